This is an optimization exercise on Yosys and OpenROAD, whose aim is small area, not a production implementation.
RTL that was checked went through simulation tests only; none was proved equivalent to the original.
Runs are listed by start time; runs that overlapped did not see each other's results, and the first one shown may already differ from the original design.
Some runs may be left out. An edit can pass the tests and still lose a function that they never use.
No functional check of the RTL was part of runs 18, 21 and 22.
In runs 10 to 22 the design's own scripts or RTL, not TritonCTS, make the clock network.
The clock port is modelled as an ideal driver, which makes a skipped or thinned clock tree look cheaper than it is; a real chip needs a root buffer or a tree.

==> flow/design.v <==
module main_clock( clock, reset, clock_out );
input clock, reset;
output reg clock_out;
reg[7:0] counter;
always @(posedge clock or negedge reset)
begin
    if (!reset)
    begin
        counter <= 8'h00;
        clock_out <= 1'h0;
    end
    else
    begin
        if (counter==8'h00)
        begin
            counter <= 0;
            clock_out <= ~clock_out;
        end
        else        
        begin
            counter <= counter+1;
            clock_out <= clock_out;
        end
    end
end
endmodule
module two_mhz_clock( clock_in, reset, clock_out );
input clock_in, reset;
output reg clock_out;
reg[11:0] counter;
always @(posedge clock_in or negedge reset)
begin
    if (!reset)
    begin
        counter <= 0;
        clock_out <= 0;
    end
    else
    begin
        if (counter==12'd49)
        begin
            counter <= 0;
            clock_out <= ~clock_out;
        end
        else
        begin
            counter <= counter+1;
            clock_out <= clock_out;
        end
    end
end
endmodule
module modulator( clock, ce, reset, trigger_signal, output_signal );
input clock, ce, reset, trigger_signal;
output reg output_signal;
reg[15:0] clock_counter;
reg[5:0] counter;
always @(negedge reset or posedge clock)
begin
    if (~reset)
    begin
        clock_counter <= 0;
        output_signal <= 1'b0;
        counter <= 0;
    end
    else if (ce)
    begin
    if (trigger_signal)
    begin
        if (counter==0)
        begin
            counter <= counter+1;
            clock_counter <= clock_counter+1;
            if (clock_counter<=16'd448)
                output_signal <= 1'b0;
            else if (clock_counter<=16'd6000)
                output_signal <= 1'b1;
            else
                output_signal <= 1'b0;
        end
        else
        begin
            counter <= counter+1;
            if (counter==6'd49)
                counter <= 0;
        end
    end
    else
    begin
        clock_counter <= 16'd0;
        output_signal <= 1'b0;
        counter <= 0;
    end
    end
end
endmodule
module data_source( clock, ce, reset, trigger, input_data, output_data );
input clock, ce, reset;
input trigger;
input[9:0] input_data;
output reg output_data;
localparam [7:0] data1 = 8'b10010010;
localparam [7:0] data4 = 8'b00000000;
reg[143:0] state;
reg[15:0] counter;
reg[7:0] data2;
reg[7:0] data3;
always @(posedge clock or negedge reset)
begin
    if (!reset)
    begin
        output_data <= 0;
        data2 <= 8'b10101010;
        data3 <= 8'b00000010;
        state[143:0] <= {data1,data1,data1,data1,data1,data1, 8'b10101010,8'b10101010,8'b10101010, 8'b00000010,8'b00000010,8'b00000010, data1,data1,data1, data4,data4,data4};
        counter <= 0;
    end
    else if (ce)
    begin
    if (trigger)
    begin
        if (counter==16'd0)
        begin
            counter <= counter+1;
            state <= {state[142:0],state[143]};
            output_data <= state[143];
        end
        else
        begin
            counter <= counter + 1;
            if (counter==16'd49)
                counter <= 0;
        end
    end
    else
    begin
        output_data <= 0;
        data2 <= input_data[7:0];
        data3[1:0] <= input_data[9:8];
        data3[7:2] <= 6'b000000;
        state[143:0] <= {data1,data1,data1,data1,data1,data1, data2,data2,data2, data3,data3,data3, data1,data1,data1, data4,data4,data4};        
        counter <= 0;
    end
    end
end
endmodule
module whitening( clock, ce_rise, ce_fall, reset, input_data, trigger, output_whitening );
input clock, ce_rise, ce_fall, reset;
input trigger;
input input_data;
output reg output_whitening;
reg[15:0] counter;
reg[6:0] state;
always @(posedge clock or negedge reset)
begin
    if (!reset)
    begin
        counter <= 0;
        state[0] <= 0;
        state[1] <= 0;
        state[2] <= 0;
        state[3] <= 0;
        state[4] <= 0;
        state[5] <= 0;
        state[6] <= 0;
    end
    else if (ce_rise)
    begin
    if (trigger)
    begin
        if (counter==16'd0)
        begin
            counter <= counter+1;
            state[6] <= state[5];
            state[5] <= state[4];
            state[4] <= state[3];
            state[3] <= state[2];
            state[2] <= state[1];
            state[1] <= state[0];
            state[0] <= input_data;
        end
        else
        begin
            counter <= counter + 1;
            if (counter==16'd49)
                counter <= 0;
        end
    end
    else
    begin
        counter <= 0;
        state[0] <= 0;
        state[1] <= 0;
        state[2] <= 0;
        state[3] <= 0;
        state[4] <= 0;
        state[5] <= 0;
        state[6] <= 0;
    end
    end
end
reg[15:0] output_counter;
always @(posedge clock or negedge reset)
begin
    if (!reset)
    begin
        output_whitening <= 0;
        output_counter <= 0;
    end
    else if (ce_fall)
    begin
    if (trigger)
    begin
        if (output_counter==16'd0)
        begin
            output_counter <= output_counter+1;
            output_whitening <= input_data ^ state[6] ^ state[3];
        end
        else
        begin
            output_counter <= output_counter + 1;
            if (output_counter==16'd49)
                output_counter <= 0;
        end
    end
    else
    begin
        output_whitening <= 0;
    end
    end
end
endmodule
module dbpsk_modulator( clock, ce, reset, input_data, trigger, output_dbpsk);
input clock, ce, reset;
input trigger;
input input_data;
output reg output_dbpsk;
reg[15:0] counter;
always @(posedge clock or negedge reset)
begin
    if (!reset)
    begin
        output_dbpsk <= 0;
        counter <= 0;
    end
    else if (ce)
    begin
    if (trigger)
    begin
        if (counter==16'd0)
        begin
            counter <= counter+1;
            if (input_data==0)
                output_dbpsk <= output_dbpsk;
            else
                output_dbpsk <= ~output_dbpsk;
        end
        else
        begin
            counter <= counter + 1;
            if (counter==16'd49)
                counter <= 0;
        end
    end
    else
    begin
        output_dbpsk <= 0;
        counter <= 0;
    end
    end
end
endmodule
module hitchhike_tx(
    clock,
    input_data,
    reset,
    trigger_signal,
    RSS_EN,
    clock_out,
    output_data_rate,
    output_signal,
    ref_signal,
    signal_into_switch
);
input        clock;
input  [9:0] input_data;
input        reset;
input        trigger_signal;
output       RSS_EN;
output       clock_out;
output       output_data_rate;
output       output_signal;
output       ref_signal;
output       signal_into_switch;
wire         ref_signal_net_0;
wire         output_signal_net_0;
wire         output_data_rate_net_0;
wire         data_source_0_output_data;
wire         whitening_0_output_whitening;
wire         data_path_signal;
wire         ce_rise;
wire         ce_fall;
assign RSS_EN             = 1'b1;
assign ref_signal         = ref_signal_net_0;
assign output_signal      = output_signal_net_0;
assign output_data_rate   = output_data_rate_net_0;
assign ce_rise = ~ref_signal_net_0;
assign ce_fall =  ref_signal_net_0;
assign data_path_signal   = (ref_signal_net_0 & output_data_rate_net_0) |
                            (~ref_signal_net_0 & ~output_data_rate_net_0);
assign signal_into_switch = (data_path_signal & output_signal_net_0) |
                            (ref_signal_net_0 & ~output_signal_net_0);
main_clock main_clock_0(
        .clock     ( clock ),
        .reset     ( reset ),
        .clock_out ( ref_signal_net_0 )
        );
two_mhz_clock two_mhz_clock_0(
        .clock_in  ( clock ),
        .reset     ( reset ),
        .clock_out ( clock_out )
        );
modulator modulator_0(
        .clock          ( clock ),
        .ce             ( ce_rise ),
        .reset          ( reset ),
        .trigger_signal ( trigger_signal ),
        .output_signal  ( output_signal_net_0 )
        );
data_source data_source_0(
        .clock       ( clock ),
        .ce          ( ce_rise ),
        .reset       ( reset ),
        .trigger     ( output_signal_net_0 ),
        .input_data  ( input_data ),
        .output_data ( data_source_0_output_data )
        );
whitening whitening_0(
        .clock            ( clock ),
        .ce_rise          ( ce_rise ),
        .ce_fall          ( ce_fall ),
        .reset            ( reset ),
        .input_data       ( data_source_0_output_data ),
        .trigger          ( output_signal_net_0 ),
        .output_whitening ( whitening_0_output_whitening )
        );
dbpsk_modulator dbpsk_modulator_0(
        .clock        ( clock ),
        .ce           ( ce_rise ),
        .reset        ( reset ),
        .input_data   ( whitening_0_output_whitening ),
        .trigger      ( output_signal_net_0 ),
        .output_dbpsk ( output_data_rate_net_0 )
        );
endmodule
==> flow/run.sh <==
#!/bin/bash
# synth_recipe.tcl (not shown) runs the flow's synth.tcl, then flattens the netlist and writes it again
# the make line also repeats each setting of config.mk as NAME=value (left out here)
make -C /OpenROAD-flow-scripts/flow DESIGN_CONFIG=/design/flow/config.mk WORK_HOME=/design/flow/orfs CLKGATE_MAP_FILE= SYNTH_SCRIPT=/design/flow/synth_recipe.tcl finish
==> flow/config.mk <==
export PLATFORM = sky130hd
export DESIGN_NAME = hitchhike_tx
export DESIGN_NICKNAME = hitchhike_tx
export VERILOG_FILES = /design/flow/design.v
export SDC_FILE = /design/flow/constraint.sdc
export NUM_CORES = 4
export LEC_CHECK = 0
export CAP_MARGIN = 20
export CORE_MARGIN = 2
export CORE_UTILIZATION = 40
export SLEW_MARGIN = 20
==> flow/constraint.sdc <==
create_clock -name core_clock -period 5.0 [get_ports {clock}]
set_input_delay 1.0000 -clock core_clock [delete_from_list [all_inputs] [get_ports {clock}]]
set_output_delay 1.0000 -clock core_clock [all_outputs]
set_load 0.01 [all_outputs]
==> impl_metrics.json, run 1 <==
{
  "r2r_start": "data_source_0.counter[0]$_DFFE_PN0N_",
  "syn_avg_cell_area_um2": 10.5,
  "grt_usage_pct": 15.3,
  "setup_viol": 0,
  "critPathSlowestCell": "clkdlybuf4s50_1",
  "drc": 0,
  "htreeDepth": 1,
  "crit_type": "register to output port",
  "fp.coreArea_um2": 29600,
  "hold_depth": 2,
  "synth_fp_nets": 1172,
  "postCtsSetupRepairBufs": 0,
  "finalSetupTns_ps": 0,
  "cts_sinks": 272,
  "cts_resized": 0,
  "synth_cells": 1138,
  "finalHoldViolCount": 0,
  "yosysSeqAreaShare_pct": 57.2,
  "chipWidth_um": 177,
  "synth_edf_count": 0,
  "ant_nets": 0,
  "ys_types": 55,
  "cts_tree": "yes",
  "worstRegToRegCells": 8,
  "crit_family": "buffers and inverters",
  "fin_crit_sh_pct": 64.8,
  "overflow": 0,
  "hold_buffers": 0,
  "rsz0062_at_grt": "false",
  "fin_crit_ps": 3240,
  "clk_pin_slew_worst_paths_ps": 60,
  "hold_end": "data_source_0.data3[1]$_DFFE_PN1P_",
  "min_from": "data_source_0.data3[1]$_DFFE_PN1P_",
  "vias": 8252,
  "relSlewSlack_pct": 34.7,
  "async_flop_share_pct": 100,
  "grt_max_degree": 147,
  "fmax_ghz": 0.309,
  "cap_violations": 0,
  "reg2reg_to": "data_source_0.state[126]$_DFFE_PN0P_",
  "drt-initial-drc-count": 596,
  "ys_seq_elements": 272,
  "drt_wl_total_mm": 23.1,
  "rows": 63,
  "drt-pass1-iter-count": 4,
  "yosysWarnings": 6,
  "drive_gt1_share_pct": 10.9,
  "arrival_ps": 2240,
  "clockRootBuffer": "clkbuf_16",
  "io_buffers": 17,
  "grt_pass1_vias": 8155,
  "clock_latency_ps": 540,
  "skew_ps": 11.2,
  "path_cells": "buf_4, xnor2_1, clkdlybuf4s50_1",
  "worst-path-buf-inv": 2,
  "routedWlPerCell_um": 14.9,
  "synthesis.area_um2": 12000,
  "min_path_type": "register to register",
  "start_kind": "register",
  "critPathMaxFanout": 47,
  "required_ps": 4000,
  "vias_per_cell": 5.32,
  "slew_viol_final": 0,
  "antenna_found_initial": 0,
  "status": "no timing/DRC/antenna violations",
  "fp.dieArea_um2": 31400,
  "synth_flop_cell": "dfrtp_1",
  "reg2reg_slack_ps": 2370,
  "start_util_pct": 40.6,
  "io_pins": 19,
  "clock_path_buffers": 3,
  "numCtsBuffers": 30,
  "final_nets": 1171,
  "gp_congestion": 0.809,
  "dp_hpwl_mm": 13.5,
  "worst_slew_pin_slew_ps": 980,
  "crit_path_end_kind": "output port",
  "area_delta_synth_final_pct": 13.1,
  "die_h_um": 177,
  "grt_pass1_wl_mm": 40.8,
  "critPathMaxStageDelay_ps": 550,
  "diodes": 0
}
-- worst min-delay path, stage by stage, from the launching register on --
cell     delay [ps]
dfstp_2         360
nand2_1          50
nand2_1          40
-- placed cells by master (no fill, tap or decap), types with 7 or more instances in the layout --
master           count
a21oi_1             51
a22o_1              95
and2_1               7
and3_1              17
and4_1               9
buf_4                9
clkbuf_1             7
clkbuf_16           31
clkdlybuf4s50_1     16
dfrtp_1            223
dfstp_2             47
ha_1                21
inv_1               26
nand2_1            163
nand2b_1             8
nand3_1             70
nand4_1             28
nor2_1              63
nor2b_1             14
nor3_1              13
nor4_1              14
o21ai_0             58
or3_1               12
or4_1               13
xnor2_1             33
xor2_1              32
-- state kept, by name (all words and copies together) (netlist names), 7 cells and up --
name	count
data_source_0.counter	16
data_source_0.data2	8
data_source_0.state	144
dbpsk_modulator_0.counter	16
main_clock_0.counter	8
modulator_0.clock_counter	16
two_mhz_clock_0.counter	12
whitening_0.counter	16
whitening_0.output_counter	16
whitening_0.state	7
-- cells by family (layout without fill, tap and decap cells) --
group / after synthesis / after routing / synth area share, %
AO/OA/AOI/OAI: 233 / 233 / 13.4
XOR/XNOR: 65 / 65 / 4.74
adder cells (fa/ha/maj): 21 / 21 / 2.19
buffers and inverters: 87 / 110 / 2.90
flip-flops: 272 / 272 / 57.2
multiplexers: 3 / 3 / 0.250
other: 1 / 1 / 0.0312
AND/OR/NAND/NOR: 456 / 456 / 19.3
-- worst max-delay path by stage --
stage                                             from                                         to  slack, ps  cells after the start
floorplan           main_clock_0.clock_out$_DFFE_PN0N_                         signal_into_switch       2430                      5
global placement                        trigger_signal  modulator_0.clock_counter[15]$_DFFE_PN0P_       1870                      5
detailed placement                      trigger_signal  modulator_0.clock_counter[15]$_DFFE_PN0P_       1760                      5
CTS                 main_clock_0.clock_out$_DFFE_PN0N_                         signal_into_switch       1730                      3
global route        main_clock_0.clock_out$_DFFE_PN0N_                         signal_into_switch       1620                      3
finish              main_clock_0.clock_out$_DFFE_PN0N_                         signal_into_switch       1760                      3
-- metrics by stage --
stage,area (um^2),setup slack (ps),util [%],instances,hold WS (ps)
6_report,13600,1760,45.9,1551,455
4_1_cts,13600,1730,45.9,1551,460
2_1_floorplan,12000,2430,-,1138,433
5_1_grt,13600,1620,45.9,1551,478
3_5_place_dp,12600,1760,42.5,1495,449
3_3_place_gp,12600,1870,42.5,1495,447
-- cell type report --
class / count / area [um^2]
inverters: 26 / 97.6
well taps: 390 / 488
fillers: 2768 / 16000
repair buffers: 28 / 283
clock inverters: 13 / 154
multi-input cells: 779 / 4820
clock buffers: 43 / 871
flip-flops and latches: 272 / 6870
-- routing by layer --
layer	vias to the layer above	GRT usage, %	part of all wire [%]
met5	-	0	0
met4	0	3.68	1.4
met3	26	2.15	3.1
met2	99	23.5	44
met1	4091	22.9	51
li1	4036	-	-
-- cell usage after synthesis, types with 3 or more instances --
library cell	n	area [um^2]
inv_1	26	97.6
nor4_2	3	37.5
xor2_1	32	280
nor2b_1	14	87.6
a21o_1	6	45.0
o311ai_0	4	35.0
and2_1	7	43.8
or4_1	13	97.6
o31ai_1	4	30.0
ha_1	21	263
or2_2	3	18.8
clkbuf_1	42	158
nand4_1	28	175
nor4_1	14	87.6
nand3_1	70	350
a22o_1	95	832
nand2_1	163	612
nor4b_1	4	35.0
nor2_1	64	240
nand3b_1	3	22.5
nand2b_1	8	50.1
or3_1	12	75.1
and4_1	9	78.8
mux2i_1	3	30.0
buf_2	12	60.1
a21oi_1	52	260
o21ai_0	58	290
and3_1	17	106
dfstp_2	47	1230
xnor2_1	33	289
buf_1	4	15.0
nor3_1	13	65.1
dfrtp_1	225	5630
Power of run 1 is not shown: the default activity estimate is doubtful for this run.
==> run 2, diff against run 1 <==
==> flow/design.v (replaced) <==
module hitchhike_tx(
    clock,
    input_data,
    reset,
    trigger_signal,
    RSS_EN,
    clock_out,
    output_data_rate,
    output_signal,
    ref_signal,
    signal_into_switch
);
input        clock;
input  [9:0] input_data;
input        reset;
input        trigger_signal;
output       RSS_EN;
output       clock_out;
output       output_data_rate;
output       output_signal;
output       ref_signal;
output       signal_into_switch;
localparam [7:0] A = 8'b10010010;
reg        ref_r;
reg  [4:0] c25;
reg        clk_out_r;
reg  [5:0] phase;
reg [15:0] sym;
reg        os;
reg        dr;
reg  [9:0] pq;
reg  [4:0] byte_i;
reg  [2:0] bit_i;
reg        src;
reg  [6:0] sr;
wire rise    = ~ref_r;
wire in_win  = (sym >= 16'd449) && (sym <= 16'd6000);
wire os_next = trigger_signal && (phase == 6'd0) && in_win;
wire rot     = os && (phase == 6'd1);
reg  [7:0] fbyte;
always @(*) begin
    if (byte_i < 5'd6)       fbyte = A;
    else if (byte_i < 5'd9)  fbyte = pq[7:0];
    else if (byte_i < 5'd12) fbyte = {6'b0, pq[9:8]};
    else if (byte_i < 5'd15) fbyte = A;
    else                     fbyte = 8'h00;
end
wire fbit = fbyte[~bit_i];
assign RSS_EN             = 1'b1;
assign ref_signal         = ref_r;
assign clock_out          = clk_out_r;
assign output_signal      = os;
assign output_data_rate   = dr;
assign signal_into_switch = os ? ~(ref_r ^ dr) : ref_r;
always @(posedge clock or negedge reset) begin
    if (!reset) begin
        ref_r     <= 1'b0;
        c25       <= 5'd0;
        clk_out_r <= 1'b0;
    end else begin
        ref_r <= ~ref_r;
        if (ref_r) begin
            if (c25 == 5'd24) begin
                c25       <= 5'd0;
                clk_out_r <= ~clk_out_r;
            end else begin
                c25 <= c25 + 5'd1;
            end
        end
    end
end
always @(posedge clock or negedge reset) begin
    if (!reset) begin
        phase <= 6'd0;
        sym   <= 16'd0;
        os    <= 1'b0;
        dr    <= 1'b0;
    end else if (rise) begin
        if (!trigger_signal) begin
            phase <= 6'd0;
            sym   <= 16'd0;
            os    <= 1'b0;
        end else begin
            phase <= (phase == 6'd49) ? 6'd0 : phase + 6'd1;
            if (phase == 6'd0) begin
                sym <= sym + 16'd1;
                os  <= in_win;
            end
        end
        if (!os)
            dr <= 1'b0;
        else if (rot)
            dr <= dr ^ src ^ sr[3] ^ sr[6];
    end
end
always @(posedge clock) begin
    if (rise) begin
        if (!os) begin
            src    <= 1'b0;
            sr     <= 7'd0;
            byte_i <= 5'd0;
            bit_i  <= 3'd0;
            if (!os_next)
                pq <= input_data;
        end else if (rot) begin
            src   <= fbit;
            sr    <= {sr[5:0], src};
            bit_i <= bit_i + 3'd1;
            if (bit_i == 3'd7)
                byte_i <= (byte_i == 5'd17) ? 5'd0 : byte_i + 5'd1;
        end
    end
end
endmodule
==> run 2 against run 1 <==
  * Still clean
  * Worst hold slack better by 13 ps
  * Clock-buffer cell count down 32
  * First-iteration DRC count down 85%
  * Die area decreased by 74%
  * Utilization rose by 1.4 points
  * Cell count fell by 74%
  * Sequential cell count shrank 215
  * Maximum frequency increased by 2.2%
  * Setup slack better by 70 ps
  * Clock skew fell by 6.9 ps
==> impl_metrics.json, run 2 <==
{
  "status": "no timing/DRC/antenna violations",
  "overflow": 0,
  "start_util_pct": 41.0,
  "multi_input_area_um2": 1310,
  "cts_sinks": 57,
  "antenna_found_initial": 0,
  "rows": 31,
  "clock_path_buffers": 2,
  "largest_reg_flops": 16,
  "worstRegToRegCells": 6,
  "final_nets": 330,
  "htreeDepth": 3,
  "drive_gt1_share_pct": 7.42,
  "die_h_um": 90.0,
  "postCtsSetupRepairBufs": 0,
  "vias": 2070,
  "relSlewSlack_pct": 50.0,
  "fillers": 690,
  "fp.coreArea_um2": 7210,
  "synthesis.area_um2": 2960,
  "dpl_cell_area_um2": 3240,
  "io_pins": 19,
  "fp.dieArea_um2": 8100,
  "synth_fp_nets": 309,
  "synth_flop_cell": "dfrtp_1",
  "grt_pass1_vias": 1943,
  "crit_path_end_kind": "output port",
  "drc": 0,
  "numCtsBuffers": 9,
  "arrival_ps": 2170,
  "chipWidth_um": 90.0,
  "worst_slew_pin_slew_ps": 744,
  "diodes": 0,
  "syn_avg_cell_area_um2": 10.4,
  "synth_top_cells_by_count": "nor2_1 (34), dfrtp_1 (31), edfxtp_1 (26), nand2_1 (24), xnor2_1 (15)",
  "yosysTopAreaCell": "edfxtp_1",
  "clockRootBuffer": "clkbuf_8",
  "final_common_cell": "nor2_1",
  "fin_crit_ps": 3170,
  "required_ps": 4000,
  "yosysWarnings": 1,
  "grt_pass1_wl_mm": 9.43,
  "grt_max_degree": 32,
  "fmax_ghz": 0.316,
  "yosysSeqAreaShare_pct": 52.6,
  "synth_edf_count": 26,
  "synth_cells": 284,
  "clk_pin_slew_worst_paths_ps": 60,
  "hold_depth": 1,
  "reg_top3": "sym x16, pq x10, sr x7",
  "seq_area_um2": 1560,
  "hold_buffers": 0,
  "setup_viol": 0,
  "cts_resized": 0,
  "area_delta_synth_final_pct": 15.4,
  "fin_crit_sh_pct": 63.4,
  "finalHoldViolCount": 0,
  "drt_wl_total_mm": 5.42,
  "gp_congestion": 0.841,
  "vias_per_cell": 5.06,
  "synth.area.top_cells": "edfxtp_1 (26%), dfrtp_1 (26%), ha_1 (5.1%), xnor2_1 (4.4%), nor2_1 (4.3%)",
  "io_buffers": 17,
  "start_kind": "register",
  "routedWlPerCell_um": 13.3,
  "ys_types": 49,
  "cap_violations": 0,
  "ys_seq_elements": 57,
  "crit_type": "register to output port",
  "critPathMaxFanout": 22,
  "clock_latency_ps": 330,
  "synth.most_common_cell": "nor2_1",
  "synth_top_area_share_pct": 26.4,
  "cts_tree": "yes",
  "min_path_type": "register to register",
  "async_flop_share_pct": 54.4,
  "finalSetupTns_ps": 0,
  "dp_hpwl_mm": 3.60,
  "skew_ps": 4.27,
  "regMostFlops": "sym",
  "rsz0062_at_grt": "false",
  "fin_area_um2": 3420,
  "drt-pass1-iter-count": 4,
  "grt_usage_pct": 14.4,
  "drt-initial-drc-count": 92,
  "ant_nets": 0,
  "slew_viol_final": 0,
  "final_cell_mix": "nor2_1 (34), dfrtp_1 (31), edfxtp_1 (26), nand2_1 (24), clkdlybuf4s50_1 (17)"
}
[run 2: changes by cell type after synthesis, moves of 18 or more]
cell / previous run / this run
clkbuf_1: 42 / 9
edfxtp_1: 0 / 26
xor2_1: 32 / 12
nand3_1: 70 / 14
o21ai_0: 58 / 13
dfrtp_1: 225 / 31
dfstp_2: 47 / 0
nand2_1: 163 / 24
a22o_1: 95 / 3
nor2_1: 64 / 34
xnor2_1: 33 / 15
nand4_1: 28 / 7
a21oi_1: 52 / 7
[run 2: final timing paths]
check                      slack, ps             startpoint                      end
setup / recovery                1830        ref_r$_DFF_PN0_       signal_into_switch
setup reg to reg                2330   phase[2]$_DFFE_PN0N_  byte_i[0]$_SDFFCE_PP0P_
max in group asynchronous       3650                  reset          ref_r$_DFF_PN0_
hold / removal                   470  clk_out_r$_DFFE_PN0P_    clk_out_r$_DFFE_PN0P_
hold reg to reg                  470  clk_out_r$_DFFE_PN0P_    clk_out_r$_DFFE_PN0P_
min in group asynchronous       1060                  reset       sym[9]$_DFFE_PN0P_
[run 2: worst max-delay path, stage by stage, from the launching register on]
cell and delay (ps):
dfrtp_1 780, inv_1 290, xnor2_1 220, clkdlybuf4s50_1 550
[run 2: area by class of cell]
cell class / count / share of cell area (%)
timing repair buffer: 21 / 5.86
sequential: 57 / 45.6
tap: 99 / 3.63
multi-input combinational: 203 / 38.3
clock inverter: 5 / 1.36
clock buffer: 11 / 3.85
inverter: 13 / 1.43
[run 2: cell families (layout without fill, tap and decap cells)]
group           after synthesis  after routing  share of synthesized area, %
compound gates               38             38                          8.50
xor+xnor                     27             27                          7.99
fa+ha+maj                    12             12                          5.07
buf+inv                      24             50                          3.17
flops                        57             57                          52.6
mux                           4              4                          1.44
other cells                   1              1                         0.127
simple gates                121            121                          21.1
[run 2: through the flow]
stage	instances	hold WS (ps)	util (%)	setup slack, ps
4_1_cts	409	474	47.3	1800
6_report	409	468	47.3	1830
3_5_place_dp	393	461	44.9	1890
2_1_floorplan	284	503	-	2240
5_1_grt	409	491	47.3	1620
3_3_place_gp	393	457	44.9	1940
[run 2: layer usage]
metal	routed length, um	GRT usage, %
met3	135	2.85
met1	2580	19.1
met5	0	0
met4	109	7.69
met2	2590	22.4
Power of run 2 is not shown: the default activity estimate is doubtful for this run.
==> run 3, diff against run 2 <==
==> flow/design.v (replaced) <==
module hitchhike_tx(
    clock,
    input_data,
    reset,
    trigger_signal,
    RSS_EN,
    clock_out,
    output_data_rate,
    output_signal,
    ref_signal,
    signal_into_switch
);
input        clock;
input  [9:0] input_data;
input        reset;
input        trigger_signal;
output       RSS_EN;
output       clock_out;
output       output_data_rate;
output       output_signal;
output       ref_signal;
output       signal_into_switch;
reg        ref_r;
reg  [4:0] c25;
reg        clko;
wire       c49    = ref_r & c25[4] & c25[3];           
wire [4:0] c25_t  = {c25_t[3:0] & c25[3:0], ref_r};    
wire [4:0] c25_n  = c49 ? 5'd0 : c25 ^ c25_t;
always @(posedge clock or negedge reset) begin
    if (!reset) begin
        ref_r <= 1'b0;
        c25   <= 5'd0;
        clko  <= 1'b0;
    end else begin
        ref_r <= ~ref_r;
        c25   <= c25_n;
        clko  <= clko ^ c49;
    end
end
reg  [5:0] phase;
reg  [8:0] hi;
reg  [2:0] t;
reg  [1:0] r;
reg  [2:0] bi;
reg        os;
wire rise  = ~ref_r;
wire en    = rise & trigger_signal;
wire clr   = rise & ~trigger_signal;
wire ph_z  = ~|phase[5:1];
wire ph0   = ph_z & ~phase[0];
wire ph1   = ph_z &  phase[0];
wire ph49  = phase[5] & phase[4] & phase[0];           
wire [5:0] ph_t = {ph_t[4:0] & phase[4:0], en};
wire [5:0] phase_n = (clr | (en & ph49)) ? 6'd0 : phase ^ ph_t;
wire s_449  = (hi == 9'd3) & ~t[2] & ~t[0] & r[1] & (&bi);
wire s_6001 = hi[5] & hi[3] & hi[0] & t[1] & ~t[0] & (&bi);
wire s_last = (&hi[8:6]) & (&hi[2:0]) & r[1] & bi[2] & bi[0];
wire se    = en & ph0;                                 
wire sclr  = clr | (se & s_last);
wire [2:0] bi_t = {bi_t[1:0] & bi[1:0], se};
wire bi_c  = bi_t[2] & bi[2];                          
wire r_c   = bi_c & r[1];                              
wire t_c   = r_c & t[2] & ~t[1];                       
wire [8:0] hi_t = {hi_t[7:0] & hi[7:0], t_c};
wire [2:0] bi_n = sclr ? 3'd6 : bi ^ bi_t;
wire [1:0] r_n  = (sclr | r_c) ? 2'd0 : bi_c ? {r[0], ~r[0] & ~r[1]} : r;
wire [2:0] t_n  = sclr ? 3'd0 : r_c ? {t[1:0], ~t[2]} : t;
wire [8:0] hi_n = sclr ? 9'd0 : hi ^ hi_t;
wire os_set = s_449 | (os & ~s_6001);
wire os_n   = clr ? 1'b0 : (se ? os_set : os);
always @(posedge clock or negedge reset) begin
    if (!reset) begin
        phase <= 6'd0;
        hi    <= 9'd0;
        t     <= 3'd0;
        r     <= 2'd0;
        bi    <= 3'd6;
        os    <= 1'b0;
    end else begin
        phase <= phase_n;
        hi    <= hi_n;
        t     <= t_n;
        r     <= r_n;
        bi    <= bi_n;
        os    <= os_n;
    end
end
reg  [9:0] pq;                                         
wire tr_p = t[2] & t[0];                               
wire tr_q = t[1] & ~t[0];                              
wire tr_0 = ~t[2] & ~t[0];                             
wire a_bit = (bi == 3'd0) | (bi == 3'd3) | (bi == 3'd6);
wire p_bit = pq[~bi];
wire q_bit = bi[2] & bi[1] & (bi[0] ? pq[8] : pq[9]);
wire fbit  = tr_p ? p_bit : tr_q ? q_bit : tr_0 ? 1'b0 : a_bit;
reg        src;
reg  [6:0] sr;
reg        dr;
wire shift = rise & ph1;
always @(posedge clock) begin
    if (shift) begin
        src <= fbit;
        sr  <= {sr[5:0], src};
    end
    if (rise & ~os & ~(ph0 & s_449))
        pq <= input_data;
end
always @(posedge clock or negedge reset) begin
    if (!reset)
        dr <= 1'b0;
    else if (rise)
        dr <= os & (dr ^ (ph1 & (src ^ sr[3] ^ sr[6])));
end
assign RSS_EN             = 1'b1;
assign ref_signal         = ref_r;
assign clock_out          = clko;
assign output_signal      = os;
assign output_data_rate   = dr;
assign signal_into_switch = os ? ~(ref_r ^ dr) : ref_r;
endmodule
==> run 3 against run 2 <==
  * Non-clock buffer count down 1
  * Die area shrank 20%
  * Worst hold slack got worse by 37 ps
  * Setup slack got worse by 1100 ps
  * First-iteration DRC count fell by 46%
  * Sequential cell count is 7 lower
  * Synthesized cell count shrank 38%
  * Clock skew grew 1.6 ps
  * Critical path depth grew 15
  * Routed wire length is 32% lower
  * Largest cell class unchanged
==> impl_metrics.json, run 3 <==
{
  "status": "no timing/DRC/antenna violations",
  "grt_pass1_wl_mm": 6.29,
  "die_h_um": 80.3,
  "drive_gt1_share_pct": 12.6,
  "antenna_found_initial": 0,
  "arrival_ps": 4460,
  "start_util_pct": 41.8,
  "yosysTopAreaCell": "dfrtp_1",
  "routedWlPerCell_um": 13.7,
  "finalSetupTns_ps": 0,
  "io_buffers": 17,
  "syn_avg_cell_area_um2": 13.2,
  "synth_fp_nets": 210,
  "fin_crit_sh_pct": 85.6,
  "fillers": 498,
  "placed_cells": 262,
  "yosysWarnings": 1,
  "synth_top_cells_by_count": "dfrtp_1 (30), ha_1 (20), edfxtp_1 (18), nor2b_1 (11), nand2_1 (9)",
  "io_pins": 19,
  "clock_latency_ps": 290,
  "met2_usage_pct": 20.2,
  "worst-path-buf-inv": 1,
  "synth_top_area_share_pct": 32.2,
  "fp.dieArea_um2": 6450,
  "crit_path_end_kind": "register",
  "drt-initial-drc-count": 50,
  "grt_util_met3_pct": 3.15,
  "drt_wl_total_mm": 3.71,
  "hold_buffers": 0,
  "top_usage_layer": "met2",
  "ant_nets": 0,
  "synth_cells": 177,
  "path_cells": "clkdlybuf4s50_1, nor2b_1, and2b_1, ha_1, ha_1, ha_1, nand2_1, nor3b_1, ha_1, ha_1, ha_1, ha_1, ha_1, ha_1, ha_1, ha_1, xor2_1, and2_1",
  "clockRootBuffer": "clkbuf_8",
  "crit_family": "adder cells",
  "reg_top3": "pq x10, hi x9, sr x7",
  "overflow": 0,
  "rsz0062_at_grt": "false",
  "vias_per_cell": 4.96,
  "critPathMaxFanout": 6,
  "critPathMaxStageDelay_ps": 490,
  "synth_edf_count": 18,
  "cap_violations": 0,
  "start_kind": "primary input",
  "rows": 27,
  "critPathSlowestCell": "clkdlybuf4s50_1",
  "yosysSeqAreaShare_pct": 57.6,
  "drc": 0,
  "slew_viol_final": 0,
  "skew_ps": 5.91,
  "async_flop_share_pct": 64.0,
  "whs_ps": 431,
  "postCtsSetupRepairBufs": 0,
  "synthesis.area_um2": 2330,
  "synth.area.top_cells": "dfrtp_1 (32%), edfxtp_1 (23%), ha_1 (11%), and2_4 (3.0%), nor2b_1 (3.0%)",
  "drt-pass1-iter-count": 4,
  "finalHoldViolCount": 0,
  "fmax_ghz": 0.234,
  "grt_usage_pct": 12.6,
  "diodes": 0,
  "numCtsBuffers": 5,
  "final_cells": 270,
  "area_delta_synth_final_pct": 15.1,
  "setup_viol": 0,
  "final_nets": 230,
  "final_cell_mix": "dfrtp_1 (30), ha_1 (20), edfxtp_1 (18), clkdlybuf4s50_1 (17), nor2b_1 (11)",
  "largest_reg_flops": 10,
  "ys_types": 42,
  "synth.most_common_cell": "dfrtp_1",
  "cts_sinks": 50,
  "gp_congestion": 0.808,
  "synth_flop_cell": "dfrtp_1",
  "grt_pass1_vias": 1373,
  "cpMostUsedCell": "ha_1",
  "clock_path_buffers": 2,
  "cts_tree": "yes",
  "vias": 1338,
  "required_ps": 5180,
  "final_common_cell": "dfrtp_1",
  "grt_util_met1_pct": 17.0,
  "cts_resized": 0,
  "crit_type": "primary input to register",
  "fin_crit_ps": 4280,
  "min_path_type": "register to register",
  "grt_max_degree": 33,
  "htreeDepth": 2,
  "clk_pin_slew_worst_paths_ps": 80,
  "regMostFlops": "pq",
  "ys_seq_elements": 50,
  "chipWidth_um": 80.3,
  "fp.coreArea_um2": 5570,
  "dp_hpwl_mm": 2.65
}
[run 3: cell count changes in the layout (fill, tap and decap cells not counted), sizes merged, moves of 8 or more]
cell    before  now
nand2       24    9
ha          12   20
nor2        34    5
xor2        12    2
edfxtp      26   18
inv         13    1
xnor2       15    6
o21ai       14    2
[run 3: final timing paths]
check / from / to / slack (ps) / depth (start not counted)
hold reg to reg: sr[1]$_DFFE_PP_ / sr[2]$_DFFE_PP_ / 430 / 0
hold / removal: sr[1]$_DFFE_PP_ / sr[2]$_DFFE_PP_ / 430 / 0
setup reg to reg: phase[5]$_DFF_PN0_ / hi[8]$_DFF_PN0_ / 1070 / 18
min in group asynchronous: reset / c25[0]$_DFF_PN0_ / 1090 / 2
max in group asynchronous: reset / bi[2]$_DFF_PN1_ / 3570 / 2
setup / recovery: trigger_signal / hi[8]$_DFF_PN0_ / 720 / 18
[run 3: layout make-up]
| class | count | area, um^2 | area share [%] |
|---|---|---|---|
| Inverter | 1 | 3.75 | 0.140 |
| Sequential cell | 50 | 1340 | 50.1 |
| Clock inverter | 2 | 33.8 | 1.26 |
| Clock buffer | 6 | 72.6 | 2.71 |
| Timing Repair Buffer | 20 | 193 | 7.18 |
| Tap cell | 72 | 90.1 | 3.36 |
| Multi-Input combinational cell | 119 | 946 | 35.3 |
[run 3: kinds of logic after synthesis]
family,after synthesis,synth area share [%]
simple gates,67,17.8
flops,50,57.6
fa+ha+maj,20,10.7
compound gates,15,4.83
xor+xnor,8,3.01
mux,8,4.03
buf+inv,8,1.77
other cells,1,0.161
[run 3: through the flow]
stage	util [%]	setup WS, ps	instance area, um^2
floorplan	-	1170	2330
global placement	46.2	509	2580
detailed placement	46.2	425	2580
CTS	48.1	723	2680
global route	48.1	502	2680
finish	48.1	722	2680
[run 3: metal layers]
| metal | wire, um | share of wire (%) |
|---|---|---|
| met3 | 85 | 2.3 |
| met5 | 0 | 0 |
| met2 | 1800 | 48 |
| met4 | 25 | 0.67 |
| met1 | 1800 | 49 |
[run 3: worst reg2reg max path, stage by stage, from the launching register on]
cell	delay [ps]
dfrtp_1	410
or3_4	400
or4_4	470
and2b_1	220
ha_1	140
ha_1	150
ha_1	270
nand2_1	150
nor3b_1	210
ha_1	180
ha_1	140
ha_1	140
ha_1	140
ha_1	140
ha_1	140
ha_1	140
ha_1	160
xor2_1	140
and2_1	130
Power of run 3 is not shown: the default activity estimate is doubtful for this run.
==> run 4, diff against run 3 <==
--- a/flow/config.mk
+++ b/flow/config.mk
@@ -8,4 +8,7 @@
 export CAP_MARGIN = 20
 export CORE_MARGIN = 2
 export CORE_UTILIZATION = 40
+export CTS_BUF_LIST = sky130_fd_sc_hd__clkbuf_8
+export CTS_CLUSTER_DIAMETER = 500
+export CTS_CLUSTER_SIZE = 100
 export SLEW_MARGIN = 20
==> run 4 against run 3 <==
  * First-iteration DRC count rose by 8.0%
  * Utilization did not move
  * Maximum frequency fell by 0.19%
  * Sequential cell count did not move
  * Largest cell class unchanged
  * Cell count did not move
  * Sequential share of layout area did not move
  * Still clean on timing, DRC and antenna
  * Critical path type unchanged
==> impl_metrics.json, run 4 <==
{
  "yosysTopAreaCell": "dfrtp_1",
  "cpMostUsedCell": "ha_1",
  "critPathMaxStageDelay_ps": 490,
  "clock_latency_ps": 290,
  "synth_top_cells_by_count": "dfrtp_1 (30), ha_1 (20), edfxtp_1 (18), nor2b_1 (11), nand2_1 (9)",
  "rsz0062_at_grt": "false",
  "worst-path-buf-inv": 1,
  "vias": 1320,
  "synthesis.area_um2": 2330,
  "async_flop_share_pct": 64.0,
  "finalSetupTns_ps": 0,
  "grt_usage_pct": 12.6,
  "grt_pass1_wl_mm": 6.29,
  "fillers": 498,
  "placed_cells": 262,
  "final_cells": 270,
  "r2r_start": "phase[5]$_DFF_PN0_",
  "numCtsBuffers": 5,
  "pre_cts_slack_ps": 425,
  "setup_viol": 0,
  "drt-initial-drc-count": 54,
  "cap_violations": 0,
  "dp_hpwl_mm": 2.65,
  "final_cell_mix": "dfrtp_1 (30), ha_1 (20), edfxtp_1 (18), clkdlybuf4s50_1 (17), nor2b_1 (11)",
  "gp_congestion": 0.808,
  "fin_crit_sh_pct": 85.7,
  "io_buffers": 17,
  "overflow": 0,
  "met2WireLength_mm": 1.81,
  "start_kind": "primary input",
  "largest_reg_flops": 10,
  "io_pins": 19,
  "start_util_pct": 41.8,
  "synth_top_area_share_pct": 32.2,
  "slew_viol_final": 0,
  "htreeDepth": 2,
  "min_path_type": "register to register",
  "rows": 27,
  "yosysSeqAreaShare_pct": 57.6,
  "synth_edf_count": 18,
  "drt_wl_total_mm": 3.71,
  "syn_avg_cell_area_um2": 13.2,
  "met1_length_mm": 1.78,
  "grt_max_degree": 33,
  "chipWidth_um": 80.3,
  "status": "no timing/DRC/antenna violations",
  "postCtsSetupRepairBufs": 0,
  "synth_cells": 177,
  "hold_depth": 0,
  "cts_tree": "yes",
  "crit_family": "adder cells",
  "fmax_ghz": 0.233,
  "min_from": "sr[1]$_DFFE_PP_",
  "clock_path_buffers": 2,
  "final_common_cell": "dfrtp_1",
  "reg2reg_slack_ps": 1060,
  "fin_crit_ps": 4290,
  "path_cells": "clkdlybuf4s50_1, nor2b_1, and2b_1, ha_1, ha_1, ha_1, nand2_1, nor3b_1, ha_1, ha_1, ha_1, ha_1, ha_1, ha_1, ha_1, ha_1, xor2_1, and2_1",
  "ant_nets": 0,
  "critPathSlowestCell": "clkdlybuf4s50_1",
  "drive_gt1_share_pct": 12.6,
  "drt-pass1-iter-count": 2,
  "synth.area.top_cells": "dfrtp_1 (32%), edfxtp_1 (23%), ha_1 (11%), and2_4 (3.0%), nor2b_1 (3.0%)",
  "die_h_um": 80.3,
  "skew_ps": 5.53,
  "finalHoldViolCount": 0,
  "fp.dieArea_um2": 6450,
  "arrival_ps": 4470,
  "diodes": 0,
  "routedWlPerCell_um": 13.8,
  "reg_top3": "pq x10, hi x9, sr x7",
  "synth_fp_nets": 210,
  "vias_per_cell": 4.89,
  "whs_ps": 431,
  "cts_resized": 0,
  "critPathMaxFanout": 6,
  "reg2reg_to": "hi[8]$_DFF_PN0_",
  "hold_buffers": 0,
  "wl_met3_um": 89,
  "synth_flop_cell": "dfrtp_1",
  "antenna_found_initial": 0,
  "crit_type": "primary input to register",
  "setup_ws_ps": 714,
  "drc": 0,
  "clk_pin_slew_worst_paths_ps": 80,
  "regMostFlops": "pq",
  "area_delta_synth_final_pct": 15.1,
  "grt_pass1_vias": 1373,
  "synth.most_common_cell": "dfrtp_1",
  "worstRegToRegCells": 18,
  "fp.coreArea_um2": 5570,
  "hold_end": "sr[2]$_DFFE_PP_",
  "final_nets": 230,
  "ys_seq_elements": 50,
  "cts_sinks": 50,
  "crit_path_end_kind": "register",
  "clockRootBuffer": "clkbuf_8",
  "required_ps": 5180,
  "top_layer_used": "met4",
  "ys_types": 42,
  "yosysWarnings": 1
}
run 4: cell counts after synthesis:
No cell type changed its count.
run 4: layer usage:
layer  global-route usage, %  vias to the layer above
li1                        -                      660
met1                    17.0                      651
met5                       0                        -
met2                    20.2                        7
met4                    3.73                        0
met3                    3.15                        2
run 4: layout make-up:
class	instances	area (um^2)	area share, %
Sequential cell	50	1340	50.1
Multi-Input combinational cell	119	946	35.3
Timing Repair Buffer	20	193	7.18
Tap cell	72	90.1	3.36
Clock buffer	5	68.8	2.57
Clock inverter	3	37.5	1.40
Inverter	1	3.75	0.140
run 4: metrics by stage:
step / util [%] / area [um^2]
floorplan: - / 2330
global placement: 46.2 / 2580
detailed placement: 46.2 / 2580
CTS: 48.1 / 2680
global route: 48.1 / 2680
finish: 48.1 / 2680
run 4: kinds of logic after synthesis:
| group | after synthesis | share of synthesized area (%) |
|---|---|---|
| buffers and inverters | 8 | 1.77 |
| DFF | 50 | 57.6 |
| and+or+nand+nor | 67 | 17.8 |
| other | 1 | 0.161 |
| AOI/OAI and AO/OA | 15 | 4.83 |
| adders and majority gates | 20 | 10.7 |
| muxes | 8 | 4.03 |
| xor gates and xnor gates | 8 | 3.01 |
run 4: worst max path at each step:
stage | from | cells after the start | end | slack [ps]
2_1_floorplan | trigger_signal | 17 | hi[8]$_DFF_PN0_ | 1170
3_3_place_gp | trigger_signal | 18 | hi[8]$_DFF_PN0_ | 510
3_5_place_dp | trigger_signal | 18 | hi[8]$_DFF_PN0_ | 420
4_1_cts | trigger_signal | 18 | hi[8]$_DFF_PN0_ | 720
5_1_grt | trigger_signal | 18 | hi[8]$_DFF_PN0_ | 500
6_report | trigger_signal | 18 | hi[8]$_DFF_PN0_ | 710
Power of run 4 is not shown: the default activity estimate is doubtful for this run.
==> run 5, diff against run 4 <==
==> flow/flow/run.sh (new file) <==
#!/bin/bash
# The standard ORFS layout (standard.sh, unchanged synthesis) with two changes:
# - ports are buffered with buf_1 instead of the resizer's default choice;
# - clock tree synthesis inserts no dummy loads.
set -euo pipefail
export BUFFER_PORTS_ARGS="-buffer_cell sky130_fd_sc_hd__buf_1"
export CTS_ARGS="-sink_clustering_enable -repair_clock_nets -dont_use_dummy_load -buf_list sky130_fd_sc_hd__clkbuf_8"
bash standard.sh > standard_flow.log 2>&1
==> flow/standard.sh (new file) <==
#!/bin/bash
# synth_recipe.tcl (not shown) runs the flow's synth.tcl, then flattens the netlist and writes it again
# the make line also repeats each setting of config.mk as NAME=value (left out here)
make -C /OpenROAD-flow-scripts/flow DESIGN_CONFIG=/design/flow/config.mk WORK_HOME=/design/flow/orfs CLKGATE_MAP_FILE= SYNTH_SCRIPT=/design/flow/synth_recipe.tcl "${@:-finish}"
--- a/flow/config.mk
+++ b/flow/config.mk
@@ -8,7 +8,4 @@
 export CAP_MARGIN = 20
 export CORE_MARGIN = 2
 export CORE_UTILIZATION = 40
-export CTS_BUF_LIST = sky130_fd_sc_hd__clkbuf_8
-export CTS_CLUSTER_DIAMETER = 500
-export CTS_CLUSTER_SIZE = 100
 export SLEW_MARGIN = 20
removed: flow/run.sh
==> run 5 against run 4 <==
  * Setup slack gained 360 ps
  * Clock skew grew 4.4 ps
  * Register-to-register slack is essentially flat
  * Maximum frequency grew 9.2%
  * Cell area shrank 5.4%
  * Cell count shrank 1.1%
  * Routed wire length grew 0.54%
  * Utilization shrank 2.6 points
  * Sequential cell count is the same
  * Clock-buffer cell count is the same
  * Area after synthesis is the same
  * Largest cell class unchanged
==> impl_metrics.json, run 5 <==
{
  "start_kind": "register",
  "chipWidth_um": 80.3,
  "drive_gt1_share_pct": 12.3,
  "yosysWarnings": 1,
  "synth_top_area_share_pct": 32.2,
  "r2r_start": "phase[5]$_DFF_PN0_",
  "numCtsBuffers": 5,
  "drt-pass1-iter-count": 4,
  "finalSetupTns_ps": 0,
  "setup_viol": 0,
  "slew_viol_final": 0,
  "worstRegToRegCells": 18,
  "async_flop_share_pct": 64.0,
  "crit_type": "register to register",
  "clk_pin_slew_worst_paths_ps": 80,
  "path_cells": "or3_4, or4_4, and2b_1, ha_1, ha_1, ha_1, nand2_1, nor3b_1, ha_1, ha_1, ha_1, ha_1, ha_1, ha_1, ha_1, ha_1, xor2_1, and2_1",
  "dp_hpwl_mm": 2.69,
  "seq_area_um2": 1340,
  "synthesis.area_um2": 2330,
  "routedWlPerCell_um": 14.0,
  "ys_types": 42,
  "skew_ps": 9.88,
  "hold_buffers": 0,
  "grt_usage_pct": 12.6,
  "synth.most_common_cell": "dfrtp_1",
  "grt_max_degree": 33,
  "area_delta_synth_final_pct": 8.91,
  "grt_pass1_vias": 1331,
  "synth_top_cells_by_count": "dfrtp_1 (30), ha_1 (20), edfxtp_1 (18), nor2b_1 (11), nand2_1 (9)",
  "htreeDepth": 2,
  "ant_nets": 0,
  "diodes": 0,
  "start_util_pct": 41.8,
  "synth_flop_cell": "dfrtp_1",
  "final_common_cell": "dfrtp_1",
  "yosysTopAreaCell": "dfrtp_1",
  "rsz0062_at_grt": "false",
  "whs_ps": 436,
  "gp_congestion": 0.782,
  "final_cell_mix": "dfrtp_1 (30), ha_1 (20), edfxtp_1 (18), buf_1 (17), nor2b_1 (11)",
  "multi_input_area_um2": 946,
  "cts_tree": "yes",
  "grt_pass1_wl_mm": 6.16,
  "vias": 1343,
  "io_pins": 19,
  "min_path_type": "register to register",
  "io_buffers": 17,
  "finalHoldViolCount": 0,
  "fin_crit_sh_pct": 78.5,
  "fillers": 526,
  "cap_violations": 0,
  "synth_edf_count": 18,
  "drt_wl_total_mm": 3.73,
  "synth.area.top_cells": "dfrtp_1 (32%), edfxtp_1 (23%), ha_1 (11%), and2_4 (3.0%), nor2b_1 (3.0%)",
  "required_ps": 5230,
  "die_h_um": 80.3,
  "clock_path_buffers": 2,
  "critPathMaxStageDelay_ps": 470,
  "timing.critical_path.from": "phase[5]$_DFF_PN0_",
  "postCtsSetupRepairBufs": 0,
  "antenna_found_initial": 0,
  "crit_path_end_kind": "register",
  "min_from": "sr[4]$_DFFE_PP_",
  "cts_sinks": 50,
  "fin_crit_ps": 3930,
  "arrival_ps": 4160,
  "status": "no timing/DRC/antenna violations",
  "fp.coreArea_um2": 5570,
  "fp.dieArea_um2": 6450,
  "regMostFlops": "pq",
  "yosysSeqAreaShare_pct": 57.6,
  "fmax_ghz": 0.255,
  "overflow": 0,
  "critPathMaxFanout": 6,
  "endpoint": "hi[8]$_DFF_PN0_",
  "reg_top3": "pq x10, hi x9, sr x7",
  "rows": 27,
  "critPathSlowestCell": "or4_4",
  "reg2reg_to": "hi[8]$_DFF_PN0_",
  "drc": 0,
  "cpMostUsedCell": "ha_1",
  "reg2reg_slack_ps": 1070,
  "synth_cells": 177,
  "clock_latency_ps": 300,
  "final_nets": 230,
  "syn_avg_cell_area_um2": 13.2,
  "drt-initial-drc-count": 56,
  "ys_seq_elements": 50,
  "largest_reg_flops": 10,
  "synth_fp_nets": 210,
  "cts_resized": 0,
  "clockRootBuffer": "clkbuf_8",
  "vias_per_cell": 5.03
}
## run 5: logic make-up (layout without fill, tap and decap cells)
| logic type | Yosys count | after routing | share of synthesized area [%] |
|---|---|---|---|
| flip-flops | 50 | 50 | 57.6 |
| multiplexers | 8 | 8 | 4.03 |
| AND/OR/NAND/NOR | 67 | 67 | 17.8 |
| other | 1 | 1 | 0.161 |
| adder cells (fa/ha/maj) | 20 | 20 | 10.7 |
| buffers and inverters | 8 | 26 | 1.77 |
| XOR/XNOR | 8 | 8 | 3.01 |
| AO/OA/AOI/OAI | 15 | 15 | 4.83 |
## run 5: metrics by stage
step,instances,cell area (um^2),setup WS (ps),utilization [%]
floorplan,177,2330,1170,-
global placement,262,2470,883,44.3
detailed placement,262,2470,820,44.3
CTS,267,2540,1050,45.5
global route,267,2540,797,45.5
finish,267,2540,1070,45.5
## run 5: worst min path at each step
stage	cells after the start	to
after floorplan	0	sr[1]$_DFFE_PP_
final	0	sr[5]$_DFFE_PP_
after global routing	0	sr[2]$_DFFE_PP_
after global placement	0	sr[2]$_DFFE_PP_
after detailed placement	0	sr[3]$_DFFE_PP_
after CTS	0	sr[2]$_DFFE_PP_
## run 5: layer usage
metal / routed length (um) / GRT usage, % / vias up
li1: - / - / 659
met1: 1840 / 16.6 / 667
met2: 1750 / 19.7 / 9
met3: 90 / 3.71 / 8
met4: 54 / 4.58 / 0
met5: 0 / 0 / -
## run 5: worst max-delay path: cells and delay by family (launching register included)
family / cells / cell delay [ps]
XOR/XNOR: 1 / 130
adder cells (fa/ha/maj): 11 / 1740
flip-flops: 1 / 410
AND/OR/NAND/NOR: 6 / 1610
## run 5: layout make-up
type                    instances  share of cell area (%)
well taps                      72                    3.55
repair buffers                 20                    3.40
flip-flops and latches         50                    52.9
inverters                       1                   0.148
multi-input cells             119                    37.3
clock buffers                   5                    2.71
Power of run 5 is not shown: the default activity estimate is doubtful for this run.
==> run 6, diff against run 5 <==
==> flow/flow/run.sh (replaced) <==
#!/bin/bash
# Layout flow: the standard flow (standard.sh) with these changes:
# - after the standard synthesis, Yosys/ABC re-map the combinational logic
#   for area (flip-flops and their names are kept; the result is checked
#   for equivalence with the standard netlist, and dropped if that fails);
# - ports are buffered with buf_1 instead of the resizer's default choice;
# - clock tree synthesis inserts no dummy loads.
set -euo pipefail
W=$PWD
F=$W/flow
RES=$W/orfs/results/${FLOW_PLATFORM}/hitchhike_tx/base
LIB=$FLOW_HOME/platforms/${FLOW_PLATFORM}/lib/sky130_fd_sc_hd__tt_025C_1v80.lib
Y=$(command -v yosys || echo "$FLOW_HOME/../tools/install/yosys/bin/yosys")

export BUFFER_PORTS_ARGS="-buffer_cell sky130_fd_sc_hd__buf_1"
export CTS_ARGS="-sink_clustering_enable -repair_clock_nets -dont_use_dummy_load -buf_list sky130_fd_sc_hd__clkbuf_8"

bash standard.sh synth > log_synth.txt 2>&1

cp "$RES/1_2_yosys.v" "$W/netlist_standard.v"
DONTUSE=$(grep -o 'cell *( *"\?sky130_fd_sc_hd__\(lpflow_[a-z0-9_]*\|probe[a-z0-9_]*\)' "$LIB" | sed 's/.*(\s*"\?//; s/^/-dont_use /' | sort -u | tr '\n' ' ')
sed -e "s#{LIB}#$LIB#g" -e "s#{IN}#$W/netlist_standard.v#" -e "s#{OUT}#$W/netlist_remap.v#" \
    -e "s#{TOP}#$FLOW_TOP#" -e "s#{DONTUSE}#$DONTUSE#" "$F/remap.ys" > "$W/remap_run.ys"
sed -e "s#{LIB}#$LIB#g" -e "s#{GOLD}#$W/netlist_standard.v#" -e "s#{GATE}#$W/netlist_remap.v#" \
    -e "s#{TOP}#$FLOW_TOP#g" "$F/equiv.ys" > "$W/equiv_run.ys"
if "$Y" -l "$W/log_remap.txt" -q "$W/remap_run.ys" > /dev/null 2>&1 \
   && "$Y" -l "$W/log_equiv.txt" -q "$W/equiv_run.ys" > /dev/null 2>&1; then
    cp "$W/netlist_remap.v" "$RES/1_2_yosys.v"
    rm -f "$RES/1_synth.odb" "$RES/1_synth.sdc"
    echo "using the re-mapped netlist"
else
    echo "re-mapping failed or not equivalent: using the standard netlist"
fi

bash standard.sh > log_layout.txt 2>&1
==> flow/flow/equiv.ys (new file) <==
# Check the re-mapped netlist against the standard one.
read_liberty -ignore_miss_func {LIB}
read_verilog {GOLD}
rename {TOP} gold
read_verilog {GATE}
rename {TOP} gate
flatten
opt_clean
async2sync
equiv_make gold gate eq
hierarchy -top eq
equiv_simple -undef
equiv_induct -undef
equiv_status -assert
==> flow/flow/remap.ys (new file) <==
# Re-map the combinational logic of the standard synthesis netlist for area.
# Flip-flops (and the tie cell) stay as they are, with their instance names.
read_liberty -ignore_miss_func {LIB}
read_verilog {IN}
hierarchy -top {TOP}
blackbox sky130_fd_sc_hd__df* sky130_fd_sc_hd__edf* sky130_fd_sc_hd__sdf* sky130_fd_sc_hd__conb_1
flatten
opt_clean
abc -liberty {LIB} {DONTUSE} -script +strash;dch,-f;amap;strash;dc2;dch,-f;amap;strash;dch,-f;amap;topo
opt_clean -purge
stat -liberty {LIB}
write_verilog -noattr {OUT}
==> run 6 against run 5 <==
  * Still clean on timing, DRC and antenna
  * Critical path depth decreased by 4
  * Synthesized cell count increased by 11%
  * Cell area decreased by 9.1%
  * Clock skew increased by 9.5 ps
  * Sequential cell count unchanged
  * Maximum frequency increased by 16%
  * Cell count increased by 8.6%
  * Clock-buffer cell count unchanged
  * Routed wire length decreased by 2.4%
  * Highest routed layer unchanged
==> impl_metrics.json, run 6 <==
{
  "status": "no timing/DRC/antenna violations",
  "yosysWarnings": 1,
  "whs_ps": 428,
  "syn_avg_cell_area_um2": 10.5,
  "cts_sinks": 50,
  "seq_area_um2": 1340,
  "worst_slew_pin_slew_ps": 792,
  "drt-pass1-iter-count": 6,
  "min_from": "sr[2]$_DFFE_PP_",
  "drive_gt1_share_pct": 4.09,
  "crit_path_end_kind": "register",
  "arrival_ps": 3600,
  "hold_depth": 0,
  "diodes": 0,
  "ant_nets": 0,
  "required_ps": 5210,
  "final_nets": 235,
  "vias": 1486,
  "fin_crit_sh_pct": 67.8,
  "synth_fp_nets": 210,
  "hold_end": "sr[3]$_DFFE_PP_",
  "rows": 26,
  "multi_input_area_um2": 659,
  "area_delta_synth_final_pct": 11.0,
  "critPathMaxStageDelay_ps": 400,
  "overflow": 0,
  "regMostFlops": "pq",
  "die_h_um": 76.1,
  "routedWlPerCell_um": 12.6,
  "relSlewSlack_pct": 47.2,
  "skew_ps": 19.3,
  "start_kind": "primary input",
  "fillers": 520,
  "hold_buffers": 0,
  "largest_reg_flops": 10,
  "io_pins": 19,
  "clock_latency_ps": 300,
  "dp_hpwl_mm": 2.65,
  "grt_usage_pct": 13.8,
  "start_util_pct": 41.0,
  "met1_length_mm": 1.79,
  "finalSetupTns_ps": 0,
  "reg_top3": "pq x10, hi x9, sr x7",
  "final_cell_mix": "nor2_1 (39), dfrtp_1 (30), nor3_1 (21), clkinv_1 (20), edfxtp_1 (18)",
  "met2WireLength_mm": 1.67,
  "top_layer_used": "met4",
  "crit_type": "primary input to register",
  "rsz0062_at_grt": "false",
  "drt_wl_total_mm": 3.65,
  "numCtsBuffers": 5,
  "grt_pass1_wl_mm": 6.49,
  "critPathSlowestCell": "or3_1",
  "drt-initial-drc-count": 67,
  "clock_path_buffers": 2,
  "r2r_start": "phase[4]$_DFF_PN0_",
  "cts_resized": 0,
  "postCtsSetupRepairBufs": 0,
  "finalHoldViolCount": 0,
  "io_buffers": 17,
  "cap_violations": 0,
  "fp.coreArea_um2": 5070,
  "path_cells": "buf_1, clkinv_1, or3_1, nor3_1, nand2_1, nor2_1, nand2_1, nor3_1, nand2_1, clkinv_1, and3_1, and3_1, nor2_1, nor3_1",
  "worstRegToRegCells": 15,
  "fmax_ghz": 0.295,
  "clockRootBuffer": "clkbuf_8",
  "critPathMaxFanout": 6,
  "cts_tree": "yes",
  "gp_congestion": 0.800,
  "reg2reg_to": "hi[7]$_DFF_PN0_",
  "antenna_found_initial": 0,
  "grt_max_degree": 33,
  "fin_crit_ps": 3390,
  "setup_viol": 0,
  "crit_family": "simple AND/OR/NAND/NOR gates",
  "fp.dieArea_um2": 5790,
  "drc": 0,
  "final_common_cell": "nor2_1",
  "chipWidth_um": 76.1,
  "htreeDepth": 2,
  "clk_pin_slew_worst_paths_ps": 80,
  "synth_cells": 197,
  "grt_pass1_vias": 1396,
  "min_path_type": "register to register",
  "slew_viol_final": 0,
  "vias_per_cell": 5.12,
  "synthesis.area_um2": 2080,
  "worst-path-buf-inv": 3,
  "wl_met3_um": 146,
  "reg2reg_slack_ps": 1620
}
==> run 6: cell types whose count changed in the layout (fill, tap and decap cells not counted), moves of 4 or more <==
cell      previous run  this run
o21ai_0              2         6
nand3_1              7         3
and2_4               8         0
and3_1               0        11
clkinv_1             0        20
nor2b_1             11         1
nor2_1               5        39
mux2i_1              6         0
ha_1                20         0
and2_1               8         0
xnor2_1              6         0
nor3_1               2        21
==> run 6: stage by stage <==
step,instance area (um^2),cells,setup slack (ps),util (%)
final,2310,290,1610,45.5
after global routing,2310,290,1200,45.5
after CTS,2310,290,1600,45.5
after detailed placement,2240,285,1290,44.1
after global placement,2240,285,1400,44.1
after floorplan,2080,197,1760,-
==> run 6: worst max path at each step <==
| stage | cells after the start | slack, ps | startpoint | to |
|---|---|---|---|---|
| finish | 14 | 1610 | trigger_signal | hi[7]$_DFF_PN0_ |
| global route | 15 | 1200 | phase[4]$_DFF_PN0_ | hi[7]$_DFF_PN0_ |
| CTS | 15 | 1600 | phase[4]$_DFF_PN0_ | hi[7]$_DFF_PN0_ |
| detailed placement | 14 | 1290 | trigger_signal | hi[7]$_DFF_PN0_ |
| global placement | 14 | 1400 | trigger_signal | hi[7]$_DFF_PN0_ |
| floorplan | 13 | 1760 | trigger_signal | hi[7]$_DFF_PN0_ |
==> run 6: layout make-up <==
class                           instances  share of cell area, %
Tap cell                               70                   3.80
Multi-Input combinational cell        127                   28.6
Sequential cell                        50                   58.2
Timing Repair Buffer                   18                   3.15
Inverter                               20                   3.25
Clock buffer                            5                   2.98
==> run 6: layer usage <==
layer / global-route usage [%] / vias up
met4: 3.82 / 0
li1: - / 759
met1: 19.6 / 691
met5: 0 / -
met3: 3.20 / 5
met2: 21.3 / 31
Power of run 6 is not shown: the default activity estimate is doubtful for this run.
==> run 7, diff against run 6 <==
--- a/flow/design.v
+++ b/flow/design.v
@@ -85,23 +85,28 @@
         os    <= os_n;
     end
 end
+localparam [7:0] A = 8'b10010010;
 reg  [9:0] pq;                                         
-wire tr_p = t[2] & t[0];                               
-wire tr_q = t[1] & ~t[0];                              
-wire tr_0 = ~t[2] & ~t[0];                             
-wire a_bit = (bi == 3'd0) | (bi == 3'd3) | (bi == 3'd6);
-wire p_bit = pq[~bi];
-wire q_bit = bi[2] & bi[1] & (bi[0] ? pq[8] : pq[9]);
-wire fbit  = tr_p ? p_bit : tr_q ? q_bit : tr_0 ? 1'b0 : a_bit;
-reg        src;
-reg  [6:0] sr;
+function [7:0] tbyte;
+    input [2:0] tj;
+    begin
+        if (tj[2] & tj[0])        tbyte = pq[7:0];           
+        else if (tj[1] & ~tj[0])  tbyte = {6'b0, pq[9:8]};   
+        else if (~tj[2] & ~tj[0]) tbyte = 8'h00;             
+        else                      tbyte = A;
+    end
+endfunction
+wire [2:0] t_back = {~t[0], t[2:1]};
+wire [7:0] cb = tbyte(t);
+wire [7:0] pb = (r == 2'd0) ? tbyte(t_back) : cb;
+wire [15:0] win = {pb, cb};                            
+wire [3:0] pos  = {1'b1, bi};                          
+wire tap1 = win[4'd15 - (pos - 4'd1)];
+wire tap5 = win[4'd15 - (pos - 4'd5)];
+wire tap8 = win[4'd15 - (pos - 4'd8)];
+wire wbit = tap1 ^ tap5 ^ tap8;
 reg        dr;
-wire shift = rise & ph1;
 always @(posedge clock) begin
-    if (shift) begin
-        src <= fbit;
-        sr  <= {sr[5:0], src};
-    end
     if (rise & ~os & ~(ph0 & s_449))
         pq <= input_data;
 end
@@ -109,7 +114,7 @@
     if (!reset)
         dr <= 1'b0;
     else if (rise)
-        dr <= os & (dr ^ (ph1 & (src ^ sr[3] ^ sr[6])));
+        dr <= os & (dr ^ (ph1 & wbit));
 end
 assign RSS_EN             = 1'b1;
 assign ref_signal         = ref_r;
--- a/flow/flow/run.sh
+++ b/flow/flow/run.sh
@@ -19,17 +19,38 @@
 
 cp "$RES/1_2_yosys.v" "$W/netlist_standard.v"
 DONTUSE=$(grep -o 'cell *( *"\?sky130_fd_sc_hd__\(lpflow_[a-z0-9_]*\|probe[a-z0-9_]*\)' "$LIB" | sed 's/.*(\s*"\?//; s/^/-dont_use /' | sort -u | tr '\n' ' ')
-sed -e "s#{LIB}#$LIB#g" -e "s#{IN}#$W/netlist_standard.v#" -e "s#{OUT}#$W/netlist_remap.v#" \
-    -e "s#{TOP}#$FLOW_TOP#" -e "s#{DONTUSE}#$DONTUSE#" "$F/remap.ys" > "$W/remap_run.ys"
-sed -e "s#{LIB}#$LIB#g" -e "s#{GOLD}#$W/netlist_standard.v#" -e "s#{GATE}#$W/netlist_remap.v#" \
-    -e "s#{TOP}#$FLOW_TOP#g" "$F/equiv.ys" > "$W/equiv_run.ys"
-if "$Y" -l "$W/log_remap.txt" -q "$W/remap_run.ys" > /dev/null 2>&1 \
-   && "$Y" -l "$W/log_equiv.txt" -q "$W/equiv_run.ys" > /dev/null 2>&1; then
-    cp "$W/netlist_remap.v" "$RES/1_2_yosys.v"
-    rm -f "$RES/1_synth.odb" "$RES/1_synth.sdc"
-    echo "using the re-mapped netlist"
+# Several ABC scripts; keep the smallest result that is equivalent.
+SCRIPTS=(
+  "+strash;dch,-f;amap;strash;dc2;dch,-f;amap;strash;dch,-f;amap;topo"
+  "+strash;dch,-f;amap;topo"
+  "+strash;dc2;dch,-f;amap;topo"
+  "+strash;dch,-f;map,-a;amap;topo"
+  "+strash;dch,-f;amap;strash;dch,-f;amap;topo"
+)
+best=""
+best_area=""
+for i in "${!SCRIPTS[@]}"; do
+  sed -e "s#{LIB}#$LIB#g" -e "s#{IN}#$W/netlist_standard.v#" -e "s#{OUT}#$W/netlist_remap_$i.v#" \
+      -e "s#{TOP}#$FLOW_TOP#" -e "s#{DONTUSE}#$DONTUSE#" -e "s#{SCRIPT}#${SCRIPTS[$i]}#" "$F/remap.ys" > "$W/remap_run_$i.ys"
+  sed -e "s#{LIB}#$LIB#g" -e "s#{GOLD}#$W/netlist_standard.v#" -e "s#{GATE}#$W/netlist_remap_$i.v#" \
+      -e "s#{TOP}#$FLOW_TOP#g" "$F/equiv.ys" > "$W/equiv_run_$i.ys"
+  if "$Y" -l "$W/log_remap_$i.txt" -q "$W/remap_run_$i.ys" > /dev/null 2>&1 \
+     && "$Y" -l "$W/log_equiv_$i.txt" -q "$W/equiv_run_$i.ys" > /dev/null 2>&1; then
+    area=$(grep 'Chip area' "$W/log_remap_$i.txt" | awk '{print $NF}')
+    echo "script $i: area $area"
+    if [[ -z "$best" ]] || awk "BEGIN{exit !($area < $best_area)}"; then
+      best=$i; best_area=$area
+    fi
+  else
+    echo "script $i: failed or not equivalent"
+  fi
+done
+if [[ -n "$best" ]]; then
+  cp "$W/netlist_remap_$best.v" "$RES/1_2_yosys.v"
+  rm -f "$RES/1_synth.odb" "$RES/1_synth.sdc"
+  echo "using re-mapped netlist $best ($best_area um2)"
 else
-    echo "re-mapping failed or not equivalent: using the standard netlist"
+  echo "no re-mapped netlist: using the standard netlist"
 fi
 
 bash standard.sh > log_layout.txt 2>&1
--- a/flow/flow/remap.ys
+++ b/flow/flow/remap.ys
@@ -6,7 +6,7 @@
 blackbox sky130_fd_sc_hd__df* sky130_fd_sc_hd__edf* sky130_fd_sc_hd__sdf* sky130_fd_sc_hd__conb_1
 flatten
 opt_clean
-abc -liberty {LIB} {DONTUSE} -script +strash;dch,-f;amap;strash;dc2;dch,-f;amap;strash;dch,-f;amap;topo
+abc -liberty {LIB} {DONTUSE} -script {SCRIPT}
 opt_clean -purge
 stat -liberty {LIB}
 write_verilog -noattr {OUT}
==> run 7 against run 6 <==
  * Utilization up 0.12 points
  * Via count up 15%
  * Clock-buffer cell count unchanged
  * Critical path depth down 1
  * Routed wire length up 18%
  * Non-clock buffer count unchanged
  * Highest routed layer unchanged
  * Global-route usage up 2.3 points
  * Synthesized cell count up 16%
  * First-iteration DRC count up 63%
  * Still clean on timing, DRC and antenna
  * Critical path type is now register to register
  * Register-to-register slack worse by 260 ps
  * Sequential cell count down 8
  * Clock skew down 5.5 ps
  * Critical endpoint unchanged
==> impl_metrics.json, run 7 <==
{
  "status": "no timing/DRC/antenna violations",
  "ant_nets": 0,
  "finalHoldViolCount": 0,
  "clockRootBuffer": "clkbuf_8",
  "worst_slew_pin_slew_ps": 765,
  "syn_avg_cell_area_um2": 9.04,
  "cts_tree": "yes",
  "setup_viol": 0,
  "drt-initial-drc-count": 109,
  "clock_latency_ps": 290,
  "largest_reg_flops": 10,
  "fp.dieArea_um2": 5770,
  "grt_max_degree": 33,
  "clock_path_buffers": 2,
  "vias_per_cell": 5.31,
  "slew_viol_final": 0,
  "fin_crit_sh_pct": 72.8,
  "reg_top3": "pq x10, hi x9, phase x6",
  "skew_ps": 13.9,
  "regMostFlops": "pq",
  "fmax_ghz": 0.275,
  "clk_pin_slew_worst_paths_ps": 80,
  "start_util_pct": 41.0,
  "io_buffers": 17,
  "vias": 1709,
  "min_path_type": "register to register",
  "final_common_cell": "nor2_1",
  "chipWidth_um": 75.9,
  "hold_buffers": 0,
  "drive_gt1_share_pct": 3.57,
  "seq_area_um2": 1100,
  "grt_usage_pct": 16.0,
  "die_h_um": 75.9,
  "relSlewSlack_pct": 49.0,
  "antenna_found_initial": 0,
  "fp.coreArea_um2": 5040,
  "final_cell_mix": "nor2_1 (46), dfrtp_1 (30), nor3_1 (23), clkinv_1 (22), buf_1 (16)",
  "start_kind": "register",
  "gp_congestion": 0.851,
  "rsz0062_at_grt": "false",
  "multi_input_area_um2": 883,
  "dp_hpwl_mm": 3.20,
  "synthesis.area_um2": 2070,
  "synth_fp_nets": 242,
  "crit_path_end_kind": "register",
  "required_ps": 5200,
  "arrival_ps": 3840,
  "grt_pass1_vias": 1575,
  "critPathMaxFanout": 9,
  "overflow": 0,
  "yosysWarnings": 1,
  "crit_type": "register to register",
  "cts_sinks": 42,
  "grt_pass1_wl_mm": 7.58,
  "numCtsBuffers": 5,
  "cap_violations": 0,
  "diodes": 0,
  "rows": 26,
  "htreeDepth": 2,
  "drc": 0,
  "final_nets": 267,
  "area_delta_synth_final_pct": 11.1,
  "drt_wl_total_mm": 4.28,
  "postCtsSetupRepairBufs": 0,
  "fillers": 491,
  "routedWlPerCell_um": 13.3,
  "synth_cells": 229,
  "io_pins": 19,
  "finalSetupTns_ps": 0,
  "cts_resized": 0,
  "drt-pass1-iter-count": 5,
  "fin_crit_ps": 3640
}
## run 7: path summary, 6_finish.rpt
| kind | startpoint | endpoint | slack (ps) | depth (start not counted) |
|---|---|---|---|---|
| max | bi[0]$_DFF_PN0_ | hi[7]$_DFF_PN0_ | 1360 | 13 |
| min | clko$_DFF_PN0_ | clko$_DFF_PN0_ | 470 | 1 |
| max reg2reg | bi[0]$_DFF_PN0_ | hi[7]$_DFF_PN0_ | 1360 | 13 |
| min reg2reg | clko$_DFF_PN0_ | clko$_DFF_PN0_ | 470 | 1 |
| max in group asynchronous | reset | bi[0]$_DFF_PN0_ | 3730 | 1 |
| min in group asynchronous | reset | c25[3]$_DFF_PN0_ | 770 | 1 |
## run 7: routing by layer
metal,vias to the layer above,global-route usage [%],wire length [um],part of all wire [%]
met1,782,23.6,2220,52
met2,44,24.3,1860,43
li1,881,-,-,-
met4,0,3.82,21,0.49
met5,-,0,0,0
met3,2,3.57,183,4.3
## run 7: worst max-delay path: stages (launching register included)
cell	delay [ps]
dfrtp_1	490
clkinv_1	310
a21oi_1	470
nand2_1	210
nor3_1	330
nand2_1	190
nor3_1	380
nand2_1	120
nor2_1	160
nand2_1	120
nor3_1	350
and2_0	220
nor2_1	50
nor3_1	170
## run 7: layout make-up
| cell class | count | area share [%] |
|---|---|---|
| repair buffers | 18 | 3.16 |
| inverters | 22 | 3.59 |
| flip-flops and latches | 42 | 48.0 |
| clock buffers | 5 | 2.99 |
| multi-input cells | 165 | 38.4 |
| well taps | 70 | 3.81 |
## run 7: stage by stage
stage          utilization [%]  cell area [um^2]  setup WS (ps)  instances  hold WS (ps)
6_report                  45.6              2300           1360        322           468
4_1_cts                   45.6              2300           1380        322           470
2_1_floorplan                -              2070           1800        229           455
3_3_place_gp              44.2              2230           1420        317           449
3_5_place_dp              44.2              2230           1290        317           459
5_1_grt                   45.6              2300            890        322           499
Power of run 7 is not shown: the default activity estimate is doubtful for this run.
==> run 8, diff against run 7 <==
--- a/flow/config.mk
+++ b/flow/config.mk
@@ -7,5 +7,5 @@
 export LEC_CHECK = 0
 export CAP_MARGIN = 20
 export CORE_MARGIN = 2
-export CORE_UTILIZATION = 40
+export CORE_UTILIZATION = 60
 export SLEW_MARGIN = 20
==> run 8 against run 7 <==
  * Routed wire length rose by 7.0%
  * Synthesized cell count did not move
  * Area after synthesis did not move
  * Die area decreased by 32%
  * Via count grew 8.3%
  * Critical path depth unchanged
  * Non-clock buffer count rose by 1
  * Critical endpoint unchanged
==> impl_metrics.json, run 8 <==
{
  "synth_cells": 229,
  "min_from": "clko$_DFF_PN0_",
  "vias": 1851,
  "fin_crit_sh_pct": 78.7,
  "synthesis.area_um2": 2070,
  "hold_buffers": 0,
  "setup_viol": 0,
  "final_cell_mix": "nor2_1 (46), dfrtp_1 (30), nor3_1 (23), clkinv_1 (22), buf_1 (17)",
  "fp.dieArea_um2": 3940,
  "utilization_pct": 68.2,
  "largest_reg_flops": 10,
  "clock_path_buffers": 2,
  "dp_hpwl_mm": 3.37,
  "chipWidth_um": 62.7,
  "start_kind": "register",
  "drc": 0,
  "cap_violations": 0,
  "timing.critical_path.from": "bi[0]$_DFF_PN0_",
  "skew_ps": 11.4,
  "drive_gt1_share_pct": 3.56,
  "overflow": 0,
  "final_common_cell": "nor2_1",
  "grt_max_degree": 33,
  "syn_avg_cell_area_um2": 9.04,
  "die_h_um": 62.7,
  "gp_congestion": 0.880,
  "drt-pass1-iter-count": 6,
  "rsz0062_at_grt": "false",
  "finalHoldViolCount": 0,
  "pre_cts_slack_ps": 1230,
  "critPathSlowestCell": "a21oi_1",
  "slew_viol_final": 0,
  "reg_top3": "pq x10, hi x9, phase x6",
  "htreeDepth": 2,
  "grt_usage_pct": 25.3,
  "cts_tree": "yes",
  "rows": 21,
  "min_path_type": "register to register",
  "area_delta_synth_final_pct": 9.92,
  "critPathMaxStageDelay_ps": 550,
  "reg2reg_slack_ps": 1060,
  "numCtsBuffers": 5,
  "r2r_start": "bi[0]$_DFF_PN0_",
  "arrival_ps": 4150,
  "clockRootBuffer": "clkbuf_8",
  "io_buffers": 17,
  "drt_wl_total_mm": 4.59,
  "ant_nets": 0,
  "endpoint": "hi[7]$_DFF_PN0_",
  "diodes": 0,
  "regMostFlops": "pq",
  "relSlewSlack_pct": 63.2,
  "critPathMaxFanout": 9,
  "reg2reg_to": "hi[7]$_DFF_PN0_",
  "grt_pass1_wl_mm": 7.80,
  "crit_path_end_kind": "register",
  "fin_crit_ps": 3940,
  "setup_ws_ps": 1060,
  "worstRegToRegCells": 13,
  "required_ps": 5220,
  "worst_slew_pin_slew_ps": 552,
  "whs_ps": 479,
  "status": "no timing/DRC/antenna violations",
  "grt_pass1_vias": 1681,
  "fp.coreArea_um2": 3340,
  "path_cells": "clkinv_1, a21oi_1, nand2_1, nor3_1, nand2_1, nor3_1, nand2_1, nor2_1, nand2_1, nor3_1, and2_0, nor2_1, nor3_1",
  "start_util_pct": 62.0,
  "antenna_found_initial": 0,
  "crit_type": "register to register",
  "yosysWarnings": 1,
  "cts_sinks": 42,
  "finalSetupTns_ps": 0,
  "cts_resized": 0,
  "drt-initial-drc-count": 176,
  "postCtsSetupRepairBufs": 0,
  "hold_depth": 1,
  "clk_pin_slew_worst_paths_ps": 70,
  "vias_per_cell": 6.19,
  "fmax_ghz": 0.254,
  "routedWlPerCell_um": 15.3,
  "final_nets": 268,
  "clock_latency_ps": 300,
  "io_pins": 19,
  "synth_fp_nets": 242
}
run 8: cell count changes in the layout (fill, tap and decap cells not counted):
| cell | change |
|---|---|
| clkbuf_2 | -1 |
| buf_1 | +1 |
| buf_4 | +1 |
run 8: critical path: cells and delay by family (launching register included):
| family | cells | cell delay [ps] |
|---|---|---|
| AND/OR/NAND/NOR | 11 | 2450 |
| AO/OA/AOI/OAI | 1 | 550 |
| flip-flops | 1 | 520 |
| buffers and inverters | 1 | 350 |
run 8: cell type report:
type                       count  area (um^2)
clock buffer                   5         68.8
timing repair buffer          19         78.8
inverter                      22         82.6
fill                         302         1060
multi-input combinational    165          883
tap                           46         57.6
sequential                    42         1100
run 8: worst min-delay path by stage:
stage | endpoint | slack [ps]
global placement | clko$_DFF_PN0_ | 450
detailed placement | clko$_DFF_PN0_ | 470
global route | clko$_DFF_PN0_ | 500
floorplan | hi[1]$_DFF_PN0_ | 460
finish | clko$_DFF_PN0_ | 480
CTS | clko$_DFF_PN0_ | 480
run 8: metrics by stage:
step / area (um^2) / cells
after floorplan: 2070 / 229
after global placement: 2210 / 294
after detailed placement: 2210 / 294
after CTS: 2270 / 299
after global routing: 2270 / 299
final: 2270 / 299
run 8: per-layer routing:
metal | share of wire [%] | GRT usage [%]
met5 | 0 | 0
met4 | 2.0 | 10.6
met3 | 8.9 | 5.95
met2 | 44 | 36.7
met1 | 45 | 36.9
Power of run 8 is not shown: the default activity estimate is doubtful for this run.
==> run 9, diff against run 8 <==
--- a/flow/config.mk
+++ b/flow/config.mk
@@ -7,5 +7,6 @@
 export LEC_CHECK = 0
 export CAP_MARGIN = 20
 export CORE_MARGIN = 2
-export CORE_UTILIZATION = 60
+export CORE_UTILIZATION = 40
+export GPL_TIMING_DRIVEN = 0
 export SLEW_MARGIN = 20
==> run 9 against run 8 <==
  * Largest cell class unchanged
  * Synthesized cell count did not move
  * Worst hold slack got worse by 7.9 ps
  * Maximum frequency rose by 1.9%
==> impl_metrics.json, run 9 <==
{
  "clk_pin_slew_worst_paths_ps": 80,
  "fp.coreArea_um2": 5040,
  "critPathMaxFanout": 9,
  "required_ps": 5200,
  "final_cells": 322,
  "min_path_type": "register to register",
  "gp_congestion": 0.876,
  "cts_resized": 0,
  "overflow": 0,
  "postCtsSetupRepairBufs": 0,
  "drive_gt1_share_pct": 3.97,
  "cts_sinks": 42,
  "diodes": 0,
  "synthesis.area_um2": 2070,
  "syn_avg_cell_area_um2": 9.04,
  "io_buffers": 17,
  "arrival_ps": 4060,
  "fin_crit_sh_pct": 77.3,
  "rows": 26,
  "worst_slew_pin_slew_ps": 810,
  "finalSetupTns_ps": 0,
  "clock_path_buffers": 2,
  "grt_pass1_vias": 1648,
  "htreeDepth": 2,
  "rsz0062_at_grt": "false",
  "area_delta_synth_final_pct": 12.3,
  "routedWlPerCell_um": 13.8,
  "numCtsBuffers": 5,
  "fillers": 498,
  "largest_reg_flops": 10,
  "setup_viol": 0,
  "fin_area_um2": 2320,
  "start_kind": "register",
  "clock_latency_ps": 290,
  "final_cell_mix": "nor2_1 (46), dfrtp_1 (30), clkinv_1 (22), nor3_1 (22), buf_1 (16)",
  "vias": 1738,
  "clockRootBuffer": "clkbuf_8",
  "drc": 0,
  "final_nets": 267,
  "fp.dieArea_um2": 5770,
  "regMostFlops": "pq",
  "dp_hpwl_mm": 3.26,
  "drt_wl_total_mm": 4.44,
  "drt-initial-drc-count": 143,
  "yosysWarnings": 1,
  "dpl_cell_area_um2": 2250,
  "placed_cells": 317,
  "drt-pass1-iter-count": 4,
  "grt_usage_pct": 16.6,
  "chipWidth_um": 75.9,
  "crit_type": "register to register",
  "grt_pass1_wl_mm": 7.78,
  "die_h_um": 75.9,
  "fin_crit_ps": 3860,
  "skew_ps": 18.9,
  "finalHoldViolCount": 0,
  "antenna_found_initial": 0,
  "status": "no timing/DRC/antenna violations",
  "cap_violations": 0,
  "start_util_pct": 41.0,
  "crit_path_end_kind": "register",
  "final_common_cell": "nor2_1",
  "reg_top3": "pq x10, hi x9, phase x6",
  "io_pins": 19,
  "synth_cells": 229,
  "slew_viol_final": 0,
  "fmax_ghz": 0.259,
  "vias_per_cell": 5.40,
  "relSlewSlack_pct": 45.7,
  "grt_max_degree": 18,
  "hold_buffers": 0,
  "cts_tree": "yes",
  "synth_fp_nets": 242,
  "ant_nets": 0
}
[run 9: cell count changes in the layout (fill, tap and decap cells not counted), sizes merged]
| cell | delta |
|---|---|
| buf | -1 |
[run 9: layout make-up]
class / count / area, um^2 / area share, %
Sequential cell: 42 / 1100 / 47.5
Tap cell: 70 / 87.6 / 3.77
Timing Repair Buffer: 18 / 92.6 / 3.98
Multi-Input combinational cell: 165 / 888 / 38.2
Inverter: 22 / 82.6 / 3.55
Clock buffer: 5 / 68.8 / 2.96
[run 9: metrics by stage]
step           util, %  setup slack [ps]  hold WS (ps)
2_1_floorplan        -              1800           455
3_3_place_gp      44.0              1190           449
3_5_place_dp      44.7              1090           457
4_1_cts           46.1              1150           469
5_1_grt           46.1               607           508
6_report          46.1              1140           471
[run 9: per-layer routing]
metal | global-route usage, % | part of all wire, % | vias up
met3 | 3.57 | 3.1 | 5
li1 | - | - | 888
met1 | 24.7 | 52 | 818
met4 | 4.91 | 1.2 | 0
met5 | 0 | 0 | -
met2 | 24.6 | 44 | 27
[run 9: final timing paths]
path	slack, ps	depth (start not counted)	endpoint	from
min in group asynchronous	640	1	c25[3]$_DFF_PN0_	reset
hold / removal	470	1	clko$_DFF_PN0_	clko$_DFF_PN0_
setup / recovery	1140	13	hi[7]$_DFF_PN0_	bi[0]$_DFF_PN0_
max in group asynchronous	3840	2	bi[2]$_DFF_PN1_	reset
setup reg to reg	1140	13	hi[7]$_DFF_PN0_	bi[0]$_DFF_PN0_
hold reg to reg	470	1	clko$_DFF_PN0_	clko$_DFF_PN0_
[run 9: worst max-delay path, cell delays in order (launching register included)]
cell and delay [ps]:
dfrtp_1 510, clkinv_1 330, a21oi_1 520, nand2_1 240, nor3_1 370, nand2_1 190
nor3_1 400, nand2_1 130, nor2_1 180, nand2_1 120, nor3_1 360, and2_0 210
nor2_1 50, nor3_1 160
Power of run 9 is not shown: the default activity estimate is doubtful for this run.
==> run 10, diff against run 9 <==
--- a/flow/flow/run.sh
+++ b/flow/flow/run.sh
@@ -4,7 +4,9 @@
 #   for area (flip-flops and their names are kept; the result is checked
 #   for equivalence with the standard netlist, and dropped if that fails);
 # - ports are buffered with buf_1 instead of the resizer's default choice;
-# - clock tree synthesis inserts no dummy loads.
+# - clock tree synthesis inserts no dummy loads, and after it the clock tree
+#   is replaced by 2 to 4 leaf buffers fed from the clock port, the smallest
+#   set that keeps the flip-flops' clock-pin slew low (flow/post_cts.tcl).
 set -euo pipefail
 W=$PWD
 F=$W/flow
@@ -13,6 +15,8 @@
 Y=$(command -v yosys || echo "$FLOW_HOME/../tools/install/yosys/bin/yosys")
 
 export BUFFER_PORTS_ARGS="-buffer_cell sky130_fd_sc_hd__buf_1"
+export POST_CTS_TCL="$F/post_cts.tcl"
+export CLOCK_SLEW_TARGET_PS=110
 export CTS_ARGS="-sink_clustering_enable -repair_clock_nets -dont_use_dummy_load -buf_list sky130_fd_sc_hd__clkbuf_8"
 
 bash standard.sh synth > log_synth.txt 2>&1
==> flow/flow/post_cts.tcl (new file) <==
source [file join [file dirname [info script]] rebuild_clock.tcl]
set cands {
  {2 sky130_fd_sc_hd__clkbuf_4}
  {3 sky130_fd_sc_hd__clkbuf_4}
  {2 sky130_fd_sc_hd__clkbuf_8}
  {4 sky130_fd_sc_hd__clkbuf_4}
  {3 sky130_fd_sc_hd__clkbuf_8}
  {2 sky130_fd_sc_hd__clkbuf_16}
  {4 sky130_fd_sc_hd__clkbuf_8}
  {3 sky130_fd_sc_hd__clkbuf_16}
  {4 sky130_fd_sc_hd__clkbuf_16}
}
foreach c $cands {
  set ::env(CLOCK_LEAVES) [lindex $c 0]
  set ::env(CLOCK_LEAF_CELL) [lindex $c 1]
  rebuild_clock_tree
  detailed_placement
  estimate_parasitics -placement
  set worst 0
  foreach p [all_registers -clock_pins -edge_triggered] {
    foreach e {rise fall} { foreach a {min max} {
      set s [expr {[sta::time_ui_sta [get_property $p slew_${a}_$e]] * 1e12}]
      if {$s > $worst} { set worst $s }
    } }
  }
  puts "clock tree [lindex $c 0] x [lindex $c 1]: worst clock-pin slew $worst ps"
  if {$worst <= $::env(CLOCK_SLEW_TARGET_PS)} break
}
check_placement -verbose
==> flow/flow/rebuild_clock.tcl (new file) <==
# Replace the clock tree with CLOCK_LEAVES buffers of type CLOCK_LEAF_CELL,
# driven straight from the clock port, each driving the flip-flops of one
# vertical strip of the core.
proc rebuild_clock_tree {} {
  set block [ord::get_db_block]
  set db [ord::get_db]
  set nleaf $::env(CLOCK_LEAVES)
  set master [$db findMaster $::env(CLOCK_LEAF_CELL)]
  set port_net [$block findNet clock]
  # collect the sinks below the tree and the tree's cells
  set todo [list $port_net]
  set kill {}
  set sinks {}
  while {[llength $todo]} {
    set n [lindex $todo 0]; set todo [lrange $todo 1 end]
    foreach it [$n getITerms] {
      if {[$it isOutputSignal]} continue
      set inst [$it getInst]
      set mn [[$inst getMaster] getName]
      if {[string match clkbuf_* [$inst getName]] || [string match clkload* [$inst getName]]} {
        lappend kill $inst
        foreach o [$inst getITerms] { if {[$o isOutputSignal] && [$o getNet] ne "NULL"} { lappend todo [$o getNet] } }
      } else {
        lappend sinks $it
      }
    }
  }
  set nets {}
  foreach inst $kill {
    foreach o [$inst getITerms] { set n [$o getNet]; if {$n ne "NULL" && $n ne $port_net} { lappend nets $n } }
    odb::dbInst_destroy $inst
  }
  foreach n [lsort -unique $nets] { odb::dbNet_destroy $n }
  # sort the sinks by x and cut them into nleaf groups
  set xs {}
  foreach it $sinks {
    set b [[$it getInst] getBBox]
    lappend xs [list [expr {([$b xMin] + [$b xMax]) / 2}] [expr {([$b yMin] + [$b yMax]) / 2}] $it]
  }
  set xs [lsort -integer -index 0 $xs]
  set n [llength $xs]
  for {set g 0} {$g < $nleaf} {incr g} {
    set lo [expr {$g * $n / $nleaf}]
    set hi [expr {($g + 1) * $n / $nleaf - 1}]
    set grp [lrange $xs $lo $hi]
    set sx 0; set sy 0
    foreach e $grp { incr sx [lindex $e 0]; incr sy [lindex $e 1] }
    set cx [expr {$sx / [llength $grp]}]; set cy [expr {$sy / [llength $grp]}]
    set net [odb::dbNet_create $block "clknet_leaf_$g"]
    $net setSigType CLOCK
    set buf [odb::dbInst_create $block $master "clkbuf_leaf_$g"]
    $buf setLocation $cx $cy
    $buf setPlacementStatus PLACED
    foreach it [$buf getITerms] {
      if {[$it isOutputSignal]} { $it connect $net } elseif {[$it isInputSignal]} { $it connect $port_net }
    }
    foreach e $grp { set it [lindex $e 2]; $it disconnect; $it connect $net }
  }
  puts "rebuild_clock_tree: $n sinks, $nleaf x $::env(CLOCK_LEAF_CELL), removed [llength $kill] cells"
}
--- a/flow/config.mk
+++ b/flow/config.mk
@@ -8,5 +8,4 @@
 export CAP_MARGIN = 20
 export CORE_MARGIN = 2
 export CORE_UTILIZATION = 40
-export GPL_TIMING_DRIVEN = 0
 export SLEW_MARGIN = 20
==> run 10 against run 9 <==
  * Still clean
  * Sequential cell count stayed put
  * Synthesized cell count stayed put
  * Die area stayed put
  * Global-route usage is 0.66 points lower
  * First-iteration DRC count is 21% lower
  * Cell area is 2.3% lower
  * Via count is 0.75% lower
  * Largest cell class unchanged
  * Highest routed layer unchanged
==> impl_metrics.json, run 10 <==
{
  "status": "no timing/DRC/antenna violations",
  "drt-initial-drc-count": 113,
  "fp.dieArea_um2": 5770,
  "vias_per_cell": 5.39,
  "chipWidth_um": 75.9,
  "required_ps": 5060,
  "fin_crit_ps": 3680,
  "diodes": 0,
  "grt_util_met1_pct": 22.8,
  "skew_ps": 10.0,
  "arrival_ps": 3740,
  "relSlewSlack_pct": 49.3,
  "met2_usage_pct": 25.2,
  "worst_slew_pin_slew_ps": 760,
  "vias": 1725,
  "reg_top3": "pq x10, hi x9, phase x6",
  "io_pins": 19,
  "cts_sinks": 42,
  "largest_reg_flops": 10,
  "die_h_um": 75.9,
  "regMostFlops": "pq",
  "fillers": 497,
  "area_delta_synth_final_pct": 9.73,
  "routedWlPerCell_um": 13.4,
  "final_nets": 265,
  "fin_crit_sh_pct": 73.6,
  "yosysWarnings": 1,
  "synth_cells": 229,
  "final_cell_mix": "nor2_1 (46), dfrtp_1 (30), nor3_1 (23), clkinv_1 (22), buf_1 (16)",
  "clock_latency_ps": 150,
  "drt-pass1-iter-count": 4,
  "clk_pin_slew_worst_paths_ps": 90,
  "syn_avg_cell_area_um2": 9.04,
  "gp_congestion": 0.851,
  "drive_gt1_share_pct": 2.80,
  "crit_type": "register to register",
  "min_path_type": "register to register",
  "antenna_found_initial": 0,
  "setup_viol": 0,
  "grt_max_degree": 33,
  "top_usage_layer": "met2",
  "fmax_ghz": 0.272,
  "grt_pass1_vias": 1593,
  "finalSetupTns_ps": 0,
  "dp_hpwl_mm": 3.20,
  "rsz0062_at_grt": "false",
  "finalHoldViolCount": 0,
  "critPathMaxFanout": 9,
  "crit_path_end_kind": "register",
  "drc": 0,
  "slew_viol_final": 0,
  "drt_wl_total_mm": 4.27,
  "grt_pass1_wl_mm": 7.59,
  "io_buffers": 17,
  "start_kind": "register",
  "synth_fp_nets": 242,
  "rows": 26,
  "grt_util_met3_pct": 3.10,
  "overflow": 0,
  "grt_usage_pct": 16.0,
  "fp.coreArea_um2": 5040,
  "utilization_pct": 45.0,
  "cap_violations": 0,
  "final_common_cell": "nor2_1",
  "synthesis.area_um2": 2070,
  "ant_nets": 0,
  "start_util_pct": 41.0
}
## run 10: cell type report
cell class	count	area [um^2]	area share, %
Sequential cell	42	1100	48.6
Multi-Input combinational cell	165	883	38.9
Tap cell	70	87.6	3.86
Inverter	22	82.6	3.64
Timing Repair Buffer	18	72.6	3.20
Buffer	3	41.3	1.82
## run 10: per-stage QoR
| step | instance area, um^2 | hold WS (ps) | cells | worst slack, ps |
|---|---|---|---|---|
| finish | 2270 | 470 | 320 | 1320 |
| global route | 2270 | 502 | 320 | 854 |
| detailed placement | 2230 | 459 | 317 | 1290 |
| global placement | 2230 | 449 | 317 | 1420 |
| floorplan | 2070 | 455 | 229 | 1800 |
## run 10: worst max-delay path: stages, from the launching register on
cell and delay (ps):
dfrtp_1 500, clkinv_1 310, a21oi_1 480, nand2_1 210
nor3_1 320, nand2_1 190, nor3_1 380, nand2_1 120
nor2_1 160, nand2_1 120, nor3_1 350, and2_0 220
nor2_1 50, nor3_1 170
## run 10: final timing paths
kind,from,end,slack [ps],depth (start not counted)
worst max register to register,bi[0]$_DFF_PN0_,hi[7]$_DFF_PN0_,1320,13
worst min register to register,clko$_DFF_PN0_,clko$_DFF_PN0_,470,1
max in group asynchronous,reset,dr$_DFFE_PN0N_,3610,1
worst min-delay path,clko$_DFF_PN0_,clko$_DFF_PN0_,470,1
worst max-delay path,bi[0]$_DFF_PN0_,hi[7]$_DFF_PN0_,1320,13
min in group asynchronous,reset,c25[1]$_DFF_PN0_,900,1
## run 10: layer usage
metal  wire length (um)  part of all wire, %  vias to the layer above
met5                  0                    0                        -
met4                 51                  1.2                        0
met3                168                  3.9                        5
met2               1870                   44                       37
met1               2180                   51                      804
li1                   -                    -                      879
Power of run 10 is not shown: the default activity estimate is doubtful for this run.
==> run 11, diff against run 10 <==
--- a/flow/flow/run.sh
+++ b/flow/flow/run.sh
@@ -30,6 +30,8 @@
   "+strash;dc2;dch,-f;amap;topo"
   "+strash;dch,-f;map,-a;amap;topo"
   "+strash;dch,-f;amap;strash;dch,-f;amap;topo"
+  "+strash;dch,-f;amap;strash;dch,-f;amap;strash;dch,-f;amap;strash;dch,-f;amap;strash;dch,-f;amap;topo"
+  "+strash;dch,-f;amap;strash;dc2;dch,-f;amap;strash;dch,-f;amap;strash;dch,-f;map,-a;strash;dch,-f;amap;topo"
 )
 best=""
 best_area=""
==> run 11 against run 10 <==
  * Critical path type is now primary input to register
  * Global-route usage grew 0.68 points
  * Register-to-register slack improved by 520 ps
  * Largest cell class unchanged
  * Synthesized cell count increased by 0.87%
  * Utilization is 0.27 points lower
  * Worst hold slack barely moved
  * Sequential share of layout area grew 0.30 points
  * Cell count is 0.63% higher
  * Setup slack better by 230 ps
  * Sequential cell count unchanged
  * Die area shrank 0.63%
  * Maximum frequency increased by 6.7%
==> impl_metrics.json, run 11 <==
{
  "diodes": 0,
  "critPathMaxStageDelay_ps": 370,
  "start_kind": "primary input",
  "fillers": 502,
  "reg_top3": "pq x10, hi x9, phase x6",
  "antenna_found_initial": 0,
  "endpoint": "hi[8]$_DFF_PN0_",
  "path_cells": "buf_1, nor2b_1, nand2_1, nor3_1, nand2_1, clkinv_1, and3_1, nand2_1, nor2_1, nand2_1, nor3_1, nand2_1, nor2_1, nor2_1, nor2_1",
  "final_common_cell": "nor2_1",
  "regMostFlops": "pq",
  "io_buffers": 17,
  "synth_fp_nets": 244,
  "area_delta_synth_final_pct": 9.80,
  "r2r_start": "bi[0]$_DFF_PN0_",
  "min_from": "clko$_DFF_PN0_",
  "worstRegToRegCells": 16,
  "fmax_ghz": 0.290,
  "io_pins": 19,
  "multi_input_area_um2": 866,
  "drc": 0,
  "ant_nets": 0,
  "final_cell_mix": "nor2_1 (56), dfrtp_1 (30), clkinv_1 (23), nor3_1 (19), buf_1 (16)",
  "status": "no timing/DRC/antenna violations",
  "cap_violations": 0,
  "die_h_um": 75.7,
  "start_util_pct": 40.8,
  "min_path_type": "register to register",
  "clk_pin_slew_worst_paths_ps": 90,
  "finalHoldViolCount": 0,
  "grt_max_degree": 33,
  "rows": 26,
  "crit_type": "primary input to register",
  "timing.critical_path.from": "trigger_signal",
  "setup_viol": 0,
  "path_depth": 15,
  "critPathSlowestCell": "nor3_1",
  "critPathMaxFanout": 7,
  "final_nets": 267,
  "fin_crit_ps": 3450,
  "drt-initial-drc-count": 70,
  "clock_latency_ps": 150,
  "cts_sinks": 42,
  "grt_pass1_wl_mm": 7.23,
  "worst-path-buf-inv": 2,
  "grt_pass1_vias": 1584,
  "drt_wl_total_mm": 4.24,
  "synthesis.area_um2": 2060,
  "relSlewSlack_pct": 48.4,
  "reg2reg_slack_ps": 1840,
  "skew_ps": 12.2,
  "vias": 1699,
  "largest_reg_flops": 10,
  "routedWlPerCell_um": 13.2,
  "cpMostUsedCell": "nand2_1",
  "synth_cells": 231,
  "finalSetupTns_ps": 0,
  "vias_per_cell": 5.28,
  "fp.coreArea_um2": 5040,
  "seq_area_um2": 1100,
  "syn_avg_cell_area_um2": 8.90,
  "crit_family": "simple AND/OR/NAND/NOR gates",
  "arrival_ps": 3530,
  "fin_crit_sh_pct": 68.9,
  "drive_gt1_share_pct": 2.78,
  "worst_slew_pin_slew_ps": 773,
  "yosysWarnings": 1,
  "grt_usage_pct": 16.7,
  "drt-pass1-iter-count": 4,
  "chipWidth_um": 75.7,
  "dp_hpwl_mm": 3.12,
  "required_ps": 5080,
  "gp_congestion": 0.794,
  "fp.dieArea_um2": 5730,
  "reg2reg_to": "hi[8]$_DFF_PN0_",
  "slew_viol_final": 0,
  "hold_depth": 1,
  "crit_path_end_kind": "register",
  "rsz0062_at_grt": "false",
  "overflow": 0
}
[run 11: final cells by class]
type | count | area share [%]
plain buffers | 3 | 1.83
repair buffers | 18 | 3.22
inverters | 23 | 3.82
flip-flops and latches | 42 | 48.9
multi-input cells | 166 | 38.4
well taps | 70 | 3.88
[run 11: worst min path at each step]
stage	slack, ps	endpoint
floorplan	450	hi[1]$_DFF_PN0_
global placement	450	clko$_DFF_PN0_
detailed placement	460	clko$_DFF_PN0_
global route	510	clko$_DFF_PN0_
finish	470	clko$_DFF_PN0_
[run 11: through the flow]
step	hold slack [ps]	instance area (um^2)	instances	worst slack (ps)	util, %
after floorplan	448	2060	231	1960	-
after global placement	450	2220	319	1620	43.9
after detailed placement	460	2220	319	1520	43.9
after global routing	509	2260	322	1180	44.8
final	470	2260	322	1550	44.8
[run 11: routing by layer]
metal,global-route usage (%),wire length [um]
met1,22.4,2140
met2,27.1,1920
met3,3.57,117
met4,4.87,61
met5,0,0
Power of run 11 is not shown: the default activity estimate is doubtful for this run.
==> run 12, diff against run 11 <==
--- a/flow/design.v
+++ b/flow/design.v
@@ -86,29 +86,35 @@
     end
 end
 localparam [7:0] A = 8'b10010010;
-reg  [9:0] pq;                                         
-function [7:0] tbyte;
-    input [2:0] tj;
-    begin
-        if (tj[2] & tj[0])        tbyte = pq[7:0];           
-        else if (tj[1] & ~tj[0])  tbyte = {6'b0, pq[9:8]};   
-        else if (~tj[2] & ~tj[0]) tbyte = 8'h00;             
-        else                      tbyte = A;
-    end
-endfunction
-wire [2:0] t_back = {~t[0], t[2:1]};
-wire [7:0] cb = tbyte(t);
-wire [7:0] pb = (r == 2'd0) ? tbyte(t_back) : cb;
-wire [15:0] win = {pb, cb};                            
-wire [3:0] pos  = {1'b1, bi};                          
-wire tap1 = win[4'd15 - (pos - 4'd1)];
-wire tap5 = win[4'd15 - (pos - 4'd5)];
-wire tap8 = win[4'd15 - (pos - 4'd8)];
-wire wbit = tap1 ^ tap5 ^ tap8;
+reg  [7:0] p;                                          
+reg  [1:0] q;                                          
+wire t_0 = ~t[2] & ~t[0];
+wire t_1 =  t[0] & ~t[1];
+wire t_2 =  t[1] & ~t[2];
+wire t_3 =  t[2] &  t[0];
+wire t_4 =  t[1] & ~t[0];
+wire t_5 =  t[2] & ~t[1];
+wire r0  = ~r[1] & ~r[0];                              
+wire [7:0] bd = 8'b1 << bi;                            
+wire f0 = t_3 & ~r0 | t_4 & r0;
+wire f3 = t_3 & ~r0 | t_3 & r0 & (bi > 3'd4) | t_4 & r0 & (bi < 3'd5);
+wire f7 = t_3 & ~r0 | t_3 & r0 & (bi != 3'd0) | t_4 & r0 & bd[0];
+wire qq = t_4 & ~r0 | t_5 & r0;
+wire g0 = qq & (bd[0] | bd[4] | bd[7]);
+wire g1 = qq & (bd[3] | bd[6]) | t_4 & bd[7];
+wire a_row = t_1 | t_2 | t_5 & ~r0;                    
+wire cst = a_row & (bd[1] | bd[4] | bd[5] | bd[7] | bd[6] & ~(t_1 & r0))
+         | t_5 & r0 & (bd[1] | bd[4] | bd[5] | bd[7])
+         | (t_0 | t_3) & r0 & bd[6];
+wire wbit = (f0 & p[7]) ^ (f3 & p[4]) ^ (f7 & p[0]) ^ (g0 & q[0]) ^ (g1 & q[1]) ^ cst;
 reg        dr;
 always @(posedge clock) begin
-    if (rise & ~os & ~(ph0 & s_449))
-        pq <= input_data;
+    if (rise & ~os & ~(ph0 & s_449)) begin
+        p <= input_data[7:0];
+        q <= input_data[9:8];
+    end else if (rise & os & ph1) begin
+        p <= {p[6:0], p[7]};
+    end
 end
 always @(posedge clock or negedge reset) begin
     if (!reset)
==> run 12 against run 11 <==
  * Utilization increased by 1.1 points
  * Sequential cell count unchanged
  * Register-to-register slack improved by 100 ps
  * Synthesized cell count decreased by 1.3%
  * Die area decreased by 2.4%
  * Area after synthesis decreased by 2.6%
  * First-iteration DRC count increased by 33%
  * Routed wire length decreased by 6.6%
  * Via count decreased by 6.8%
  * Sequential share of layout area increased by 1.4 points
  * Global-route usage decreased by 0.65 points
==> impl_metrics.json, run 12 <==
{
  "fp.dieArea_um2": 5590,
  "clock_latency_ps": 150,
  "worst-path-buf-inv": 1,
  "cap_violations": 0,
  "setup_viol": 0,
  "start_util_pct": 41.9,
  "vias": 1584,
  "largest_reg_flops": 9,
  "cpMostUsedCell": "nor2_1",
  "io_buffers": 17,
  "fin_crit_ps": 3350,
  "grt_pass1_wl_mm": 6.81,
  "crit_family": "simple AND/OR/NAND/NOR gates",
  "whs_ps": 473,
  "crit_path_end_kind": "register",
  "cts_sinks": 42,
  "ant_nets": 0,
  "drt-initial-drc-count": 93,
  "io_pins": 19,
  "start_kind": "primary input",
  "rsz0062_at_grt": "false",
  "syn_avg_cell_area_um2": 8.79,
  "critPathMaxStageDelay_ps": 320,
  "yosysWarnings": 1,
  "synth_cells": 228,
  "rows": 25,
  "overflow": 0,
  "drive_gt1_share_pct": 2.42,
  "critPathSlowestCell": "nor2_1",
  "grt_max_degree": 33,
  "drt-pass1-iter-count": 4,
  "final_cells": 315,
  "min_path_type": "register to register",
  "reg_top3": "hi x9, p x8, phase x6",
  "arrival_ps": 3420,
  "fmax_ghz": 0.299,
  "fin_area_um2": 2190,
  "diodes": 0,
  "slew_viol_final": 0,
  "final_cell_mix": "nor2_1 (44), clkinv_1 (31), dfrtp_1 (30), nor3_1 (23), a21oi_1 (17)",
  "final_nets": 263,
  "synthesis.area_um2": 2000,
  "chipWidth_um": 74.8,
  "synth_fp_nets": 241,
  "finalHoldViolCount": 0,
  "regMostFlops": "hi",
  "drc": 0,
  "clk_pin_slew_worst_paths_ps": 90,
  "status": "no timing/DRC/antenna violations",
  "skew_ps": 9.23,
  "dpl_cell_area_um2": 2150,
  "required_ps": 5070,
  "grt_pass1_vias": 1452,
  "worst_slew_pin_slew_ps": 782,
  "grt_usage_pct": 16.0,
  "routedWlPerCell_um": 12.6,
  "die_h_um": 74.8,
  "fp.coreArea_um2": 4790,
  "path_cells": "buf_1, nand2_1, nor3_1, nand4_1, nor2_1, nand2_1, nor2_1, nand2_1, nor2_1, nand2_1, nor2_1, nand2_1, nor2_1, nor2_1, nor3_1",
  "vias_per_cell": 5.03,
  "dp_hpwl_mm": 2.99,
  "placed_cells": 312,
  "fin_crit_sh_pct": 67.0,
  "finalSetupTns_ps": 0,
  "area_delta_synth_final_pct": 9.49,
  "relSlewSlack_pct": 47.9,
  "antenna_found_initial": 0,
  "crit_type": "primary input to register",
  "final_common_cell": "nor2_1",
  "critPathMaxFanout": 6,
  "gp_congestion": 0.794,
  "drt_wl_total_mm": 3.96
}
==> run 12: routing by layer <==
layer  up-vias  GRT usage [%]  part of all wire [%]  wire [um]
li1        834              -                     -          -
met1       730           23.5                    51       2020
met2        15           24.9                    45       1800
met3         5           2.95                   2.5        100
met4         0           3.57                   1.0         40
met5         -              0                     0          0
==> run 12: final timing paths <==
| path | from | to | slack (ps) | cells after the start |
|---|---|---|---|---|
| setup reg to reg | ref_r$_DFF_PN0_ | hi[7]$_DFF_PN0_ | 1940 | 15 |
| hold reg to reg | clko$_DFF_PN0_ | clko$_DFF_PN0_ | 470 | 1 |
| max in group asynchronous | reset | c25[0]$_DFF_PN0_ | 3590 | 1 |
| min in group asynchronous | reset | hi[6]$_DFF_PN0_ | 910 | 1 |
| hold / removal | clko$_DFF_PN0_ | clko$_DFF_PN0_ | 470 | 1 |
| setup / recovery | trigger_signal | hi[7]$_DFF_PN0_ | 1650 | 15 |
==> run 12: final cells by class <==
class / instances / area, um^2
Fill cell: 464 / 2590
Timing Repair Buffer: 17 / 65.1
Buffer: 3 / 41.3
Multi-Input combinational cell: 155 / 783
Sequential cell: 42 / 1100
Tap cell: 67 / 83.8
Inverter: 31 / 116
==> run 12: per-stage QoR <==
stage / util, % / worst slack (ps)
after detailed placement: 45.0 / 1520
final: 45.8 / 1650
after global placement: 45.0 / 1650
after floorplan: - / 2040
after global routing: 45.8 / 1260
==> run 12: worst reg2reg max path: stages (launching register included) <==
cell      delay (ps)
dfrtp_1          520
clkinv_1         160
nand2_1          140
nor3_1           300
nand4_1          210
nor2_1           320
nand2_1          120
nor2_1           170
nand2_1          100
nor2_1           180
nand2_1          110
nor2_1           170
nand2_1          130
nor2_1           150
nor2_1            60
nor3_1           150
Power of run 12 is not shown: the default activity estimate is doubtful for this run.
==> run 13, diff against run 12 <==
==> flow/flow/run.sh (replaced) <==
#!/bin/bash
# Layout flow: the standard flow (standard.sh) with these changes:
# - after the standard synthesis, Yosys/ABC re-map the combinational logic
#   for area with several ABC scripts (flip-flops and their names are kept);
#   each result is checked for equivalence with the standard netlist, and
#   the smallest equivalent one is used (the standard netlist if none is);
# - ports are buffered with buf_1 instead of the resizer's default choice;
# - clock tree synthesis inserts no dummy loads, and after it the clock tree
#   is replaced by 2 to 4 leaf buffers fed from the clock port, the smallest
#   set that keeps the flip-flops' clock-pin slew low (flow/post_cts.tcl).
# Each tool's output goes to a log_*.txt file in the work folder.
set -euo pipefail
W=$PWD
F=$W/flow
RES=$W/orfs/results/${FLOW_PLATFORM}/hitchhike_tx/base
LIB=$FLOW_HOME/platforms/${FLOW_PLATFORM}/lib/sky130_fd_sc_hd__tt_025C_1v80.lib
Y=$(command -v yosys || echo "$FLOW_HOME/../tools/install/yosys/bin/yosys")

export BUFFER_PORTS_ARGS="-buffer_cell sky130_fd_sc_hd__buf_1"
export POST_CTS_TCL="$F/post_cts.tcl"
export CLOCK_SLEW_TARGET_PS=110
export CTS_ARGS="-sink_clustering_enable -repair_clock_nets -dont_use_dummy_load -buf_list sky130_fd_sc_hd__clkbuf_8"

bash standard.sh synth > log_synth.txt 2>&1

cp "$RES/1_2_yosys.v" "$W/netlist_standard.v"
DONTUSE=$(grep -o 'cell *( *"\?sky130_fd_sc_hd__\(lpflow_[a-z0-9_]*\|probe[a-z0-9_]*\)' "$LIB" | sed 's/.*(\s*"\?//; s/^/-dont_use /' | sort -u | tr '\n' ' ')

# ABC scripts, one per line; each is tried and the smallest equivalent
# result is kept.
A="strash; dch -f; amap"
B="strash; dc2; dch -f; amap"
cat > "$W/abc_scripts.txt" <<EOS
$A; $B; $A; topo
$A; topo
$B; topo
strash; dch -f; map -a; amap; topo
$A; $A; topo
$A; $A; $A; $A; $A; topo
$A; $B; $A; strash; dch -f; map -a; $A; topo
strash; &get -n; &deepsyn -T 30; &put; $A; $A; $A; topo
strash; &get -n; &deepsyn -T 30 -S 3; &put; $A; $A; $A; topo
strash; &get -n; &deepsyn -T 30 -S 7; &put; $A; $B; $A; topo
strash; &get -n; &deepsyn -T 30; &dch -f; &nf -R 1000; &put; topo
EOS

best=""
best_area=""
i=0
while IFS= read -r script; do
  echo "$script" | tr ';' '\n' > "$W/abc_$i.script"
  sed -e "s#{LIB}#$LIB#g" -e "s#{IN}#$W/netlist_standard.v#" -e "s#{OUT}#$W/netlist_remap_$i.v#" \
      -e "s#{TOP}#$FLOW_TOP#" -e "s#{DONTUSE}#$DONTUSE#" -e "s#{SCRIPT}#$W/abc_$i.script#" "$F/remap.ys" > "$W/remap_run_$i.ys"
  sed -e "s#{LIB}#$LIB#g" -e "s#{GOLD}#$W/netlist_standard.v#" -e "s#{GATE}#$W/netlist_remap_$i.v#" \
      -e "s#{TOP}#$FLOW_TOP#g" "$F/equiv.ys" > "$W/equiv_run_$i.ys"
  if "$Y" -l "$W/log_remap_$i.txt" -q "$W/remap_run_$i.ys" > /dev/null 2>&1 \
     && ! grep -q 'is unknown' "$W/log_remap_$i.txt" \
     && ! grep -q '^ *assign .*[&|^~]' "$W/netlist_remap_$i.v" \
     && "$Y" -l "$W/log_equiv_$i.txt" -q "$W/equiv_run_$i.ys" > /dev/null 2>&1; then
    area=$(grep 'Chip area' "$W/log_remap_$i.txt" | awk '{print $NF}')
    echo "script $i: area $area"
    if [[ -z "$best" ]] || awk "BEGIN{exit !($area < $best_area)}"; then
      best=$i; best_area=$area
    fi
  else
    echo "script $i: failed, left gates unmapped, or not equivalent"
  fi
  i=$((i + 1))
done < "$W/abc_scripts.txt"

if [[ -n "$best" ]]; then
  cp "$W/netlist_remap_$best.v" "$RES/1_2_yosys.v"
  rm -f "$RES/1_synth.odb" "$RES/1_synth.sdc"
  echo "using re-mapped netlist $best ($best_area um2)"
else
  echo "no re-mapped netlist: using the standard netlist"
fi

bash standard.sh > log_layout.txt 2>&1
==> run 13 against run 12 <==
  * Setup slack improved by 500 ps
  * Highest routed layer unchanged
  * Sequential cell count did not move
  * Utilization decreased by 0.19 points
  * Largest cell class unchanged
  * Sequential share of layout area up 0.88 points
  * Via count shrank 5.0%
  * Area after synthesis is 1.9% lower
  * Worst hold slack lost 7.8 ps
  * Global-route usage shrank 1.0 points
==> impl_metrics.json, run 13 <==
{
  "status": "no timing/DRC/antenna violations",
  "drive_gt1_share_pct": 2.52,
  "io_buffers": 17,
  "syn_avg_cell_area_um2": 9.02,
  "r2r_start": "bi[2]$_DFF_PN1_",
  "skew_ps": 3.22,
  "worstRegToRegCells": 15,
  "drc": 0,
  "reg2reg_to": "hi[7]$_DFF_PN0_",
  "synth_cells": 218,
  "regMostFlops": "hi",
  "hold_end": "clko$_DFF_PN0_",
  "overflow": 0,
  "drt-pass1-iter-count": 4,
  "cts_sinks": 42,
  "grt_pass1_vias": 1411,
  "min_from": "clko$_DFF_PN0_",
  "final_common_cell": "nor2_1",
  "arrival_ps": 2920,
  "cap_violations": 0,
  "dp_hpwl_mm": 2.79,
  "required_ps": 5070,
  "synth_fp_nets": 231,
  "area_delta_synth_final_pct": 9.68,
  "drt-initial-drc-count": 68,
  "synthesis.area_um2": 1970,
  "finalSetupTns_ps": 0,
  "cpMostUsedCell": "nor2_1",
  "rsz0062_at_grt": "false",
  "ant_nets": 0,
  "final_cell_mix": "nor2_1 (48), dfrtp_1 (30), clkinv_1 (24), nor3_1 (22), buf_1 (16)",
  "path_cells": "clkinv_1, nor2_1, clkinv_1, nor2_1, nand2_1, nor2b_1, and3_1, and2_0, nand2_1, nor2_1, nand2_1, nor2_1, and3_1, nor2_1, nor3_1",
  "drt_wl_total_mm": 3.72,
  "gp_congestion": 0.782,
  "clk_pin_slew_worst_paths_ps": 90,
  "crit_type": "register to register",
  "min_path_type": "register to register",
  "clock_latency_ps": 150,
  "die_h_um": 74.1,
  "fin_crit_ps": 2850,
  "finalHoldViolCount": 0,
  "chipWidth_um": 74.1,
  "setup_viol": 0,
  "critPathMaxStageDelay_ps": 570,
  "grt_usage_pct": 15.0,
  "worst-path-buf-inv": 2,
  "relSlewSlack_pct": 48.2,
  "reg2reg_slack_ps": 2150,
  "crit_family": "simple AND/OR/NAND/NOR gates",
  "grt_max_degree": 33,
  "vias": 1505,
  "whs_ps": 466,
  "hold_depth": 1,
  "grt_pass1_wl_mm": 6.43,
  "rows": 25,
  "antenna_found_initial": 0,
  "vias_per_cell": 4.93,
  "io_pins": 19,
  "critPathMaxFanout": 4,
  "slew_viol_final": 0,
  "diodes": 0,
  "worst_slew_pin_slew_ps": 777,
  "final_nets": 253,
  "largest_reg_flops": 9,
  "start_util_pct": 41.6,
  "fp.coreArea_um2": 4720,
  "critPathSlowestCell": "dfstp_2",
  "fin_crit_sh_pct": 56.9,
  "crit_path_end_kind": "register",
  "start_kind": "register",
  "routedWlPerCell_um": 12.2,
  "fp.dieArea_um2": 5490,
  "fmax_ghz": 0.351,
  "yosysWarnings": 1,
  "reg_top3": "hi x9, p x8, phase x6"
}
run 13: per-stage QoR:
| stage | util (%) | instances | area, um^2 | worst slack (ps) |
|---|---|---|---|---|
| after floorplan | - | 218 | 1970 | 2450 |
| after global placement | 44.8 | 302 | 2110 | 2280 |
| after detailed placement | 44.8 | 302 | 2110 | 2190 |
| after global routing | 45.6 | 305 | 2160 | 1800 |
| final | 45.6 | 305 | 2160 | 2150 |
run 13: how the worst max path moves through the flow:
stage | start | end | slack [ps] | depth (start not counted)
detailed placement | bi[2]$_DFF_PN1_ | hi[7]$_DFF_PN0_ | 2190 | 15
finish | bi[2]$_DFF_PN1_ | hi[7]$_DFF_PN0_ | 2150 | 15
global placement | bi[2]$_DFF_PN1_ | hi[7]$_DFF_PN0_ | 2280 | 15
floorplan | bi[2]$_DFF_PN1_ | hi[7]$_DFF_PN0_ | 2450 | 15
global route | bi[2]$_DFF_PN1_ | hi[8]$_DFF_PN0_ | 1800 | 16
run 13: layout make-up:
class	count	area [um^2]
fillers	480	2570
flip-flops and latches	42	1100
multi-input cells	152	772
inverters	24	90.1
well taps	67	83.8
repair buffers	17	65.1
plain buffers	3	41.3
run 13: routing by layer:
layer | vias up | GRT usage, % | part of all wire [%]
li1 | 804 | - | -
met1 | 680 | 20.5 | 52
met2 | 17 | 24.5 | 44
met3 | 4 | 3.66 | 2.8
met4 | 0 | 3.03 | 0.94
met5 | - | 0 | 0
Power of run 13 is not shown: the default activity estimate is doubtful for this run.
==> run 14, diff against run 13 <==
--- a/flow/design.v
+++ b/flow/design.v
@@ -52,7 +52,7 @@
 wire ph49  = phase[5] & phase[4] & phase[0];           
 wire [5:0] ph_t = {ph_t[4:0] & phase[4:0], en};
 wire [5:0] phase_n = (clr | (en & ph49)) ? 6'd0 : phase ^ ph_t;
-wire s_449  = (hi == 9'd3) & ~t[2] & ~t[0] & r[1] & (&bi);
+wire s_449  = hi[1] & hi[0] & ~|hi[8:5] & r[1] & (&bi);
 wire s_6001 = hi[5] & hi[3] & hi[0] & t[1] & ~t[0] & (&bi);
 wire s_last = (&hi[8:6]) & (&hi[2:0]) & r[1] & bi[2] & bi[0];
 wire se    = en & ph0;                                 
==> run 14 against run 13 <==
  * Cell count decreased by 5.9%
  * Still clean on timing, DRC and antenna
  * Critical path depth decreased by 7
  * Sequential cell count unchanged
  * Largest cell class unchanged
  * Die area decreased by 1.1%
  * Clock skew increased by 6.8 ps
  * Maximum frequency decreased by 7.3%
  * Register-to-register slack got worse by 230 ps
==> impl_metrics.json, run 14 <==
{
  "status": "no timing/DRC/antenna violations",
  "start_util_pct": 41.4,
  "fin_area_um2": 2120,
  "diodes": 0,
  "fin_crit_ps": 3070,
  "top_layer_used": "met4",
  "drt-initial-drc-count": 92,
  "min_path_type": "register to register",
  "largest_reg_flops": 9,
  "whs_ps": 471,
  "clk_pin_slew_worst_paths_ps": 90,
  "crit_type": "register to register",
  "critPathSlowestCell": "dfstp_2",
  "crit_path_end_kind": "register",
  "worst-path-buf-inv": 2,
  "rows": 25,
  "worst_slew_pin_slew_ps": 822,
  "fin_crit_sh_pct": 61.4,
  "seq_area_um2": 1100,
  "drc": 0,
  "cts_sinks": 42,
  "start_kind": "register",
  "cap_violations": 0,
  "routedWlPerCell_um": 13.4,
  "grt_pass1_vias": 1498,
  "wl_met3_um": 155,
  "gp_congestion": 0.791,
  "reg_top3": "hi x9, p x8, phase x6",
  "multi_input_area_um2": 752,
  "drt_wl_total_mm": 3.85,
  "syn_avg_cell_area_um2": 9.12,
  "path_cells": "clkinv_1, nor2_1, nand2_1, nor4_1, o21ai_1, nand2_1, clkinv_1, o22a_1",
  "final_common_cell": "nor2_1",
  "setup_viol": 0,
  "met1_length_mm": 1.78,
  "overflow": 0,
  "final_cell_mix": "nor2_1 (46), dfrtp_1 (30), clkinv_1 (23), nor3_1 (18), nand2_1 (18)",
  "fp.coreArea_um2": 4690,
  "crit_family": "simple AND/OR/NAND/NOR gates",
  "dpl_cell_area_um2": 2070,
  "die_h_um": 73.7,
  "chipWidth_um": 73.7,
  "finalSetupTns_ps": 0,
  "yosysWarnings": 1,
  "fmax_ghz": 0.326,
  "synthesis.area_um2": 1940,
  "finalHoldViolCount": 0,
  "synth_cells": 213,
  "grt_max_degree": 33,
  "dp_hpwl_mm": 2.91,
  "fp.dieArea_um2": 5430,
  "required_ps": 4900,
  "fillers": 467,
  "regMostFlops": "hi",
  "grt_usage_pct": 16.1,
  "synth_fp_nets": 226,
  "slew_viol_final": 0,
  "critPathMaxStageDelay_ps": 560,
  "vias_per_cell": 5.35,
  "io_pins": 19,
  "io_buffers": 17,
  "area_delta_synth_final_pct": 8.96,
  "antenna_found_initial": 0,
  "drt-pass1-iter-count": 4,
  "clock_latency_ps": 150,
  "skew_ps": 9.98,
  "vias": 1536,
  "rsz0062_at_grt": "false",
  "final_nets": 248,
  "drive_gt1_share_pct": 2.58,
  "met2WireLength_mm": 1.87,
  "relSlewSlack_pct": 45.2,
  "critPathMaxFanout": 10,
  "arrival_ps": 2970,
  "grt_pass1_wl_mm": 6.77,
  "ant_nets": 0
}
run 14: changes by cell type in the layout (fill, tap and decap cells not counted), sizes merged, moves of 2 or more:
cell and delta:
nand2 +3, o22ai -2, o21ai +3, nor3 -4, nor2b -2, a211oi -2, a22oi -2, nor2 -2
run 14: path summary, 6_finish.rpt:
check                                   end  depth (start not counted)             from  slack (ps)
max                          p[5]$_DFFE_PP_                          8  bi[2]$_DFF_PN1_        1930
min                          clko$_DFF_PN0_                          1   clko$_DFF_PN0_         470
max reg2reg                  p[5]$_DFFE_PP_                          8  bi[2]$_DFF_PN1_        1930
min reg2reg                  clko$_DFF_PN0_                          1   clko$_DFF_PN0_         470
max in group asynchronous   hi[8]$_DFF_PN0_                          1            reset        3550
min in group asynchronous  t[1]$_DFFE_PN0N_                          1            reset         910
run 14: layout make-up:
cell class | count | area share [%]
inverters | 23 | 4.08
plain buffers | 3 | 1.95
multi-input cells | 148 | 35.5
flip-flops and latches | 42 | 52.2
well taps | 54 | 3.19
repair buffers | 17 | 3.08
run 14: per-layer routing:
metal / vias to the layer above / GRT usage (%)
met5: - / 0
met4: 0 / 3.64
met3: 5 / 2.88
met2: 20 / 27.1
met1: 732 / 21.5
li1: 779 / -
run 14: worst reg2reg max path, cell delays in order (launching register included):
cell and delay, ps:
dfstp_2 560, clkinv_1 100, nor2_1 200, nand2_1 140, nor4_1 450, o21ai_1 360
nand2_1 360, clkinv_1 360, o22a_1 310
run 14: metrics by stage:
step / utilization, % / setup slack, ps / std cells
final: 45.1 / 1930 / 287
after global routing: 45.1 / 1500 / 287
after detailed placement: 44.2 / 1800 / 284
after global placement: 44.2 / 1940 / 284
after floorplan: - / 2340 / 213
Power of run 14 is not shown: the default activity estimate is doubtful for this run.
==> run 15, diff against run 14 <==
--- a/flow/config.mk
+++ b/flow/config.mk
@@ -7,5 +7,5 @@
 export LEC_CHECK = 0
 export CAP_MARGIN = 20
 export CORE_MARGIN = 2
-export CORE_UTILIZATION = 40
+export CORE_UTILIZATION = 55
 export SLEW_MARGIN = 20
==> run 15 against run 14 <==
  * Routed wire length shrank 4.2%
  * Utilization grew 18 points
  * Via count grew 0.59%
  * Cell area shrank 0.47%
  * Critical path depth grew 6
  * Cell count shrank 2.8%
  * Still clean on timing, DRC and antenna
  * Largest cell class unchanged
  * Maximum frequency grew 0.92%
==> impl_metrics.json, run 15 <==
{
  "clock_latency_ps": 150,
  "regMostFlops": "hi",
  "reg_top3": "hi x9, p x8, phase x6",
  "final_nets": 248,
  "finalHoldViolCount": 0,
  "chipWidth_um": 63.4,
  "worst_slew_pin_slew_ps": 782,
  "rsz0062_at_grt": "false",
  "drive_gt1_share_pct": 2.58,
  "min_path_type": "register to register",
  "rows": 21,
  "diodes": 0,
  "skew_ps": 8.93,
  "required_ps": 5070,
  "utilization_pct": 62.6,
  "start_kind": "register",
  "drt-initial-drc-count": 126,
  "finalSetupTns_ps": 0,
  "synth_cells": 213,
  "drt-pass1-iter-count": 6,
  "synth_fp_nets": 226,
  "drc": 0,
  "syn_avg_cell_area_um2": 9.12,
  "fp.dieArea_um2": 4020,
  "vias": 1545,
  "routedWlPerCell_um": 13.2,
  "fillers": 313,
  "cts_sinks": 42,
  "grt_max_degree": 33,
  "critPathMaxFanout": 4,
  "synthesis.area_um2": 1940,
  "dp_hpwl_mm": 2.87,
  "die_h_um": 63.4,
  "start_util_pct": 57.7,
  "crit_path_end_kind": "register",
  "final_cell_mix": "nor2_1 (46), dfrtp_1 (30), clkinv_1 (23), nor3_1 (18), nand2_1 (18)",
  "clk_pin_slew_worst_paths_ps": 90,
  "cap_violations": 0,
  "io_buffers": 17,
  "grt_pass1_vias": 1553,
  "ant_nets": 0,
  "crit_type": "register to register",
  "fp.coreArea_um2": 3360,
  "largest_reg_flops": 9,
  "relSlewSlack_pct": 47.9,
  "antenna_found_initial": 0,
  "vias_per_cell": 5.54,
  "area_delta_synth_final_pct": 8.44,
  "fin_crit_sh_pct": 60.9,
  "final_common_cell": "nor2_1",
  "overflow": 0,
  "io_pins": 19,
  "setup_viol": 0,
  "status": "no timing/DRC/antenna violations",
  "fmax_ghz": 0.329,
  "fin_crit_ps": 3040,
  "arrival_ps": 3110,
  "grt_usage_pct": 20.3,
  "slew_viol_final": 0,
  "drt_wl_total_mm": 3.69,
  "yosysWarnings": 1,
  "grt_pass1_wl_mm": 6.55,
  "gp_congestion": 0.835
}
==> run 15: area by class of cell <==
class	instances	area [um^2]	area share [%]
timing repair buffer	17	65.1	3.09
sequential	42	1100	52.4
multi-input combinational	148	752	35.7
buffer	3	41.3	1.96
inverter	23	86.3	4.10
tap	46	57.6	2.73
==> run 15: critical path, stage by stage (launching register included) <==
cell      delay (ps)
dfrtp_1          400
nor3_1           270
nand2_1          120
nor3_1           270
clkinv_1         180
nor2_1           220
clkinv_1         150
nor2_1           160
nand2_1          110
nor2_1           170
and2_0           220
and3_1           240
and3_1           220
nor2_1            60
nor3_1           160
==> run 15: path summary, 6_finish.rpt <==
| check | from | endpoint | slack, ps | cells past startpoint |
|---|---|---|---|---|
| setup reg to reg | phase[1]$_DFF_PN0_ | hi[7]$_DFF_PN0_ | 1960 | 14 |
| hold reg to reg | clko$_DFF_PN0_ | clko$_DFF_PN0_ | 460 | 1 |
| setup / recovery | phase[1]$_DFF_PN0_ | hi[7]$_DFF_PN0_ | 1960 | 14 |
| hold / removal | clko$_DFF_PN0_ | clko$_DFF_PN0_ | 460 | 1 |
| max in group asynchronous | reset | phase[5]$_DFF_PN0_ | 3590 | 1 |
| min in group asynchronous | reset | hi[2]$_DFF_PN0_ | 910 | 1 |
==> run 15: per-layer routing <==
metal  vias up  wire length, um  global-route usage [%]
li1        786                -                       -
met1       726             1640                    25.4
met2        29             1880                    35.9
met3         4              136                    4.11
met4         0               32                    5.16
met5         -                0                       0
==> run 15: per-stage QoR <==
| stage | hold slack [ps] | instance area (um^2) | instances | setup slack, ps |
|---|---|---|---|---|
| floorplan | 472 | 1940 | 213 | 2340 |
| global placement | 449 | 2060 | 276 | 1980 |
| detailed placement | 459 | 2060 | 276 | 1890 |
| global route | 512 | 2110 | 279 | 1540 |
| finish | 462 | 2110 | 279 | 1960 |
Power of run 15 is not shown: the default activity estimate is doubtful for this run.
==> run 16, diff against run 15 <==
--- a/flow/flow/run.sh
+++ b/flow/flow/run.sh
@@ -30,24 +30,17 @@
 # result is kept.
 A="strash; dch -f; amap"
 B="strash; dc2; dch -f; amap"
-cat > "$W/abc_scripts.txt" <<EOS
-$A; $B; $A; topo
-$A; topo
-$B; topo
-strash; dch -f; map -a; amap; topo
-$A; $A; topo
-$A; $A; $A; $A; $A; topo
-$A; $B; $A; strash; dch -f; map -a; $A; topo
-strash; &get -n; &deepsyn -T 30; &put; $A; $A; $A; topo
-strash; &get -n; &deepsyn -T 30 -S 3; &put; $A; $A; $A; topo
-strash; &get -n; &deepsyn -T 30 -S 7; &put; $A; $B; $A; topo
-strash; &get -n; &deepsyn -T 30; &dch -f; &nf -R 1000; &put; topo
-EOS
+{
+  echo "$A; $B; $A; topo"
+  echo "$A; $A; $A; $A; $A; topo"
+  echo "$A; $B; $A; strash; dch -f; map -a; $A; topo"
+  for s in $(seq 1 16); do
+    echo "strash; &get -n; &deepsyn -T 30 -S $s; &put; $A; $A; $A; topo"
+  done
+} > "$W/abc_scripts.txt"
 
-best=""
-best_area=""
-i=0
-while IFS= read -r script; do
+remap_one() {
+  local i=$1 script=$2
   echo "$script" | tr ';' '\n' > "$W/abc_$i.script"
   sed -e "s#{LIB}#$LIB#g" -e "s#{IN}#$W/netlist_standard.v#" -e "s#{OUT}#$W/netlist_remap_$i.v#" \
       -e "s#{TOP}#$FLOW_TOP#" -e "s#{DONTUSE}#$DONTUSE#" -e "s#{SCRIPT}#$W/abc_$i.script#" "$F/remap.ys" > "$W/remap_run_$i.ys"
@@ -57,7 +50,25 @@
      && ! grep -q 'is unknown' "$W/log_remap_$i.txt" \
      && ! grep -q '^ *assign .*[&|^~]' "$W/netlist_remap_$i.v" \
      && "$Y" -l "$W/log_equiv_$i.txt" -q "$W/equiv_run_$i.ys" > /dev/null 2>&1; then
-    area=$(grep 'Chip area' "$W/log_remap_$i.txt" | awk '{print $NF}')
+    grep 'Chip area' "$W/log_remap_$i.txt" | awk '{print $NF}' > "$W/area_$i.txt"
+  fi
+}
+
+# run the scripts NUM_CORES at a time
+jobs_max=${NUM_CORES:-4}
+n=0
+while IFS= read -r script; do
+  remap_one "$n" "$script" &
+  n=$((n + 1))
+  if (( n % jobs_max == 0 )); then wait; fi
+done < "$W/abc_scripts.txt"
+wait
+
+best=""
+best_area=""
+for ((i = 0; i < n; i++)); do
+  if [[ -s "$W/area_$i.txt" ]]; then
+    area=$(cat "$W/area_$i.txt")
     echo "script $i: area $area"
     if [[ -z "$best" ]] || awk "BEGIN{exit !($area < $best_area)}"; then
       best=$i; best_area=$area
@@ -65,8 +76,7 @@
   else
     echo "script $i: failed, left gates unmapped, or not equivalent"
   fi
-  i=$((i + 1))
-done < "$W/abc_scripts.txt"
+done
 
 if [[ -n "$best" ]]; then
   cp "$W/netlist_remap_$best.v" "$RES/1_2_yosys.v"
--- a/flow/config.mk
+++ b/flow/config.mk
@@ -7,5 +7,5 @@
 export LEC_CHECK = 0
 export CAP_MARGIN = 20
 export CORE_MARGIN = 2
-export CORE_UTILIZATION = 55
+export CORE_UTILIZATION = 40
 export SLEW_MARGIN = 20
==> run 16 against run 15 <==
  * Worst hold slack better by 15 ps
  * Clock skew is 4.1 ps lower
  * Routed wire length is 1.1% lower
  * Global-route usage is 5.2 points lower
  * Sequential cell count stayed put
  * Maximum frequency is 7.4% lower
  * Register-to-register slack worse by 240 ps
  * Largest cell class unchanged
==> impl_metrics.json, run 16 <==
{
  "drt-pass1-iter-count": 4,
  "top_layer_used": "met4",
  "required_ps": 4830,
  "min_path_type": "register to register",
  "worst-path-buf-inv": 1,
  "cap_violations": 0,
  "dp_hpwl_mm": 2.69,
  "crit_type": "register to register",
  "vias": 1445,
  "die_h_um": 73.2,
  "fp.dieArea_um2": 5350,
  "diodes": 0,
  "critPathSlowestCell": "dfrtp_1",
  "met1_length_mm": 1.74,
  "grt_usage_pct": 15.1,
  "grt_max_degree": 33,
  "rows": 25,
  "antenna_found_initial": 0,
  "slew_viol_final": 0,
  "min_from": "clko$_DFF_PN0_",
  "utilization_pct": 44.8,
  "ant_nets": 0,
  "routedWlPerCell_um": 13.2,
  "path_cells": "nor4_1, nand3_1, nor2_1, nand2_1, nor2_1, nand2_1, o31ai_1, nor2_1, clkinv_1, o21ai_1",
  "drc": 0,
  "clk_pin_slew_worst_paths_ps": 90,
  "clock_latency_ps": 150,
  "synthesis.area_um2": 1910,
  "reg_top3": "hi x9, p x8, phase x6",
  "final_cells": 276,
  "start_util_pct": 41.0,
  "gp_congestion": 0.773,
  "relSlewSlack_pct": 48.5,
  "drive_gt1_share_pct": 2.70,
  "finalSetupTns_ps": 0,
  "timing.critical_path.from": "ref_r$_DFF_PN0_",
  "status": "no timing/DRC/antenna violations",
  "crit_family": "simple AND/OR/NAND/NOR gates",
  "finalHoldViolCount": 0,
  "io_buffers": 17,
  "area_delta_synth_final_pct": 9.09,
  "critPathMaxStageDelay_ps": 490,
  "synth_fp_nets": 215,
  "critPathMaxFanout": 11,
  "arrival_ps": 3120,
  "io_pins": 19,
  "met2WireLength_mm": 1.79,
  "final_common_cell": "nor2_1",
  "start_kind": "register",
  "fin_crit_sh_pct": 65.7,
  "regMostFlops": "hi",
  "yosysWarnings": 1,
  "grt_pass1_vias": 1422,
  "worst_slew_pin_slew_ps": 773,
  "cpMostUsedCell": "nor2_1",
  "overflow": 0,
  "synth_cells": 202,
  "final_nets": 237,
  "drt_wl_total_mm": 3.65,
  "wl_met3_um": 87,
  "placed_cells": 273,
  "grt_pass1_wl_mm": 6.31,
  "cts_sinks": 42,
  "final_cell_mix": "nor2_1 (43), dfrtp_1 (30), clkinv_1 (20), nor3_1 (18), buf_1 (16)",
  "skew_ps": 4.86,
  "fmax_ghz": 0.304,
  "fin_crit_ps": 3290,
  "fillers": 454,
  "drt-initial-drc-count": 87,
  "rsz0062_at_grt": "false",
  "syn_avg_cell_area_um2": 9.47,
  "vias_per_cell": 5.24,
  "r2r_start": "ref_r$_DFF_PN0_",
  "crit_path_end_kind": "register",
  "setup_viol": 0,
  "chipWidth_um": 73.2,
  "largest_reg_flops": 9,
  "fp.coreArea_um2": 4660
}
-- run 16: cell type report --
type	instances	area [um^2]	share of cell area [%]
Buffer	3	41.3	1.98
Multi-Input combinational cell	140	734	35.2
Tap cell	54	67.6	3.24
Timing Repair Buffer	17	65.1	3.12
Sequential cell	42	1100	52.9
Inverter	20	75.1	3.60
-- run 16: worst paths after layout --
path	cells after the start	endpoint	slack [ps]
setup reg to reg	10	p[0]$_DFFE_PP_	1710
max in group asynchronous	1	phase[2]$_DFF_PN0_	3600
setup / recovery	10	p[0]$_DFFE_PP_	1710
min in group asynchronous	1	hi[2]$_DFF_PN0_	910
hold reg to reg	1	clko$_DFF_PN0_	480
hold / removal	1	clko$_DFF_PN0_	480
-- run 16: per-layer routing --
metal,vias to the layer above,GRT usage (%)
met5,-,0
met4,0,3.09
li1,766,-
met2,14,26.0
met3,2,3.73
met1,663,19.4
-- run 16: stage by stage --
stage                     hold WS, ps  setup slack (ps)  cell area (um^2)
final                             478              1710              2090
after global routing              523              1370              2090
after detailed placement          461              1550              2050
after global placement            449              1660              2050
after floorplan                   455              2090              1910
Power of run 16 is not shown: the default activity estimate is doubtful for this run.
==> run 17, diff against run 16 <==
--- a/flow/flow/run.sh
+++ b/flow/flow/run.sh
@@ -1,9 +1,5 @@
 #!/bin/bash
 # Layout flow: the standard flow (standard.sh) with these changes:
-# - after the standard synthesis, Yosys/ABC re-map the combinational logic
-#   for area with several ABC scripts (flip-flops and their names are kept);
-#   each result is checked for equivalence with the standard netlist, and
-#   the smallest equivalent one is used (the standard netlist if none is);
 # - ports are buffered with buf_1 instead of the resizer's default choice;
 # - clock tree synthesis inserts no dummy loads, and after it the clock tree
 #   is replaced by 2 to 4 leaf buffers fed from the clock port, the smallest
@@ -40,9 +36,9 @@
 } > "$W/abc_scripts.txt"
 
 remap_one() {
-  local i=$1 script=$2
+  local i=$1 script=$2 in=${3:-$W/netlist_standard.v}
   echo "$script" | tr ';' '\n' > "$W/abc_$i.script"
-  sed -e "s#{LIB}#$LIB#g" -e "s#{IN}#$W/netlist_standard.v#" -e "s#{OUT}#$W/netlist_remap_$i.v#" \
+  sed -e "s#{LIB}#$LIB#g" -e "s#{IN}#$in#" -e "s#{OUT}#$W/netlist_remap_$i.v#" \
       -e "s#{TOP}#$FLOW_TOP#" -e "s#{DONTUSE}#$DONTUSE#" -e "s#{SCRIPT}#$W/abc_$i.script#" "$F/remap.ys" > "$W/remap_run_$i.ys"
   sed -e "s#{LIB}#$LIB#g" -e "s#{GOLD}#$W/netlist_standard.v#" -e "s#{GATE}#$W/netlist_remap_$i.v#" \
       -e "s#{TOP}#$FLOW_TOP#g" "$F/equiv.ys" > "$W/equiv_run_$i.ys"
@@ -79,6 +75,27 @@
 done
 
 if [[ -n "$best" ]]; then
+  first=$n
+  for s in $(seq 1 8); do
+    remap_one "$n" "strash; &get -n; &deepsyn -T 30 -S $s; &put; $A; $A; $A; topo" "$W/netlist_remap_$best.v" &
+    n=$((n + 1))
+    if (( (n - first) % jobs_max == 0 )); then wait; fi
+  done
+  wait
+  for ((i = first; i < n; i++)); do
+    if [[ -s "$W/area_$i.txt" ]]; then
+      area=$(cat "$W/area_$i.txt")
+      echo "script $i (second round): area $area"
+      if awk "BEGIN{exit !($area < $best_area)}"; then
+        best=$i; best_area=$area
+      fi
+    else
+      echo "script $i (second round): failed, left gates unmapped, or not equivalent"
+    fi
+  done
+fi
+
+if [[ -n "$best" ]]; then
   cp "$W/netlist_remap_$best.v" "$RES/1_2_yosys.v"
   rm -f "$RES/1_synth.odb" "$RES/1_synth.sdc"
   echo "using re-mapped netlist $best ($best_area um2)"
==> run 17 against run 16 <==
  * Cell area fell by 0.36%
  * Routed wire length fell by 1.4%
  * Global-route usage fell by 0.45 points
  * Utilization fell by 0.16 points
  * Sequential share of layout area rose by 0.19 points
  * Via count rose by 0.28%
  * Maximum frequency rose by 4.5%
==> impl_metrics.json, run 17 <==
{
  "whs_ps": 471,
  "pre_cts_slack_ps": 1830,
  "cts_sinks": 42,
  "vias_per_cell": 5.27,
  "start_util_pct": 40.9,
  "fin_area_um2": 2080,
  "rows": 25,
  "syn_avg_cell_area_um2": 9.48,
  "grt_pass1_wl_mm": 6.11,
  "drt_wl_total_mm": 3.60,
  "fin_crit_ps": 3150,
  "synth_cells": 201,
  "crit_type": "register to register",
  "reg_top3": "hi x9, p x8, phase x6",
  "start_kind": "register",
  "arrival_ps": 2980,
  "io_pins": 19,
  "grt_pass1_vias": 1352,
  "diodes": 0,
  "chipWidth_um": 73.0,
  "drive_gt1_share_pct": 2.71,
  "rsz0062_at_grt": "false",
  "io_buffers": 17,
  "final_nets": 236,
  "grt_max_degree": 33,
  "antenna_found_initial": 0,
  "fp.coreArea_um2": 4660,
  "skew_ps": 6.44,
  "reg2reg_slack_ps": 1850,
  "area_delta_synth_final_pct": 9.13,
  "ant_nets": 0,
  "fmax_ghz": 0.318,
  "clk_pin_slew_worst_paths_ps": 90,
  "required_ps": 4830,
  "fillers": 476,
  "clock_latency_ps": 150,
  "crit_path_end_kind": "register",
  "drt-pass1-iter-count": 4,
  "finalSetupTns_ps": 0,
  "relSlewSlack_pct": 47.8,
  "synthesis.area_um2": 1910,
  "drt-initial-drc-count": 58,
  "dpl_cell_area_um2": 2040,
  "status": "no timing/DRC/antenna violations",
  "final_common_cell": "nor2_1",
  "cap_violations": 0,
  "multi_input_area_um2": 731,
  "finalHoldViolCount": 0,
  "vias": 1449,
  "routedWlPerCell_um": 13.1,
  "min_path_type": "register to register",
  "grt_usage_pct": 14.7,
  "largest_reg_flops": 9,
  "synth_fp_nets": 214,
  "final_cell_mix": "nor2_1 (44), dfrtp_1 (30), clkinv_1 (19), nor3_1 (17), buf_1 (16)",
  "fp.dieArea_um2": 5330,
  "slew_viol_final": 0,
  "seq_area_um2": 1100,
  "gp_congestion": 0.846,
  "critPathMaxFanout": 13,
  "worst_slew_pin_slew_ps": 780,
  "die_h_um": 73.0,
  "overflow": 0,
  "dp_hpwl_mm": 2.64,
  "yosysWarnings": 1,
  "setup_ws_ps": 1850,
  "setup_viol": 0,
  "drc": 0,
  "regMostFlops": "hi",
  "fin_crit_sh_pct": 62.9
}
==> run 17: final cells by class <==
cell class	instances	area share, %
sequential	42	53.1
multi-input combinational	140	35.1
buffer	3	1.99
tap	54	3.25
timing repair buffer	17	3.13
inverter	19	3.43
==> run 17: worst paths after layout <==
check | from | cells past startpoint | end
setup / recovery | ref_r$_DFF_PN0_ | 9 | p[4]$_DFFE_PP_
hold / removal | clko$_DFF_PN0_ | 1 | clko$_DFF_PN0_
setup reg to reg | ref_r$_DFF_PN0_ | 9 | p[4]$_DFFE_PP_
hold reg to reg | clko$_DFF_PN0_ | 1 | clko$_DFF_PN0_
max in group asynchronous | reset | 1 | t[1]$_DFFE_PN0N_
min in group asynchronous | reset | 1 | clko$_DFF_PN0_
==> run 17: per-stage QoR <==
step	util [%]	instances
5_1_grt	44.6	275
2_1_floorplan	-	201
6_report	44.6	275
3_3_place_gp	43.7	272
3_5_place_dp	43.7	272
==> run 17: layer usage <==
metal | track usage [%] | part of all wire [%]
met2 | 24.3 | 48
met4 | 4.32 | 1.3
met5 | 0 | 0
met3 | 3.31 | 2.9
met1 | 19.2 | 48
==> run 17: critical path: stages (launching register included) <==
cell and delay, ps:
dfrtp_1 580, nor4_1 130, and3_1 210, nand3_1 110
clkinv_1 120, nand2_1 130, o31ai_1 90, nor2_1 600
clkinv_1 460, nand2_1 380
Power of run 17 is not shown: the default activity estimate is doubtful for this run.
==> run 18, diff against run 17 <==
--- a/flow/design.v
+++ b/flow/design.v
@@ -23,9 +23,8 @@
 reg        ref_r;
 reg  [4:0] c25;
 reg        clko;
-wire       c49    = ref_r & c25[4] & c25[3];           
-wire [4:0] c25_t  = {c25_t[3:0] & c25[3:0], ref_r};    
-wire [4:0] c25_n  = c49 ? 5'd0 : c25 ^ c25_t;
+wire       c49    = ref_r & ~c25[0] & ~c25[1] & ~c25[3] & c25[4];    
+wire [4:0] c25_n  = c49 ? 5'd0 : ref_r ? {c25[3:0], ~(c25[4] ^ c25[2])} : c25;
 always @(posedge clock or negedge reset) begin
     if (!reset) begin
         ref_r <= 1'b0;
@@ -46,12 +45,11 @@
 wire rise  = ~ref_r;
 wire en    = rise & trigger_signal;
 wire clr   = rise & ~trigger_signal;
-wire ph_z  = ~|phase[5:1];
-wire ph0   = ph_z & ~phase[0];
-wire ph1   = ph_z &  phase[0];
-wire ph49  = phase[5] & phase[4] & phase[0];           
-wire [5:0] ph_t = {ph_t[4:0] & phase[4:0], en};
-wire [5:0] phase_n = (clr | (en & ph49)) ? 6'd0 : phase ^ ph_t;
+wire ph0   = ~phase[0] & ~phase[1] & ~phase[2] & ~phase[3] & ~phase[4];
+wire ph1   = phase[0] & ~phase[1] & ~phase[2] & ~phase[3] & ~phase[4] & ~phase[5];
+wire ph49  = phase[0] & ~phase[1] & ~phase[2] & phase[3] & ~phase[5];           
+wire [5:0] phase_n = (clr | (en & ph49)) ? 6'd0 :
+                     en ? {phase[4:0], ~(phase[5] ^ phase[4])} : phase;
 wire s_449  = hi[1] & hi[0] & ~|hi[8:5] & r[1] & (&bi);
 wire s_6001 = hi[5] & hi[3] & hi[0] & t[1] & ~t[0] & (&bi);
 wire s_last = (&hi[8:6]) & (&hi[2:0]) & r[1] & bi[2] & bi[0];
==> run 18 against run 17 <==
  * Register-to-register slack got worse by 180 ps
  * Routed wire length increased by 6.9%
  * Die area increased by 0.49%
  * Maximum frequency decreased by 5.5%
  * Via count increased by 7.3%
  * Cell count increased by 1.1%
  * Sequential cell count unchanged
  * Clock skew about the same
  * Synthesized cell count increased by 1.0%
  * Global-route usage increased by 0.90 points
  * Setup slack got worse by 180 ps
  * Critical path type unchanged
  * Critical endpoint is now hi[8]$_DFF_PN0_
==> impl_metrics.json, run 18 <==
{
  "antenna_found_initial": 0,
  "critPathMaxFanout": 21,
  "crit_path_end_kind": "register",
  "crit_family": "simple AND/OR/NAND/NOR gates",
  "drc": 0,
  "grt_max_degree": 33,
  "final_cell_mix": "clkinv_1 (32), nor2_1 (31), dfrtp_1 (30), nand2_1 (18), buf_1 (16)",
  "seq_area_um2": 1100,
  "crit_type": "register to register",
  "clk_pin_slew_worst_paths_ps": 90,
  "gp_congestion": 0.843,
  "placed_cells": 275,
  "syn_avg_cell_area_um2": 9.44,
  "drt-pass1-iter-count": 4,
  "fp.dieArea_um2": 5360,
  "final_common_cell": "clkinv_1",
  "multi_input_area_um2": 692,
  "fp.coreArea_um2": 4660,
  "final_cells": 278,
  "critPathMaxStageDelay_ps": 470,
  "drt_wl_total_mm": 3.84,
  "diodes": 0,
  "synth_cells": 203,
  "worst-path-buf-inv": 1,
  "setup_viol": 0,
  "min_path_type": "register to register",
  "chipWidth_um": 73.2,
  "fin_crit_sh_pct": 66.6,
  "cts_sinks": 42,
  "synth_fp_nets": 216,
  "skew_ps": 6.59,
  "setup_ws_ps": 1670,
  "worst_slew_pin_slew_ps": 782,
  "path_cells": "clkinv_1, nand3_1, nor4_1, nand2_1, nor2_1, and3_1, nand2_1, nor2_1, and2_0, nand2_1, nor2_1, nand2_1, nor2_1, nand2_1, nor2_1, nor2_1, nor2_1",
  "yosysWarnings": 1,
  "rows": 25,
  "start_util_pct": 41.1,
  "grt_pass1_vias": 1469,
  "fin_crit_ps": 3330,
  "routedWlPerCell_um": 13.8,
  "drt-initial-drc-count": 69,
  "slew_viol_final": 0,
  "ant_nets": 0,
  "relSlewSlack_pct": 47.9,
  "largest_reg_flops": 9,
  "grt_pass1_wl_mm": 6.56,
  "vias_per_cell": 5.59,
  "cpMostUsedCell": "nor2_1",
  "clock_latency_ps": 150,
  "required_ps": 5090,
  "fmax_ghz": 0.300,
  "regMostFlops": "hi",
  "rsz0062_at_grt": "false",
  "finalSetupTns_ps": 0,
  "pre_cts_slack_ps": 1690,
  "finalHoldViolCount": 0,
  "cap_violations": 0,
  "drive_gt1_share_pct": 3.13,
  "final_nets": 239,
  "io_pins": 19,
  "vias": 1555,
  "dp_hpwl_mm": 2.82,
  "fillers": 472,
  "io_buffers": 17,
  "arrival_ps": 3420,
  "grt_usage_pct": 15.6,
  "overflow": 0,
  "start_kind": "register",
  "reg_top3": "hi x9, p x8, phase x6",
  "critPathSlowestCell": "dfrtp_1",
  "area_delta_synth_final_pct": 9.47,
  "synthesis.area_um2": 1920,
  "die_h_um": 73.2,
  "status": "no timing/DRC/antenna violations"
}
## run 18: area by class of cell
type	instances	area share (%)
flip-flops and latches	42	52.6
multi-input cells	129	33.0
inverters	32	5.73
repair buffers	18	3.46
well taps	54	3.22
plain buffers	3	1.97
## run 18: final timing paths
check | endpoint | from | cells after the start | slack, ps
setup / recovery | hi[8]$_DFF_PN0_ | ref_r$_DFF_PN0_ | 17 | 1670
hold / removal | clko$_DFF_PN0_ | clko$_DFF_PN0_ | 1 | 490
setup reg to reg | hi[8]$_DFF_PN0_ | ref_r$_DFF_PN0_ | 17 | 1670
hold reg to reg | clko$_DFF_PN0_ | clko$_DFF_PN0_ | 1 | 490
max in group asynchronous | phase[4]$_DFFE_PN0P_ | reset | 1 | 3590
min in group asynchronous | t[2]$_DFFE_PN0N_ | reset | 1 | 910
## run 18: metrics by stage
| stage | utilization [%] | hold WS (ps) | area, um^2 |
|---|---|---|---|
| 2_1_floorplan | - | 490 | 1920 |
| 5_1_grt | 45.0 | 528 | 2100 |
| 3_5_place_dp | 44.1 | 474 | 2060 |
| 3_3_place_gp | 44.1 | 481 | 2060 |
| 6_report | 45.0 | 495 | 2100 |
## run 18: worst register-to-register path, cell delays in order, from the launching register on
cell,delay [ps]
dfrtp_1,470
clkinv_1,330
nand3_1,190
nor4_1,290
nand2_1,150
nor2_1,270
and3_1,240
nand2_1,80
nor2_1,160
and2_0,200
nand2_1,100
nor2_1,150
nand2_1,100
nor2_1,160
nand2_1,100
nor2_1,130
nor2_1,50
nor2_1,70
## run 18: per-layer routing
metal	vias to the layer above	share of wire, %	GRT usage (%)
met5	-	0	0
met4	0	0.78	3.09
met3	2	5.5	3.59
met2	44	46	25.4
met1	740	48	21.4
li1	769	-	-
Power of run 18 is not shown: the default activity estimate is doubtful for this run.
==> run 19, diff against run 18 <==
--- a/flow/design.v
+++ b/flow/design.v
@@ -23,8 +23,9 @@
 reg        ref_r;
 reg  [4:0] c25;
 reg        clko;
-wire       c49    = ref_r & ~c25[0] & ~c25[1] & ~c25[3] & c25[4];    
-wire [4:0] c25_n  = c49 ? 5'd0 : ref_r ? {c25[3:0], ~(c25[4] ^ c25[2])} : c25;
+wire       c49    = ref_r & c25[4] & c25[3];           
+wire [4:0] c25_t  = {c25_t[3:0] & c25[3:0], ref_r};    
+wire [4:0] c25_n  = c49 ? 5'd0 : c25 ^ c25_t;
 always @(posedge clock or negedge reset) begin
     if (!reset) begin
         ref_r <= 1'b0;
@@ -45,11 +46,12 @@
 wire rise  = ~ref_r;
 wire en    = rise & trigger_signal;
 wire clr   = rise & ~trigger_signal;
-wire ph0   = ~phase[0] & ~phase[1] & ~phase[2] & ~phase[3] & ~phase[4];
-wire ph1   = phase[0] & ~phase[1] & ~phase[2] & ~phase[3] & ~phase[4] & ~phase[5];
-wire ph49  = phase[0] & ~phase[1] & ~phase[2] & phase[3] & ~phase[5];           
-wire [5:0] phase_n = (clr | (en & ph49)) ? 6'd0 :
-                     en ? {phase[4:0], ~(phase[5] ^ phase[4])} : phase;
+wire ph_z  = ~|phase[5:1];
+wire ph0   = ph_z & ~phase[0];
+wire ph1   = ph_z &  phase[0];
+wire ph49  = phase[5] & phase[4] & phase[0];           
+wire [5:0] ph_t = {ph_t[4:0] & phase[4:0], en};
+wire [5:0] phase_n = (clr | (en & ph49)) ? 6'd0 : phase ^ ph_t;
 wire s_449  = hi[1] & hi[0] & ~|hi[8:5] & r[1] & (&bi);
 wire s_6001 = hi[5] & hi[3] & hi[0] & t[1] & ~t[0] & (&bi);
 wire s_last = (&hi[8:6]) & (&hi[2:0]) & r[1] & bi[2] & bi[0];
--- a/flow/flow/post_cts.tcl
+++ b/flow/flow/post_cts.tcl
@@ -1,10 +1,19 @@
+# Post-CTS hook: replace the clock tree with two to four leaf buffers fed
+# straight from the clock port: the smallest set (by cell area) whose
+# flip-flop clock-pin slew, estimated from placement, stays under
+# CLOCK_SLEW_TARGET_PS.
 source [file join [file dirname [info script]] rebuild_clock.tcl]
 set cands {
-  {2 sky130_fd_sc_hd__clkbuf_4}
-  {3 sky130_fd_sc_hd__clkbuf_4}
-  {2 sky130_fd_sc_hd__clkbuf_8}
-  {4 sky130_fd_sc_hd__clkbuf_4}
+  {2 sky130_fd_sc_hd__buf_4}
+  {3 sky130_fd_sc_hd__buf_4}
+  {2 sky130_fd_sc_hd__buf_6}
+  {4 sky130_fd_sc_hd__buf_4}
+  {2 sky130_fd_sc_hd__buf_8}
+  {3 sky130_fd_sc_hd__buf_6}
+  {2 sky130_fd_sc_hd__buf_12}
   {3 sky130_fd_sc_hd__clkbuf_8}
+  {4 sky130_fd_sc_hd__buf_6}
+  {3 sky130_fd_sc_hd__buf_8}
   {2 sky130_fd_sc_hd__clkbuf_16}
   {4 sky130_fd_sc_hd__clkbuf_8}
   {3 sky130_fd_sc_hd__clkbuf_16}
==> run 19 against run 18 <==
  * Still clean on timing, DRC and antenna
  * Cell count fell by 1.1%
  * Register-to-register slack better by 190 ps
  * Synthesized cell count shrank 0.99%
  * Sequential cell count is the same
  * Area after synthesis decreased by 0.52%
  * Routed wire length down 6.8%
  * Worst hold slack worse by 23 ps
  * Global-route usage is 1.1 points lower
  * Die area decreased by 0.49%
==> impl_metrics.json, run 19 <==
{
  "overflow": 0,
  "crit_family": "simple AND/OR/NAND/NOR gates",
  "seq_area_um2": 1100,
  "synth_cells": 201,
  "vias_per_cell": 5.25,
  "area_delta_synth_final_pct": 8.73,
  "start_kind": "register",
  "required_ps": 4810,
  "synth_fp_nets": 214,
  "finalHoldViolCount": 0,
  "grt_pass1_vias": 1359,
  "fmax_ghz": 0.318,
  "setup_viol": 0,
  "multi_input_area_um2": 731,
  "grt_pass1_wl_mm": 6.11,
  "clk_pin_slew_worst_paths_ps": 100,
  "routedWlPerCell_um": 13.0,
  "ant_nets": 0,
  "diodes": 0,
  "rsz0062_at_grt": "false",
  "antenna_found_initial": 0,
  "path_cells": "nor4_1, and3_1, nand3_1, clkinv_1, nand2_1, o31ai_1, nor2_1, clkinv_1, nand2_1",
  "grt_max_degree": 33,
  "grt_usage_pct": 14.5,
  "gp_congestion": 0.846,
  "largest_reg_flops": 9,
  "relSlewSlack_pct": 47.8,
  "status": "no timing/DRC/antenna violations",
  "min_path_type": "register to register",
  "final_cell_mix": "nor2_1 (44), dfrtp_1 (30), clkinv_1 (19), nor3_1 (17), buf_1 (16)",
  "crit_path_end_kind": "register",
  "reg_top3": "hi x9, p x8, phase x6",
  "drt-pass1-iter-count": 4,
  "drt_wl_total_mm": 3.58,
  "start_util_pct": 40.9,
  "critPathSlowestCell": "nor2_1",
  "finalSetupTns_ps": 0,
  "fp.coreArea_um2": 4660,
  "io_pins": 19,
  "yosysWarnings": 1,
  "crit_type": "register to register",
  "fin_area_um2": 2070,
  "critPathMaxStageDelay_ps": 600,
  "fillers": 476,
  "critPathMaxFanout": 13,
  "vias": 1445,
  "io_buffers": 17,
  "chipWidth_um": 73.0,
  "skew_ps": 9.00,
  "fin_crit_ps": 3140,
  "fp.dieArea_um2": 5330,
  "final_common_cell": "nor2_1",
  "die_h_um": 73.0,
  "drive_gt1_share_pct": 2.71,
  "worst-path-buf-inv": 2,
  "drt-initial-drc-count": 40,
  "cap_violations": 0,
  "fin_crit_sh_pct": 62.8,
  "syn_avg_cell_area_um2": 9.48,
  "worst_slew_pin_slew_ps": 781,
  "dpl_cell_area_um2": 2040,
  "dp_hpwl_mm": 2.64,
  "clock_latency_ps": 130,
  "cts_sinks": 42,
  "drc": 0,
  "arrival_ps": 2950,
  "slew_viol_final": 0,
  "regMostFlops": "hi",
  "final_nets": 236,
  "rows": 25,
  "utilization_pct": 44.5,
  "synthesis.area_um2": 1910
}
## run 19: metal layers
layer  part of all wire, %  wire [um]  GRT usage (%)
met4                  0.75         27           3.09
met1                    48       1720           19.1
met3                   2.8        101           3.31
met2                    48       1730           24.4
met5                     0          0              0
## run 19: final timing paths
path,startpoint,endpoint,slack [ps],cells after the start
max reg2reg,ref_r$_DFF_PN0_,p[0]$_DFFE_PP_,1860,9
min,clko$_DFF_PN0_,clko$_DFF_PN0_,470,1
min reg2reg,clko$_DFF_PN0_,clko$_DFF_PN0_,470,1
max in group asynchronous,reset,t[0]$_DFFE_PN0N_,3570,1
max,ref_r$_DFF_PN0_,p[0]$_DFFE_PP_,1860,9
min in group asynchronous,reset,clko$_DFF_PN0_,930,1
## run 19: stage by stage
| stage | cells | hold WS [ps] | worst slack [ps] |
|---|---|---|---|
| 6_report | 275 | 472 | 1860 |
| 5_1_grt | 275 | 531 | 1500 |
| 3_5_place_dp | 272 | 463 | 1830 |
| 3_3_place_gp | 272 | 452 | 1940 |
| 2_1_floorplan | 201 | 458 | 2420 |
## run 19: worst reg2reg max path, delay by kind of cell (launching register included)
kind / cells / cell delay [ps]
buffers and inverters: 2 / 580
AO/OA/AOI/OAI: 1 / 90
AND/OR/NAND/NOR: 6 / 1570
flip-flops: 1 / 580
## run 19: final cells by class
class | instances | share of cell area, %
buffer | 3 | 1.63
inverter | 19 | 3.44
multi-input combinational | 140 | 35.3
sequential | 42 | 53.3
tap | 54 | 3.26
timing repair buffer | 17 | 3.14
Power of run 19 is not shown: the default activity estimate is doubtful for this run.
==> run 20, diff against run 19 <==
--- a/flow/flow/run.sh
+++ b/flow/flow/run.sh
@@ -30,7 +30,7 @@
   echo "$A; $B; $A; topo"
   echo "$A; $A; $A; $A; $A; topo"
   echo "$A; $B; $A; strash; dch -f; map -a; $A; topo"
-  for s in $(seq 1 16); do
+  for s in $(seq 1 28); do
     echo "strash; &get -n; &deepsyn -T 30 -S $s; &put; $A; $A; $A; topo"
   done
 } > "$W/abc_scripts.txt"
@@ -76,7 +76,7 @@
 
 if [[ -n "$best" ]]; then
   first=$n
-  for s in $(seq 1 8); do
+  for s in $(seq 1 12); do
     remap_one "$n" "strash; &get -n; &deepsyn -T 30 -S $s; &put; $A; $A; $A; topo" "$W/netlist_remap_$best.v" &
     n=$((n + 1))
     if (( (n - first) % jobs_max == 0 )); then wait; fi
==> run 20 against run 19 <==
  * Critical path depth did not move
  * Cell area did not move
  * Routed wire length did not move
  * First-iteration DRC count did not move
  * Critical path type unchanged
  * Synthesized cell count did not move
  * Maximum frequency did not move
  * Clock skew did not move
  * Worst hold slack did not move
  * Still clean
  * Utilization did not move
  * Die area did not move
==> impl_metrics.json, run 20 <==
{
  "yosysWarnings": 1,
  "drc": 0,
  "syn_avg_cell_area_um2": 9.48,
  "antenna_found_initial": 0,
  "finalSetupTns_ps": 0,
  "rsz0062_at_grt": "false",
  "clock_latency_ps": 130,
  "reg_top3": "hi x9, p x8, phase x6",
  "final_cells": 275,
  "critPathSlowestCell": "nor2_1",
  "path_depth": 9,
  "setup_viol": 0,
  "fp.coreArea_um2": 4660,
  "clk_pin_slew_worst_paths_ps": 100,
  "synthesis.area_um2": 1910,
  "finalHoldViolCount": 0,
  "crit_path_end_kind": "register",
  "largest_reg_flops": 9,
  "die_h_um": 73.0,
  "grt_pass1_vias": 1359,
  "grt_usage_pct": 14.5,
  "crit_family": "simple AND/OR/NAND/NOR gates",
  "cap_violations": 0,
  "fin_crit_sh_pct": 62.8,
  "routedWlPerCell_um": 13.0,
  "min_path_type": "register to register",
  "vias": 1445,
  "fp.dieArea_um2": 5330,
  "fin_crit_ps": 3140,
  "worst-path-buf-inv": 2,
  "chipWidth_um": 73.0,
  "fmax_ghz": 0.318,
  "vias_per_cell": 5.25,
  "diodes": 0,
  "status": "no timing/DRC/antenna violations",
  "crit_type": "register to register",
  "critPathMaxFanout": 13,
  "drt-pass1-iter-count": 4,
  "rows": 25,
  "relSlewSlack_pct": 47.8,
  "final_nets": 236,
  "drive_gt1_share_pct": 2.71,
  "io_pins": 19,
  "io_buffers": 17,
  "arrival_ps": 2950,
  "required_ps": 4810,
  "placed_cells": 272,
  "hold_depth": 1,
  "drt-initial-drc-count": 40,
  "start_util_pct": 40.9,
  "worstRegToRegCells": 9,
  "start_kind": "register",
  "skew_ps": 9.00,
  "path_cells": "nor4_1, and3_1, nand3_1, clkinv_1, nand2_1, o31ai_1, nor2_1, clkinv_1, nand2_1",
  "dp_hpwl_mm": 2.64,
  "slew_viol_final": 0,
  "drt_wl_total_mm": 3.58,
  "synth_cells": 201,
  "gp_congestion": 0.846,
  "grt_max_degree": 33,
  "final_cell_mix": "nor2_1 (44), dfrtp_1 (30), clkinv_1 (19), nor3_1 (17), buf_1 (16)",
  "cts_sinks": 42,
  "ant_nets": 0,
  "grt_pass1_wl_mm": 6.11,
  "synth_fp_nets": 214,
  "area_delta_synth_final_pct": 8.73,
  "regMostFlops": "hi",
  "worst_slew_pin_slew_ps": 781,
  "final_common_cell": "nor2_1",
  "overflow": 0,
  "critPathMaxStageDelay_ps": 600
}
-- run 20: through the flow --
stage / area (um^2) / utilization, % / hold slack [ps] / worst slack (ps)
after floorplan: 1910 / - / 458 / 2420
after global placement: 2040 / 43.7 / 452 / 1940
after detailed placement: 2040 / 43.7 / 463 / 1830
after global routing: 2070 / 44.5 / 531 / 1500
final: 2070 / 44.5 / 472 / 1860
-- run 20: metal layers --
layer	routed length (um)	track usage, %	up-vias
li1	-	-	756
met1	1720	19.1	673
met2	1730	24.4	14
met3	101	3.31	2
met4	27	3.09	0
met5	0	0	-
-- run 20: path summary, 6_finish.rpt --
kind                                 start                to  slack (ps)
setup / recovery           ref_r$_DFF_PN0_    p[0]$_DFFE_PP_        1860
hold / removal              clko$_DFF_PN0_    clko$_DFF_PN0_         470
setup reg to reg           ref_r$_DFF_PN0_    p[0]$_DFFE_PP_        1860
hold reg to reg             clko$_DFF_PN0_    clko$_DFF_PN0_         470
max in group asynchronous            reset  t[0]$_DFFE_PN0N_        3570
min in group asynchronous            reset    clko$_DFF_PN0_         930
-- run 20: worst reg2reg max path, stage by stage (launching register included) --
cell      delay, ps
dfrtp_1         580
nor4_1          130
and3_1          210
nand3_1         110
clkinv_1        120
nand2_1         130
o31ai_1          90
nor2_1          600
clkinv_1        460
nand2_1         390
-- run 20: final cells by class --
| class | count | area [um^2] |
|---|---|---|
| buffer | 3 | 33.8 |
| fill | 476 | 2590 |
| inverter | 19 | 71.3 |
| multi-input combinational | 140 | 731 |
| sequential | 42 | 1100 |
| tap | 54 | 67.6 |
| timing repair buffer | 17 | 65.1 |
Power of run 20 is not shown: the default activity estimate is doubtful for this run.
==> run 21, diff against run 20 <==
--- a/flow/design.v
+++ b/flow/design.v
@@ -106,14 +106,17 @@
 wire cst = a_row & (bd[1] | bd[4] | bd[5] | bd[7] | bd[6] & ~(t_1 & r0))
          | t_5 & r0 & (bd[1] | bd[4] | bd[5] | bd[7])
          | (t_0 | t_3) & r0 & bd[6];
-wire wbit = (f0 & p[7]) ^ (f3 & p[4]) ^ (f7 & p[0]) ^ (g0 & q[0]) ^ (g1 & q[1]) ^ cst;
+wire [2:0] bi3 = bi + 3'd3;
+wire [2:0] bim = bi - 3'd1;
+wire pa = p[~bi];                                      
+wire pb = p[~bi3];                                     
+wire pc = p[~bim];                                     
+wire wbit = (f0 & pa) ^ (f3 & pb) ^ (f7 & pc) ^ (g0 & q[0]) ^ (g1 & q[1]) ^ cst;
 reg        dr;
 always @(posedge clock) begin
     if (rise & ~os & ~(ph0 & s_449)) begin
         p <= input_data[7:0];
         q <= input_data[9:8];
-    end else if (rise & os & ph1) begin
-        p <= {p[6:0], p[7]};
     end
 end
 always @(posedge clock or negedge reset) begin
==> run 21 against run 20 <==
  * Still clean
  * Setup slack better by 160 ps
  * Die area grew 1.1%
  * Synthesized cell count grew 5.5%
  * Global-route usage up 1.7 points
  * Routed wire length grew 4.8%
  * Clock skew shrank 1.1 ps
  * Utilization grew 0.29 points
  * Highest routed layer unchanged
==> impl_metrics.json, run 21 <==
{
  "relSlewSlack_pct": 46.6,
  "grt_pass1_wl_mm": 6.82,
  "finalSetupTns_ps": 0,
  "vias_per_cell": 5.31,
  "vias": 1512,
  "min_path_type": "register to register",
  "final_common_cell": "nor2_1",
  "io_pins": 19,
  "die_h_um": 73.4,
  "skew_ps": 7.91,
  "crit_family": "compound AO/OA/AOI/OAI gates",
  "critPathMaxStageDelay_ps": 600,
  "worstRegToRegCells": 15,
  "cts_sinks": 42,
  "drt_wl_total_mm": 3.75,
  "drc": 0,
  "critPathMaxFanout": 6,
  "cap_violations": 0,
  "synth_cells": 212,
  "critPathSlowestCell": "dfstp_2",
  "gp_congestion": 0.866,
  "hold_depth": 1,
  "reg2reg_to": "dr$_DFFE_PN0N_",
  "reg_top3": "hi x9, p x8, phase x6",
  "rsz0062_at_grt": "false",
  "crit_path_end_kind": "register",
  "fin_crit_sh_pct": 59.7,
  "regMostFlops": "hi",
  "slew_viol_final": 0,
  "hold_end": "hi[4]$_DFF_PN0_",
  "min_from": "hi[4]$_DFF_PN0_",
  "drive_gt1_share_pct": 2.16,
  "reg2reg_slack_ps": 2020,
  "fp.coreArea_um2": 4690,
  "largest_reg_flops": 9,
  "required_ps": 5010,
  "fmax_ghz": 0.335,
  "grt_usage_pct": 16.2,
  "cpMostUsedCell": "nor2_1",
  "chipWidth_um": 73.4,
  "synth_fp_nets": 225,
  "path_cells": "clkinv_1, nor2_1, nor3_1, a32oi_1, a21oi_1, o21ai_0, nor2_1, a221oi_1, nand2_1, o21ai_0, o21ai_0, a211oi_1, nor2_1, nor2_1, a21oi_1",
  "start_kind": "register",
  "grt_pass1_vias": 1480,
  "setup_viol": 0,
  "status": "no timing/DRC/antenna violations",
  "grt_max_degree": 33,
  "final_nets": 246,
  "rows": 25,
  "dp_hpwl_mm": 2.86,
  "ant_nets": 0,
  "drt-initial-drc-count": 148,
  "antenna_found_initial": 0,
  "routedWlPerCell_um": 13.2,
  "arrival_ps": 2990,
  "synthesis.area_um2": 1930,
  "clk_pin_slew_worst_paths_ps": 90,
  "final_cell_mix": "nor2_1 (52), dfrtp_1 (30), clkinv_1 (20), nand2_1 (17), buf_1 (16)",
  "clock_latency_ps": 120,
  "r2r_start": "bi[1]$_DFF_PN1_",
  "fin_crit_ps": 2980,
  "start_util_pct": 41.1,
  "fp.dieArea_um2": 5390,
  "finalHoldViolCount": 0,
  "drt-pass1-iter-count": 4,
  "yosysWarnings": 1,
  "syn_avg_cell_area_um2": 9.09,
  "worst_slew_pin_slew_ps": 802,
  "worst-path-buf-inv": 1,
  "io_buffers": 17,
  "diodes": 0,
  "overflow": 0,
  "crit_type": "register to register",
  "area_delta_synth_final_pct": 8.96
}
==> run 21: layer usage <==
metal,vias to the layer above,routed length [um],GRT usage (%)
met2,32,1690,25.0
met5,-,0,0
met1,684,1870,23.7
li1,791,-,-
met3,5,145,2.88
met4,0,48,4.24
==> run 21: final cells by class <==
| type | count | area [um^2] |
|---|---|---|
| flip-flops and latches | 42 | 1100 |
| multi-input cells | 150 | 748 |
| repair buffers | 17 | 65.1 |
| fillers | 454 | 2590 |
| well taps | 54 | 67.6 |
| inverters | 20 | 75.1 |
| plain buffers | 2 | 40.0 |
==> run 21: how the worst max path moves through the flow <==
stage / start / end / slack [ps] / cells after the start
after global routing: bi[1]$_DFF_PN1_ / dr$_DFFE_PN0N_ / 1620 / 15
after detailed placement: bi[1]$_DFF_PN1_ / dr$_DFFE_PN0N_ / 2060 / 15
after floorplan: phase[4]$_DFF_PN0_ / hi[7]$_DFF_PN0_ / 2540 / 14
final: bi[1]$_DFF_PN1_ / dr$_DFFE_PN0N_ / 2020 / 15
after global placement: bi[1]$_DFF_PN1_ / dr$_DFFE_PN0N_ / 2020 / 15
==> run 21: stage by stage <==
stage               instance area, um^2  hold slack (ps)  setup slack, ps  util [%]  instances
floorplan                          1930              433             2540         -        212
global placement                   2060              457             2020      43.9        283
detailed placement                 2060              458             2060      43.9        283
global route                       2100              503             1620      44.7        285
finish                             2100              467             2020      44.7        285
Power of run 21 is not shown: the default activity estimate is doubtful for this run.
==> run 22, diff against run 21 <==
--- a/flow/design.v
+++ b/flow/design.v
@@ -39,8 +39,7 @@
 end
 reg  [5:0] phase;
 reg  [8:0] hi;
-reg  [2:0] t;
-reg  [1:0] r;
+reg  [4:0] by;
 reg  [2:0] bi;
 reg        os;
 wire rise  = ~ref_r;
@@ -52,19 +51,18 @@
 wire ph49  = phase[5] & phase[4] & phase[0];           
 wire [5:0] ph_t = {ph_t[4:0] & phase[4:0], en};
 wire [5:0] phase_n = (clr | (en & ph49)) ? 6'd0 : phase ^ ph_t;
-wire s_449  = hi[1] & hi[0] & ~|hi[8:5] & r[1] & (&bi);
-wire s_6001 = hi[5] & hi[3] & hi[0] & t[1] & ~t[0] & (&bi);
-wire s_last = (&hi[8:6]) & (&hi[2:0]) & r[1] & bi[2] & bi[0];
+wire s_449  = hi[1] & hi[0] & ~|hi[8:5] & by[1] & (&bi);
+wire s_6001 = hi[5] & hi[3] & hi[0] & by[3] & by[2] & (&bi);
+wire s_last = (&hi[8:6]) & (&hi[2:0]) & by[1] & bi[2] & bi[0];
 wire se    = en & ph0;                                 
 wire sclr  = clr | (se & s_last);
 wire [2:0] bi_t = {bi_t[1:0] & bi[1:0], se};
 wire bi_c  = bi_t[2] & bi[2];                          
-wire r_c   = bi_c & r[1];                              
-wire t_c   = r_c & t[2] & ~t[1];                       
+wire [4:0] by_t = {by_t[3:0] & by[3:0], bi_c};
+wire t_c   = bi_c & by[4] & by[0];                     
 wire [8:0] hi_t = {hi_t[7:0] & hi[7:0], t_c};
 wire [2:0] bi_n = sclr ? 3'd6 : bi ^ bi_t;
-wire [1:0] r_n  = (sclr | r_c) ? 2'd0 : bi_c ? {r[0], ~r[0] & ~r[1]} : r;
-wire [2:0] t_n  = sclr ? 3'd0 : r_c ? {t[1:0], ~t[2]} : t;
+wire [4:0] by_n = (sclr | t_c) ? 5'd0 : by ^ by_t;
 wire [8:0] hi_n = sclr ? 9'd0 : hi ^ hi_t;
 wire os_set = s_449 | (os & ~s_6001);
 wire os_n   = clr ? 1'b0 : (se ? os_set : os);
@@ -72,15 +70,13 @@
     if (!reset) begin
         phase <= 6'd0;
         hi    <= 9'd0;
-        t     <= 3'd0;
-        r     <= 2'd0;
+        by    <= 5'd0;
         bi    <= 3'd6;
         os    <= 1'b0;
     end else begin
         phase <= phase_n;
         hi    <= hi_n;
-        t     <= t_n;
-        r     <= r_n;
+        by    <= by_n;
         bi    <= bi_n;
         os    <= os_n;
     end
@@ -88,13 +84,13 @@
 localparam [7:0] A = 8'b10010010;
 reg  [7:0] p;                                          
 reg  [1:0] q;                                          
-wire t_0 = ~t[2] & ~t[0];
-wire t_1 =  t[0] & ~t[1];
-wire t_2 =  t[1] & ~t[2];
-wire t_3 =  t[2] &  t[0];
-wire t_4 =  t[1] & ~t[0];
-wire t_5 =  t[2] & ~t[1];
-wire r0  = ~r[1] & ~r[0];                              
+wire t_0 = by < 5'd3;
+wire t_1 = (by > 5'd2)  & (by < 5'd6);
+wire t_2 = (by > 5'd5)  & (by < 5'd9);
+wire t_3 = (by > 5'd8)  & (by < 5'd12);
+wire t_4 = (by > 5'd11) & (by < 5'd15);
+wire t_5 = by > 5'd14;
+wire r0  = (by == 5'd0) | (by == 5'd3) | (by == 5'd6) | (by == 5'd9) | (by == 5'd12) | (by == 5'd15);
 wire [7:0] bd = 8'b1 << bi;                            
 wire f0 = t_3 & ~r0 | t_4 & r0;
 wire f3 = t_3 & ~r0 | t_3 & r0 & (bi > 3'd4) | t_4 & r0 & (bi < 3'd5);
@@ -106,17 +102,14 @@
 wire cst = a_row & (bd[1] | bd[4] | bd[5] | bd[7] | bd[6] & ~(t_1 & r0))
          | t_5 & r0 & (bd[1] | bd[4] | bd[5] | bd[7])
          | (t_0 | t_3) & r0 & bd[6];
-wire [2:0] bi3 = bi + 3'd3;
-wire [2:0] bim = bi - 3'd1;
-wire pa = p[~bi];                                      
-wire pb = p[~bi3];                                     
-wire pc = p[~bim];                                     
-wire wbit = (f0 & pa) ^ (f3 & pb) ^ (f7 & pc) ^ (g0 & q[0]) ^ (g1 & q[1]) ^ cst;
+wire wbit = (f0 & p[7]) ^ (f3 & p[4]) ^ (f7 & p[0]) ^ (g0 & q[0]) ^ (g1 & q[1]) ^ cst;
 reg        dr;
 always @(posedge clock) begin
     if (rise & ~os & ~(ph0 & s_449)) begin
         p <= input_data[7:0];
         q <= input_data[9:8];
+    end else if (rise & os & ph1) begin
+        p <= {p[6:0], p[7]};
     end
 end
 always @(posedge clock or negedge reset) begin
--- a/flow/flow/run.sh
+++ b/flow/flow/run.sh
@@ -30,7 +30,7 @@
   echo "$A; $B; $A; topo"
   echo "$A; $A; $A; $A; $A; topo"
   echo "$A; $B; $A; strash; dch -f; map -a; $A; topo"
-  for s in $(seq 1 28); do
+  for s in $(seq 1 16); do
     echo "strash; &get -n; &deepsyn -T 30 -S $s; &put; $A; $A; $A; topo"
   done
 } > "$W/abc_scripts.txt"
@@ -76,7 +76,7 @@
 
 if [[ -n "$best" ]]; then
   first=$n
-  for s in $(seq 1 12); do
+  for s in $(seq 1 8); do
     remap_one "$n" "strash; &get -n; &deepsyn -T 30 -S $s; &put; $A; $A; $A; topo" "$W/netlist_remap_$best.v" &
     n=$((n + 1))
     if (( (n - first) % jobs_max == 0 )); then wait; fi
==> run 22 against run 21 <==
  * Still clean on timing, DRC and antenna
  * Register-to-register slack gained 140 ps
  * Via count shrank 2.1%
  * Maximum frequency rose by 5.0%
  * Cell area fell by 0.36%
  * Synthesized cell count increased by 0.94%
  * Die area about the same
==> impl_metrics.json, run 22 <==
{
  "status": "no timing/DRC/antenna violations",
  "setup_viol": 0,
  "min_path_type": "register to register",
  "path_depth": 16,
  "grt_pass1_vias": 1431,
  "fp.dieArea_um2": 5380,
  "final_nets": 249,
  "vias": 1480,
  "reg2reg_slack_ps": 2160,
  "relSlewSlack_pct": 47.2,
  "drt-pass1-iter-count": 4,
  "io_buffers": 17,
  "grt_pass1_wl_mm": 6.41,
  "fmax_ghz": 0.352,
  "grt_usage_pct": 15.4,
  "setup_ws_ps": 2160,
  "arrival_ps": 2880,
  "slew_viol_final": 0,
  "finalSetupTns_ps": 0,
  "yosysWarnings": 1,
  "critPathSlowestCell": "dfstp_2",
  "chipWidth_um": 73.4,
  "antenna_found_initial": 0,
  "diodes": 0,
  "cts_sinks": 42,
  "vias_per_cell": 5.14,
  "crit_type": "register to register",
  "r2r_start": "bi[1]$_DFF_PN1_",
  "crit_path_end_kind": "register",
  "critPathMaxStageDelay_ps": 570,
  "routedWlPerCell_um": 13.0,
  "hold_depth": 1,
  "dp_hpwl_mm": 2.78,
  "overflow": 0,
  "worstRegToRegCells": 16,
  "final_cell_mix": "nor2_1 (48), dfrtp_1 (30), clkinv_1 (24), o21ai_0 (20), nand2_1 (19)",
  "die_h_um": 73.4,
  "drt-initial-drc-count": 59,
  "fin_crit_sh_pct": 56.9,
  "synth_fp_nets": 227,
  "skew_ps": 6.33,
  "cap_violations": 0,
  "syn_avg_cell_area_um2": 9.00,
  "rsz0062_at_grt": "false",
  "fp.coreArea_um2": 4690,
  "io_pins": 19,
  "area_delta_synth_final_pct": 8.64,
  "synth_cells": 214,
  "fin_crit_ps": 2840,
  "hold_end": "hi[4]$_DFF_PN0_",
  "drc": 0,
  "drt_wl_total_mm": 3.75,
  "synthesis.area_um2": 1930,
  "required_ps": 5040,
  "pre_cts_slack_ps": 2180,
  "reg_top3": "hi x9, p x8, phase x6",
  "reg2reg_to": "hi[8]$_DFF_PN0_",
  "clock_latency_ps": 130,
  "crit_family": "simple AND/OR/NAND/NOR gates",
  "min_from": "hi[4]$_DFF_PN0_",
  "start_kind": "register",
  "path_cells": "clkinv_1, nor2_1, nand2_1, clkinv_1, nand2_1, nor2_1, and2_0, nand2_1, nor2_1, and2_0, nand2_1, nor2_1, nand2_1, nor2_1, nor2_1, a211oi_1",
  "rows": 25,
  "finalHoldViolCount": 0,
  "clk_pin_slew_worst_paths_ps": 90,
  "regMostFlops": "hi",
  "drive_gt1_share_pct": 2.56,
  "ant_nets": 0,
  "cpMostUsedCell": "nor2_1",
  "start_util_pct": 41.0,
  "worst-path-buf-inv": 2,
  "gp_congestion": 0.803,
  "grt_max_degree": 33,
  "worst_slew_pin_slew_ps": 791,
  "final_common_cell": "nor2_1",
  "critPathMaxFanout": 6,
  "largest_reg_flops": 9
}
[run 22: worst max path at each step]
| stage | startpoint | slack [ps] | end |
|---|---|---|---|
| 2_1_floorplan | bi[1]$_DFF_PN1_ | 2490 | hi[8]$_DFF_PN0_ |
| 5_1_grt | phase[4]$_DFF_PN0_ | 1730 | hi[8]$_DFF_PN0_ |
| 3_3_place_gp | bi[1]$_DFF_PN1_ | 2290 | hi[8]$_DFF_PN0_ |
| 6_report | bi[1]$_DFF_PN1_ | 2160 | hi[8]$_DFF_PN0_ |
| 3_5_place_dp | bi[1]$_DFF_PN1_ | 2180 | hi[8]$_DFF_PN0_ |
[run 22: per-layer routing]
layer  up-vias  global-route usage [%]  routed length (um)
met1       676                    20.2                1810
met3         2                    3.57                 105
met2        18                    26.2                1810
met4         0                    2.83                  23
met5         -                       0                   0
li1        784                       -                   -
[run 22: through the flow]
step	utilization, %	cell area [um^2]	hold WS [ps]	std cells
after floorplan	-	1930	433	214
after global placement	43.9	2060	454	285
after detailed placement	43.9	2060	484	285
after global routing	44.6	2090	530	288
final	44.6	2090	487	288
[run 22: area by class of cell]
cell class	count	area [um^2]
inverters	24	90.1
well taps	54	67.6
flip-flops and latches	42	1100
plain buffers	3	33.8
fillers	492	2600
multi-input cells	148	732
repair buffers	17	65.1
Power of run 22 is not shown: the default activity estimate is doubtful for this run.

==> what the ideal ports hide <==
The flow's constraints put no driver on any port. The routed layouts listed below were extracted and timed again, unchanged, in two steps.
Step 1 assumes that a clkbuf_16 drives the clock port and a buf_2 every other input.
Step 2, shift: input delay + t, output delay - t, t = (earliest + latest rising clock arrival at the registers) / 2. This alone moves slack from input paths to output paths.
a / b / c = no drivers / after step 1 / after step 2; a / b = the first two.
run | t, ns | setup WS [ns] | hold slack, ns | worst setup path after step 2 | latest minus earliest clock arrival (ns)
run 1 | 0.581 | 1.762 / 1.718 / 1.685 | 0.455 / 0.455 / 0.455 | input to register | 0.015 / 0.015
run 2 | 0.356 | 1.832 / 1.803 / 1.889 | 0.468 / 0.468 / 0.468 | input to register | 0.005 / 0.005
run 3 | 0.317 | 0.722 / 0.727 / 0.410 | 0.431 / 0.431 / 0.431 | input to register | 0.006 / 0.006
run 4 | 0.313 | 0.714 / 0.718 / 0.405 | 0.431 / 0.431 / 0.431 | input to register | 0.005 / 0.006
run 5 | 0.318 | 1.073 / 1.073 / 0.818 | 0.436 / 0.436 / 0.436 | input to register | 0.010 / 0.010
run 6 | 0.315 | 1.609 / 1.609 / 1.294 | 0.428 / 0.428 / 0.428 | input to register | 0.019 / 0.020
run 7 | 0.308 | 1.359 / 1.359 / 1.230 | 0.468 / 0.468 / 0.468 | input to register | 0.014 / 0.014
run 8 | 0.317 | 1.064 / 1.064 / 1.064 | 0.479 / 0.479 / 0.479 | register to register | 0.012 / 0.011
run 9 | 0.310 | 1.137 / 1.137 / 1.068 | 0.471 / 0.471 / 0.471 | input to register | 0.019 / 0.019
run 10 | 0.191 | 1.321 / 1.321 / 1.211 | 0.470 / 0.470 / 0.470 | input to register | 0.010 / 0.010
run 11 | 0.192 | 1.553 / 1.575 / 1.383 | 0.470 / 0.470 / 0.470 | input to register | 0.012 / 0.012
run 12 | 0.192 | 1.651 / 1.672 / 1.480 | 0.473 / 0.473 / 0.473 | input to register | 0.009 / 0.009
run 13 | 0.195 | 2.154 / 2.154 / 2.154 | 0.466 / 0.466 / 0.466 | register to register | 0.003 / 0.003
run 14 | 0.193 | 1.929 / 1.929 / 1.929 | 0.471 / 0.471 / 0.471 | register to register | 0.010 / 0.010
run 15 | 0.185 | 1.957 / 1.957 / 1.957 | 0.462 / 0.462 / 0.462 | register to register | 0.009 / 0.009
run 16 | 0.193 | 1.714 / 1.714 / 1.714 | 0.478 / 0.478 / 0.478 | register to register | 0.005 / 0.005
run 17 | 0.194 | 1.855 / 1.855 / 1.855 | 0.471 / 0.471 / 0.471 | register to register | 0.006 / 0.007
run 18 | 0.190 | 1.671 / 1.671 / 1.671 | 0.495 / 0.495 / 0.495 | register to register | 0.007 / 0.007
run 19 | 0.168 | 1.858 / 1.858 / 1.858 | 0.472 / 0.472 / 0.472 | register to register | 0.009 / 0.009
run 20 | 0.168 | 1.858 / 1.858 / 1.858 | 0.472 / 0.472 / 0.472 | register to register | 0.009 / 0.009
run 21 | 0.169 | 2.015 / 2.015 / 2.015 | 0.467 / 0.467 / 0.467 | register to register | 0.008 / 0.007
run 22 | 0.169 | 2.156 / 2.156 / 2.156 | 0.487 / 0.487 / 0.487 | register to register | 0.006 / 0.007
After both steps setup and hold are still met in every run listed. For run 6, which loses most, drivers alone change the setup slack by 0.000 ns; drivers and shift together by -0.315 ns.
